Source: an optimization exercise on an open RTL-to-GDS flow (aim: small area). Production flows keep margins and buffers that such runs may drop.
Where RTL was checked, it was by simulation tests only, not by an equivalence proof against the original.
Order is by start time. A run may have started before the one above it ended, and the first run may already hold edits.
The series may have gaps, and a smaller design here may also do less where the tests do not look.
The RTL of runs 8, 9, 13 to 15, 18 and 19 was laid out without a check of its function.
Power figures rest on the tool's default switching activity, not on a simulated workload.

===== design.v =====
`timescale 1ns / 1ps
module ALU(function_select,shift,A,B,F,zero,neg,carry,overflow,X);
    input [3:0] function_select;
    input [2:0] shift;
    input [7:0] A,B;
    output reg [7:0] X;
    output wire [7:0] F;
    output zero,neg,carry,overflow;
     reg zero,neg,carry,overflow;
    reg [8:0] regcarry;  
    always@(*)begin
        regcarry = 9'b0;
        X = ~B+1;
        case(function_select)
            4'b0000: regcarry = A+B;
            4'b0001: regcarry = A&B;
            4'b0010: regcarry[7:0] = A+ (~B +1);
            4'b0011: regcarry = A<B;
            4'b0100: regcarry = ~A;
            4'b0101: regcarry = A|B;
            4'b0110: regcarry = A^B;
            4'b0111: regcarry = A<< shift;
            4'b1000: regcarry = A>> shift; 
            4'b1001: regcarry = A;
            default: regcarry = 9'b0;
        endcase
        if(regcarry == 0)
        begin
           zero = 1; 
        end
        else 
        begin 
            zero = 0;
         end
        if( regcarry[7]== 1 )
            begin 
            neg = 1;
            end
        else
            begin
            neg = 0;
            end
        if(regcarry[8]== 1'b1)
        begin
            carry = 1;
        end
        else
        begin
            carry = 0;
        end 
        if(function_select == 4'b0010)
        begin
            if(A[7]== X[7] && regcarry[7]!=A[7])
                begin
                overflow = 1;
                end
           else
                begin
                overflow = 0;
                end
        end
        else
        if(A[7]== B[7]&& regcarry[7]!=A[7])
        begin
            overflow = 1;
        end
        else
        begin
            overflow = 0;
        end
     end
    assign F = regcarry[7:0];
endmodule
`timescale 1ns / 1ps
module BranchDetection(BS_In,RW_In,MW_In,PS_In,Inst_In,BranchD_O,BS_N);
input wire [1:0] BS_In;
input wire  RW_In,MW_In,PS_In;
input wire [16:0] Inst_In;
output wire BS_N;
output wire [16:0] BranchD_O;
wire  BSTemp;
assign BSTemp = BS_In[0] || BS_In[1];
assign BS_N = ~ BSTemp;
assign RW_O = RW_In && BS_N;
assign MW_O = MW_In && BS_N;
assign PS_O = PS_In && BS_N;
assign BranchD_O = Inst_In & BS_N;
endmodule
`timescale 1ns / 1ps
module Branch_select(pc,bus_B,BrA);
input [7:0] pc,bus_B;
output reg [7:0]BrA;
always @(pc,bus_B)
begin
    BrA = pc + bus_B;
end
endmodule
`timescale 1ns / 1ps
module Constant_unit(IM,CS,cu_out);
input [5:0] IM;
input CS;
output reg [7:0] cu_out;
    always @(CS or IM)
begin
if(CS==0)
     cu_out[7:0] = {2'b00,IM[5:0]};
else if(CS==1 && IM[5]==1'b1)
     cu_out[7:0] = {{2{IM[5]}},IM[5:0]};
else
     cu_out[7:0] = {{2{IM[5]}},IM[5:0]};
end
endmodule
`timescale 1ns / 1ps
module DHS(MA,MB,RW,AA,BA,DA,DHS_O,DHS_I);
input wire MA,MB,RW;
input wire [2:0] AA,BA,DA;
output wire DHS_O,DHS_I;
wire HA,HB,CmpAOut,CmpBOut,NMA,NMB,DAOr;
assign CmpAOut = (AA == DA) ? 1:0;
assign CmpBOut = (BA == DA) ? 1:0;
assign DAOr = (DA[2] || DA[1] || DA[0]);
assign NMA = ~MA;
assign NMB = ~MB;
assign HA = RW && NMA && DAOr && CmpAOut;
assign HB = RW && NMB && DAOr && CmpBOut;
assign DHS_O = HA || HB;
assign DHS_I = ~DHS_O;
endmodule
`timescale 1ns / 1ps
module Reg_f(clk,A_add,B_add,D_add,Data_in,write_enable,A_data,B_data);
input clk;
input write_enable;
input [2:0] A_add,B_add,D_add;
input [7:0] Data_in;
output reg [7:0] A_data, B_data;
reg [7:0] Rf [1:7];  
always @(*) begin
    case(A_add)
    0 : A_data = 8'b0;
    1 : A_data = Rf[1];
    2 : A_data = Rf[2];
    3 : A_data = Rf[3];
    4 : A_data = Rf[4];
    5 : A_data = Rf[5];
    6 : A_data = Rf[6];
    default : A_data = Rf[7];
    endcase
    case(B_add)
    0 : B_data = 8'b0;
    1 : B_data = Rf[1];
    2 : B_data = Rf[2];
    3 : B_data = Rf[3];
    4 : B_data = Rf[4];
    5 : B_data = Rf[5];
    6 : B_data = Rf[6];
    default : B_data = Rf[7];
    endcase
end
always @(negedge clk)begin
    if(write_enable) begin
    case(D_add)
    0 : ;
    1 : Rf[1] <= Data_in;
    2 : Rf[2] <= Data_in;
    3 : Rf[3] <= Data_in;
    4 : Rf[4] <= Data_in;
    5 : Rf[5] <= Data_in;
    6 : Rf[6] <= Data_in;
    7 : Rf[7] <= Data_in;
endcase
    end
    end
endmodule
`timescale 1ns / 1ps
module MUX_A(registerA,pc_1,bus_A,MA);
    input [7:0] registerA;
    input [7:0] pc_1;
    input MA;
    output reg [7:0] bus_A;
    always@(MA or pc_1 or registerA)
    begin
        if(MA == 0)
        begin
            bus_A = registerA;
        end
       else 
        begin
            bus_A = pc_1;
        end
        end
endmodule
`timescale 1ns / 1ps
module MUX_B(registerB,CS,MB,bus_B);
input [7 :0] registerB;
    input [7:0] CS;
    input MB;
    output reg [7:0]bus_B;
    always@(MB or registerB or CS)
    begin
        if(MB == 0)
        begin
            bus_B = registerB;
        end
       else
        begin
            bus_B = CS;
        end
        end
endmodule
`timescale 1ns / 1ps
module MUX_C(BS,PCIn,PCout,BrA,RAA,PS,Z);
input PS,Z;
input [1:0] BS;
input [7:0] BrA,RAA,PCIn;
output [7:0] PCout;
wire [1:0] Select;
assign Select = {BS[1] & ~BS[0], BS[0] & (BS [1] | (PS^Z))};
assign PCout = (Select == 2'b00) ? PCIn:
               (Select == 2'b01) ? BrA:
               (Select == 2'b10) ? RAA:
               (Select == 2'b11) ? BrA:
               8'b0;
endmodule
`timescale 1ns / 1ps
module MUX_D(alu_fs,datamem_out,MD,bus_D,Fpga_imp);
input [7:0] alu_fs,datamem_out,Fpga_imp;
input [1:0] MD;
output reg [7:0] bus_D;
always@(*)
    begin
        if(MD == 0)
        begin
            bus_D = alu_fs;
        end
       else if (MD == 1)
        begin
            bus_D = datamem_out;
        end
        else if(MD == 2)
        begin 
            bus_D = Fpga_imp;
        end
        else
        begin
            bus_D = alu_fs;
        end
        end
endmodule
`timescale 1ns / 1ps
module Instruction_Decoder(instruct,RW,DA,MD,BS,PS,MW,FS,MA,MB,AA,BA,CS,fpga_wrt);
    input [16:0] instruct;
    output reg [1:0] MD,BS;
    output reg [3:0] FS;
    output reg RW,PS,MW,MA,MB,CS;
    output reg [2:0] DA,AA,BA;
    output reg fpga_wrt;  
    reg [4:0] OPCODE;
    always@(*)
    begin
    AA = instruct[8:6];
    BA = instruct[5:3];
    DA = instruct[11:9];
    OPCODE=instruct[16:12];
    FS = 4'b1001; MD = 2'b00; BS = 2'b00; RW = 1'b0; PS = 1'b0; MW = 1'b0;
    MA = 1'b0; MB = 1'b0; CS = 1'b0; fpga_wrt = 1'b0;
    case(OPCODE)
    5'b00000: begin
     FS = 4'b1001; 
     MD = 2'b00;
     BS = 2'b00; 
     RW = 1'b0;
     PS = 1'b0; 
     MW = 1'b0;
     MA = 1'b0; 
     MB = 1'b0; 
     CS = 1'b0;
     AA = 3'b000;
     BA = 3'b000;
     DA = 3'b000;
     end
    5'b00001: begin 
    FS = 4'b0000; 
    MD = 2'b00 ; 
    BS = 2'b00;
    RW = 1'b1;
    PS = 1'b0; 
    MW = 1'b0;
    MA = 1'b0; 
    MB = 1'b0; 
    CS = 1'b0; 
    AA = instruct[8:6];
    BA = instruct[5:3];
    DA = instruct[11:9];
    end
    5'b00010: begin 
    FS = 4'b0001; 
    MD = 2'b00 ; 
    BS = 2'b00;
    RW = 1'b1;
    PS = 1'b0; 
    MW = 1'b0;
    MA = 1'b0; 
    MB = 1'b1; 
    CS = 1'b0;
    BA = 3'b000; 
    AA = instruct[8:6];
    DA = instruct[11:9];
    end
    5'b00011: begin 
    FS = 4'b0000; 
    MD = 2'b00; 
    BS = 2'b00; 
    RW = 1'b1;
    PS = 1'b0; 
    MW = 1'b0;
    MA = 1'b0; 
    MB = 1'b1; 
    CS = 1'b1;
    BA = 3'b000;
    AA = instruct[8:6];
    DA = instruct[11:9];
    end
    5'b00100: begin 
    FS = 4'b0010; 
    MD = 2'b00 ; 
    BS = 2'b00;
    RW = 1'b1;
    PS = 1'b0; 
    MW = 1'b0;
    MA = 1'b0; 
    MB = 1'b0; 
    CS = 1'b0; 
    AA = instruct[8:6];
    BA = instruct[5:3];
    DA = instruct[11:9];
    end
    5'b00101: begin 
    FS = 4'b0011; 
    MD = 2'b00; 
    BS = 2'b00; 
    RW = 1'b1;
    PS = 1'b0; 
    MW = 1'b0;
    MA = 1'b0; 
    MB = 1'b0; 
    CS = 1'b0; 
    AA = instruct[8:6];
    BA = instruct[5:3];
    DA = instruct[11:9];
    end
    5'b00110: begin 
    FS = 4'b0100;
    MD = 2'b00; 
    BS = 2'b00; 
    RW = 1'b1;
    PS = 1'b0; 
    MW = 1'b0;
    MA = 1'b0; 
    MB = 1'b0; 
    CS = 1'b0;
    BA = 3'b000; 
    AA = instruct[8:6];
    DA = instruct[11:9];
    end
    5'b00111: begin 
    FS = 4'b1001; 
    MD = 2'b01; 
    BS = 2'b00;
    RW = 1'b1;
    PS = 1'b0; 
    MW = 1'b0;
    MA = 1'b0; 
    MB = 1'b0; 
    CS = 1'b0;
    BA = 3'b000;
    AA = instruct[8:6];
    DA = instruct[11:9];
    end
    5'b01000: begin 
    FS = 4'b1001; 
    MD = 2'b00; 
    BS = 2'b00; 
    RW = 1'b0;
    PS = 1'b0; 
    MW = 1'b1;
    MA = 1'b0; 
    MB = 1'b0; 
    CS = 1'b0;
    DA = 3'b000;
    AA = instruct[8:6]; 
    BA = instruct[5:3];
    end
    5'b01001: begin 
    FS = 4'b1001; 
    MD = 2'b00; 
    BS = 2'b00; 
    RW = 1'b1;
    PS = 1'b0; 
    MW = 1'b0;
    MA = 1'b0; 
    MB = 1'b0; 
    CS = 1'b0;
    BA = 3'b000; 
    AA = instruct[8:6];
    DA = instruct[11:9];
    end
    5'b01010: begin 
    FS = 4'b1001; 
    MD = 2'b00; 
    BS = 2'b11; 
    RW = 1'b0;
    PS = 1'b0; 
    MW = 1'b0;
    MA = 1'b1; 
    MB = 1'b1; 
    CS = 1'b1;
    DA = 3'b000;
    AA = 3'b000;
    BA = 3'b000; 
    end
    5'b01011:begin 
    FS = 4'b1001; 
    MD = 2'b00; 
    BS = 2'b10; 
    RW = 1'b0;
    PS = 1'b0; 
    MW = 1'b0;
    MA = 1'b0; 
    MB = 1'b0; 
    CS = 1'b1;
    DA = 3'b000;
    BA = instruct[5:3];
    AA = instruct[8:6]; 
    end
    5'b01100: begin 
    FS = 4'b1001; 
    MD = 2'b00; 
    BS = 2'b11; 
    RW = 1'b1;
    PS = 1'b0; 
    MW = 1'b0;
    MA = 1'b1; 
    MB = 1'b1; 
    CS = 1'b1;
    DA = instruct[11:9]; 
    AA = 3'b000;
    BA = 3'b000;
    end
    5'b01101: begin 
    FS = 4'b0101; 
    MD = 2'b00; 
    BS = 2'b00;
    RW = 1'b1;
    PS = 1'b0; 
    MW = 1'b0;
    MA = 1'b0; 
    MB = 1'b1; 
    CS = 1'b0;
    BA = 3'b000; 
    AA = instruct[8:6];
    DA = instruct[11:9];
    end 
    5'b01110: begin 
    FS = 4'b0110; 
    MD = 2'b00; 
    BS = 2'b00; 
    RW = 1'b1;
    PS = 1'b0; 
    MW = 1'b0;
    MA = 1'b0; 
    MB = 1'b0; 
    CS = 1'b0; 
    AA = instruct[8:6];
    BA = instruct[5:3];
    end
    5'b01111: begin 
    FS = 4'b0111; 
    MD = 2'b00; 
    BS = 2'b00; 
    RW = 1'b1;
    PS = 1'b0; 
    MW = 1'b0;
    MA = 1'b0; 
    MB = 1'b0; 
    CS = 1'b0;
    BA = 3'b000;  
    AA = instruct[8:6];
    DA = instruct[11:9];
    end
    5'b10001: begin 
    FS = 4'b1000; 
    MD = 2'b00; 
    BS = 2'b00;
    RW = 1'b1;
    PS = 1'b0; 
    MW = 1'b0;
    MA = 1'b0; 
    MB = 1'b0; 
    CS = 1'b0;
    BA = 3'b000;
    AA = instruct[8:6];
    DA = instruct[11:9]; 
    end
    5'b10010: begin 
    FS = 4'b1001; 
    MD = 2'b00; 
    BS = 2'b01; 
    RW = 1'b0;
    PS = 1'b0; 
    MW = 1'b0;
    MA = 1'b0; 
    MB = 1'b1; 
    CS = 1'b1;
    DA = 3'b000;
    AA = instruct[8:6];
    BA = 3'b000; 
    end
    5'b10011: begin 
    FS = 4'b1001; 
    MD = 2'b00; 
    BS = 2'b01;
    RW = 1'b0;
    PS = 1'b1; 
    MW = 1'b0;
    MA = 1'b0; 
    MB = 1'b1; 
    CS = 1'b1;
    DA = 3'b000;
    AA = instruct[8:6];
    BA = 3'b000; 
    end
    5'b10100: begin
    FS = 4'b0000; MD = 2'b10 ; BS = 2'b00; DA = instruct[11:9]; AA = instruct[8:6]; BA = instruct[5:3]; 
    RW = 1'b1;PS = 1'b0; MW = 1'b0;MA = 1'b0; MB = 1'b0; CS = 1'b0; fpga_wrt = 1'b0;
    end
    5'b10101: begin
     FS = 4'b0000; MD = 2'b00 ; BS = 2'b00; DA = 3'b000; AA = instruct[8:6]; BA = instruct[5:3]; 
    RW = 1'b1;PS = 1'b0; MW = 1'b0;MA = 1'b0; MB = 1'b0; CS = 1'b0; fpga_wrt = 1'b1;
    end
    default : begin
    AA = 3'b000; BA = 3'b000; DA = 3'b000;
    end
    endcase
    end
endmodule
`timescale 1ns / 1ps
module MCU(clk,reset,imem_addr,imem_data,dmem_addr,dmem_we,dmem_wdata,dmem_rdata,
           in_data,out_we,out_addr,out_data);
input clk,reset;
output [7:0] imem_addr;    
input [16:0] imem_data;    
output [7:0] dmem_addr;    
output dmem_we;            
output [7:0] dmem_wdata;   
input [7:0] dmem_rdata;    
input [7:0] in_data;       
output out_we;             
output [7:0] out_addr, out_data;
reg [7:0] PC_R;
wire [7:0] MuxC_Out;
wire [7:0] Pc_Fetch, Pc_pc1_Fetch;
wire [16:0] Inst_Fetch;
wire [16:0] Branch_Fetch;
reg [7:0] Pc1_IF_R;
reg [16:0] IR_IF_R;
assign Pc_Fetch = PC_R;
assign Pc_pc1_Fetch = PC_R + 8'h1;  
assign imem_addr = Pc_Fetch;
assign Inst_Fetch = imem_data;
wire [2:0] AA_Decoder,BA_Decoder, DA_Dec, SH_Dec;
wire [7:0] A_Data_Decoder,B_Data_Decoder,PC1_Dec;
wire RW_Dec,PS_Dec,MW_Dec, MA_Dec, MB_Dec,CS_Dec,BS_Invert_wire;
wire [1:0] MD_Dec, BS_Dec;
wire [3:0] FS_Dec;
wire [7:0] busA_Dec, busB_Dec, constant_output_Dec;
wire [5:0] IM_Dec;
wire [16:0] IR_Dec;
wire FPGA_Dec;  
reg [7:0] PC2_Dec_R, busA_Dec_R,busB_Dec_R;
reg RW_Dec_R,PS_Dec_R,MW_Dec_R;
reg [2:0] DA_Dec_R,SH_Dec_R;
reg [1:0] MD_Dec_R, BS_Dec_R;
reg [3 :0] FS_Dec_R;
assign PC1_Dec = Pc1_IF_R;
assign IR_Dec = IR_IF_R;
assign IM_Dec = IR_IF_R[5:0];
assign SH_Dec = IR_IF_R[2:0];
MUX_A MuxACall(.registerA(A_Data_Decoder),.pc_1(PC1_Dec),.bus_A(busA_Dec),.MA(MA_Dec));
MUX_B MuxBCall(.registerB(B_Data_Decoder),.CS(constant_output_Dec),.MB(MB_Dec),.bus_B(busB_Dec));
Instruction_Decoder InstructionDecoderCall(.instruct(IR_Dec),.RW(RW_Dec),.DA(DA_Dec),.MD(MD_Dec),.BS(BS_Dec),
           .PS(PS_Dec),.MW(MW_Dec),.FS(FS_Dec),.MA(MA_Dec),.MB(MB_Dec),.AA(AA_Decoder),.BA(BA_Decoder),.CS(CS_Dec),.fpga_wrt(FPGA_Dec));
   Constant_unit ConstantunitCall(.IM(IM_Dec),.CS(CS_Dec),.cu_out(constant_output_Dec));
BranchDetection BranchdetectCall(.BS_In(BS_Dec),.RW_In(RW_Dec),.MW_In(MW_Dec),.PS_In(PS_Dec),.Inst_In(Inst_Fetch),.BranchD_O(Branch_Fetch),.BS_N(BS_Invert_wire));   
wire RW_EX,PS_EX, MW_EX;
wire [2:0] DA_EX,SH_EX; 
wire [1:0] MD_EX,BS_EX;
wire [3:0] FS_EX; 
wire [7:0] PC2_EX;
wire [7:0] BrA_EX; 
wire [7:0] BusB_EX,RAA_EX;
wire [7:0] ALU_FS_EX,Datamem_EX;
wire Zero_EX,Carry_EX,Neg_EX,Overflow_EX;
wire DHS_Out, DHS_Not_W;
wire [7:0] Fpga_DataIO_Ex;  
reg RW_EX_R;
reg [2:0] DA_EX_R;
reg [1:0] MD_EX_R;
reg [7:0] ALU_EX_R, Datamem_EX_R;
reg [7:0] FPGA_DataIO_R;
reg FPGA_Dec_R;  
assign RW_EX = RW_Dec_R; 
assign PS_EX = PS_Dec_R;
assign MW_EX = MW_Dec_R;
assign DA_EX = DA_Dec_R; 
assign SH_EX = SH_Dec_R;
assign MD_EX = MD_Dec_R;
assign BS_EX = BS_Dec_R;
assign FS_EX = FS_Dec_R;
assign PC2_EX = PC2_Dec_R; 
assign BusB_EX = busB_Dec_R;
assign RAA_EX = busA_Dec_R;
Branch_select AdderCall(.pc(PC2_EX),.bus_B(BusB_EX),.BrA(BrA_EX));
ALU ALUCall(.function_select(FS_EX),.shift(SH_EX),.A(RAA_EX),.B(BusB_EX),.F(ALU_FS_EX),.zero(Zero_EX),.neg(Neg_EX),.carry(Carry_EX),.overflow(Overflow_EX));
assign dmem_addr = RAA_EX;
assign dmem_we = MW_EX;
assign dmem_wdata = BusB_EX;
assign Datamem_EX = dmem_rdata;
MUX_C PC_Fetch(.BS(BS_EX),.PCIn(Pc_pc1_Fetch),.PCout(MuxC_Out),.BrA(BrA_EX),.RAA(RAA_EX),.PS(PS_EX),.Z(Zero_EX));
DHS DHSCall(.MA(MA_Dec),.MB(MB_Dec),.RW(RW_EX),.AA(AA_Decoder),.BA(BA_Decoder),.DA(DA_EX),.DHS_O(DHS_Out),.DHS_I(DHS_Not_W));
assign out_we = FPGA_Dec_R;
assign out_addr = RAA_EX;
assign out_data = BusB_EX;
assign Fpga_DataIO_Ex = in_data;
wire [7:0] alu_wb,busD_wb;
wire [2:0] da_wb;
wire rw_wb;
wire [7:0] datamem_wb;
wire [1:0] md_wb;
wire [7:0] FPGA_wb;
assign alu_wb = ALU_EX_R;
assign da_wb = DA_EX_R;
assign rw_wb = RW_EX_R;
assign datamem_wb = Datamem_EX_R;
assign md_wb = MD_EX_R;
assign FPGA_wb = FPGA_DataIO_R;
Reg_f Regfile_Fetch(.clk(clk),.A_add(AA_Decoder),.B_add(BA_Decoder),.D_add(da_wb),.Data_in(busD_wb),.write_enable(rw_wb),.A_data(A_Data_Decoder),.B_data(B_Data_Decoder));
MUX_D MUX_D_Call(.alu_fs(alu_wb),.datamem_out(datamem_wb),.MD(md_wb),.bus_D(busD_wb),.Fpga_imp(FPGA_wb));
always @(posedge clk or negedge reset)
begin
if(!reset)
begin
PC_R <= 0;
Pc1_IF_R <= 0;
IR_IF_R <= 0;
PC2_Dec_R <= 0;
busA_Dec_R <= 0;
busB_Dec_R <= 0;
RW_Dec_R <= 0;
PS_Dec_R <= 0;
MW_Dec_R <= 0;
DA_Dec_R <= 0;
SH_Dec_R <= 0;
MD_Dec_R <= 0;
BS_Dec_R <= 0;
FS_Dec_R <= 0;
FPGA_Dec_R <= 0;
 RW_EX_R <= 0;
 DA_EX_R <= 0;
 MD_EX_R <= 0;
 ALU_EX_R <= 0;
 Datamem_EX_R <= 0;
 FPGA_DataIO_R <= 0;
end
else
begin
if(DHS_Out == 0)  
begin
PC_R <= MuxC_Out;
Pc1_IF_R <= Pc_pc1_Fetch;
IR_IF_R <= (BS_Dec[0] || BS_Dec[1]) ? Branch_Fetch : Inst_Fetch;
PC2_Dec_R <= PC1_Dec;
busA_Dec_R <= busA_Dec;
busB_Dec_R <= busB_Dec;
RW_Dec_R <= RW_Dec;
PS_Dec_R <= PS_Dec;
MW_Dec_R <= MW_Dec;
DA_Dec_R <= DA_Dec;
SH_Dec_R <= SH_Dec;
MD_Dec_R <= MD_Dec;
BS_Dec_R <= BS_Dec;
FS_Dec_R <= FS_Dec;
FPGA_Dec_R <= FPGA_Dec;
end
else  
begin
 PC_R   <= PC_R;
 Pc1_IF_R <= Pc1_IF_R;
 IR_IF_R <= IR_IF_R;
 PC2_Dec_R <= PC2_Dec_R;
 busA_Dec_R <= busA_Dec;
 busB_Dec_R <= busB_Dec;
 RW_Dec_R <= RW_Dec && DHS_Not_W;
 DA_Dec_R <= DA_Dec & {3{DHS_Not_W}};
 MD_Dec_R <= MD_Dec;
 BS_Dec_R <= BS_Dec & {2{DHS_Not_W}};
 PS_Dec_R <= PS_Dec;
 MW_Dec_R <= MW_Dec && DHS_Not_W;
 FS_Dec_R <= FS_Dec;
 SH_Dec_R <= SH_Dec;
 FPGA_Dec_R <= FPGA_Dec && DHS_Not_W;
  end 
 RW_EX_R <= RW_EX;
 DA_EX_R <= DA_EX;
 MD_EX_R <= MD_EX;
 ALU_EX_R <= ALU_FS_EX;
 Datamem_EX_R <= Datamem_EX;
 FPGA_DataIO_R <= Fpga_DataIO_Ex;
end
end
endmodule

===== run.sh =====
#!/bin/bash
# synth_recipe.tcl (not shown) runs the flow's synth.tcl, then flattens the netlist and writes it again
# the make line also repeats each setting of config.mk as NAME=value (left out here)
make -C /OpenROAD-flow-scripts/flow DESIGN_CONFIG=/design/flow/config.mk WORK_HOME=/design/flow/orfs CLKGATE_MAP_FILE= SYNTH_SCRIPT=/design/flow/synth_recipe.tcl finish

===== config.mk =====
export PLATFORM = sky130hd
export DESIGN_NAME = MCU
export DESIGN_NICKNAME = MCU
export VERILOG_FILES = /design/flow/design.v
export SDC_FILE = /design/flow/constraint.sdc
export NUM_CORES = 4
export LEC_CHECK = 0
export CAP_MARGIN = 20
export CORE_MARGIN = 2
export CORE_UTILIZATION = 40
export SLEW_MARGIN = 20

===== constraint.sdc =====
create_clock -name core_clock -period 10.0 [get_ports {clk}]
set_input_delay 2.0000 -clock core_clock [delete_from_list [all_inputs] [get_ports {clk}]]
set_output_delay 2.0000 -clock core_clock [all_outputs]
set_load 0.01 [all_outputs]

==> results.rst, run 1 <==
.. list-table::
   :header-rows: 1

   * - Metric
     - Value
   * - Clock net sink count
     - 161
   * - Area growth, synth to finish
     - 17.75%
   * - Power, Total
     - 3.732 mW
   * - Final net count
     - 1094
   * - Height of the die
     - 155.8 um
   * - Hold Fails Final Rpt
     - 0
   * - Final HPWL DP
     - 19090 um
   * - Worst slew pin tran
     - 1.112 ns
   * - Post-synthesis average cell area
     - 9.874 sq um
   * - Initial DRC Count
     - 733
   * - Number of port buffers
     - 76
   * - Warnings, synthesis
     - 13
   * - Kind of start point of the critical path
     - flip-flop
   * - Core region area
     - 22640 sq um
   * - TritonCTS clock tree
     - built
   * - Number of gates resized after cts
     - 0
   * - Number of ports placed on the die boundary
     - 77
   * - Total nets after synthesis
     - 1004
   * - Clock root buffer master
     - clkbuf_16
   * - Clk latency of the worst-skew pair
     - 0.47 ns
   * - Number of placement rows
     - 55
   * - Via density per instance
     - 5.747
   * - Routed via count
     - 7598
   * - Total placed cells including tap cells
     - 1234
   * - Total clock buffers created by CTS
     - 17
   * - Arrival @ worst endpoint
     - 1.91 ns
   * - VDD IR-drop max
     - 0.1951 mV
   * - Max Slew Vio Count
     - 0
   * - Number of remaining DRC errors
     - 0
   * - Largest net degree at the start of global routing
     - 55
   * - DRT Pass-1 Iters
     - 7
   * - Async set-reset flop share out of synthesis
     - 0.6522
   * - Max-slew headroom
     - 0.2559
   * - Hold buffer count at CTS
     - 0
   * - Routed WL per cell
     - 20.30 um
   * - Max clock buf depth
     - 2
   * - Utilization after layout
     - 0.4791
   * - Count of H-tree levels built during CTS
     - 4
   * - Total GRT Usage
     - 0.2271
   * - Remaining Overflow, GRT
     - 0
   * - Required time of the worst setup path
     - 5.19 ns
   * - Path class of the lowest-slack min-delay path
     - flip-flop to flip-flop
   * - Initial antenna violation count
     - 0
   * - Post-synthesis sequential element count
     - 161
   * - Die outline area
     - 24260 sq um
   * - Remaining number of nets flagged by the antenna check after routing
     - 0
   * - First-pass GRT wire length
     - 41820 um
   * - Max Cap Violations
     - 0
   * - Starting density of the core
     - 0.4069
   * - Number of enable-type register cells in the synthesized netlist
     - 56
   * - Setup TNS after final layout
     - 0 ns
   * - Worst setup path category
     - flip-flop to flip-flop
   * - Power per cell area
     - 344.0 nW/um^2
   * - Detailed Route WL
     - 26840 um
   * - Sequential element share of the synthesized area
     - 0.4677
   * - CP endpoint kind
     - flip-flop
   * - Number of buffers inserted to repair setup after CTS
     - 0
   * - Unrepaired setup endpoints after global routing
     - false
   * - Layout cell share with drive strength beyond 1
     - 0.07143
   * - Post-layout instance count excluding filler cells
     - 1322
   * - Distinct cell type count after synthesis
     - 71
   * - Post-synth top flop
     - dfrtp_1
   * - Via count of the first global-routing pass
     - 7303
   * - Clock transition at the registers of the reported paths
     - 0.07 ns
   * - Routability cong.
     - 0.9289
   * - Total of fill cells in the finished design
     - 2095
   * - Final setup violation count
     - 0
   * - Cell count after synthesis
     - 933
   * - Static power due to leakage
     - 4.461 nW
   * - Cell area after technology mapping
     - 9213 sq um
   * - Result of the run
     - complete, no violations
   * - Width of the die
     - 155.8 um
   * - Setup Skew
     - 0.03833 ns
   * - Maximum fanout encountered on the critical timing path
     - 14
==> worst paths after layout <==
kind                                  start                      to  slack, ns  depth (start not counted)
worst max-delay path             MD_EX_R[0]  Regfile_Fetch.Rf[2][2]       3.29                          4
worst min-delay path            MD_Dec_R[0]              MD_EX_R[0]       0.34                          0
worst max register to register   MD_EX_R[0]  Regfile_Fetch.Rf[2][2]       3.29                          4
worst min register to register  MD_Dec_R[0]              MD_EX_R[0]       0.34                          0
max in group asynchronous             reset           busB_Dec_R[5]       7.30                          2
min in group asynchronous             reset             IR_IF_R[11]       1.59                          1
==> routing by layer <==
layer  part of all wire  vias up  global-route usage
li1                   -     3571                   -
met1               0.44     3664              0.3032
met2               0.46      296              0.3584
met3              0.054       67             0.04250
met4              0.042        0              0.1083
met5                  0        -                   0
==> worst max-delay path, stage by stage, from the launching register on <==
cell      delay, ns
dfrtp_1        0.63
nand2b_1       0.23
nand2_1        0.18
nor2_1         0.06
nor2_1         0.37
==> metrics by stage <==
step / instance area (sq um) / setup WS (ns) / hold WS, ns
2_1_floorplan: 9213 / 3.582 / 0.3312
3_3_place_gp: 10060 / 3.398 / 0.3360
3_5_place_dp: 10060 / 3.322 / 0.3379
4_1_cts: 10850 / 3.291 / 0.3463
5_1_grt: 10850 / 3.084 / 0.3495
6_report: 10850 / 3.286 / 0.3448
==> placed cells by master (no fill, tap or decap), types with 27 or more instances in the layout <==
cell / netlist / routed
a21oi_1: 45 / 45
clkdlybuf4s50_1: 0 / 75
dfrtp_1: 105 / 105
edfxtp_1: 56 / 56
ha_1: 33 / 33
inv_1: 46 / 101
mux2i_1: 27 / 27
nand2_1: 110 / 110
nor2_1: 69 / 69
o21ai_0: 66 / 66
==> Yosys cell counts (15+ instances only) <==
cell type    n  share of area
a21oi_1     45          0.024
a22oi_1     26          0.021
a32oi_1     15          0.014
buf_4       17          0.014
clkbuf_1    37          0.015
dfrtp_1    105           0.29
edfxtp_1    56           0.18
ha_1        33          0.045
inv_1       46          0.019
mux2i_1     27          0.029
nand2_1    110          0.045
nand2b_1    17          0.012
nor2_1      69          0.028
nor2b_1     19          0.013
nor3_1      18         0.0098
o21ai_0     66          0.036
==> cell type report <==
| class | count | area (sq um) | share of cell area |
|---|---|---|---|
| clock buffers | 20 | 456.7 | 0.04210 |
| flip-flops and latches | 161 | 4309 | 0.3972 |
| diodes | 1 | 2.502 | 0.0002307 |
| well taps | 285 | 356.6 | 0.03287 |
| inverters | 45 | 168.9 | 0.01557 |
| multi-input cells | 658 | 4400 | 0.4057 |
| repair buffers | 84 | 818.3 | 0.07543 |
| clock inverters | 68 | 335.3 | 0.03091 |
==> cell families after synthesis <==
group | count (synthesis) | share of synthesized area
flops | 161 | 0.4677
xor+xnor | 20 | 0.01983
fa+ha+maj | 36 | 0.05134
mux | 48 | 0.06641
buf+inv | 114 | 0.05609
compound gates | 250 | 0.1791
simple gates | 304 | 0.1594
==> sequential cells by signal, indices dropped and copies added, names as in the netlist <==
name / flops
IR_IF_R: 17
busB_Dec_R: 8
FPGA_Dec_R: 1
SH_Dec_R: 3
MD_Dec_R: 2
Datamem_EX_R: 8
BS_Dec_R: 2
DA_EX_R: 3
MW_Dec_R: 1
MD_EX_R: 2
PC2_Dec_R: 8
DA_Dec_R: 3
Regfile_Fetch.Rf: 56
PS_Dec_R: 1
FPGA_DataIO_R: 8
PC_R: 8
RW_Dec_R: 1
RW_EX_R: 1
Pc1_IF_R: 8
busA_Dec_R: 8
FS_Dec_R: 4
ALU_EX_R: 8
==> where the power goes <==
part | leakage, nW | internal (mW) | switching, mW
combinational | 2.06 | 0.739 | 0.973
sequential | 1.82 | 0.910 | 0.377
clock | 0.586 | 0.392 | 0.340
total | 4.46 | 2.04 | 1.69
==> inputs of run 2 (changes only) <==
==> design.v (replaced) <==
`timescale 1ns / 1ps
module MCU(clk,reset,imem_addr,imem_data,dmem_addr,dmem_we,dmem_wdata,dmem_rdata,
           in_data,out_we,out_addr,out_data);
input clk,reset;
output [7:0] imem_addr;
input [16:0] imem_data;
output [7:0] dmem_addr;
output dmem_we;
output [7:0] dmem_wdata;
input [7:0] dmem_rdata;
input [7:0] in_data;
output out_we;
output [7:0] out_addr, out_data;
reg [7:0] pc;         
reg [7:0] pc1;        
reg [4:0] ir_op;      
reg [11:0] ir_f;
reg [7:0] exA;        
reg [7:0] exB;        
reg [2:0] exD;        
reg [1:0] exC;        
reg [7:0] rf1, rf2, rf3, rf4, rf5, rf6, rf7;
wire ex_nod  = (exD == 3'd0);
wire jump    = (exC == 2'b11);
assign dmem_we   = (exC == 2'b01) & ex_nod;
assign out_we    = (exC == 2'b10) & ex_nod;
assign dmem_addr = exA;
assign out_addr  = exA;
assign dmem_wdata = exB;
assign out_data   = exB;
wire [7:0] wb = (exC == 2'b00) ? exB :
                (exC == 2'b01) ? dmem_rdata :
                (exC == 2'b10) ? in_data : exA;
always @(posedge clk) begin
    case (exD)
    3'd1: rf1 <= wb;
    3'd2: rf2 <= wb;
    3'd3: rf3 <= wb;
    3'd4: rf4 <= wb;
    3'd5: rf5 <= wb;
    3'd6: rf6 <= wb;
    3'd7: rf7 <= wb;
    default: ;
    endcase
end
wire [2:0] fD = ir_f[11:9];
wire [2:0] fA = ir_f[8:6];
wire [2:0] fB = ir_f[5:3];
wire [5:0] im = ir_f[5:0];
wire [2:0] sh = ir_f[2:0];
wire o_add = ir_op == 5'b00001;
wire o_ani = ir_op == 5'b00010;
wire o_adi = ir_op == 5'b00011;
wire o_sub = ir_op == 5'b00100;
wire o_slt = ir_op == 5'b00101;
wire o_not = ir_op == 5'b00110;
wire o_ld  = ir_op == 5'b00111;
wire o_st  = ir_op == 5'b01000;
wire o_mov = ir_op == 5'b01001;
wire o_jmp = ir_op == 5'b01010;
wire o_jmr = ir_op == 5'b01011;
wire o_jml = ir_op == 5'b01100;
wire o_ori = ir_op == 5'b01101;
wire o_xor = ir_op == 5'b01110;
wire o_shl = ir_op == 5'b01111;
wire o_shr = ir_op == 5'b10001;
wire o_bz  = ir_op == 5'b10010;
wire o_bnz = ir_op == 5'b10011;
wire o_in  = ir_op == 5'b10100;
wire o_out = ir_op == 5'b10101;
wire rdA = o_add | o_ani | o_adi | o_sub | o_slt | o_not | o_ld | o_st | o_mov |
           o_jmr | o_ori | o_xor | o_shl | o_shr | o_bz | o_bnz | o_in | o_out;
wire rdB = o_add | o_sub | o_slt | o_st | o_jmr | o_xor | o_in | o_out;
wire alu_wr = o_add | o_ani | o_adi | o_sub | o_slt | o_not | o_mov |
              o_ori | o_xor | o_shl | o_shr;
wire branch = o_jmp | o_jmr | o_jml | o_bz | o_bnz;
wire stall = ~ex_nod & ((rdA & (fA == exD)) | (rdB & (fB == exD)));
reg [7:0] rA, rB;
always @(*) begin
    case (fA)
    3'd1: rA = rf1; 3'd2: rA = rf2; 3'd3: rA = rf3; 3'd4: rA = rf4;
    3'd5: rA = rf5; 3'd6: rA = rf6; 3'd7: rA = rf7; default: rA = 8'd0;
    endcase
    case (fB)
    3'd1: rB = rf1; 3'd2: rB = rf2; 3'd3: rB = rf3; 3'd4: rB = rf4;
    3'd5: rB = rf5; 3'd6: rB = rf6; 3'd7: rB = rf7; default: rB = 8'd0;
    endcase
end
wire use_pc = o_jmp | o_jml | o_bz | o_bnz;
wire [7:0] opA = use_pc ? pc1 : rA;
wire use_rb  = o_add | o_sub | o_slt | o_xor | o_st | o_out;
wire use_sx  = o_adi | use_pc;
wire use_zx  = o_ani | o_ori;
wire [7:0] opB = use_rb ? rB :
                 use_sx ? {{2{im[5]}}, im} :
                 use_zx ? {2'b00, im} : 8'd0;
wire inv = o_sub | o_slt;
wire [8:0] sum = {1'b0, opA} + {1'b0, opB ^ {8{inv}}} + {8'd0, inv};
reg [7:0] res;
always @(*) begin
    if (o_slt)                 res = {7'd0, ~sum[8]};
    else if (o_ani)            res = opA & opB;
    else if (o_ori)            res = opA | opB;
    else if (o_xor)            res = opA ^ opB;
    else if (o_not)            res = ~opA;
    else if (o_shl)            res = opA << sh;
    else if (o_shr)            res = opA >> sh;
    else if (o_st | o_out)     res = opB;
    else                       res = sum[7:0];
end
wire zA = (rA == 8'd0);
wire taken = o_jmp | o_jmr | o_jml | (o_bz & zA) | (o_bnz & ~zA);
wire dnz = (fD != 3'd0);
reg [2:0] nD;
reg [1:0] nC;
always @(*) begin
    nD = 3'd0; nC = 2'b00;
    if (alu_wr) nD = fD;
    if (o_ld)  begin nD = fD; nC = {1'b0, dnz}; end
    if (o_in)  begin nD = fD; nC = {dnz, 1'b0}; end
    if (o_st)  nC = 2'b01;
    if (o_out) nC = 2'b10;
    if (o_jml) nD = fD;
    if (taken) nC = 2'b11;
end
wire [7:0] pc_inc = pc + 8'd1;
always @(posedge clk or negedge reset) begin
    if (!reset) begin
        pc <= 8'd0;
        ir_op <= 5'd0;
        exD <= 3'd0;
        exC <= 2'b00;
    end else begin
        exD <= stall ? 3'd0 : nD;
        exC <= stall ? 2'b00 : nC;
        if (!stall) begin
            pc <= jump ? exB : pc_inc;
            ir_op <= branch ? 5'd0 : imem_data[16:12];
        end
    end
end
always @(posedge clk) begin
    exA <= opA;
    exB <= res;
    if (!stall) begin
        pc1 <= pc_inc;
        ir_f <= imem_data[11:0];
    end
end
assign imem_addr = pc;
endmodule
--- a/config.mk
+++ b/config.mk
@@ -5,6 +5,7 @@
 export SDC_FILE = /design/flow/constraint.sdc
 export NUM_CORES = 4
 export LEC_CHECK = 0
+export ABC_AREA = 1
 export CAP_MARGIN = 20
 export CORE_MARGIN = 2
 export CORE_UTILIZATION = 40
==> run 2 against run 1 <==
Still clean. Sequential cell count shrank 51. Cell count shrank 12%. Clock-buffer cell count decreased by 11. Via count is 16% lower. Sequential share of layout area fell by 2.3 points. Synthesized area fell by 24%. Clock skew fell by 0.031 ns. Global-route usage increased by 1.0 points. Critical path depth unchanged. Wire length decreased by 21%.
==> results.rst, run 2 <==
.. list-table::
   :header-rows: 1

   * - Metric
     - Value
   * - Library cell with the largest summed area after synthesis
     - edfxtp_1
   * - Remaining number of nets flagged by the antenna check after routing
     - 0 (unchanged)
   * - Required time of the worst setup path
     - 8.00 ns (+2.81 ns)
   * - Met2 demand-to-capacity share in global routing
     - 0.3649 (+0.006473)
   * - Initial DRC Count
     - 600 (-18%)
   * - Number of enable-type register cells in the synthesized netlist
     - 76 (+36%)
   * - Arrival @ worst endpoint
     - 2.60 ns (+0.69 ns)
   * - Largest net degree at the start of global routing
     - 47 (-15%)
   * - Number of remaining DRC errors
     - 0 (unchanged)
   * - Number of port buffers
     - 76 (unchanged)
   * - Clk latency of the worst-skew pair
     - 0.37 ns (-0.10 ns)
   * - Cell breakdown of the critical path
     - clkinv_1 -> nand2_1 -> nor2_1 -> clkdlybuf4s50_1
   * - Hold buffer count at CTS
     - 0 (unchanged)
   * - DRT Pass-1 Iters
     - 5 (-2)
   * - Sequential element share of the synthesized area
     - 0.4365 (-0.03125)
   * - Final cycle utilization of the critical path
     - 0.4603
   * - Cell count after synthesis
     - 882 (-5.5%)
   * - Busiest grt layer
     - met2
   * - Total nets after synthesis
     - 942 (-6.2%)
   * - Worst-path cell with the longest stage delay
     - dfrtp_1
   * - Number of buffers inserted to repair setup after CTS
     - 0 (unchanged)
   * - Path class of the lowest-slack min-delay path
     - flip-flop to flip-flop
   * - Most frequent cells in the layout
     - 193 x nand2_1, 107 x inv_1, 81 x nor2_1, 76 x clkdlybuf4s50_1, 76 x edfxtp_1
   * - Cell area after technology mapping
     - 6994 sq um (-24%)
   * - Remaining Overflow, GRT
     - 0 (unchanged)
   * - Max Slew Vio Count
     - 0 (unchanged)
   * - Unrepaired setup endpoints after global routing
     - false
   * - Setup Skew
     - 0.007192 ns (-0.03114 ns)
   * - Final setup violation count
     - 0 (unchanged)
   * - Met1 Use GR
     - 0.3457 (+0.04246)
   * - Max clock buf depth
     - 2 (unchanged)
   * - Count leader, synth
     - nand2_1
   * - Final HPWL DP
     - 16380 um (-14%)
   * - Max Cap Violations
     - 0 (unchanged)
   * - Warnings, synthesis
     - 1 (-12)
   * - Result of the run
     - complete, no violations
   * - Post-synthesis average cell area
     - 7.930 sq um (-20%)
   * - Diode count
     - 0 (-1)
   * - Worst setup path category
     - flip-flop to output port
   * - Kind of start point of the critical path
     - flip-flop
   * - Total clock buffers created by CTS
     - 9 (-8)
   * - Hold Fails Final Rpt
     - 0 (unchanged)
   * - Final net count
     - 996 (-9.0%)
   * - Post-synthesis sequential element count
     - 110 (-32%)
   * - Total of fill cells in the finished design
     - 1701 (-19%)
   * - Fraction of met3 tracks used by global routing
     - 0.03468 (-0.007824)
   * - Async set-reset flop share out of synthesis
     - 0.1636 (-0.4885)
   * - Clock transition at the registers of the reported paths
     - 0.08 ns (about the same)
   * - Fmax achieved
     - 0.2173 GHz
   * - Die outline area
     - 18560 sq um (-24%)
   * - Initial antenna violation count
     - 0 (unchanged)
   * - Setup TNS after final layout
     - 0 ns (unchanged)
   * - Routed WL per cell
     - 18.22 um (-10%)
   * - Distinct cell type count after synthesis
     - 50 (-30%)
   * - Max-slew headroom
     - 0.3030 (+0.04707)
   * - Register containing the most flip-flops in the final layout
     - ir_f
   * - Clock root buffer master
     - clkbuf_16
   * - Worst slew pin tran
     - 1.037 ns (-0.07536 ns)
   * - Area growth, synth to finish
     - 16.58%
   * - Maximum fanout encountered on the critical timing path
     - 14 (unchanged)
   * - Number of ports placed on the die boundary
     - 77 (unchanged)
   * - Tmin final
     - 4.603 ns
   * - Via count of the first global-routing pass
     - 5862 (-20%)
   * - Yosys top cell area share
     - 0.3263 (+0.04109)
   * - Starting density of the core
     - 0.4072 (about the same)
   * - Routability cong.
     - 0.9670 (+4.1%)
   * - Leading post-synthesis cells by instance count
     - 193 x nand2_1, 107 x inv_1, 81 x nor2_1, 76 x edfxtp_1, 63 x nand3_1
   * - Detailed Route WL
     - 21240 um (-21%)
   * - Number of gates resized after cts
     - 0 (unchanged)
   * - Core region area
     - 17180 sq um (-24%)
   * - Routed via count
     - 6372 (-16%)
   * - Max FFs per register
     - 12 (-79%)
   * - Slowest cell delay on critical path
     - 0.73 ns (+0.10 ns)
   * - CP endpoint kind
     - output port
   * - First-pass GRT wire length
     - 33260 um (-20%)
   * - Biggest area contributors in the synthesized netlist
     - edfxtp_1 33%, nand2_1 10%, dfrtp_1 6.4%
   * - Count of H-tree levels built during CTS
     - 3 (-1)
   * - Total GRT Usage
     - 0.2376 (+0.01050)
   * - Via density per instance
     - 5.465 (-4.9%)
   * - Leading cell type in the layout, fill and taps excluded
     - nand2_1
   * - Post-synth top flop
     - edfxtp_1
   * - Number of placement rows
     - 48 (-13%)
   * - Layout cell share with drive strength beyond 1
     - 0.07120 (-0.0002277)
   * - Clock net sink count
     - 110 (-32%)
   * - TritonCTS clock tree
     - built
   * - Height of the die
     - 136.2 um (-13%)
   * - Width of the die
     - 136.2 um (-13%)
-- run 2: layer usage --
| layer | vias to the layer above | part of all wire |
|---|---|---|
| met5 | - | 0 |
| met4 | 0 | 0.019 |
| met3 | 33 | 0.076 |
| met2 | 302 | 0.44 |
| met1 | 2993 | 0.46 |
| li1 | 3044 | - |
-- run 2: cells by family (layout without fill, tap and decap cells) --
kind of cell | Yosys count | in the layout | synth area share
compound gates | 160 | 160 | 0.1338
simple gates | 403 | 403 | 0.2553
xor+xnor | 23 | 23 | 0.02880
flops | 110 | 110 | 0.4365
fa+ha+maj | 25 | 25 | 0.04580
buf+inv | 161 | 220 | 0.09982
-- run 2: worst max-delay path, delay by kind of cell (launching register included) --
| family | cells | cell delay [ns] |
|---|---|---|
| DFF | 1 | 0.73 |
| buffers and inverters | 2 | 0.96 |
| and+or+nand+nor | 2 | 0.56 |
-- run 2: layout make-up --
cell class,count,area (sq um),area share
clock buffers,9,225.2,0.02762
clock inverters,7,83.83,0.01028
inverters,121,454.2,0.05570
multi-input cells,611,3243,0.3977
flip-flops and latches,110,3053,0.3744
well taps,225,281.5,0.03453
repair buffers,83,813.3,0.09974
-- run 2: path summary, 6_finish.rpt --
check / startpoint / endpoint / slack (ns) / cells past startpoint
hold reg to reg: ir_f[11] / exD[2] / 0.52 / 2
min in group asynchronous: reset / pc[4] / 2.11 / 1
setup / recovery: exC[0] / out_we / 5.40 / 4
setup reg to reg: ir_op[4] / exB[6] / 6.01 / 24
hold / removal: ir_f[11] / exD[2] / 0.52 / 2
max in group asynchronous: reset / exD[1] / 7.36 / 1
-- run 2: per-stage QoR --
| stage | instance area, sq um | hold WS [ns] | utilization | cells | setup WS, ns |
|---|---|---|---|---|---|
| 6_report | 8154 | 0.5172 | 0.4747 | 1166 | 5.397 |
| 3_3_place_gp | 7845 | 0.5061 | 0.4567 | 1150 | 5.858 |
| 5_1_grt | 8154 | 0.5664 | 0.4747 | 1166 | 5.286 |
| 4_1_cts | 8154 | 0.5150 | 0.4747 | 1166 | 5.474 |
| 2_1_floorplan | 6994 | 0.4916 | - | 882 | 6.879 |
| 3_5_place_dp | 7845 | 0.5026 | 0.4567 | 1150 | 5.882 |
Power of run 2 is not shown: the default activity estimate is doubtful for this run.
==> inputs of run 3 (changes only) <==
--- a/config.mk
+++ b/config.mk
@@ -5,7 +5,6 @@
 export SDC_FILE = /design/flow/constraint.sdc
 export NUM_CORES = 4
 export LEC_CHECK = 0
-export ABC_AREA = 1
 export CAP_MARGIN = 20
 export CORE_MARGIN = 2
 export CORE_UTILIZATION = 40
==> run 3 against run 2 <==
Still clean on timing, DRC and antenna. Via count shrank 9.7%. Clock-buffer cell count unchanged. Maximum frequency down 4.8%. Critical endpoint is now exB[6]. Largest cell class unchanged. First-iteration DRC count down 2.2%. Global-route usage up 0.33 points. Non-clock buffer count shrank 4. Clock skew is 0.0036 ns higher.
==> results.rst, run 3 <==
.. list-table::
   :header-rows: 1

   * - Metric
     - Value
   * - Biggest area contributors in the synthesized netlist
     - edfxtp_1 32%, dfrtp_1 6.3%, mux4_2 5.6%
   * - Via density per instance
     - 5.995 (+9.7%)
   * - Total GRT Usage
     - 0.2410 (+0.003329)
   * - Final setup violation count
     - 0 (unchanged)
   * - Worst setup path category
     - flip-flop to flip-flop
   * - Max clock buf depth
     - 2 (unchanged)
   * - Hold buffer count at CTS
     - 0 (unchanged)
   * - Post-synthesis sequential element count
     - 110 (unchanged)
   * - Number of ports placed on the die boundary
     - 77 (unchanged)
   * - Result of the run
     - complete, no violations
   * - Total clock buffers created by CTS
     - 9 (unchanged)
   * - Count leader, synth
     - edfxtp_1
   * - Routed via count
     - 5755 (-9.7%)
   * - Required time of the worst setup path
     - 10.26 ns (+2.26 ns)
   * - Remaining number of nets flagged by the antenna check after routing
     - 0 (unchanged)
   * - Post-synthesis average cell area
     - 10.27 sq um (+29%)
   * - Largest net degree at the start of global routing
     - 34 (-28%)
   * - Fmax achieved
     - 0.2069 GHz (-4.8%)
   * - Layout cell share with drive strength beyond 1
     - 0.09252 (+0.02132)
   * - Kind of start point of the critical path
     - flip-flop
   * - Initial antenna violation count
     - 0 (unchanged)
   * - Remaining Overflow, GRT
     - 0 (unchanged)
   * - Path class of the lowest-slack min-delay path
     - flip-flop to flip-flop
   * - First-pass GRT wire length
     - 33720 um (+1.4%)
   * - Clock transition at the registers of the reported paths
     - 0.08 ns (about the same)
   * - Die outline area
     - 19030 sq um (+2.6%)
   * - Clk latency of the worst-skew pair
     - 0.37 ns (about the same)
   * - Clock root buffer master
     - clkbuf_16
   * - CP endpoint kind
     - flip-flop
   * - Sequential element share of the synthesized area
     - 0.4253 (-0.01118)
   * - Max Cap Violations
     - 0 (unchanged)
   * - Maximum fanout encountered on the critical timing path
     - 33 (+19)
   * - Distinct cell type count after synthesis
     - 76 (+52%)
   * - Area growth, synth to finish
     - 14.94%
   * - Post-synth top flop
     - edfxtp_1
   * - Initial DRC Count
     - 587 (-2.2%)
   * - Warnings, synthesis
     - 1 (unchanged)
   * - Multi-input logic area
     - 3729 sq um (+15%)
   * - Routed WL per cell
     - 22.99 um (+26%)
   * - Via count of the first global-routing pass
     - 5622 (-4.1%)
   * - Most frequent cells in the layout
     - 76 x clkdlybuf4s50_1, 76 x edfxtp_1, 62 x nand2_1, 53 x nor2_1, 49 x a21oi_1
   * - Starting density of the core
     - 0.4121 (+0.004944)
   * - Max Slew Vio Count
     - 0 (unchanged)
   * - Total of fill cells in the finished design
     - 1626 (-4.4%)
   * - Setup Skew
     - 0.01080 ns (+0.003603 ns)
   * - Width of the die
     - 138.0 um (+1.3%)
   * - Async set-reset flop share out of synthesis
     - 0.1636 (unchanged)
   * - Height of the die
     - 138.0 um (+1.3%)
   * - Count of H-tree levels built during CTS
     - 3 (unchanged)
   * - Leading post-synthesis cells by instance count
     - 76 x edfxtp_1, 62 x nand2_1, 53 x nor2_1, 49 x a21oi_1, 48 x o21ai_0
   * - FF+latch area
     - 3053 sq um (unchanged)
   * - Number of port buffers
     - 76 (unchanged)
   * - Max-slew headroom
     - 0.2574 (-0.04560)
   * - Number of buffers inserted to repair setup after CTS
     - 0 (unchanged)
   * - Routability cong.
     - 0.9979 (+3.2%)
   * - Cell area after technology mapping
     - 7178 sq um (+2.6%)
   * - Core region area
     - 17420 sq um (+1.4%)
   * - Final net count
     - 790 (-21%)
   * - Final HPWL DP
     - 16200 um (-1.1%)
   * - Number of enable-type register cells in the synthesized netlist
     - 76 (unchanged)
   * - Final cycle utilization of the critical path
     - 0.4834 (+0.02312)
   * - Hold Fails Final Rpt
     - 0 (unchanged)
   * - Arrival @ worst endpoint
     - 5.09 ns (+2.49 ns)
   * - Setup TNS after final layout
     - 0 ns (unchanged)
   * - Diode count
     - 0 (unchanged)
   * - Library cell with the largest summed area after synthesis
     - edfxtp_1
   * - Number of placement rows
     - 48 (unchanged)
   * - DRT Pass-1 Iters
     - 5 (unchanged)
   * - Detailed Route WL
     - 22070 um (+3.9%)
   * - Number of gates resized after cts
     - 0 (unchanged)
   * - Yosys top cell area share
     - 0.3179 (-0.008361)
   * - Max FFs per register
     - 12 (unchanged)
   * - Total nets after synthesis
     - 759 (-19%)
   * - TritonCTS clock tree
     - built
   * - Unrepaired setup endpoints after global routing
     - false
   * - Register containing the most flip-flops in the final layout
     - ir_f
   * - Cell count after synthesis
     - 699 (-21%)
   * - Worst slew pin tran
     - 1.105 ns (+0.06875 ns)
   * - Tmin final
     - 4.834 ns (+0.2312 ns)
   * - Clock net sink count
     - 110 (unchanged)
   * - Number of remaining DRC errors
     - 0 (unchanged)
## run 3: kinds of logic (layout without fill, tap and decap cells)
family	after synthesis	in the layout	share of synthesized area
XOR/XNOR	27	27	0.03556
AND/OR/NAND/NOR	213	213	0.1452
flip-flops	110	110	0.4253
AO/OA/AOI/OAI	177	177	0.1658
buffers and inverters	85	121	0.05787
adder cells (fa/ha/maj)	25	25	0.04462
multiplexers	62	62	0.1257
## run 3: metal layers
metal | track usage | part of all wire
met4 | 0.09127 | 0.029
met1 | 0.3319 | 0.45
met2 | 0.3859 | 0.47
met3 | 0.03436 | 0.050
met5 | 0 | 0
## run 3: layout make-up
| class | instances | share of cell area |
|---|---|---|
| sequential | 110 | 0.3700 |
| timing repair buffer | 79 | 0.09493 |
| tap | 225 | 0.03412 |
| clock inverter | 7 | 0.009554 |
| inverter | 26 | 0.01213 |
| clock buffer | 9 | 0.02730 |
| multi-input combinational | 504 | 0.4519 |
## run 3: final timing paths
check	from	endpoint	slack, ns	depth (start not counted)
setup reg to reg	ir_op[3]	exB[6]	5.17	17
min in group asynchronous	reset	pc[6]	2.12	1
hold reg to reg	ir_f[11]	exD[2]	0.50	1
max in group asynchronous	reset	exD[1]	7.35	1
hold / removal	ir_f[11]	exD[2]	0.50	1
setup / recovery	ir_op[3]	exB[6]	5.17	17
## run 3: critical path: stages, from the launching register on
cell      delay (ns)
dfrtp_1         1.01
nor4b_1         0.42
a211oi_1        0.09
o22ai_1         0.61
o31ai_1         0.28
nor2_1          0.24
a21o_1          0.16
xor2_1          0.16
ha_1            0.29
a21o_1          0.19
a21oi_1         0.20
o21ai_0         0.20
xnor2_1         0.18
nor2_1          0.05
a21oi_1         0.18
o32a_1          0.17
nand2_1         0.06
a31o_1          0.24
## run 3: metrics by stage
stage	hold WS, ns	cells	setup slack [ns]	utilization	instance area [sq um]
floorplan	0.4449	699	6.314	-	7178
global placement	0.4790	944	5.452	0.4563	7946
CTS	0.5032	960	5.274	0.4737	8250
global route	0.5173	960	4.661	0.4737	8250
detailed placement	0.4842	944	5.316	0.4563	7946
finish	0.4991	960	5.166	0.4737	8250
Power of run 3 is not shown: the default activity estimate is doubtful for this run.
==> inputs of run 4 (changes only) <==
==> flow/run.sh (new file) <==
#!/bin/bash
# Own layout flow: the standard ORFS flow, with
#  - synthesis as standard.sh synth runs it, but with a stronger ABC area
#    script (flow/abc_area.script); the flip-flops are mapped before ABC
#    runs, so the registers, their names and cells are the standard ones;
#  - port buffers of the smallest buffer cell;
#  - clock tree without dummy loads.
# Each step's full output goes to a log file in this folder.
set -euo pipefail
W=$PWD
rm -rf "$W/scripts_mod"
cp -r "$FLOW_HOME/scripts" "$W/scripts_mod"
cp "$W/flow/abc_area.script" "$W/scripts_mod/abc_area.script"

SCRIPTS_DIR="$W/scripts_mod" ABC_AREA=1 bash standard.sh synth > "$W/log_synth.txt" 2>&1

source "$W/flow/knobs.sh"
bash standard.sh finish > "$W/log_layout.txt" 2>&1
==> flow/abc_area.script (new file) <==
strash
&get -n
&deepsyn -T 30
&put
dch -f
map -a
topo
==> flow/knobs.sh (new file) <==
export BUFFER_PORTS_ARGS="-buffer_cell sky130_fd_sc_hd__buf_1"
export CTS_ARGS="-sink_clustering_enable -repair_clock_nets -dont_use_dummy_load"
==> standard.sh (new file) <==
#!/bin/bash
# synth_recipe.tcl (not shown) runs the flow's synth.tcl, then flattens the netlist and writes it again
# the make line also repeats each setting of config.mk as NAME=value (left out here)
make -C /OpenROAD-flow-scripts/flow DESIGN_CONFIG=/design/flow/config.mk WORK_HOME=/design/flow/orfs CLKGATE_MAP_FILE= SYNTH_SCRIPT=/design/flow/synth_recipe.tcl "${@:-finish}"
--- a/config.mk
+++ b/config.mk
@@ -5,6 +5,7 @@
 export SDC_FILE = /design/flow/constraint.sdc
 export NUM_CORES = 4
 export LEC_CHECK = 0
+export ABC_AREA = 1
 export CAP_MARGIN = 20
 export CORE_MARGIN = 2
 export CORE_UTILIZATION = 40
removed: run.sh
==> run 4 against run 3 <==
Largest cell class is now sequential cells. Global-route usage is 0.80 points higher. Core utilization fell by 1.4 points. Sequential cell count unchanged.
==> results.rst, run 4 <==
.. list-table::
   :header-rows: 1

   * - Metric
     - Value
   * - Async set-reset flop share out of synthesis
     - 0.1636 (unchanged)
   * - First-pass GRT wire length
     - 30580 um (-9.3%)
   * - Sink of the worst hold path
     - exD[2]
   * - CP endpoint kind
     - flip-flop
   * - FF+latch area
     - 3053 sq um (unchanged)
   * - Layout cell share with drive strength beyond 1
     - 0.04675 (-0.04576)
   * - Max Slew Vio Count
     - 0 (unchanged)
   * - Clock root buffer master
     - clkbuf_16
   * - Number of gates resized after cts
     - 0 (unchanged)
   * - Fmax achieved
     - 0.1862 GHz (-10%)
   * - Area growth, synth to finish
     - 12.18%
   * - Diode count
     - 0 (unchanged)
   * - Path class of the lowest-slack min-delay path
     - flip-flop to flip-flop
   * - Most frequent cells in the layout
     - 97 x nor2_1, 92 x clkinv_1, 89 x nand2_1, 76 x edfxtp_1, 75 x buf_1
   * - Met1 Use GR
     - 0.3531 (+0.02118)
   * - Max-slew headroom
     - 0.4006 (+0.1432)
   * - Via count of the first global-routing pass
     - 5303 (-5.7%)
   * - Worst setup startpoint
     - ir_op[0]
   * - Worst slew pin tran
     - 0.8958 ns (-0.2096 ns)
   * - Kind of start point of the critical path
     - flip-flop
   * - Total cell area at the placement stage
     - 6782 sq um (-15%)
   * - Die outline area
     - 16630 sq um (-13%)
   * - Remaining number of nets flagged by the antenna check after routing
     - 0 (unchanged)
   * - Number of enable-type register cells in the synthesized netlist
     - 76 (unchanged)
   * - Startpoint of the lowest-slack hold path
     - ir_f[11]
   * - Hold buffer count at CTS
     - 0 (unchanged)
   * - Max Cap Violations
     - 0 (unchanged)
   * - Library cell with the largest summed area after synthesis
     - edfxtp_1
   * - Distinct cell type count after synthesis
     - 33 (-57%)
   * - Setup TNS after final layout
     - 0 ns (unchanged)
   * - Crit path buf inv count
     - 3 (+3)
   * - Hold Fails Final Rpt
     - 0 (unchanged)
   * - Via density per instance
     - 5.886 (-1.8%)
   * - Leading cell type in the layout, fill and taps excluded
     - nor2_1
   * - Largest net degree at the start of global routing
     - 32 (-5.9%)
   * - Clock transition at the registers of the reported paths
     - 0.07 ns (about the same)
   * - Initial antenna violation count
     - 1 (+1)
   * - Routed via count
     - 5774 (+0.33%)
   * - Met2 demand-to-capacity share in global routing
     - 0.3754 (-0.01051)
   * - Core region area
     - 15260 sq um (-12%)
   * - TritonCTS clock tree
     - built
   * - Count of H-tree levels built during CTS
     - 3 (unchanged)
   * - Final cycle utilization of the critical path
     - 0.5371 (+0.05366)
   * - Starting density of the core
     - 0.4094 (-0.002711)
   * - Detailed Route WL
     - 20370 um (-7.7%)
   * - Total clock buffers created by CTS
     - 9 (unchanged)
   * - Post-synthesis sequential element count
     - 110 (unchanged)
   * - Cell class contributing the biggest share of worst-path delay
     - compound AO/OA/AOI/OAI gates
   * - Cell breakdown of the critical path
     - clkinv_1 -> nor2_1 -> clkinv_1 -> nor2_1 -> clkinv_1 -> nand2_1 -> a21oi_1 -> o41ai_1 -> nand2_1 -> nor2_1 -> a22o_2 -> nor2_1 -> o21ai_0 -> fa_1 -> a21oi_1 -> o21bai_1 -> a21oi_1 -> o21bai_1 -> a21oi_1 -> o21ai_0 -> nand4_1 -> o21ai_0 -> o211ai_1
   * - Unrepaired setup endpoints after global routing
     - false
   * - Warnings, synthesis
     - 1 (unchanged)
   * - Max clock buf depth
     - 2 (unchanged)
   * - Number of buffers inserted to repair setup after CTS
     - 0 (unchanged)
   * - Leading post-synthesis cells by instance count
     - 97 x nor2_1, 93 x clkinv_1, 89 x nand2_1, 76 x edfxtp_1, 57 x a22oi_1
   * - Yosys top cell area share
     - 0.3653 (+0.04738)
   * - Busiest grt layer
     - met2
   * - Total of fill cells in the finished design
     - 1473 (-9.4%)
   * - Result of the run
     - complete, no violations
   * - DRT Pass-1 Iters
     - 6 (+1)
   * - Number of ports placed on the die boundary
     - 77 (unchanged)
   * - Remaining Overflow, GRT
     - 0 (unchanged)
   * - Count leader, synth
     - nor2_1
   * - Final HPWL DP
     - 15850 um (-2.2%)
   * - Number of port buffers
     - 76 (unchanged)
   * - Register containing the most flip-flops in the final layout
     - ir_f
   * - Clk latency of the worst-skew pair
     - 0.36 ns (about the same)
   * - Worst-path cell with the longest stage delay
     - nor2_1
   * - Cell count after synthesis
     - 687 (-1.7%)
   * - Routed WL per cell
     - 20.77 um (-9.6%)
   * - Clock net sink count
     - 110 (unchanged)
   * - Cell area after technology mapping
     - 6247 sq um (-13%)
   * - Total GRT Usage
     - 0.2489 (+0.007978)
   * - Number of placement rows
     - 45 (-6.3%)
   * - Reg2Reg Setup Slack
     - 4.63 ns (-0.54 ns)
   * - Final design instance area without fill
     - 7008 sq um (-15%)
   * - Initial DRC Count
     - 640 (+9.0%)
   * - Final setup violation count
     - 0 (unchanged)
   * - Worst Reg2Reg Path Length in Cells
     - 23 (+6)
   * - Critical register-to-register path endpoint
     - exB[6]
   * - Required time of the worst setup path
     - 10.23 ns (-0.03 ns)
   * - Post-synthesis average cell area
     - 9.094 sq um (-11%)
   * - Total nets after synthesis
     - 747 (-1.6%)
   * - Width of the die
     - 129.0 um (-6.5%)
   * - Height of the die
     - 129.0 um (-6.5%)
   * - Number of remaining DRC errors
     - 0 (unchanged)
   * - Final net count
     - 832 (+5.3%)
   * - Worst hold stages
     - 2 (+1)
   * - Multi-input logic area
     - 2725 sq um (-27%)
   * - RR Startpoint
     - ir_op[0]
   * - Slowest cell delay on critical path
     - 0.62 ns (-0.39 ns)
   * - Routability cong.
     - 0.9895 (-0.84%)
   * - Post-synth top flop
     - edfxtp_1
   * - Maximum fanout encountered on the critical timing path
     - 9 (-73%)
   * - Sequential element share of the synthesized area
     - 0.4887 (+0.06337)
   * - Fraction of met3 tracks used by global routing
     - 0.05198 (+0.01762)
   * - Worst setup path category
     - flip-flop to flip-flop
   * - Biggest area contributors in the synthesized netlist
     - edfxtp_1 37%, dfrtp_1 7.2%, a22oi_1 6.8%
   * - Tmin final
     - 5.371 ns (+0.5366 ns)
   * - Max FFs per register
     - 12 (unchanged)
   * - Setup Skew
     - 0.02382 ns (+0.01302 ns)
   * - Arrival @ worst endpoint
     - 5.60 ns (+0.51 ns)
-- run 4: changes by cell type after synthesis, sizes merged, moves of 28 or more --
cell,delta
a21oi,-28
a22oi,+55
clkbuf,-29
clkinv,+93
mux2i,-30
nor2,+44
-- run 4: worst register-to-register path: stages, from the launching register on --
cell and delay (ns):
dfrtp_1 0.50, clkinv_1 0.22, nor2_1 0.18, clkinv_1 0.12, nor2_1 0.11, clkinv_1 0.10
nand2_1 0.07, a21oi_1 0.06, o41ai_1 0.60, nand2_1 0.27, nor2_1 0.62, a22o_2 0.28
nor2_1 0.08, o21ai_0 0.49, fa_1 0.32, a21oi_1 0.08, o21bai_1 0.20, a21oi_1 0.10
o21bai_1 0.23, a21oi_1 0.10, o21ai_0 0.10, nand4_1 0.11, o21ai_0 0.20, o211ai_1 0.12
-- run 4: per-stage QoR --
stage,setup slack (ns),std cells,utilization,hold slack [ns]
after floorplan,6.105,687,-,0.4771
after global placement,4.760,972,0.4444,0.4899
after detailed placement,4.737,972,0.4444,0.4879
after CTS,4.713,981,0.4592,0.4834
after global routing,4.117,981,0.4593,0.4865
final,4.629,981,0.4593,0.4877
-- run 4: layout make-up --
cell class,instances,share of cell area
Clock buffer,9,0.03214
Inverter,93,0.04981
Multi-Input combinational cell,468,0.3889
Sequential cell,110,0.4356
Tap cell,211,0.03767
Timing Repair Buffer,90,0.05588
-- run 4: worst max-delay path by stage --
stage / to / slack, ns / cells past startpoint
global route: exB[6] / 4.12 / 23
global placement: exB[6] / 4.76 / 23
CTS: exB[6] / 4.71 / 23
finish: exB[6] / 4.63 / 23
floorplan: exB[7] / 6.10 / 26
detailed placement: exB[6] / 4.74 / 23
-- run 4: layer usage --
layer | part of all wire | up-vias | routed length [um]
li1 | - | 2642 | -
met1 | 0.44 | 2763 | 8985
met2 | 0.45 | 318 | 9075
met3 | 0.079 | 49 | 1605
met4 | 0.034 | 2 | 697
met5 | 0.00049 | - | 10
-- run 4: logic make-up (layout without fill, tap and decap cells) --
logic type	Yosys count	after routing	synth area share
buffers and inverters	109	192	0.07511
XOR/XNOR	17	17	0.02383
adder cells (fa/ha/maj)	25	25	0.05127
AND/OR/NAND/NOR	246	246	0.1634
AO/OA/AOI/OAI	180	180	0.1977
flip-flops	110	110	0.4887
Power of run 4 is not shown: the default activity estimate is doubtful for this run.
==> inputs of run 5 (changes only) <==
--- a/design.v
+++ b/design.v
@@ -12,7 +12,7 @@
 output out_we;
 output [7:0] out_addr, out_data;
 reg [7:0] pc;         
-reg [7:0] pc1;        
+reg aj;               
 reg [4:0] ir_op;      
 reg [11:0] ir_f;
 reg [7:0] exA;        
@@ -86,16 +86,26 @@
     3'd5: rB = rf5; 3'd6: rB = rf6; 3'd7: rB = rf7; default: rB = 8'd0;
     endcase
 end
-wire use_pc = o_jmp | o_jml | o_bz | o_bnz;
+wire [7:0] pc1 = aj ? exB : pc;
+wire use_br = o_jmp | o_jml | o_bz | o_bnz;
+wire use_pc = use_br | (ir_op == 5'b00000);
 wire [7:0] opA = use_pc ? pc1 : rA;
 wire use_rb  = o_add | o_sub | o_slt | o_xor | o_st | o_out;
-wire use_sx  = o_adi | use_pc;
+wire use_sx  = o_adi | use_br;
 wire use_zx  = o_ani | o_ori;
 wire [7:0] opB = use_rb ? rB :
                  use_sx ? {{2{im[5]}}, im} :
                  use_zx ? {2'b00, im} : 8'd0;
+wire o_nop = ir_op == 5'b00000;
 wire inv = o_sub | o_slt;
-wire [8:0] sum = {1'b0, opA} + {1'b0, opB ^ {8{inv}}} + {8'd0, inv};
+wire cin = inv | o_nop;    
+wire [8:0] sum = {1'b0, opA} + {1'b0, opB ^ {8{inv}}} + {8'd0, cin};
+wire [2:0] ra = o_shr ? (3'd0 - sh) : sh;
+wire [15:0] rot2 = {opA, opA} << ra;
+wire [7:0] rot = rot2[15:8];
+wire [7:0] mskl = 8'hff << sh;
+wire [7:0] mskr = 8'hff >> sh;
+wire [7:0] shv = rot & (o_shr ? mskr : mskl);
 reg [7:0] res;
 always @(*) begin
     if (o_slt)                 res = {7'd0, ~sum[8]};
@@ -103,8 +113,7 @@
     else if (o_ori)            res = opA | opB;
     else if (o_xor)            res = opA ^ opB;
     else if (o_not)            res = ~opA;
-    else if (o_shl)            res = opA << sh;
-    else if (o_shr)            res = opA >> sh;
+    else if (o_shl | o_shr)    res = shv;
     else if (o_st | o_out)     res = opB;
     else                       res = sum[7:0];
 end
@@ -130,7 +139,9 @@
         ir_op <= 5'd0;
         exD <= 3'd0;
         exC <= 2'b00;
+        aj <= 1'b0;
     end else begin
+        aj <= jump;
         exD <= stall ? 3'd0 : nD;
         exC <= stall ? 2'b00 : nC;
         if (!stall) begin
@@ -143,7 +154,6 @@
     exA <= opA;
     exB <= res;
     if (!stall) begin
-        pc1 <= pc_inc;
         ir_f <= imem_data[11:0];
     end
 end
==> flow/run.sh (replaced) <==
#!/bin/bash
# Own layout flow: the standard ORFS flow, with
#  - synthesis as standard.sh synth runs it, but with a stronger ABC area
#    script (flow/abc_area.script); the flip-flops are mapped before ABC
#    runs, so the registers, their names and cells are the standard ones;
#  - no separate full/half-adder extraction, so ABC maps adders with the
#    rest of the logic;
#  - port buffers of the smallest buffer cell;
#  - clock tree without dummy loads.
# Each step's full output goes to a log file in this folder.
set -euo pipefail
W=$PWD
rm -rf "$W/scripts_mod"
cp -r "$FLOW_HOME/scripts" "$W/scripts_mod"
cp "$W/flow/abc_area.script" "$W/scripts_mod/abc_area.script"

SCRIPTS_DIR="$W/scripts_mod" ABC_AREA=1 ADDER_MAP_FILE= bash standard.sh synth > "$W/log_synth.txt" 2>&1

source "$W/flow/knobs.sh"
bash standard.sh finish > "$W/log_layout.txt" 2>&1
==> flow/abc_area.script (replaced) <==
strash
&get -n
&deepsyn -T 30
&put
dch -f
amap
topo
==> flow/knobs.sh (replaced) <==
export BUFFER_PORTS_ARGS="-buffer_cell sky130_fd_sc_hd__buf_1"
export CTS_ARGS="-sink_clustering_enable -repair_clock_nets -dont_use_dummy_load -buf_list sky130_fd_sc_hd__clkbuf_8"
==> run 5 against run 4 <==
Via count decreased by 6.4%. Die area decreased by 11%. Synthesized area decreased by 11%. Cell area decreased by 12%. Core utilization decreased by 0.14 points. Cell count decreased by 14%. Largest cell class unchanged. Maximum frequency decreased by 15%. Register-to-register slack got worse by 0.93 ns. First-iteration DRC count increased by 55%. Hold slack improved by 0.040 ns.
==> results.rst, run 5 <==
.. list-table::
   :header-rows: 1

   * - Metric
     - Value
   * - Result of the run
     - complete, no violations
   * - Number of placement rows
     - 42 (-6.7%)
   * - DRT Pass-1 Iters
     - 7 (+1)
   * - Distinct cell type count after synthesis
     - 43 (+30%)
   * - Library cell with the largest summed area after synthesis
     - edfxtp_1
   * - Final net count
     - 706 (-15%)
   * - Initial DRC Count
     - 992 (+55%)
   * - Hold buffer count at CTS
     - 0 (unchanged)
   * - Total GRT Usage
     - 0.2612 (+0.01227)
   * - Leading post-synthesis cells by instance count
     - 101 x nor2_1, 68 x clkinv_1, 68 x edfxtp_1, 45 x o22ai_1, 35 x nand2_1
   * - Leading cell type in the layout, fill and taps excluded
     - nor2_1
   * - Cell count after synthesis
     - 593 (-14%)
   * - TritonCTS clock tree
     - built
   * - Area growth, synth to finish
     - 10.85%
   * - Total clock buffers created by CTS
     - 9 (unchanged)
   * - Routed via count
     - 5406 (-6.4%)
   * - Most frequent cells in the layout
     - 101 x nor2_1, 76 x buf_1, 68 x clkinv_1, 68 x edfxtp_1, 45 x o22ai_1
   * - Clk latency of the worst-skew pair
     - 0.38 ns (+0.02 ns)
   * - Unrepaired setup endpoints after global routing
     - false
   * - Max-slew headroom
     - 0.2910 (-0.1096)
   * - Hold Fails Final Rpt
     - 0 (unchanged)
   * - Async set-reset flop share out of synthesis
     - 0.1845 (+0.02083)
   * - Number of ports placed on the die boundary
     - 77 (unchanged)
   * - Max clock buf depth
     - 2 (unchanged)
   * - Register containing the most flip-flops in the final layout
     - ir_f
   * - Slowest cell delay on critical path
     - 0.55 ns (-0.07 ns)
   * - Yosys top cell area share
     - 0.3689 (+0.003585)
   * - Post-synthesis average cell area
     - 9.334 sq um (+2.6%)
   * - Clock transition at the registers of the reported paths
     - 0.09 ns (+0.02 ns)
   * - Required time of the worst setup path
     - 10.28 ns (+0.05 ns)
   * - Setup TNS after final layout
     - 0 ns (unchanged)
   * - Worst hold-check slack
     - 0.5275 ns (+0.03978 ns)
   * - Initial antenna violation count
     - 0 (-1)
   * - Final HPWL DP
     - 14610 um (-7.8%)
   * - CP endpoint kind
     - flip-flop
   * - First-pass GRT wire length
     - 28260 um (-7.6%)
   * - Diode count
     - 0 (unchanged)
   * - Width of the die
     - 121.6 um (-5.7%)
   * - Max FFs per register
     - 12 (unchanged)
   * - Via count of the first global-routing pass
     - 4883 (-7.9%)
   * - Path class of the lowest-slack min-delay path
     - flip-flop to flip-flop
   * - Tmin final
     - 6.304 ns (+0.9331 ns)
   * - Starting density of the core
     - 0.4131 (+0.003642)
   * - Core region area
     - 13400 sq um (-12%)
   * - Routability cong.
     - 0.9817 (-0.79%)
   * - Post-synthesis sequential element count
     - 103 (-6.4%)
   * - Final setup violation count
     - 0 (unchanged)
   * - Post-synth top flop
     - edfxtp_1
   * - Layout cell share with drive strength beyond 1
     - 0.03438 (-0.01237)
   * - Warnings, synthesis
     - 1 (unchanged)
   * - Number of remaining DRC errors
     - 0 (unchanged)
   * - Largest net degree at the start of global routing
     - 21 (-34%)
   * - Height of the die
     - 121.6 um (-5.7%)
   * - Final cycle utilization of the critical path
     - 0.6304 (+0.09331)
   * - Via density per instance
     - 6.398 (+8.7%)
   * - Worst-path cell with the longest stage delay
     - a222oi_1
   * - Most Frequent Cell on Critical Path
     - nor2_1
   * - Biggest area contributors in the synthesized netlist
     - edfxtp_1 37%, dfrtp_1 8.6%, nor2_1 6.8%
   * - Arrival @ worst endpoint
     - 6.59 ns (+0.99 ns)
   * - Clock root buffer master
     - clkbuf_8
   * - Total nets after synthesis
     - 628 (-16%)
   * - Number of enable-type register cells in the synthesized netlist
     - 68 (-11%)
   * - Cell area after technology mapping
     - 5535 sq um (-11%)
   * - Number of port buffers
     - 76 (unchanged)
   * - Max Cap Violations
     - 0 (unchanged)
   * - Remaining Overflow, GRT
     - 0 (unchanged)
   * - Fmax achieved
     - 0.1586 GHz (-15%)
   * - Number of buffers inserted to repair setup after CTS
     - 0 (unchanged)
   * - Worst slew pin tran
     - 1.055 ns (+0.1596 ns)
   * - Maximum fanout encountered on the critical timing path
     - 11 (+2)
   * - Clock net sink count
     - 103 (-6.4%)
   * - Sequential element share of the synthesized area
     - 0.5127 (+0.02397)
   * - Max Slew Vio Count
     - 0 (unchanged)
   * - Detailed Route WL
     - 19210 um (-5.7%)
   * - Die outline area
     - 14800 sq um (-11%)
   * - Number of gates resized after cts
     - 0 (unchanged)
   * - Worst setup path category
     - flip-flop to flip-flop
   * - Count leader, synth
     - nor2_1
   * - Kind of start point of the critical path
     - flip-flop
   * - Setup Skew
     - 0.01669 ns (-0.007125 ns)
   * - Remaining number of nets flagged by the antenna check after routing
     - 0 (unchanged)
   * - Routed WL per cell
     - 22.74 um (+9.5%)
   * - Count of H-tree levels built during CTS
     - 3 (unchanged)
==> run 5: changes by cell type after synthesis, sizes merged, moves of 8 or more <==
cell	previous run	this run
a222oi	0	15
a22oi	57	16
a31oi	3	12
and3	0	10
clkinv	93	68
edfxtp	76	68
ha	24	0
nand2	89	35
nand4	10	1
o211ai	11	1
o21ai	30	19
o22ai	20	45
xor2	11	0
==> run 5: metal layers <==
| layer | vias to the layer above | share of wire | routed length (um) | global-route usage |
|---|---|---|---|---|
| li1 | 2422 | - | - | - |
| met1 | 2508 | 0.43 | 8193 | 0.3738 |
| met2 | 413 | 0.42 | 7983 | 0.3792 |
| met3 | 63 | 0.12 | 2291 | 0.06320 |
| met4 | 0 | 0.039 | 743 | 0.1085 |
| met5 | - | 0 | 0 | 0 |
==> run 5: area by class of cell <==
| cell class | count | area, sq um |
|---|---|---|
| Tap cell | 176 | 220.2 |
| Sequential cell | 103 | 2838 |
| Clock buffer | 9 | 123.9 |
| Timing Repair Buffer | 83 | 341.6 |
| Fill cell | 1309 | 7264 |
| Inverter | 68 | 255.2 |
| Multi-Input combinational cell | 406 | 2357 |
==> run 5: critical path, delay by kind of cell (launching register included) <==
family | cells | cell delay (ns)
simple gates | 16 | 2.79
compound gates | 7 | 1.76
buf+inv | 6 | 1.28
flops | 1 | 0.38
==> run 5: stage by stage <==
step	setup WS [ns]	util	cell area [sq um]	instances
floorplan	5.101	-	5535	593
global placement	4.124	0.4474	5996	835
detailed placement	3.835	0.4483	6007	836
CTS	3.776	0.4575	6131	845
global route	2.954	0.4579	6136	845
finish	3.696	0.4579	6136	845
==> run 5: final timing paths <==
path | slack [ns] | endpoint | depth (start not counted) | from
max in group asynchronous | 7.94 | exC[1] | 2 | reset
worst max-delay path | 3.70 | exB[7] | 29 | ir_op[1]
worst max register to register | 3.70 | exB[7] | 29 | ir_op[1]
min in group asynchronous | 1.55 | pc[1] | 1 | reset
worst min-delay path | 0.53 | pc[5] | 2 | exB[5]
worst min register to register | 0.53 | pc[5] | 2 | exB[5]
==> run 5: cell families after synthesis <==
kind of cell | synth area share
AO/OA/AOI/OAI | 0.2502
buffers and inverters | 0.06781
flip-flops | 0.5127
AND/OR/NAND/NOR | 0.1693
Power of run 5 is not shown: the default activity estimate is doubtful for this run.
==> inputs of run 6 (changes only) <==
==> flow/knobs.sh (replaced) <==
export BUFFER_PORTS_ARGS="-buffer_cell sky130_fd_sc_hd__buf_1"
export CTS_ARGS="-sink_clustering_enable -repair_clock_nets -dont_use_dummy_load -buf_list sky130_fd_sc_hd__clkbuf_8 -sink_clustering_size 25 -sink_clustering_max_diameter 200"
==> run 6 against run 5 <==
Clock skew did not move. Maximum frequency did not move. Non-clock buffer count did not move. Global-route usage did not move. Cell count did not move. Wire length did not move. Cell area did not move. Via count did not move. Highest routed layer unchanged. Synthesized cell count did not move. Still clean. Sequential share of layout area did not move.
==> results.rst, run 6 <==
.. list-table::
   :header-rows: 1

   * - Metric
     - Value
   * - Result of the run
     - complete, no violations
   * - Layout cell share with drive strength beyond 1
     - 0.03438 (unchanged)
   * - Final setup violation count
     - 0 (unchanged)
   * - Clock transition at the registers of the reported paths
     - 0.09 ns (about the same)
   * - Total stage count of the critical path
     - 29 (unchanged)
   * - Clock root buffer master
     - clkbuf_8
   * - Routed via count
     - 5406 (unchanged)
   * - Detailed Route WL
     - 19210 um (unchanged)
   * - Setup Skew
     - 0.01669 ns (unchanged)
   * - Unrepaired setup endpoints after global routing
     - false
   * - Number of buffers inserted to repair setup after CTS
     - 0 (unchanged)
   * - Maximum fanout encountered on the critical timing path
     - 11 (unchanged)
   * - Slowest cell delay on critical path
     - 0.55 ns (about the same)
   * - Total GRT Usage
     - 0.2612 (unchanged)
   * - Path class of the lowest-slack min-delay path
     - flip-flop to flip-flop
   * - Final HPWL DP
     - 14610 um (unchanged)
   * - Post-synth top flop
     - edfxtp_1
   * - Total nets after synthesis
     - 628 (unchanged)
   * - Clock net sink count
     - 103 (unchanged)
   * - Count of H-tree levels built during CTS
     - 3 (unchanged)
   * - Tmin final
     - 6.304 ns (unchanged)
   * - Reg2Reg Setup Slack
     - 3.70 ns (about the same)
   * - Worst slew pin tran
     - 1.055 ns (unchanged)
   * - Area growth, synth to finish
     - 10.85% (unchanged)
   * - Timing endpoint of the critical path
     - exB[7]
   * - Initial DRC Count
     - 992 (unchanged)
   * - Cell class contributing the biggest share of worst-path delay
     - simple AND/OR/NAND/NOR gates
   * - DRT Pass-1 Iters
     - 7 (unchanged)
   * - Leading cell type in the layout, fill and taps excluded
     - nor2_1
   * - Yosys top cell area share
     - 0.3689 (unchanged)
   * - Worst setup startpoint
     - ir_op[1]
   * - Via density per instance
     - 6.398 (unchanged)
   * - Max Cap Violations
     - 0 (unchanged)
   * - Fmax achieved
     - 0.1586 GHz (unchanged)
   * - Number of placement rows
     - 42 (unchanged)
   * - TritonCTS clock tree
     - built
   * - Warnings, synthesis
     - 1 (unchanged)
   * - Required time of the worst setup path
     - 10.28 ns (about the same)
   * - Post-layout instance count excluding filler cells
     - 845 (unchanged)
   * - Number of port buffers
     - 76 (unchanged)
   * - Die outline area
     - 14800 sq um (unchanged)
   * - Most Frequent Cell on Critical Path
     - nor2_1
   * - Cell count after synthesis
     - 593 (unchanged)
   * - Kind of start point of the critical path
     - flip-flop
   * - Hold buffer count at CTS
     - 0 (unchanged)
   * - Count leader, synth
     - nor2_1
   * - Number of remaining DRC errors
     - 0 (unchanged)
   * - Critical register-to-register path endpoint
     - exB[7]
   * - Worst Reg2Reg Path Length in Cells
     - 29 (unchanged)
   * - Hold Fails Final Rpt
     - 0 (unchanged)
   * - Initial antenna violation count
     - 0 (unchanged)
   * - Worst setup path category
     - flip-flop to flip-flop
   * - Number of ports placed on the die boundary
     - 77 (unchanged)
   * - Biggest area contributors in the synthesized netlist
     - edfxtp_1 37%, dfrtp_1 8.6%, nor2_1 6.8%
   * - Distinct cell type count after synthesis
     - 43 (unchanged)
   * - Remaining number of nets flagged by the antenna check after routing
     - 0 (unchanged)
   * - CP endpoint kind
     - flip-flop
   * - Cell area after technology mapping
     - 5535 sq um (unchanged)
   * - Leading post-synthesis cells by instance count
     - 101 x nor2_1, 68 x clkinv_1, 68 x edfxtp_1, 45 x o22ai_1, 35 x nand2_1
   * - Largest net degree at the start of global routing
     - 21 (unchanged)
   * - Clk latency of the worst-skew pair
     - 0.38 ns (about the same)
   * - Total placed cells including tap cells
     - 836 (unchanged)
   * - Met2 demand-to-capacity share in global routing
     - 0.3792 (unchanged)
   * - Post-synthesis average cell area
     - 9.334 sq um (unchanged)
   * - Core region area
     - 13400 sq um (unchanged)
   * - Register containing the most flip-flops in the final layout
     - ir_f
   * - Remaining Overflow, GRT
     - 0 (unchanged)
   * - Async set-reset flop share out of synthesis
     - 0.1845 (unchanged)
   * - Max-slew headroom
     - 0.2910 (unchanged)
   * - Total clock buffers created by CTS
     - 9 (unchanged)
   * - Fraction of met3 tracks used by global routing
     - 0.06320 (unchanged)
   * - Sequential element share of the synthesized area
     - 0.5127 (unchanged)
   * - Crit path buf inv count
     - 6 (unchanged)
   * - Max Slew Vio Count
     - 0 (unchanged)
   * - Busiest grt layer
     - met2
   * - Number of enable-type register cells in the synthesized netlist
     - 68 (unchanged)
   * - Width of the die
     - 121.6 um (unchanged)
   * - Worst-path cell with the longest stage delay
     - a222oi_1
   * - Final net count
     - 706 (unchanged)
   * - Met1 Use GR
     - 0.3738 (unchanged)
   * - Starting density of the core
     - 0.4131 (unchanged)
   * - RR Startpoint
     - ir_op[1]
   * - Via count of the first global-routing pass
     - 4883 (unchanged)
   * - Max clock buf depth
     - 2 (unchanged)
   * - Routability cong.
     - 0.9817 (unchanged)
   * - Most frequent cells in the layout
     - 101 x nor2_1, 76 x buf_1, 68 x clkinv_1, 68 x edfxtp_1, 45 x o22ai_1
   * - Arrival @ worst endpoint
     - 6.59 ns (about the same)
   * - Post-synthesis sequential element count
     - 103 (unchanged)
   * - Routed WL per cell
     - 22.74 um (unchanged)
   * - Library cell with the largest summed area after synthesis
     - edfxtp_1
   * - First-pass GRT wire length
     - 28260 um (unchanged)
   * - Diode count
     - 0 (unchanged)
   * - Setup TNS after final layout
     - 0 ns (unchanged)
   * - Final cycle utilization of the critical path
     - 0.6304 (unchanged)
   * - Height of the die
     - 121.6 um (unchanged)
   * - Max FFs per register
     - 12 (unchanged)
   * - Number of gates resized after cts
     - 0 (unchanged)
run 6: cell counts in the layout (fill, tap and decap cells not counted):
Identical to the previous run, type by type.
run 6: cell type report:
cell class	instances	area [sq um]
Multi-Input combinational cell	406	2357
Inverter	68	255.2
Clock buffer	9	123.9
Timing Repair Buffer	83	341.6
Fill cell	1309	7264
Sequential cell	103	2838
Tap cell	176	220.2
run 6: routing by layer:
layer  vias up  share of wire
met5         -              0
met4         0          0.039
met3        63           0.12
met2       413           0.42
met1      2508           0.43
li1       2422              -
run 6: logic make-up (layout without fill, tap and decap cells):
group,count (synthesis),count (layout),share of synthesized area
simple gates,213,213,0.1693
buf+inv,84,160,0.06781
compound gates,193,193,0.2502
flops,103,103,0.5127
run 6: worst reg2reg max path, delay by kind of cell (launching register included):
| kind | cells | cell delay [ns] |
|---|---|---|
| AOI/OAI and AO/OA | 7 | 1.76 |
| buffers and inverters | 6 | 1.28 |
| DFF | 1 | 0.38 |
| and+or+nand+nor | 16 | 2.79 |
run 6: worst min-delay path by stage:
| stage | from | slack, ns | end | depth (start not counted) |
|---|---|---|---|---|
| floorplan | ir_f[9] | 0.49 | exD[0] | 1 |
| global placement | ir_f[9] | 0.50 | exD[0] | 1 |
| detailed placement | ir_f[11] | 0.52 | exD[2] | 1 |
| CTS | exB[5] | 0.51 | pc[5] | 2 |
| global route | ir_f[10] | 0.56 | exD[1] | 1 |
| finish | exB[5] | 0.53 | pc[5] | 2 |
run 6: through the flow:
stage / hold slack, ns / utilization / area (sq um) / setup slack (ns)
floorplan: 0.4916 / - / 5535 / 5.101
global placement: 0.5022 / 0.4474 / 5996 / 4.124
detailed placement: 0.5161 / 0.4483 / 6007 / 3.835
CTS: 0.5145 / 0.4575 / 6131 / 3.776
global route: 0.5567 / 0.4579 / 6136 / 2.954
finish: 0.5275 / 0.4579 / 6136 / 3.696
Power of run 6 is not shown: the default activity estimate is doubtful for this run.
==> inputs of run 7 (changes only) <==
==> flow/knobs.sh (replaced) <==
export BUFFER_PORTS_ARGS="-buffer_cell sky130_fd_sc_hd__buf_1"
export CTS_ARGS="-sink_clustering_enable -repair_clock_nets -dont_use_dummy_load -buf_list \"sky130_fd_sc_hd__clkbuf_4 sky130_fd_sc_hd__clkbuf_8\""
==> run 7 against run 6 <==
Clock-buffer cell count unchanged. Core utilization unchanged. Cell area unchanged. Wire length unchanged. Synthesized cell count unchanged. Maximum frequency unchanged. Sequential cell count unchanged. Largest cell class unchanged. Critical path type unchanged.
==> results.rst, run 7 <==
.. list-table::
   :header-rows: 1

   * - Metric
     - Value
   * - Post-placement setup slack
     - 3.835 ns (unchanged)
   * - Setup TNS after final layout
     - 0 ns (unchanged)
   * - Most frequent cells in the layout
     - 101 x nor2_1, 76 x buf_1, 68 x clkinv_1, 68 x edfxtp_1, 45 x o22ai_1
   * - Setup Skew
     - 0.01669 ns (unchanged)
   * - Slowest cell delay on critical path
     - 0.55 ns (about the same)
   * - Max FFs per register
     - 12 (unchanged)
   * - Layout cell share with drive strength beyond 1
     - 0.03438 (unchanged)
   * - Cell area after technology mapping
     - 5535 sq um (unchanged)
   * - Number of enable-type register cells in the synthesized netlist
     - 68 (unchanged)
   * - Core region area
     - 13400 sq um (unchanged)
   * - Count leader, synth
     - nor2_1
   * - Initial antenna violation count
     - 0 (unchanged)
   * - Total nets after synthesis
     - 628 (unchanged)
   * - Total GRT Usage
     - 0.2612 (unchanged)
   * - Worst setup path category
     - flip-flop to flip-flop
   * - Register containing the most flip-flops in the final layout
     - ir_f
   * - Crit path buf inv count
     - 6 (unchanged)
   * - Number of ports placed on the die boundary
     - 77 (unchanged)
   * - Diode count
     - 0 (unchanged)
   * - Post-synthesis sequential element count
     - 103 (unchanged)
   * - Tmin final
     - 6.304 ns (unchanged)
   * - Routed WL per cell
     - 22.74 um (unchanged)
   * - Worst hold-check slack
     - 0.5275 ns (unchanged)
   * - Library cell with the largest summed area after synthesis
     - edfxtp_1
   * - Worst Reg2Reg Path Length in Cells
     - 29 (unchanged)
   * - Critical register-to-register path endpoint
     - exB[7]
   * - Path class of the lowest-slack min-delay path
     - flip-flop to flip-flop
   * - Kind of start point of the critical path
     - flip-flop
   * - Reg2Reg Setup Slack
     - 3.70 ns (about the same)
   * - Number of placement rows
     - 42 (unchanged)
   * - Remaining number of nets flagged by the antenna check after routing
     - 0 (unchanged)
   * - Sequential element share of the synthesized area
     - 0.5127 (unchanged)
   * - Largest net degree at the start of global routing
     - 21 (unchanged)
   * - Dominant combinational cell family by area after synthesis
     - compound AO/OA/AOI/OAI gates
   * - Routability cong.
     - 0.9817 (unchanged)
   * - Total cell area at the placement stage
     - 6007 sq um (unchanged)
   * - Height of the die
     - 121.6 um (unchanged)
   * - Cell count after synthesis
     - 593 (unchanged)
   * - Post-synth top flop
     - edfxtp_1
   * - Post-route worst setup slack
     - 3.696 ns (unchanged)
   * - FF+latch area
     - 2838 sq um (unchanged)
   * - Final net count
     - 706 (unchanged)
   * - Compound-cell area share of the yosys netlist
     - 0.2502 (unchanged)
   * - Xor and xnor area share after synthesis
     - 0 (unchanged)
   * - Final setup violation count
     - 0 (unchanged)
   * - Maximum fanout encountered on the critical timing path
     - 11 (unchanged)
   * - Routed via count
     - 5406 (unchanged)
   * - Most Frequent Cell on Critical Path
     - nor2_1
   * - Hold Fails Final Rpt
     - 0 (unchanged)
   * - Synth Area in Adders
     - 0 (unchanged)
   * - Leading cell type in the layout, fill and taps excluded
     - nor2_1
   * - Hold buffer count at CTS
     - 0 (unchanged)
   * - Biggest area contributors in the synthesized netlist
     - edfxtp_1 37%, dfrtp_1 8.6%, nor2_1 6.8%
   * - Cell class contributing the biggest share of worst-path delay
     - simple AND/OR/NAND/NOR gates
   * - Clock transition at the registers of the reported paths
     - 0.09 ns (about the same)
   * - Starting density of the core
     - 0.4131 (unchanged)
   * - Final HPWL DP
     - 14610 um (unchanged)
   * - CP endpoint kind
     - flip-flop
   * - Worst-path cell with the longest stage delay
     - a222oi_1
   * - Initial DRC Count
     - 992 (unchanged)
   * - Distinct cell type count after synthesis
     - 43 (unchanged)
   * - Fraction of the mapped netlist area in simple logic gates
     - 0.1693 (unchanged)
   * - Max Slew Vio Count
     - 0 (unchanged)
   * - Post-synthesis average cell area
     - 9.334 sq um (unchanged)
   * - DRT Pass-1 Iters
     - 7 (unchanged)
   * - Sink of the worst hold path
     - pc[5]
   * - Number of port buffers
     - 76 (unchanged)
   * - Required time of the worst setup path
     - 10.28 ns (about the same)
   * - Clk latency of the worst-skew pair
     - 0.38 ns (about the same)
   * - Arrival @ worst endpoint
     - 6.59 ns (about the same)
   * - Clock root buffer master
     - clkbuf_8
   * - Total clock buffers created by CTS
     - 9 (unchanged)
   * - Number of gates resized after cts
     - 0 (unchanged)
   * - Detailed Route WL
     - 19210 um (unchanged)
   * - Via density per instance
     - 6.398 (unchanged)
   * - TritonCTS clock tree
     - built
   * - Max-slew headroom
     - 0.2910 (unchanged)
   * - Width of the die
     - 121.6 um (unchanged)
   * - Fmax achieved
     - 0.1586 GHz (unchanged)
   * - Multi-input logic area
     - 2357 sq um (unchanged)
   * - Area growth, synth to finish
     - 10.85% (unchanged)
   * - First-pass GRT wire length
     - 28260 um (unchanged)
   * - Die outline area
     - 14800 sq um (unchanged)
   * - Async set-reset flop share out of synthesis
     - 0.1845 (unchanged)
   * - Remaining Overflow, GRT
     - 0 (unchanged)
   * - Number of buffers inserted to repair setup after CTS
     - 0 (unchanged)
   * - Yosys top cell area share
     - 0.3689 (unchanged)
   * - RR Startpoint
     - ir_op[1]
   * - Multiplexer area fraction after synthesis
     - 0 (unchanged)
   * - Max Cap Violations
     - 0 (unchanged)
   * - Number of remaining DRC errors
     - 0 (unchanged)
   * - Total of fill cells in the finished design
     - 1309 (unchanged)
   * - Count of H-tree levels built during CTS
     - 3 (unchanged)
   * - Clock net sink count
     - 103 (unchanged)
   * - Via count of the first global-routing pass
     - 4883 (unchanged)
   * - Worst hold stages
     - 2 (unchanged)
   * - Leading post-synthesis cells by instance count
     - 101 x nor2_1, 68 x clkinv_1, 68 x edfxtp_1, 45 x o22ai_1, 35 x nand2_1
   * - Final cycle utilization of the critical path
     - 0.6304 (unchanged)
   * - Warnings, synthesis
     - 1 (unchanged)
   * - Startpoint of the lowest-slack hold path
     - exB[5]
   * - Unrepaired setup endpoints after global routing
     - false
   * - Final design instance area without fill
     - 6136 sq um (unchanged)
   * - Result of the run
     - complete, no violations
   * - Worst slew pin tran
     - 1.055 ns (unchanged)
   * - Max clock buf depth
     - 2 (unchanged)
==> run 7: final cells by class <==
cell class,count,share of cell area
well taps,176,0.03589
inverters,68,0.04160
clock buffers,9,0.02019
repair buffers,83,0.05567
flip-flops and latches,103,0.4625
multi-input cells,406,0.3842
==> run 7: logic make-up after synthesis <==
kind of cell | after synthesis
AOI/OAI and AO/OA | 193
buffers and inverters | 84
DFF | 103
and+or+nand+nor | 213
==> run 7: worst min-delay path, cell delays in order (launching register included) <==
cell and delay (ns):
dfxtp_1 0.37, nand2_1 0.08, o31ai_1 0.06
==> run 7: layer usage <==
metal,up-vias,part of all wire,track usage
li1,2422,-,-
met1,2508,0.43,0.3738
met2,413,0.42,0.3792
met3,63,0.12,0.06320
met4,0,0.039,0.1085
met5,-,0,0
==> run 7: how the worst max path moves through the flow <==
| stage | cells after the start | end | start | slack (ns) |
|---|---|---|---|---|
| global route | 29 | exB[7] | ir_op[1] | 2.95 |
| detailed placement | 29 | exB[7] | ir_op[1] | 3.83 |
| floorplan | 29 | exB[7] | ir_op[1] | 5.10 |
| finish | 29 | exB[7] | ir_op[1] | 3.70 |
| global placement | 27 | exB[7] | ir_op[0] | 4.12 |
| CTS | 29 | exB[7] | ir_op[1] | 3.78 |
==> run 7: stage by stage <==
| stage | utilization | instances |
|---|---|---|
| 6_report | 0.4579 | 845 |
| 5_1_grt | 0.4579 | 845 |
| 4_1_cts | 0.4575 | 845 |
| 3_5_place_dp | 0.4483 | 836 |
| 3_3_place_gp | 0.4474 | 835 |
| 2_1_floorplan | - | 593 |
Power of run 7 is not shown: the default activity estimate is doubtful for this run.
==> inputs of run 8 (changes only) <==
--- a/design.v
+++ b/design.v
@@ -75,48 +75,12 @@
               o_ori | o_xor | o_shl | o_shr;
 wire branch = o_jmp | o_jmr | o_jml | o_bz | o_bnz;
 wire stall = ~ex_nod & ((rdA & (fA == exD)) | (rdB & (fB == exD)));
-reg [7:0] rA, rB;
-always @(*) begin
-    case (fA)
-    3'd1: rA = rf1; 3'd2: rA = rf2; 3'd3: rA = rf3; 3'd4: rA = rf4;
-    3'd5: rA = rf5; 3'd6: rA = rf6; 3'd7: rA = rf7; default: rA = 8'd0;
-    endcase
-    case (fB)
-    3'd1: rB = rf1; 3'd2: rB = rf2; 3'd3: rB = rf3; 3'd4: rB = rf4;
-    3'd5: rB = rf5; 3'd6: rB = rf6; 3'd7: rB = rf7; default: rB = 8'd0;
-    endcase
-end
+wire [7:0] rA, rB;
+RfRead u_rdA(.a(fA), .r1(rf1), .r2(rf2), .r3(rf3), .r4(rf4), .r5(rf5), .r6(rf6), .r7(rf7), .q(rA));
+RfRead u_rdB(.a(fB), .r1(rf1), .r2(rf2), .r3(rf3), .r4(rf4), .r5(rf5), .r6(rf6), .r7(rf7), .q(rB));
 wire [7:0] pc1 = aj ? exB : pc;
-wire use_br = o_jmp | o_jml | o_bz | o_bnz;
-wire use_pc = use_br | (ir_op == 5'b00000);
-wire [7:0] opA = use_pc ? pc1 : rA;
-wire use_rb  = o_add | o_sub | o_slt | o_xor | o_st | o_out;
-wire use_sx  = o_adi | use_br;
-wire use_zx  = o_ani | o_ori;
-wire [7:0] opB = use_rb ? rB :
-                 use_sx ? {{2{im[5]}}, im} :
-                 use_zx ? {2'b00, im} : 8'd0;
-wire o_nop = ir_op == 5'b00000;
-wire inv = o_sub | o_slt;
-wire cin = inv | o_nop;    
-wire [8:0] sum = {1'b0, opA} + {1'b0, opB ^ {8{inv}}} + {8'd0, cin};
-wire [2:0] ra = o_shr ? (3'd0 - sh) : sh;
-wire [15:0] rot2 = {opA, opA} << ra;
-wire [7:0] rot = rot2[15:8];
-wire [7:0] mskl = 8'hff << sh;
-wire [7:0] mskr = 8'hff >> sh;
-wire [7:0] shv = rot & (o_shr ? mskr : mskl);
-reg [7:0] res;
-always @(*) begin
-    if (o_slt)                 res = {7'd0, ~sum[8]};
-    else if (o_ani)            res = opA & opB;
-    else if (o_ori)            res = opA | opB;
-    else if (o_xor)            res = opA ^ opB;
-    else if (o_not)            res = ~opA;
-    else if (o_shl | o_shr)    res = shv;
-    else if (o_st | o_out)     res = opB;
-    else                       res = sum[7:0];
-end
+wire [7:0] opA, res;
+Alu u_alu(.ir_op(ir_op), .ir_f(ir_f), .rA(rA), .rB(rB), .pc1(pc1), .opA(opA), .res(res));
 wire zA = (rA == 8'd0);
 wire taken = o_jmp | o_jmr | o_jml | (o_bz & zA) | (o_bnz & ~zA);
 wire dnz = (fD != 3'd0);
@@ -132,7 +96,7 @@
     if (o_jml) nD = fD;
     if (taken) nC = 2'b11;
 end
-wire [7:0] pc_inc = pc + 8'd1;
+wire [7:0] pc_inc = pc + {7'd0, ~stall};    
 always @(posedge clk or negedge reset) begin
     if (!reset) begin
         pc <= 8'd0;
@@ -144,8 +108,8 @@
         aj <= jump;
         exD <= stall ? 3'd0 : nD;
         exC <= stall ? 2'b00 : nC;
+        pc <= jump ? exB : pc_inc;
         if (!stall) begin
-            pc <= jump ? exB : pc_inc;
             ir_op <= branch ? 5'd0 : imem_data[16:12];
         end
     end
@@ -159,3 +123,71 @@
 end
 assign imem_addr = pc;
 endmodule
+module RfRead(a, r1, r2, r3, r4, r5, r6, r7, q);
+input [2:0] a;
+input [7:0] r1, r2, r3, r4, r5, r6, r7;
+output reg [7:0] q;
+always @(*) begin
+    case (a)
+    3'd1: q = r1; 3'd2: q = r2; 3'd3: q = r3; 3'd4: q = r4;
+    3'd5: q = r5; 3'd6: q = r6; 3'd7: q = r7; default: q = 8'd0;
+    endcase
+end
+endmodule
+module Alu(ir_op, ir_f, rA, rB, pc1, opA, res);
+input [4:0] ir_op;
+input [11:0] ir_f;
+input [7:0] rA, rB, pc1;
+output [7:0] opA;
+output reg [7:0] res;
+wire [5:0] im = ir_f[5:0];
+wire [2:0] sh = ir_f[2:0];
+wire o_nop = ir_op == 5'b00000;
+wire o_add = ir_op == 5'b00001;
+wire o_ani = ir_op == 5'b00010;
+wire o_adi = ir_op == 5'b00011;
+wire o_sub = ir_op == 5'b00100;
+wire o_slt = ir_op == 5'b00101;
+wire o_not = ir_op == 5'b00110;
+wire o_st  = ir_op == 5'b01000;
+wire o_jmp = ir_op == 5'b01010;
+wire o_jml = ir_op == 5'b01100;
+wire o_ori = ir_op == 5'b01101;
+wire o_xor = ir_op == 5'b01110;
+wire o_shl = ir_op == 5'b01111;
+wire o_shr = ir_op == 5'b10001;
+wire o_bz  = ir_op == 5'b10010;
+wire o_bnz = ir_op == 5'b10011;
+wire o_out = ir_op == 5'b10101;
+wire use_br = o_jmp | o_jml | o_bz | o_bnz;
+wire use_pc = use_br | (ir_op == 5'b00000);
+assign opA = use_pc ? pc1 : rA;
+wire use_rb  = o_add | o_sub | o_slt | o_xor | o_st | o_out;
+wire use_sx  = o_adi | use_br;
+wire use_zx  = o_ani | o_ori;
+wire [7:0] opB = use_rb ? rB :
+                 use_sx ? {{2{im[5]}}, im} :
+                 use_zx ? {2'b00, im} : 8'd0;
+wire inv = o_sub | o_slt;
+wire cin = inv | o_nop;    
+wire pass = o_st | o_out;
+wire [7:0] aA = opA & {8{~pass}};
+wire [7:0] bB = (opB ^ {8{inv}}) | {8{o_not}};
+wire [7:0] p = aA ^ bB;
+wire [7:0] g = aA & bB;
+wire [8:0] s9 = {1'b0, aA} + {1'b0, bB} + {8'd0, cin};
+wire [7:0] c = s9[7:0] ^ p;
+wire arith = ~(o_ani | o_ori | o_xor | o_not | pass);
+wire [7:0] alu = (p & {8{~o_ani}}) ^ (g & {8{o_ani | o_ori}}) ^ (c & {8{arith}});
+wire [2:0] ra = o_shr ? (3'd0 - sh) : sh;
+wire [15:0] rot2 = {opA, opA} << ra;
+wire [7:0] rot = rot2[15:8];
+wire [7:0] mskl = 8'hff << sh;
+wire [7:0] mskr = 8'hff >> sh;
+wire [7:0] shv = rot & (o_shr ? mskr : mskl);
+always @(*) begin
+    if (o_slt)                 res = {7'd0, ~s9[8]};
+    else if (o_shl | o_shr)    res = shv;
+    else                       res = alu;
+end
+endmodule
--- a/flow/run.sh
+++ b/flow/run.sh
@@ -5,6 +5,9 @@
 #    runs, so the registers, their names and cells are the standard ones;
 #  - no separate full/half-adder extraction, so ABC maps adders with the
 #    rest of the logic;
+#  - each module of the RTL (the register-file read ports and the ALU are
+#    modules of their own) mapped on its own, then flattened as the standard flow's
+#    synthesis script does; all registers are in MCU;
 #  - port buffers of the smallest buffer cell;
 #  - clock tree without dummy loads.
 # Each step's full output goes to a log file in this folder.
@@ -14,7 +17,8 @@
 cp -r "$FLOW_HOME/scripts" "$W/scripts_mod"
 cp "$W/flow/abc_area.script" "$W/scripts_mod/abc_area.script"
 
-SCRIPTS_DIR="$W/scripts_mod" ABC_AREA=1 ADDER_MAP_FILE= bash standard.sh synth > "$W/log_synth.txt" 2>&1
+SCRIPTS_DIR="$W/scripts_mod" ABC_AREA=1 ADDER_MAP_FILE= SYNTH_HIERARCHICAL=1 \
+  SYNTH_MINIMUM_KEEP_SIZE=0 bash standard.sh synth > "$W/log_synth.txt" 2>&1
 
 source "$W/flow/knobs.sh"
 bash standard.sh finish > "$W/log_layout.txt" 2>&1
==> flow/knobs.sh (replaced) <==
export BUFFER_PORTS_ARGS="-buffer_cell sky130_fd_sc_hd__buf_1"
export CTS_ARGS="-sink_clustering_enable -repair_clock_nets -dont_use_dummy_load -buf_list sky130_fd_sc_hd__clkbuf_8"
==> run 8 against run 7 <==
Die area decreased by 0.33%. Critical endpoint is now exB[7]. Sequential cell count is the same. Non-clock buffer count up 9. Register-to-register slack improved by 1.7 ns. Clock skew rose by 0.0094 ns. Synthesized area down 0.34%. Via count is 4.3% lower. First-iteration DRC count decreased by 23%.
==> results.rst, run 8 <==
.. list-table::
   :header-rows: 1

   * - Metric
     - Value
   * - Worst setup startpoint
     - ir_op[2]
   * - Clock net sink count
     - 103 (unchanged)
   * - Max clock buf depth
     - 2 (unchanged)
   * - Number of port buffers
     - 76 (unchanged)
   * - Layout cell share with drive strength beyond 1
     - 0.03801 (+0.003632)
   * - RR Startpoint
     - ir_op[2]
   * - Final cycle utilization of the critical path
     - 0.4630 (-0.1674)
   * - Core region area
     - 13350 sq um (-0.39%)
   * - CP endpoint kind
     - flip-flop
   * - Initial antenna violation count
     - 0 (unchanged)
   * - Cell count after synthesis
     - 599 (+1.0%)
   * - Remaining Overflow, GRT
     - 0 (unchanged)
   * - Most frequent cells in the layout
     - 102 x nor2_1, 87 x clkinv_1, 76 x buf_1, 68 x edfxtp_1, 54 x o22ai_1
   * - Post-synthesis average cell area
     - 9.210 sq um (-1.3%)
   * - Total nets after synthesis
     - 634 (+0.96%)
   * - Sum of met3 wire segment lengths after detailed routing
     - 1423 um (-38%)
   * - Diode count
     - 0 (unchanged)
   * - Total GRT Usage
     - 0.2297 (-0.03146)
   * - Total stage count of the critical path
     - 22 (-24%)
   * - Clock transition at the registers of the reported paths
     - 0.10 ns (about the same)
   * - Result of the run
     - complete, no violations
   * - Biggest area contributors in the synthesized netlist
     - edfxtp_1 37%, dfrtp_1 8.6%, nor2_1 6.9%
   * - Sequential element share of the synthesized area
     - 0.5144 (+0.001744)
   * - Register containing the most flip-flops in the final layout
     - ir_f
   * - Path class of the lowest-slack min-delay path
     - flip-flop to flip-flop
   * - Worst setup path category
     - flip-flop to flip-flop
   * - Worst slew pin tran
     - 0.9990 ns (-0.05642 ns)
   * - Number of ports placed on the die boundary
     - 77 (unchanged)
   * - Arrival @ worst endpoint
     - 4.95 ns (-1.64 ns)
   * - Number of buffers inserted to repair setup after CTS
     - 0 (unchanged)
   * - Routed WL per cell
     - 19.25 um (-15%)
   * - Starting density of the core
     - 0.4133 (about the same)
   * - Total clock buffers created by CTS
     - 9 (unchanged)
   * - Final net count
     - 721 (+2.1%)
   * - TritonCTS clock tree
     - built
   * - Yosys top cell area share
     - 0.3702 (+0.001255)
   * - Largest net degree at the start of global routing
     - 20 (-4.8%)
   * - Hold buffer count at CTS
     - 0 (unchanged)
   * - Required time of the worst setup path
     - 10.32 ns (+0.04 ns)
   * - Warnings, synthesis
     - 9 (+8)
   * - Number of placement rows
     - 42 (unchanged)
   * - Timing endpoint of the critical path
     - exB[7]
   * - Fmax achieved
     - 0.2160 GHz (+36%)
   * - Die outline area
     - 14750 sq um (-0.33%)
   * - Setup Skew
     - 0.02610 ns (+0.009411 ns)
   * - Library cell with the largest summed area after synthesis
     - edfxtp_1
   * - Routability cong.
     - 0.8807 (-10%)
   * - Height of the die
     - 121.4 um (-0.16%)
   * - Most Frequent Cell on Critical Path
     - nor2_1
   * - Async set-reset flop share out of synthesis
     - 0.1845 (unchanged)
   * - Max Slew Vio Count
     - 0 (unchanged)
   * - Kind of start point of the critical path
     - flip-flop
   * - Post-synth top flop
     - edfxtp_1
   * - Max Cap Violations
     - 0 (unchanged)
   * - Crit path buf inv count
     - 2 (-4)
   * - Number of remaining DRC errors
     - 0 (unchanged)
   * - Slowest cell delay on critical path
     - 0.78 ns (+0.23 ns)
   * - Number of gates resized after cts
     - 0 (unchanged)
   * - Count of H-tree levels built during CTS
     - 3 (unchanged)
   * - Leading post-synthesis cells by instance count
     - 102 x nor2_1, 87 x clkinv_1, 68 x edfxtp_1, 54 x o22ai_1, 34 x a22oi_1
   * - Width of the die
     - 121.4 um (-0.16%)
   * - Top routing layer used
     - met4
   * - Unrepaired setup endpoints after global routing
     - false
   * - Via count of the first global-routing pass
     - 4818 (-1.3%)
   * - Maximum fanout encountered on the critical timing path
     - 18 (+7)
   * - Routed via count
     - 5175 (-4.3%)
   * - Post-synthesis sequential element count
     - 103 (unchanged)
   * - Hold Fails Final Rpt
     - 0 (unchanged)
   * - Count leader, synth
     - nor2_1
   * - Final HPWL DP
     - 12870 um (-12%)
   * - DRT Pass-1 Iters
     - 7 (unchanged)
   * - Initial DRC Count
     - 761 (-23%)
   * - Via density per instance
     - 6.017 (-5.9%)
   * - Met2 routed wirelength
     - 7487 um (-6.2%)
   * - Critical register-to-register path endpoint
     - exB[7]
   * - Distinct cell type count after synthesis
     - 35 (-19%)
   * - Worst-path cell with the longest stage delay
     - o21ai_0
   * - Clock root buffer master
     - clkbuf_8
   * - Max-slew headroom
     - 0.3279 (+0.03688)
   * - Cell area after technology mapping
     - 5517 sq um (-0.34%)
   * - Routed met1 length
     - 7203 um (-12%)
   * - Area growth, synth to finish
     - 11.50%
   * - Detailed Route WL
     - 16560 um (-14%)
   * - Number of enable-type register cells in the synthesized netlist
     - 68 (unchanged)
   * - Leading cell type in the layout, fill and taps excluded
     - nor2_1
   * - Final setup violation count
     - 0 (unchanged)
   * - Max FFs per register
     - 12 (unchanged)
   * - Setup TNS after final layout
     - 0 ns (unchanged)
   * - Cell class contributing the biggest share of worst-path delay
     - compound AO/OA/AOI/OAI gates
   * - Reg2Reg Setup Slack
     - 5.37 ns (+1.67 ns)
   * - Worst Reg2Reg Path Length in Cells
     - 22 (-24%)
   * - Clk latency of the worst-skew pair
     - 0.38 ns (about the same)
   * - Total of fill cells in the finished design
     - 1351 (+3.2%)
   * - Tmin final
     - 4.630 ns (-1.674 ns)
   * - Remaining number of nets flagged by the antenna check after routing
     - 0 (unchanged)
   * - First-pass GRT wire length
     - 25480 um (-9.8%)
   * - Cell breakdown of the critical path
     - clkinv_1 -> nand3_1 -> o21ai_0 -> clkinv_1 -> o22ai_1 -> nor2_1 -> or2_0 -> a21oi_1 -> nor2_1 -> nor2_1 -> nor2_1 -> nor2_1 -> nor2_1 -> nor2_1 -> nor2_1 -> nor2_1 -> o21a_1 -> o21ai_0 -> nor2b_1 -> a211oi_1 -> nor2_1 -> nor2_1
==> run 8: metrics by stage <==
| step | std cells | util | instance area (sq um) | hold slack [ns] | setup WS, ns |
|---|---|---|---|---|---|
| floorplan | 599 | - | 5517 | 0.4666 | 6.149 |
| global placement | 851 | 0.4512 | 6022 | 0.4777 | 5.678 |
| detailed placement | 851 | 0.4515 | 6027 | 0.4920 | 5.477 |
| CTS | 860 | 0.4608 | 6151 | 0.5136 | 5.453 |
| global route | 860 | 0.4608 | 6151 | 0.5518 | 4.853 |
| finish | 860 | 0.4608 | 6151 | 0.5121 | 5.370 |
==> run 8: cell type report <==
| type | count | area, sq um | area share |
|---|---|---|---|
| Tap cell | 176 | 220.2 | 0.03580 |
| Multi-Input combinational cell | 393 | 2237 | 0.3637 |
| Clock buffer | 9 | 123.9 | 0.02014 |
| Sequential cell | 103 | 2838 | 0.4614 |
| Timing Repair Buffer | 92 | 405.4 | 0.06591 |
| Inverter | 87 | 326.6 | 0.05309 |
==> run 8: how the worst min path moves through the flow <==
stage / start / slack [ns] / end / cells past startpoint
CTS: ir_f[11] / 0.51 / exD[2] / 1
detailed placement: ir_f[11] / 0.49 / exD[2] / 1
floorplan: ir_f[9] / 0.47 / exD[0] / 1
finish: ir_f[11] / 0.51 / exD[2] / 1
global placement: ir_f[11] / 0.48 / exD[2] / 1
global route: ir_f[11] / 0.55 / exD[2] / 1
==> run 8: modules after synthesis (local to each module, per instance) <==
module	flops+latches	cell area [sq um]	times used	cells
Alu	0	1179	1	236
RfRead	0	287.8	2	41
MCU	103	3762	1	281
==> run 8: per-layer routing <==
metal  GRT usage  vias up
met1      0.3182     2461
met4     0.07902        0
met5           0        -
li1            -     2429
met2      0.3578      250
met3     0.04934       35
==> run 8: cell families (layout without fill, tap and decap cells) <==
logic type             count (synthesis)  count (layout)  share of synthesized area
AO/OA/AOI/OAI                        194             194                     0.2488
buffers and inverters                103             188                    0.08097
flip-flops                           103             103                     0.5144
AND/OR/NAND/NOR                      199             199                     0.1558
Power of run 8 is not shown: the default activity estimate is doubtful for this run.
==> inputs of run 9 (changes only) <==
--- a/config.mk
+++ b/config.mk
@@ -6,7 +6,7 @@
 export NUM_CORES = 4
 export LEC_CHECK = 0
 export ABC_AREA = 1
-export CAP_MARGIN = 20
+export CAP_MARGIN = 0
 export CORE_MARGIN = 2
 export CORE_UTILIZATION = 40
-export SLEW_MARGIN = 20
+export SLEW_MARGIN = 0
==> run 9 against run 8 <==
Still clean on timing, DRC and antenna. Register-to-register slack worse by 0.03 ns. Non-clock buffer count stayed put. Global-route usage hardly changed.
==> results.rst, run 9 <==
.. list-table::
   :header-rows: 1

   * - Metric
     - Value
   * - Post-synthesis sequential element count
     - 103 (unchanged)
   * - Number of remaining DRC errors
     - 0 (unchanged)
   * - Reg2Reg Setup Slack
     - 5.34 ns (-0.03 ns)
   * - Core region area
     - 13350 sq um (unchanged)
   * - Diode count
     - 0 (unchanged)
   * - Largest net degree at the start of global routing
     - 20 (unchanged)
   * - Count of H-tree levels built during CTS
     - 3 (unchanged)
   * - Path class of the lowest-slack min-delay path
     - flip-flop to flip-flop
   * - Clk latency of the worst-skew pair
     - 0.39 ns (about the same)
   * - Starting density of the core
     - 0.4133 (unchanged)
   * - Clock net sink count
     - 103 (unchanged)
   * - Post-synthesis average cell area
     - 9.210 sq um (unchanged)
   * - Sequential element share of the synthesized area
     - 0.5144 (unchanged)
   * - Unrepaired setup endpoints after global routing
     - false
   * - Routed WL per cell
     - 19.18 um (-0.36%)
   * - Fmax achieved
     - 0.2145 GHz (-0.68%)
   * - Max FFs per register
     - 12 (unchanged)
   * - Final HPWL DP
     - 12830 um (-0.33%)
   * - Max-slew headroom
     - 0.1499 (-0.1779)
   * - Via density per instance
     - 5.969 (-0.81%)
   * - Cell count after synthesis
     - 599 (unchanged)
   * - Number of gates resized after cts
     - 0 (unchanged)
   * - Cell area after technology mapping
     - 5517 sq um (unchanged)
   * - Result of the run
     - complete, no violations
   * - Number of placement rows
     - 42 (unchanged)
   * - Initial antenna violation count
     - 0 (unchanged)
   * - Max clock buf depth
     - 2 (unchanged)
   * - Worst setup path category
     - flip-flop to flip-flop
   * - Final cycle utilization of the critical path
     - 0.4661 (+0.003162)
   * - Setup Skew
     - 0.02753 ns (+0.001421 ns)
   * - Via count of the first global-routing pass
     - 4820 (+0.042%)
   * - Total cell area at the placement stage
     - 6022 sq um (about the same)
   * - Remaining number of nets flagged by the antenna check after routing
     - 0 (unchanged)
   * - Worst slew pin tran
     - 1.265 ns (+0.2664 ns)
   * - Routability cong.
     - 0.8807 (unchanged)
   * - Required time of the worst setup path
     - 10.32 ns (about the same)
   * - DRT Pass-1 Iters
     - 8 (+1)
   * - Max Cap Violations
     - 0 (unchanged)
   * - First-pass GRT wire length
     - 25340 um (-0.57%)
   * - Detailed Route WL
     - 16500 um (-0.36%)
   * - Maximum fanout encountered on the critical timing path
     - 18 (unchanged)
   * - Count leader, synth
     - nor2_1
   * - Hold buffer count at CTS
     - 0 (unchanged)
   * - CP endpoint kind
     - flip-flop
   * - Number of port buffers
     - 76 (unchanged)
   * - Setup TNS after final layout
     - 0 ns (unchanged)
   * - Height of the die
     - 121.4 um (unchanged)
   * - Leading post-synthesis cells by instance count
     - 102 x nor2_1, 87 x clkinv_1, 68 x edfxtp_1, 54 x o22ai_1, 34 x a22oi_1
   * - Leading cell type in the layout, fill and taps excluded
     - nor2_1
   * - TritonCTS clock tree
     - built
   * - Yosys top cell area share
     - 0.3702 (unchanged)
   * - Library cell with the largest summed area after synthesis
     - edfxtp_1
   * - Most frequent cells in the layout
     - 102 x nor2_1, 87 x clkinv_1, 76 x buf_1, 68 x edfxtp_1, 54 x o22ai_1
   * - Area growth, synth to finish
     - 11.41% (about the same)
   * - Warnings, synthesis
     - 9 (unchanged)
   * - Clock root buffer master
     - clkbuf_8
   * - Number of buffers inserted to repair setup after CTS
     - 0 (unchanged)
   * - Remaining Overflow, GRT
     - 0 (unchanged)
   * - Layout cell share with drive strength beyond 1
     - 0.03655 (-0.001462)
   * - Final net count
     - 721 (unchanged)
   * - Total of fill cells in the finished design
     - 1320 (-2.3%)
   * - Max Slew Vio Count
     - 0 (unchanged)
   * - Post-synth top flop
     - edfxtp_1
   * - Final setup violation count
     - 0 (unchanged)
   * - Die outline area
     - 14750 sq um (unchanged)
   * - Register containing the most flip-flops in the final layout
     - ir_f
   * - Biggest area contributors in the synthesized netlist
     - edfxtp_1 37%, dfrtp_1 8.6%, nor2_1 6.9%
   * - Width of the die
     - 121.4 um (unchanged)
   * - Total clock buffers created by CTS
     - 9 (unchanged)
   * - Total nets after synthesis
     - 634 (unchanged)
   * - Final design instance area without fill
     - 6146 sq um (about the same)
   * - Number of ports placed on the die boundary
     - 77 (unchanged)
   * - Total GRT Usage
     - 0.2301 (+0.0003251)
   * - Hold Fails Final Rpt
     - 0 (unchanged)
   * - Tmin final
     - 4.661 ns (+0.03162 ns)
   * - Routed via count
     - 5133 (-0.81%)
   * - Kind of start point of the critical path
     - flip-flop
   * - Distinct cell type count after synthesis
     - 35 (unchanged)
   * - Async set-reset flop share out of synthesis
     - 0.1845 (unchanged)
   * - Initial DRC Count
     - 653 (-14%)
   * - Arrival @ worst endpoint
     - 4.98 ns (+0.03 ns)
   * - Clock transition at the registers of the reported paths
     - 0.08 ns (-0.02 ns)
   * - Number of enable-type register cells in the synthesized netlist
     - 68 (unchanged)
-- run 9: cells by family after synthesis --
| group | synth area share |
|---|---|
| AO/OA/AOI/OAI | 0.2488 |
| AND/OR/NAND/NOR | 0.1558 |
| buffers and inverters | 0.08097 |
| flip-flops | 0.5144 |
-- run 9: critical path, cell delays in order (launching register included) --
cell	delay [ns]
dfrtp_1	0.59
clkinv_1	0.15
nand3_1	0.12
o21ai_0	0.78
clkinv_1	0.42
o22ai_1	0.34
nor2_1	0.10
or2_0	0.25
a21oi_1	0.23
nor2_1	0.07
nor2_1	0.13
nor2_1	0.06
nor2_1	0.14
nor2_1	0.06
nor2_1	0.12
nor2_1	0.05
nor2_1	0.14
o21a_1	0.17
o21ai_0	0.11
nor2b_1	0.16
a211oi_1	0.27
nor2_1	0.06
nor2_1	0.09
-- run 9: metrics by stage --
stage	hold WS (ns)	setup slack, ns	utilization	instances
after CTS	0.5130	5.432	0.4604	860
after floorplan	0.4666	6.149	-	599
final	0.5122	5.339	0.4604	860
after global routing	0.5513	4.812	0.4604	860
after global placement	0.4777	5.678	0.4512	851
after detailed placement	0.4900	5.439	0.4512	851
-- run 9: modules after synthesis, one instance, submodules excluded --
module | area, sq um | cells | flops+latches
Alu | 1179 | 236 | 0
RfRead | 287.8 | 41 | 0
MCU | 3762 | 281 | 103
-- run 9: final timing paths --
path / cells past startpoint / to / from
worst min-delay path: 2 / pc[4] / exB[4]
worst max register to register: 22 / exB[7] / ir_op[2]
worst max-delay path: 22 / exB[7] / ir_op[2]
max in group asynchronous: 2 / pc[5] / reset
min in group asynchronous: 2 / ir_op[0] / reset
worst min register to register: 2 / pc[4] / exB[4]
-- run 9: final cells by class --
class                      instances  area, sq um  area share
tap                              176        220.2     0.03583
timing repair buffer              92        405.4     0.06596
inverter                          87        326.6     0.05314
clock buffer                       9        123.9     0.02015
sequential                       103         2838      0.4617
multi-input combinational        393         2232      0.3632
-- run 9: layer usage --
metal | routed length (um) | up-vias | global-route usage
met2 | 7527 | 275 | 0.3655
met4 | 414 | 0 | 0.08118
li1 | - | 2435 | -
met5 | 0 | - | 0
met1 | 7076 | 2395 | 0.3155
met3 | 1477 | 28 | 0.04323
Power of run 9 is not shown: the default activity estimate is doubtful for this run.
==> inputs of run 10 (changes only) <==
--- a/design.v
+++ b/design.v
@@ -179,15 +179,22 @@
 wire [7:0] c = s9[7:0] ^ p;
 wire arith = ~(o_ani | o_ori | o_xor | o_not | pass);
 wire [7:0] alu = (p & {8{~o_ani}}) ^ (g & {8{o_ani | o_ori}}) ^ (c & {8{arith}});
-wire [2:0] ra = o_shr ? (3'd0 - sh) : sh;
-wire [15:0] rot2 = {opA, opA} << ra;
-wire [7:0] rot = rot2[15:8];
-wire [7:0] mskl = 8'hff << sh;
-wire [7:0] mskr = 8'hff >> sh;
-wire [7:0] shv = rot & (o_shr ? mskr : mskl);
+wire [7:0] shv;
+Shift u_sh(.a(opA), .sh(sh), .shr(o_shr), .y(shv));
 always @(*) begin
     if (o_slt)                 res = {7'd0, ~s9[8]};
     else if (o_shl | o_shr)    res = shv;
     else                       res = alu;
 end
 endmodule
+module Shift(a, sh, shr, y);
+input [7:0] a;
+input [2:0] sh;
+input shr;
+output [7:0] y;
+wire [7:0] ar = {a[0], a[1], a[2], a[3], a[4], a[5], a[6], a[7]};
+wire [7:0] x = shr ? ar : a;
+wire [7:0] z = x << sh;
+wire [7:0] zr = {z[0], z[1], z[2], z[3], z[4], z[5], z[6], z[7]};
+assign y = shr ? zr : z;
+endmodule
--- a/flow/run.sh
+++ b/flow/run.sh
@@ -3,6 +3,7 @@
 #  - synthesis as standard.sh synth runs it, but with a stronger ABC area
 #    script (flow/abc_area.script); the flip-flops are mapped before ABC
 #    runs, so the registers, their names and cells are the standard ones;
+#  - after area mapping, ABC sizes gates for their loads;
 #  - no separate full/half-adder extraction, so ABC maps adders with the
 #    rest of the logic;
 #  - each module of the RTL (the register-file read ports and the ALU are
==> flow/abc_area.script (replaced) <==
strash
&get -n
&deepsyn -T 30
&put
dch -f
amap
topo
stime -c
upsize -c
dnsize -c
--- a/config.mk
+++ b/config.mk
@@ -6,7 +6,7 @@
 export NUM_CORES = 4
 export LEC_CHECK = 0
 export ABC_AREA = 1
-export CAP_MARGIN = 0
+export CAP_MARGIN = 20
 export CORE_MARGIN = 2
 export CORE_UTILIZATION = 40
-export SLEW_MARGIN = 0
+export SLEW_MARGIN = 20
==> run 10 against run 9 <==
Critical path depth increased by 1. Largest cell class unchanged. Synthesized cell count decreased by 4.5%. Hold slack got worse by 0.0050 ns. Cell count decreased by 3.6%. Core utilization decreased by 0.75 points. Register-to-register slack got worse by 0.03 ns. Global-route usage increased by 0.22 points. Wire length increased by 4.2%.
==> results.rst, run 10 <==
.. list-table::
   :header-rows: 1

   * - Metric
     - Value
   * - Total clock buffers created by CTS
     - 9 (unchanged)
   * - Biggest area contributors in the synthesized netlist
     - edfxtp_1 36%, dfrtp_1 8.3%, dfxtp_1 5.6%
   * - Maximum fanout encountered on the critical timing path
     - 9 (-9)
   * - Initial antenna violation count
     - 0 (unchanged)
   * - Count leader, synth
     - edfxtp_1
   * - Remaining number of nets flagged by the antenna check after routing
     - 0 (unchanged)
   * - Routed via count
     - 4992 (-2.7%)
   * - Clock root buffer master
     - clkbuf_8
   * - Worst setup path category
     - flip-flop to flip-flop
   * - Die outline area
     - 15280 sq um (+3.6%)
   * - Required time of the worst setup path
     - 10.27 ns (-0.05 ns)
   * - Worst slew pin tran
     - 0.8856 ns (-0.3797 ns)
   * - Busiest grt layer
     - met2
   * - Number of remaining DRC errors
     - 0 (unchanged)
   * - Layout cell share with drive strength beyond 1
     - 0.1248 (+0.08826)
   * - Result of the run
     - complete, no violations
   * - Remaining Overflow, GRT
     - 0 (unchanged)
   * - Warnings, synthesis
     - 9 (unchanged)
   * - Clock net sink count
     - 103 (unchanged)
   * - Routability cong.
     - 0.9308 (+5.7%)
   * - Count of H-tree levels built during CTS
     - 3 (unchanged)
   * - Leading post-synthesis cells by instance count
     - 68 x edfxtp_1, 62 x nor2_1, 57 x clkinv_1, 47 x o22ai_1, 35 x nand2_1
   * - Clock transition at the registers of the reported paths
     - 0.10 ns (+0.02 ns)
   * - TritonCTS clock tree
     - built
   * - Max FFs per register
     - 12 (unchanged)
   * - First-pass GRT wire length
     - 26080 um (+2.9%)
   * - Arrival @ worst endpoint
     - 4.95 ns (-0.03 ns)
   * - Number of port buffers
     - 76 (unchanged)
   * - Sequential element share of the synthesized area
     - 0.4960 (-0.01845)
   * - Diode count
     - 0 (unchanged)
   * - Worst hold-check slack
     - 0.5071 ns (-0.005050 ns)
   * - Number of ports placed on the die boundary
     - 77 (unchanged)
   * - Width of the die
     - 123.6 um (+1.8%)
   * - Final setup violation count
     - 0 (unchanged)
   * - Starting density of the core
     - 0.4106 (-0.002679)
   * - Setup TNS after final layout
     - 0 ns (unchanged)
   * - Initial DRC Count
     - 731 (+12%)
   * - Path class of the lowest-slack min-delay path
     - flip-flop to flip-flop
   * - Most frequent cells in the layout
     - 76 x buf_1, 68 x edfxtp_1, 62 x nor2_1, 57 x clkinv_1, 47 x o22ai_1
   * - Post-synth top flop
     - edfxtp_1
   * - Total GRT Usage
     - 0.2323 (+0.002223)
   * - Final net count
     - 686 (-4.9%)
   * - Hold buffer count at CTS
     - 0 (unchanged)
   * - Fraction of met3 tracks used by global routing
     - 0.04350 (+0.0002651)
   * - Leading cell type in the layout, fill and taps excluded
     - buf_1
   * - Via count of the first global-routing pass
     - 4718 (-2.1%)
   * - Via density per instance
     - 6.022 (+0.89%)
   * - Max clock buf depth
     - 2 (unchanged)
   * - Number of buffers inserted to repair setup after CTS
     - 0 (unchanged)
   * - Area growth, synth to finish
     - 10.30%
   * - Hold Fails Final Rpt
     - 0 (unchanged)
   * - Unrepaired setup endpoints after global routing
     - false
   * - Height of the die
     - 123.6 um (+1.8%)
   * - Total of fill cells in the finished design
     - 1345 (+1.9%)
   * - Number of placement rows
     - 43 (+2.4%)
   * - Largest net degree at the start of global routing
     - 20 (unchanged)
   * - Post-synthesis sequential element count
     - 103 (unchanged)
   * - Max Cap Violations
     - 0 (unchanged)
   * - Final HPWL DP
     - 13230 um (+3.1%)
   * - Total nets after synthesis
     - 607 (-4.3%)
   * - Register containing the most flip-flops in the final layout
     - ir_f
   * - Cell count after synthesis
     - 572 (-4.5%)
   * - Yosys top cell area share
     - 0.3569 (-0.01327)
   * - Clk latency of the worst-skew pair
     - 0.39 ns (about the same)
   * - Fmax achieved
     - 0.2133 GHz (-0.57%)
   * - Tmin final
     - 4.688 ns (+0.02675 ns)
   * - Post-synthesis average cell area
     - 10.00 sq um (+8.6%)
   * - Async set-reset flop share out of synthesis
     - 0.1845 (unchanged)
   * - Final cycle utilization of the critical path
     - 0.4688 (+0.002675)
   * - Number of gates resized after cts
     - 0 (unchanged)
   * - Library cell with the largest summed area after synthesis
     - edfxtp_1
   * - Core region area
     - 13930 sq um (+4.4%)
   * - Detailed Route WL
     - 17180 um (+4.2%)
   * - Max Slew Vio Count
     - 0 (unchanged)
   * - Cell area after technology mapping
     - 5722 sq um (+3.7%)
   * - Routed WL per cell
     - 20.73 um (+8.1%)
   * - Kind of start point of the critical path
     - flip-flop
   * - Number of enable-type register cells in the synthesized netlist
     - 68 (unchanged)
   * - Setup Skew
     - 0.02435 ns (-0.003177 ns)
   * - Distinct cell type count after synthesis
     - 59 (+69%)
   * - Met2 demand-to-capacity share in global routing
     - 0.3802 (+0.01463)
   * - Max-slew headroom
     - 0.4033 (+0.2534)
   * - DRT Pass-1 Iters
     - 7 (-1)
   * - Met1 Use GR
     - 0.3119 (-0.003643)
   * - CP endpoint kind
     - flip-flop
==> run 10: per-module statistics from Yosys, one instance, submodules excluded <==
module / cells / copies in the design
MCU: 281 / 1
Alu: 159 / 1
Shift: 50 / 1
RfRead: 41 / 2
==> run 10: layer usage <==
| layer | wire length (um) | share of wire |
|---|---|---|
| met5 | 0 | 0 |
| met4 | 258 | 0.015 |
| met3 | 1190 | 0.069 |
| met2 | 8090 | 0.47 |
| met1 | 7645 | 0.44 |
==> run 10: cell families (layout without fill, tap and decap cells) <==
| group | after synthesis | in the layout | share of synthesized area |
|---|---|---|---|
| flip-flops | 103 | 103 | 0.4960 |
| buffers and inverters | 96 | 173 | 0.07632 |
| AO/OA/AOI/OAI | 190 | 190 | 0.2602 |
| AND/OR/NAND/NOR | 183 | 183 | 0.1675 |
==> run 10: final timing paths <==
path                          start     end  slack, ns  cells after the start
max in group asynchronous     reset  exC[0]       8.16                      2
min reg2reg                ir_f[11]  exD[2]       0.51                      1
min                        ir_f[11]  exD[2]       0.51                      1
max                        ir_op[0]  exB[0]       5.31                     23
min in group asynchronous     reset  exD[0]       1.57                      2
max reg2reg                ir_op[0]  exB[0]       5.31                     23
==> run 10: layout make-up <==
cell class / instances / area [sq um] / area share
multi-input cells: 373 / 2462 / 0.3902
inverters: 80 / 316.6 / 0.05016
well taps: 180 / 225.2 / 0.03569
clock buffers: 9 / 123.9 / 0.01963
flip-flops and latches: 103 / 2838 / 0.4496
repair buffers: 84 / 345.3 / 0.05472
==> run 10: critical path, cell delays in order (launching register included) <==
cell and delay (ns):
dfrtp_1 0.46, nor2_1 0.23, inv_1 0.12, o31ai_2 0.57
or2_1 0.20, o21ai_1 0.07, nand3_1 0.12, o21ai_2 0.08
clkinv_2 0.12, o21ai_4 0.09, inv_4 0.09, o21ai_4 0.11
nor2_8 0.20, inv_4 0.08, o22ai_1 0.25, clkinv_1 0.18
a22o_1 0.29, a222oi_1 0.39, o22ai_1 0.17, o221ai_1 0.20
o22ai_1 0.10, nor2_1 0.12, o32ai_1 0.10, a31o_1 0.21
==> run 10: through the flow <==
stage	setup slack [ns]	instances	area [sq um]	util
floorplan	6.169	572	5722	-
global placement	5.604	820	6177	0.4433
detailed placement	5.438	820	6187	0.4440
CTS	5.403	829	6311	0.4529
global route	4.767	829	6311	0.4529
finish	5.312	829	6311	0.4529
Power of run 10 is not shown: the default activity estimate is doubtful for this run.
==> inputs of run 11 (changes only) <==
--- a/flow/run.sh
+++ b/flow/run.sh
@@ -3,7 +3,6 @@
 #  - synthesis as standard.sh synth runs it, but with a stronger ABC area
 #    script (flow/abc_area.script); the flip-flops are mapped before ABC
 #    runs, so the registers, their names and cells are the standard ones;
-#  - after area mapping, ABC sizes gates for their loads;
 #  - no separate full/half-adder extraction, so ABC maps adders with the
 #    rest of the logic;
 #  - each module of the RTL (the register-file read ports and the ALU are
==> flow/abc_area.script (replaced) <==
strash
&get -n
&deepsyn -T 30
&put
dch -f
amap
topo
==> run 11 against run 10 <==
Die area is 4.7% lower. Global-route usage is 0.25 points higher. Critical path type unchanged. Cell count is 0.12% lower. Non-clock buffer count is 3 higher. Maximum frequency decreased by 28%. Clock skew shrank 0.011 ns. First-iteration DRC count fell by 18%. Largest cell class unchanged. Cell area down 4.1%. Critical endpoint is now exB[6]. Setup slack lost 1.8 ns.
==> results.rst, run 11 <==
.. list-table::
   :header-rows: 1

   * - Metric
     - Value
   * - Count of H-tree levels built during CTS
     - 3 (unchanged)
   * - Total nets after synthesis
     - 607 (unchanged)
   * - CP endpoint kind
     - flip-flop
   * - Clock root buffer master
     - clkbuf_8
   * - Max Slew Vio Count
     - 0 (unchanged)
   * - Number of gates resized after cts
     - 0 (unchanged)
   * - Via count of the first global-routing pass
     - 4696 (-0.47%)
   * - Worst setup path category
     - flip-flop to flip-flop
   * - Core region area
     - 13240 sq um (-5.0%)
   * - Library cell with the largest summed area after synthesis
     - edfxtp_1
   * - Result of the run
     - complete, no violations
   * - Starting density of the core
     - 0.4112 (+0.0005733)
   * - Remaining Overflow, GRT
     - 0 (unchanged)
   * - Height of the die
     - 120.7 um (-2.4%)
   * - Final cycle utilization of the critical path
     - 0.6513 (+0.1825)
   * - Fmax achieved
     - 0.1535 GHz (-28%)
   * - Tmin final
     - 6.513 ns (+1.825 ns)
   * - Kind of start point of the critical path
     - flip-flop
   * - Final setup violation count
     - 0 (unchanged)
   * - Number of remaining DRC errors
     - 0 (unchanged)
   * - Post-synthesis sequential element count
     - 103 (unchanged)
   * - Detailed Route WL
     - 16510 um (-3.9%)
   * - Max clock buf depth
     - 2 (unchanged)
   * - Setup TNS after final layout
     - 0 ns (unchanged)
   * - Clock net sink count
     - 103 (unchanged)
   * - Width of the die
     - 120.7 um (-2.4%)
   * - Arrival @ worst endpoint
     - 6.79 ns (+1.84 ns)
   * - Post-synth top flop
     - edfxtp_1
   * - Sequential element share of the synthesized area
     - 0.5211 (+0.02519)
   * - Setup Skew
     - 0.01363 ns (-0.01072 ns)
   * - Layout cell share with drive strength beyond 1
     - 0.03681 (-0.08800)
   * - Unrepaired setup endpoints after global routing
     - false
   * - Cell area after technology mapping
     - 5445 sq um (-4.8%)
   * - Post-route worst setup slack
     - 3.487 ns (-1.825 ns)
   * - TritonCTS clock tree
     - built
   * - Die outline area
     - 14560 sq um (-4.7%)
   * - Final HPWL DP
     - 12700 um (-4.0%)
   * - Warnings, synthesis
     - 9 (unchanged)
   * - Leading cell type in the layout, fill and taps excluded
     - clkinv_1
   * - Number of buffers inserted to repair setup after CTS
     - 0 (unchanged)
   * - Path class of the lowest-slack min-delay path
     - flip-flop to flip-flop
   * - Routed via count
     - 4979 (-0.26%)
   * - Total placed cells including tap cells
     - 818 (-0.24%)
   * - Clk latency of the worst-skew pair
     - 0.39 ns (about the same)
   * - Initial antenna violation count
     - 0 (unchanged)
   * - Count leader, synth
     - clkinv_1
   * - Clock transition at the registers of the reported paths
     - 0.09 ns (about the same)
   * - Number of enable-type register cells in the synthesized netlist
     - 68 (unchanged)
   * - Total clock buffers created by CTS
     - 9 (unchanged)
   * - Routed WL per cell
     - 19.94 um (-3.8%)
   * - Number of port buffers
     - 76 (unchanged)
   * - Register containing the most flip-flops in the final layout
     - ir_f
   * - Hold Fails Final Rpt
     - 0 (unchanged)
   * - Area growth, synth to finish
     - 11.19%
   * - Number of placement rows
     - 42 (-2.3%)
   * - Post-synthesis average cell area
     - 9.520 sq um (-4.8%)
   * - Utilization after layout
     - 0.4572 (+0.004295)
   * - Hold buffer count at CTS
     - 0 (unchanged)
   * - RR Startpoint
     - ir_op[0]
   * - Max Cap Violations
     - 0 (unchanged)
   * - Worst slew pin tran
     - 1.109 ns (+0.2233 ns)
   * - Largest net degree at the start of global routing
     - 20 (unchanged)
   * - Reg2Reg Setup Slack
     - 3.49 ns (-1.82 ns)
   * - Total of fill cells in the finished design
     - 1312 (-2.5%)
   * - Initial DRC Count
     - 596 (-18%)
   * - Async set-reset flop share out of synthesis
     - 0.1845 (unchanged)
   * - Startpoint of the lowest-slack hold path
     - ir_f[9]
   * - Most frequent cells in the layout
     - 80 x clkinv_1, 76 x buf_1, 73 x nor2_1, 68 x edfxtp_1, 48 x o22ai_1
   * - Total GRT Usage
     - 0.2348 (+0.002529)
   * - Cell count after synthesis
     - 572 (unchanged)
   * - Maximum fanout encountered on the critical timing path
     - 9 (unchanged)
   * - Max FFs per register
     - 12 (unchanged)
   * - DRT Pass-1 Iters
     - 7 (unchanged)
   * - Worst setup startpoint
     - ir_op[0]
   * - Routability cong.
     - 0.9345 (+0.40%)
   * - Required time of the worst setup path
     - 10.27 ns (about the same)
   * - First-pass GRT wire length
     - 25690 um (-1.5%)
   * - Leading post-synthesis cells by instance count
     - 80 x clkinv_1, 73 x nor2_1, 68 x edfxtp_1, 48 x o22ai_1, 39 x nand2_1
   * - Distinct cell type count after synthesis
     - 36 (-39%)
   * - Post-layout instance count excluding filler cells
     - 828 (-0.12%)
   * - Post-placement setup slack
     - 3.761 ns (-1.677 ns)
   * - Number of ports placed on the die boundary
     - 77 (unchanged)
   * - Final net count
     - 689 (+0.44%)
   * - Diode count
     - 0 (unchanged)
   * - Remaining number of nets flagged by the antenna check after routing
     - 0 (unchanged)
   * - Max-slew headroom
     - 0.2551 (-0.1483)
   * - Yosys top cell area share
     - 0.3750 (+0.01812)
   * - Biggest area contributors in the synthesized netlist
     - edfxtp_1 38%, dfrtp_1 8.7%, dfxtp_1 5.9%
   * - Via density per instance
     - 6.013 (-0.14%)
[run 11: through the flow]
stage | area, sq um | hold slack (ns)
global route | 6055 | 0.5318
finish | 6055 | 0.4950
detailed placement | 5911 | 0.4797
floorplan | 5445 | 0.4666
global placement | 5906 | 0.4766
CTS | 6035 | 0.5011
[run 11: worst max-delay path: stages (launching register included)]
cell	delay (ns)
dfrtp_1	0.46
nor2_1	0.21
clkinv_1	0.15
o31ai_1	0.80
or2_0	0.21
o21ai_0	0.09
nand3_1	0.10
o21ai_0	0.14
clkinv_1	0.17
o21ai_0	0.21
clkinv_1	0.16
o21ai_0	0.30
nor2_1	0.57
clkinv_1	0.37
o22ai_1	0.35
nor2_1	0.12
o21ai_0	0.26
clkinv_1	0.09
o21ai_0	0.23
clkinv_1	0.09
o21ai_0	0.23
nand2_1	0.11
a31oi_1	0.24
nand2_1	0.08
nand2_1	0.09
o22ai_1	0.10
and2_0	0.18
o32ai_1	0.27
[run 11: final timing paths]
path                                  to  cells past startpoint
worst max-delay path              exB[6]                     27
max in group asynchronous         exC[0]                      2
worst min register to register    exD[0]                      1
worst max register to register    exB[6]                     27
min in group asynchronous       ir_op[1]                      2
worst min-delay path              exD[0]                      1
[run 11: layout make-up]
class / count / area (sq um) / share of cell area
Sequential cell: 103 / 2838 / 0.4687
Multi-Input combinational cell: 373 / 2207 / 0.3645
Timing Repair Buffer: 87 / 365.4 / 0.06034
Inverter: 80 / 300.3 / 0.04960
Tap cell: 176 / 220.2 / 0.03637
Clock buffer: 9 / 123.9 / 0.02046
[run 11: per-layer routing]
metal	up-vias	track usage	part of all wire
met5	-	0	0
met3	27	0.04387	0.074
met4	0	0.05451	0.016
met1	2365	0.3270	0.44
met2	243	0.3810	0.47
li1	2344	-	-
[run 11: kinds of logic after synthesis]
family / count (synthesis) / synth area share
compound gates: 190 / 0.2516
simple gates: 183 / 0.1500
flops: 103 / 0.5211
buf+inv: 96 / 0.07721
[run 11: per-module statistics from Yosys (local to each module, per instance)]
| module | area, sq um | cells inside | times used | flip-flops and latches |
|---|---|---|---|---|
| MCU | 3762 | 281 | 1 | 103 |
| Alu | 815.8 | 159 | 1 | 0 |
| Shift | 291.5 | 50 | 1 | 0 |
| RfRead | 287.8 | 41 | 2 | 0 |
Power of run 11 is not shown: the default activity estimate is doubtful for this run.
==> inputs of run 12 (changes only) <==
--- a/config.mk
+++ b/config.mk
@@ -9,4 +9,5 @@
 export CAP_MARGIN = 20
 export CORE_MARGIN = 2
 export CORE_UTILIZATION = 40
+export GPL_TIMING_DRIVEN = 0
 export SLEW_MARGIN = 20
==> run 12 against run 11 <==
Still clean. Cell area up 1.6%. Clock skew increased by 0.016 ns. Cell count grew 0.85%. Hold slack improved by 0.0054 ns. Critical path type unchanged.
==> results.rst, run 12 <==
.. list-table::
   :header-rows: 1

   * - Metric
     - Value
   * - Number of port buffers
     - 76 (unchanged)
   * - Height of the die
     - 120.7 um (unchanged)
   * - Total nets after synthesis
     - 607 (unchanged)
   * - TritonCTS clock tree
     - built
   * - DRT Pass-1 Iters
     - 5 (-2)
   * - Worst slew pin tran
     - 1.208 ns (+0.09874 ns)
   * - Routed WL per cell
     - 19.43 um (-2.6%)
   * - Met2 demand-to-capacity share in global routing
     - 0.3697 (-0.01130)
   * - Count leader, synth
     - clkinv_1
   * - Remaining Overflow, GRT
     - 0 (unchanged)
   * - Layout cell share with drive strength beyond 1
     - 0.06070 (+0.02389)
   * - Clock transition at the registers of the reported paths
     - 0.11 ns (+0.02 ns)
   * - Hold Fails Final Rpt
     - 0 (unchanged)
   * - Final setup violation count
     - 0 (unchanged)
   * - Leading post-synthesis cells by instance count
     - 80 x clkinv_1, 73 x nor2_1, 68 x edfxtp_1, 48 x o22ai_1, 39 x nand2_1
   * - Setup Skew
     - 0.03008 ns (+0.01645 ns)
   * - Diode count
     - 0 (unchanged)
   * - Area growth, synth to finish
     - 13.01%
   * - CP endpoint kind
     - flip-flop
   * - Post-synthesis average cell area
     - 9.520 sq um (unchanged)
   * - Most frequent cells in the layout
     - 80 x clkinv_1, 75 x buf_1, 73 x nor2_1, 68 x edfxtp_1, 48 x o22ai_1
   * - Biggest area contributors in the synthesized netlist
     - edfxtp_1 38%, dfrtp_1 8.7%, dfxtp_1 5.9%
   * - Total of fill cells in the finished design
     - 1307 (-0.38%)
   * - Total GRT Usage
     - 0.2275 (-0.007280)
   * - Count of H-tree levels built during CTS
     - 3 (unchanged)
   * - Fraction of met3 tracks used by global routing
     - 0.03443 (-0.009434)
   * - Total clock buffers created by CTS
     - 9 (unchanged)
   * - Worst setup path category
     - flip-flop to flip-flop
   * - Setup TNS after final layout
     - 0 ns (unchanged)
   * - Clock root buffer master
     - clkbuf_8
   * - Via density per instance
     - 5.944 (-1.2%)
   * - Number of gates resized after cts
     - 0 (unchanged)
   * - Fmax achieved
     - 0.1487 GHz (-3.1%)
   * - Result of the run
     - complete, no violations
   * - Die outline area
     - 14560 sq um (unchanged)
   * - Starting density of the core
     - 0.4112 (unchanged)
   * - Maximum fanout encountered on the critical timing path
     - 9 (unchanged)
   * - Async set-reset flop share out of synthesis
     - 0.1845 (unchanged)
   * - Final cycle utilization of the critical path
     - 0.6725 (+0.02117)
   * - Width of the die
     - 120.7 um (unchanged)
   * - Final HPWL DP
     - 12400 um (-2.3%)
   * - Library cell with the largest summed area after synthesis
     - edfxtp_1
   * - Sequential element share of the synthesized area
     - 0.5211 (unchanged)
   * - Max-slew headroom
     - 0.1887 (-0.06633)
   * - Max FFs per register
     - 12 (unchanged)
   * - Yosys top cell area share
     - 0.3750 (unchanged)
   * - Hold buffer count at CTS
     - 0 (unchanged)
   * - Register containing the most flip-flops in the final layout
     - ir_f
   * - Initial antenna violation count
     - 0 (unchanged)
   * - Max Cap Violations
     - 0 (unchanged)
   * - Number of placement rows
     - 42 (unchanged)
   * - Distinct cell type count after synthesis
     - 36 (unchanged)
   * - Max clock buf depth
     - 2 (unchanged)
   * - Largest net degree at the start of global routing
     - 20 (unchanged)
   * - Met1 Use GR
     - 0.3079 (-0.01918)
   * - Routed via count
     - 4963 (-0.32%)
   * - Number of buffers inserted to repair setup after CTS
     - 0 (unchanged)
   * - Final net count
     - 696 (+1.0%)
   * - First-pass GRT wire length
     - 24850 um (-3.3%)
   * - Leading cell type in the layout, fill and taps excluded
     - clkinv_1
   * - Via count of the first global-routing pass
     - 4636 (-1.3%)
   * - Number of enable-type register cells in the synthesized netlist
     - 68 (unchanged)
   * - Post-synth top flop
     - edfxtp_1
   * - Post-synthesis sequential element count
     - 103 (unchanged)
   * - Busiest grt layer
     - met2
   * - Core region area
     - 13240 sq um (unchanged)
   * - Cell count after synthesis
     - 572 (unchanged)
   * - Path class of the lowest-slack min-delay path
     - flip-flop to flip-flop
   * - Clock net sink count
     - 103 (unchanged)
   * - Clk latency of the worst-skew pair
     - 0.40 ns (about the same)
   * - Initial DRC Count
     - 497 (-17%)
   * - Number of ports placed on the die boundary
     - 77 (unchanged)
   * - Warnings, synthesis
     - 9 (unchanged)
   * - Detailed Route WL
     - 16230 um (-1.7%)
   * - Tmin final
     - 6.725 ns (+0.2117 ns)
   * - Number of remaining DRC errors
     - 0 (unchanged)
   * - Required time of the worst setup path
     - 10.28 ns (about the same)
   * - Cell area after technology mapping
     - 5445 sq um (unchanged)
   * - Routability cong.
     - 0.9040 (-3.3%)
   * - Remaining number of nets flagged by the antenna check after routing
     - 0 (unchanged)
   * - Unrepaired setup endpoints after global routing
     - false
   * - Arrival @ worst endpoint
     - 7.01 ns (+0.22 ns)
   * - Kind of start point of the critical path
     - flip-flop
   * - Max Slew Vio Count
     - 0 (unchanged)
run 12: changes by cell type in the layout (fill, tap and decap cells not counted):
cell | previous run | this run
o21ai_2 | 0 | 1
nor3_2 | 4 | 11
nor3_1 | 15 | 8
buf_4 | 10 | 17
o21ai_1 | 1 | 0
buf_1 | 76 | 75
buf_6 | 0 | 1
run 12: area by class of cell:
cell class	instances	area [sq um]	area share
multi-input combinational	373	2246	0.3650
sequential	103	2838	0.4612
buffer	16	120.1	0.01952
tap	176	220.2	0.03579
timing repair buffer	78	305.3	0.04961
clock buffer	9	123.9	0.02013
inverter	80	300.3	0.04880
run 12: metal layers:
metal,wire [um],vias to the layer above
met2,7554,219
met5,0,-
li1,-,2353
met4,316,0
met1,7117,2367
met3,1238,24
run 12: metrics by stage:
stage	worst slack [ns]	hold WS (ns)	area [sq um]	cells	util
6_report	3.275	0.5004	6153	835	0.4647
5_1_grt	2.607	0.5268	6153	835	0.4647
4_1_cts	3.443	0.5035	6138	835	0.4635
3_5_place_dp	3.463	0.4781	6015	826	0.4542
3_3_place_gp	3.592	0.4791	5951	824	0.4494
2_1_floorplan	5.005	0.4666	5445	572	-
run 12: cells by family after synthesis:
family	share of synthesized area
buffers and inverters	0.07721
AOI/OAI and AO/OA	0.2516
and+or+nand+nor	0.1500
DFF	0.5211
run 12: final timing paths:
kind                               start       end  slack (ns)  cells past startpoint
worst max-delay path            ir_op[0]    exB[6]        3.28                     27
worst min-delay path            ir_f[11]    exD[2]        0.50                      1
worst max register to register  ir_op[0]    exB[6]        3.28                     27
min in group asynchronous          reset    exD[1]        1.56                      1
worst min register to register  ir_f[11]    exD[2]        0.50                      1
max in group asynchronous          reset  ir_op[4]        8.07                      1
run 12: worst max-delay path: stages (launching register included):
cell and delay [ns]:
dfrtp_1 0.47, nor2_1 0.20, clkinv_1 0.14, o31ai_1 0.81, or2_0 0.23, o21ai_0 0.09, nand3_1 0.09, o21ai_0 0.18
clkinv_1 0.20, o21ai_0 0.23, clkinv_1 0.18, o21ai_0 0.31, nor2_1 0.55, clkinv_1 0.36, o22ai_1 0.41, nor2_1 0.12
o21ai_0 0.27, clkinv_1 0.09, o21ai_0 0.23, clkinv_1 0.09, o21ai_0 0.27, nand2_1 0.11, a31oi_1 0.27, nand2_1 0.09
nand2_1 0.10, o22ai_1 0.10, and2_0 0.18, o32ai_1 0.26
run 12: per-module statistics from Yosys (local to each module, per instance):
module  flops+latches  cells inside  area, sq um  times used
Alu                 0           159        815.8           1
MCU               103           281         3762           1
RfRead              0            41        287.8           2
Shift               0            50        291.5           1
Power of run 12 is not shown: the default activity estimate is doubtful for this run.
==> inputs of run 13 (changes only) <==
--- a/design.v
+++ b/design.v
@@ -103,9 +103,7 @@
         ir_op <= 5'd0;
         exD <= 3'd0;
         exC <= 2'b00;
-        aj <= 1'b0;
     end else begin
-        aj <= jump;
         exD <= stall ? 3'd0 : nD;
         exC <= stall ? 2'b00 : nC;
         pc <= jump ? exB : pc_inc;
@@ -114,6 +112,7 @@
         end
     end
 end
+always @(posedge clk) aj <= jump;
 always @(posedge clk) begin
     exA <= opA;
     exB <= res;
--- a/config.mk
+++ b/config.mk
@@ -9,5 +9,4 @@
 export CAP_MARGIN = 20
 export CORE_MARGIN = 2
 export CORE_UTILIZATION = 40
-export GPL_TIMING_DRIVEN = 0
 export SLEW_MARGIN = 20
==> run 13 against run 12 <==
Setup slack improved by 0.15 ns. Maximum frequency is 2.4% higher. Global-route usage rose by 1.2 points. Hold slack gained 0.014 ns. Clock skew decreased by 0.0085 ns. Cell area down 1.6%. Highest routed layer unchanged.
==> results.rst, run 13 <==
.. list-table::
   :header-rows: 1

   * - Metric
     - Value
   * - Maximum fanout encountered on the critical timing path
     - 9 (unchanged)
   * - Hold Fails Final Rpt
     - 0 (unchanged)
   * - Leading post-synthesis cells by instance count
     - 72 x clkinv_1, 72 x nor2_1, 68 x edfxtp_1, 38 x nand2_1, 38 x o22ai_1
   * - Cell count after synthesis
     - 569 (-0.52%)
   * - Post-placement setup slack
     - 3.616 ns (+0.1529 ns)
   * - Core region area
     - 13240 sq um (unchanged)
   * - Layout cell share with drive strength beyond 1
     - 0.03846 (-0.02224)
   * - Width of the die
     - 120.6 um (about the same)
   * - Max Cap Violations
     - 0 (unchanged)
   * - Remaining number of nets flagged by the antenna check after routing
     - 0 (unchanged)
   * - Clock root buffer master
     - clkbuf_8
   * - DRT Pass-1 Iters
     - 7 (+2)
   * - Final net count
     - 687 (-1.3%)
   * - Total cell area at the placement stage
     - 5926 sq um (-1.5%)
   * - CP endpoint kind
     - flip-flop
   * - Clock transition at the registers of the reported paths
     - 0.08 ns (-0.03 ns)
   * - Worst setup path category
     - flip-flop to flip-flop
   * - Max Slew Vio Count
     - 0 (unchanged)
   * - Count of H-tree levels built during CTS
     - 3 (unchanged)
   * - Register containing the most flip-flops in the final layout
     - ir_f
   * - Arrival @ worst endpoint
     - 6.84 ns (-0.17 ns)
   * - Post-synth top flop
     - edfxtp_1
   * - Final HPWL DP
     - 12820 um (+3.4%)
   * - Initial DRC Count
     - 541 (+8.9%)
   * - Final cycle utilization of the critical path
     - 0.6570 (-0.01546)
   * - Detailed Route WL
     - 17040 um (+5.0%)
   * - Unrepaired setup endpoints after global routing
     - false
   * - Post-synthesis sequential element count
     - 103 (unchanged)
   * - Setup TNS after final layout
     - 0 ns (unchanged)
   * - Clock net sink count
     - 103 (unchanged)
   * - Max clock buf depth
     - 2 (unchanged)
   * - Height of the die
     - 120.6 um (about the same)
   * - Utilization after layout
     - 0.4572 (-0.007464)
   * - Leading cell type in the layout, fill and taps excluded
     - buf_1
   * - Via density per instance
     - 6.071 (+2.1%)
   * - Library cell with the largest summed area after synthesis
     - edfxtp_1
   * - Tmin final
     - 6.570 ns (-0.1546 ns)
   * - Number of gates resized after cts
     - 0 (unchanged)
   * - Starting density of the core
     - 0.4105 (-0.0006613)
   * - Post-route worst setup slack
     - 3.430 ns (+0.1546 ns)
   * - Fmax achieved
     - 0.1522 GHz (+2.4%)
   * - Result of the run
     - complete, no violations
   * - Area growth, synth to finish
     - 11.37%
   * - First-pass GRT wire length
     - 26000 um (+4.6%)
   * - Number of enable-type register cells in the synthesized netlist
     - 68 (unchanged)
   * - Worst Reg2Reg Path Length in Cells
     - 27 (unchanged)
   * - Number of placement rows
     - 42 (unchanged)
   * - Distinct cell type count after synthesis
     - 36 (unchanged)
   * - Largest net degree at the start of global routing
     - 20 (unchanged)
   * - Sequential element share of the synthesized area
     - 0.5211 (about the same)
   * - Async set-reset flop share out of synthesis
     - 0.1748 (-0.009709)
   * - Number of port buffers
     - 76 (unchanged)
   * - Number of remaining DRC errors
     - 0 (unchanged)
   * - Final setup violation count
     - 0 (unchanged)
   * - Biggest area contributors in the synthesized netlist
     - edfxtp_1 38%, dfrtp_1 8.3%, dfxtp_1 6.3%
   * - Kind of start point of the critical path
     - flip-flop
   * - Routed WL per cell
     - 20.62 um (+6.1%)
   * - Number of buffers inserted to repair setup after CTS
     - 0 (unchanged)
   * - Path class of the lowest-slack min-delay path
     - flip-flop to flip-flop
   * - Yosys top cell area share
     - 0.3756 (+0.0006041)
   * - Final design instance area without fill
     - 6055 sq um (-1.6%)
   * - Number of ports placed on the die boundary
     - 77 (unchanged)
   * - Warnings, synthesis
     - 9 (unchanged)
   * - Total GRT Usage
     - 0.2397 (+0.01212)
   * - Worst hold stages
     - 1 (unchanged)
   * - Max FFs per register
     - 12 (unchanged)
   * - Required time of the worst setup path
     - 10.27 ns (about the same)
   * - Total clock buffers created by CTS
     - 9 (unchanged)
   * - Routed via count
     - 5015 (+1.0%)
   * - Diode count
     - 0 (unchanged)
   * - Most frequent cells in the layout
     - 76 x buf_1, 72 x clkinv_1, 72 x nor2_1, 68 x edfxtp_1
   * - Initial antenna violation count
     - 0 (unchanged)
   * - Cell area after technology mapping
     - 5436 sq um (-0.16%)
   * - Die outline area
     - 14540 sq um (-0.16%)
   * - Hold buffer count at CTS
     - 0 (unchanged)
   * - Total of fill cells in the finished design
     - 1292 (-1.1%)
   * - Post-synthesis average cell area
     - 9.554 sq um (+0.37%)
   * - Worst slew pin tran
     - 1.129 ns (-0.07815 ns)
   * - Clk latency of the worst-skew pair
     - 0.38 ns (-0.02 ns)
   * - Remaining Overflow, GRT
     - 0 (unchanged)
   * - Routability cong.
     - 0.9471 (+4.8%)
   * - Max-slew headroom
     - 0.2412 (+0.05250)
   * - TritonCTS clock tree
     - built
   * - Setup Skew
     - 0.02159 ns (-0.008485 ns)
   * - Via count of the first global-routing pass
     - 4743 (+2.3%)
   * - Total nets after synthesis
     - 604 (-0.49%)
-- run 13: cell count changes after synthesis, sizes merged, moves of 2 or more --
cell,change
o22ai,-10
nand3,+4
a32oi,-2
o211ai,-2
a21oi,+3
a221o,+4
nor3,+2
o221ai,-3
clkinv,-8
a32o,+3
o21ai,+6
a31oi,+3
-- run 13: cells by family (layout without fill, tap and decap cells) --
logic type | after synthesis | count (layout) | share of synthesized area
and+or+nand+nor | 188 | 188 | 0.1558
AOI/OAI and AO/OA | 190 | 190 | 0.2513
buffers and inverters | 88 | 169 | 0.07181
DFF | 103 | 103 | 0.5211
-- run 13: area by class of cell --
| cell class | instances | area, sq um | share of cell area |
|---|---|---|---|
| flip-flops and latches | 103 | 2833 | 0.4679 |
| multi-input cells | 378 | 2232 | 0.3687 |
| repair buffers | 88 | 375.4 | 0.06200 |
| inverters | 72 | 270.3 | 0.04464 |
| well taps | 176 | 220.2 | 0.03637 |
| clock buffers | 9 | 123.9 | 0.02046 |
-- run 13: layer usage --
metal | wire length (um) | up-vias | track usage
met1 | 7374 | 2349 | 0.3325
met3 | 1464 | 36 | 0.04151
met4 | 406 | 0 | 0.07558
li1 | - | 2332 | -
met2 | 7790 | 298 | 0.3835
met5 | 0 | - | 0
-- run 13: worst paths after layout --
path | slack [ns] | start | to
setup / recovery | 3.43 | ir_op[4] | exB[6]
hold / removal | 0.51 | ir_f[10] | exD[1]
min in group asynchronous | 1.58 | reset | pc[7]
max in group asynchronous | 8.17 | reset | ir_op[4]
hold reg to reg | 0.51 | ir_f[10] | exD[1]
setup reg to reg | 3.43 | ir_op[4] | exB[6]
-- run 13: worst max-delay path: stages, from the launching register on --
cell	delay (ns)
dfrtp_1	0.46
nor2_1	0.22
clkinv_1	0.15
o31ai_1	0.86
or2_0	0.23
o21ai_0	0.10
nand3_1	0.10
o21ai_0	0.12
clkinv_1	0.16
o21ai_0	0.23
clkinv_1	0.18
o21ai_0	0.32
nor2_1	0.54
clkinv_1	0.35
o22ai_1	0.41
nor2_1	0.12
o21ai_0	0.27
clkinv_1	0.09
o21ai_0	0.23
clkinv_1	0.09
o21ai_0	0.20
nand2_1	0.10
a31oi_1	0.27
nand2_1	0.08
nand2_1	0.09
o22ai_1	0.09
and2_0	0.17
o32ai_1	0.25
-- run 13: metrics by stage --
| step | cells | hold slack, ns |
|---|---|---|
| after floorplan | 569 | 0.4666 |
| after global placement | 817 | 0.4875 |
| after detailed placement | 817 | 0.4913 |
| after CTS | 826 | 0.5171 |
| after global routing | 826 | 0.5356 |
| final | 826 | 0.5145 |
-- run 13: Yosys stat by module, one instance, submodules excluded --
module	cells	flops+latches
Alu	159	0
MCU	278	103
RfRead	41	0
Shift	50	0
Power of run 13 is not shown: the default activity estimate is doubtful for this run.
==> inputs of run 14 (changes only) <==
==> flow/knobs.sh (replaced) <==
export BUFFER_PORTS_ARGS="-buffer_cell sky130_fd_sc_hd__buf_1"
export CTS_ARGS="-sink_clustering_enable -repair_clock_nets -dont_use_dummy_load -buf_list sky130_fd_sc_hd__clkbuf_8"
export GPL_KEEP_OVERFLOW=0
==> run 14 against run 13 <==
Still clean. Via count is 0.72% lower. Global-route usage down 0.60 points. Cell area is the same. Sequential cell count stayed put. Critical endpoint is now exB[7].
==> results.rst, run 14 <==
.. list-table::
   :header-rows: 1

   * - Metric
     - Value
   * - Result of the run
     - complete, no violations
   * - Number of enable-type register cells in the synthesized netlist
     - 68 (unchanged)
   * - Sink of the worst hold path
     - exD[0]
   * - Unrepaired setup endpoints after global routing
     - false
   * - Hold buffer count at CTS
     - 0 (unchanged)
   * - Detailed Route WL
     - 16590 um (-2.6%)
   * - Remaining Overflow, GRT
     - 0 (unchanged)
   * - Routability cong.
     - 0.9488 (+0.18%)
   * - Xor and xnor area share after synthesis
     - 0 (unchanged)
   * - Total clock buffers created by CTS
     - 9 (unchanged)
   * - Layout cell share with drive strength beyond 1
     - 0.04510 (+0.006640)
   * - Count of H-tree levels built during CTS
     - 3 (unchanged)
   * - Area growth, synth to finish
     - 11.37% (unchanged)
   * - Clock root buffer master
     - clkbuf_8
   * - Required time of the worst setup path
     - 10.28 ns (about the same)
   * - Max Cap Violations
     - 0 (unchanged)
   * - Synth Area in Adders
     - 0 (unchanged)
   * - Reg2Reg Setup Slack
     - 3.49 ns (+0.06 ns)
   * - Number of buffers inserted to repair setup after CTS
     - 0 (unchanged)
   * - Worst setup path category
     - flip-flop to flip-flop
   * - CP endpoint kind
     - flip-flop
   * - Remaining number of nets flagged by the antenna check after routing
     - 0 (unchanged)
   * - Post-synth top flop
     - edfxtp_1
   * - Fraction of the mapped netlist area in simple logic gates
     - 0.1558 (unchanged)
   * - Final setup violation count
     - 0 (unchanged)
   * - Max-slew headroom
     - 0.3192 (+0.07800)
   * - Leading post-synthesis cells by instance count
     - 72 x clkinv_1, 72 x nor2_1, 68 x edfxtp_1, 38 x nand2_1, 38 x o22ai_1
   * - Worst slew pin tran
     - 1.017 ns (-0.1121 ns)
   * - Via density per instance
     - 6.079 (+0.13%)
   * - Clk latency of the worst-skew pair
     - 0.38 ns (about the same)
   * - Worst setup startpoint
     - ir_op[2]
   * - Path class of the lowest-slack min-delay path
     - flip-flop to flip-flop
   * - Arrival @ worst endpoint
     - 6.79 ns (-0.05 ns)
   * - Width of the die
     - 120.6 um (unchanged)
   * - Max clock buf depth
     - 2 (unchanged)
   * - Max Slew Vio Count
     - 0 (unchanged)
   * - First-pass GRT wire length
     - 25270 um (-2.8%)
   * - Clock net sink count
     - 103 (unchanged)
   * - RR Startpoint
     - ir_op[2]
   * - Async set-reset flop share out of synthesis
     - 0.1748 (unchanged)
   * - Biggest area contributors in the synthesized netlist
     - edfxtp_1 38%, dfrtp_1 8.3%, dfxtp_1 6.3%
   * - Largest net degree at the start of global routing
     - 19 (-5.0%)
   * - Initial DRC Count
     - 710 (+31%)
   * - Via count of the first global-routing pass
     - 4576 (-3.5%)
   * - Compound-cell area share of the yosys netlist
     - 0.2513 (unchanged)
   * - Worst Reg2Reg Path Length in Cells
     - 31 (+15%)
   * - Diode count
     - 0 (unchanged)
   * - Slowest cell delay on critical path
     - 0.55 ns (-0.31 ns)
   * - Hold Fails Final Rpt
     - 0 (unchanged)
   * - Library cell with the largest summed area after synthesis
     - edfxtp_1
   * - Multiplexer area fraction after synthesis
     - 0 (unchanged)
   * - Cell area after technology mapping
     - 5436 sq um (unchanged)
   * - Total nets after synthesis
     - 604 (unchanged)
   * - Startpoint of the lowest-slack hold path
     - ir_f[9]
   * - Warnings, synthesis
     - 9 (unchanged)
   * - Clock transition at the registers of the reported paths
     - 0.09 ns (about the same)
   * - Distinct cell type count after synthesis
     - 36 (unchanged)
   * - Final cycle utilization of the critical path
     - 0.6511 (-0.005851)
   * - DRT Pass-1 Iters
     - 8 (+1)
   * - Max FFs per register
     - 12 (unchanged)
   * - Die outline area
     - 14540 sq um (unchanged)
   * - Sequential element share of the synthesized area
     - 0.5211 (unchanged)
   * - Post-synthesis average cell area
     - 9.554 sq um (unchanged)
   * - Leading cell type in the layout, fill and taps excluded
     - buf_1
   * - Final HPWL DP
     - 12690 um (-1.0%)
   * - Routed via count
     - 4979 (-0.72%)
   * - Total GRT Usage
     - 0.2337 (-0.006007)
   * - Setup Skew
     - 0.02314 ns (+0.001549 ns)
   * - Core region area
     - 13240 sq um (unchanged)
   * - Tmin final
     - 6.511 ns (-0.05851 ns)
   * - Kind of start point of the critical path
     - flip-flop
   * - Fmax achieved
     - 0.1536 GHz (+0.90%)
   * - Height of the die
     - 120.6 um (unchanged)
   * - Maximum fanout encountered on the critical timing path
     - 10 (+1)
   * - Starting density of the core
     - 0.4105 (unchanged)
   * - Initial antenna violation count
     - 0 (unchanged)
   * - Worst hold stages
     - 1 (unchanged)
   * - TritonCTS clock tree
     - built
   * - Critical register-to-register path endpoint
     - exB[7]
   * - Number of placement rows
     - 42 (unchanged)
   * - Number of ports placed on the die boundary
     - 77 (unchanged)
   * - Dominant combinational cell family by area after synthesis
     - compound AO/OA/AOI/OAI gates
   * - Final net count
     - 680 (-1.0%)
   * - Post-synthesis sequential element count
     - 103 (unchanged)
   * - Register containing the most flip-flops in the final layout
     - ir_f
   * - Cell count after synthesis
     - 569 (unchanged)
   * - Number of port buffers
     - 76 (unchanged)
   * - Yosys top cell area share
     - 0.3756 (unchanged)
   * - Number of remaining DRC errors
     - 0 (unchanged)
   * - Total of fill cells in the finished design
     - 1329 (+2.9%)
   * - Setup TNS after final layout
     - 0 ns (unchanged)
   * - Routed WL per cell
     - 20.26 um (-1.8%)
   * - Most frequent cells in the layout
     - 75 x buf_1, 72 x clkinv_1, 72 x nor2_1, 68 x edfxtp_1
   * - Number of gates resized after cts
     - 0 (unchanged)
   * - Worst-path cell with the longest stage delay
     - dfrtp_1
-- run 14: cell counts after synthesis --
Identical to the previous run, type by type.
-- run 14: layout make-up --
cell class / instances / area (sq um) / area share
Sequential cell: 103 / 2833 / 0.4679
Multi-Input combinational cell: 378 / 2282 / 0.3769
Timing Repair Buffer: 81 / 325.3 / 0.05373
Inverter: 72 / 270.3 / 0.04464
Tap cell: 176 / 220.2 / 0.03637
Clock buffer: 9 / 123.9 / 0.02046
-- run 14: metal layers --
layer | wire, um | GRT usage | vias up
met3 | 1824 | 0.07358 | 35
met5 | 0 | 0 | -
met4 | 446 | 0.08067 | 0
met1 | 6912 | 0.3157 | 2338
li1 | - | - | 2334
met2 | 7407 | 0.3556 | 272
-- run 14: how the worst max path moves through the flow --
| stage | to | slack [ns] | cells past startpoint |
|---|---|---|---|
| CTS | exB[7] | 3.63 | 31 |
| finish | exB[7] | 3.49 | 31 |
| global placement | exB[0] | 4.05 | 23 |
| floorplan | exB[7] | 4.98 | 28 |
| detailed placement | exB[7] | 3.68 | 31 |
| global route | exB[6] | 2.70 | 30 |
-- run 14: Yosys stat by module (local to each module, per instance) --
module	flip-flops and latches	copies in the design
Alu	0	1
MCU	103	1
RfRead	0	2
Shift	0	1
-- run 14: stage by stage --
step	area [sq um]	hold slack [ns]	util	std cells	setup WS, ns
2_1_floorplan	5436	0.4666	-	569	4.979
3_3_place_gp	5822	0.4925	0.4396	805	4.052
3_5_place_dp	5911	0.4795	0.4463	810	3.681
4_1_cts	6035	0.5000	0.4557	819	3.629
5_1_grt	6055	0.5471	0.4572	819	2.695
6_report	6055	0.4949	0.4572	819	3.489
-- run 14: critical path: cells and delay by family, from the launching register on --
family	cells	cell delay, ns
simple gates	11	1.84
flops	1	0.55
buf+inv	7	1.23
compound gates	13	2.78
-- run 14: cell families after synthesis --
group,count (synthesis)
AND/OR/NAND/NOR,188
buffers and inverters,88
flip-flops,103
AO/OA/AOI/OAI,190
Power of run 14 is not shown: the default activity estimate is doubtful for this run.
==> inputs of run 15 (changes only) <==
==> flow/knobs.sh (replaced) <==
export BUFFER_PORTS_ARGS="-buffer_cell sky130_fd_sc_hd__buf_1"
export CTS_ARGS="-sink_clustering_enable -repair_clock_nets -dont_use_dummy_load -buf_list sky130_fd_sc_hd__clkbuf_8 -sink_buffer_max_cap_derate 2.0 -sink_clustering_size 30 -sink_clustering_max_diameter 120"
==> run 15 against run 14 <==
The run now fails in clock tree synthesis. Synthesized area stayed put. Synthesized cell count unchanged.
==> results.rst, run 15 <==
.. list-table::
   :header-rows: 1

   * - Metric
     - Value
   * - Sequential element share of the synthesized area
     - 0.5211 (unchanged)
   * - Distinct cell type count after synthesis
     - 36 (unchanged)
   * - Leading post-synthesis cells by instance count
     - 72 x clkinv_1, 72 x nor2_1, 68 x edfxtp_1, 38 x nand2_1, 38 x o22ai_1
   * - Number of enable-type register cells in the synthesized netlist
     - 68 (unchanged)
   * - Cell count after synthesis
     - 569 (unchanged)
   * - Last stage the flow got to
     - clock tree synthesis
   * - Starting density of the core
     - 0.4105 (unchanged)
   * - Synth Area in Adders
     - 0 (unchanged)
   * - Total placed cells including tap cells
     - 817 (+0.86%)
   * - Number of placement rows
     - 42 (unchanged)
   * - Yosys top cell area share
     - 0.3756 (unchanged)
   * - Total nets after synthesis
     - 604 (unchanged)
   * - Warnings, synthesis
     - 9 (unchanged)
   * - Library cell with the largest summed area after synthesis
     - edfxtp_1
   * - Width of the die
     - 120.6 um (unchanged)
   * - Fraction of the mapped netlist area in simple logic gates
     - 0.1558 (unchanged)
   * - Final HPWL DP
     - 12820 um (+1.1%)
   * - Compound-cell area share of the yosys netlist
     - 0.2513 (unchanged)
   * - Error Message
     - [ERROR CTS-0109] sink_buffer_max_cap_derate needs to be between 0 and 1.0.
   * - Post-synthesis average cell area
     - 9.554 sq um (unchanged)
   * - Post-synth top flop
     - edfxtp_1
   * - Biggest area contributors in the synthesized netlist
     - edfxtp_1 38%, dfrtp_1 8.3%, dfxtp_1 6.3%
   * - Result of the run
     - did not finish
   * - Dominant combinational cell family by area after synthesis
     - compound AO/OA/AOI/OAI gates
   * - Cell area after technology mapping
     - 5436 sq um (unchanged)
   * - Multiplexer area fraction after synthesis
     - 0 (unchanged)
   * - Height of the die
     - 120.6 um (unchanged)
   * - Number of port buffers
     - 76 (unchanged)
   * - Number of ports placed on the die boundary
     - 77 (unchanged)
   * - Async set-reset flop share out of synthesis
     - 0.1748 (unchanged)
   * - Routability cong.
     - 0.9471 (-0.18%)
   * - Xor and xnor area share after synthesis
     - 0 (unchanged)
   * - Post-synthesis sequential element count
     - 103 (unchanged)
[run 15: cells by family after synthesis]
logic type | count (synthesis)
compound gates | 190
simple gates | 188
flops | 103
buf+inv | 88
[run 15: worst max-delay path by stage]
stage / end / cells past startpoint / startpoint
after detailed placement: exB[6] / 27 / ir_op[4]
after global placement: exB[7] / 28 / ir_op[4]
after floorplan: exB[7] / 28 / ir_op[4]
[run 15: stage by stage]
stage / setup WS (ns) / cell area, sq um
after detailed placement: 3.616 / 5926
after floorplan: 4.979 / 5436
after global placement: 3.981 / 5926
[run 15: modules after synthesis (local to each module, per instance)]
module | cell area, sq um | flip-flops and latches
MCU | 3754 | 103
Alu | 815.8 | 0
Shift | 291.5 | 0
RfRead | 287.8 | 0
==> inputs of run 16 (changes only) <==
--- a/design.v
+++ b/design.v
@@ -164,14 +164,14 @@
 wire use_rb  = o_add | o_sub | o_slt | o_xor | o_st | o_out;
 wire use_sx  = o_adi | use_br;
 wire use_zx  = o_ani | o_ori;
-wire [7:0] opB = use_rb ? rB :
+wire [7:0] opB = o_not ? 8'hff : use_rb ? (rB ^ {8{inv}}) :
                  use_sx ? {{2{im[5]}}, im} :
                  use_zx ? {2'b00, im} : 8'd0;
 wire inv = o_sub | o_slt;
 wire cin = inv | o_nop;    
 wire pass = o_st | o_out;
 wire [7:0] aA = opA & {8{~pass}};
-wire [7:0] bB = (opB ^ {8{inv}}) | {8{o_not}};
+wire [7:0] bB = opB;
 wire [7:0] p = aA ^ bB;
 wire [7:0] g = aA & bB;
 wire [8:0] s9 = {1'b0, aA} + {1'b0, bB} + {8'd0, cin};
==> flow/knobs.sh (replaced) <==
export BUFFER_PORTS_ARGS="-buffer_cell sky130_fd_sc_hd__buf_1"
export CTS_ARGS="-sink_clustering_enable -repair_clock_nets -dont_use_dummy_load -buf_list sky130_fd_sc_hd__clkbuf_8"
==> run 16 against run 15 <==
The run now finishes clean. Synthesized area fell by 0.92%. Synthesized cell count is 2.5% lower.
==> results.rst, run 16 <==
.. list-table::
   :header-rows: 1

   * - Metric
     - Value
   * - Routed via count
     - 5049
   * - Compound-cell area share of the yosys netlist
     - 0.2551 (+0.003729)
   * - Leading post-synthesis cells by instance count
     - 75 x nor2_1, 68 x edfxtp_1, 61 x clkinv_1, 36 x nand2_1, 34 x o22ai_1
   * - Max Cap Violations
     - 0
   * - Clock root buffer master
     - clkbuf_8
   * - Multiplexer area fraction after synthesis
     - 0 (unchanged)
   * - Total nets after synthesis
     - 590 (-2.3%)
   * - Detailed Route WL
     - 17180 um
   * - Initial DRC Count
     - 831
   * - Area growth, synth to finish
     - 11.34%
   * - Critical register-to-register path endpoint
     - exB[7]
   * - RR Startpoint
     - ir_op[2]
   * - Post-synthesis average cell area
     - 9.705 sq um (+1.6%)
   * - Required time of the worst setup path
     - 10.27 ns
   * - Final net count
     - 672
   * - Height of the die
     - 120.0 um (-0.44%)
   * - Cell area after technology mapping
     - 5386 sq um (-0.92%)
   * - Post-synthesis sequential element count
     - 103 (unchanged)
   * - Maximum fanout encountered on the critical timing path
     - 9
   * - Dominant combinational cell family by area after synthesis
     - compound AO/OA/AOI/OAI gates
   * - Number of placement rows
     - 42 (unchanged)
   * - Startpoint of the lowest-slack hold path
     - ir_f[9]
   * - Width of the die
     - 120.0 um (-0.44%)
   * - Number of port buffers
     - 76 (unchanged)
   * - Sequential element share of the synthesized area
     - 0.5259 (+0.004841)
   * - Worst setup startpoint
     - ir_op[2]
   * - Routability cong.
     - 0.9475 (about the same)
   * - Total cell area at the placement stage
     - 5868 sq um (-0.97%)
   * - Fmax achieved
     - 0.1700 GHz
   * - Final setup violation count
     - 0
   * - Arrival @ worst endpoint
     - 6.15 ns
   * - Synth Area in Adders
     - 0 (unchanged)
   * - Starting density of the core
     - 0.4084 (-0.002159)
   * - Number of gates resized after cts
     - 0
   * - Worst slew pin tran
     - 1.118 ns
   * - Warnings, synthesis
     - 9 (unchanged)
   * - Sink of the worst hold path
     - exD[0]
   * - Worst hold stages
     - 1
   * - Total clock buffers created by CTS
     - 9
   * - Number of remaining DRC errors
     - 0
   * - First-pass GRT wire length
     - 25740 um
   * - Reg2Reg Setup Slack
     - 4.12 ns
   * - Clk latency of the worst-skew pair
     - 0.38 ns
   * - Most frequent cells in the layout
     - 76 x buf_1, 75 x nor2_1, 68 x edfxtp_1, 61 x clkinv_1, 36 x nand2_1
   * - Total placed cells including tap cells
     - 802 (-1.8%)
   * - Diode count
     - 0
   * - Cell count after synthesis
     - 555 (-2.5%)
   * - Setup Skew
     - 0.01927 ns
   * - Max-slew headroom
     - 0.2493
   * - Max Slew Vio Count
     - 0
   * - Number of buffers inserted to repair setup after CTS
     - 0
   * - Die outline area
     - 14410 sq um
   * - TritonCTS clock tree
     - built
   * - Setup TNS after final layout
     - 0 ns
   * - Path class of the lowest-slack min-delay path
     - flip-flop to flip-flop
   * - Result of the run
     - complete, no violations
   * - Post-synth top flop
     - edfxtp_1
   * - Max clock buf depth
     - 2
   * - Tmin final
     - 5.882 ns
   * - Core region area
     - 13190 sq um
   * - Max FFs per register
     - 12
   * - Via count of the first global-routing pass
     - 4558
   * - Layout cell share with drive strength beyond 1
     - 0.03780
   * - Register containing the most flip-flops in the final layout
     - ir_f
   * - Hold Fails Final Rpt
     - 0
   * - Largest net degree at the start of global routing
     - 21
   * - Initial antenna violation count
     - 0
   * - Via density per instance
     - 6.226
   * - Library cell with the largest summed area after synthesis
     - edfxtp_1
   * - Clock transition at the registers of the reported paths
     - 0.09 ns
   * - Distinct cell type count after synthesis
     - 36 (unchanged)
   * - DRT Pass-1 Iters
     - 6
   * - Biggest area contributors in the synthesized netlist
     - edfxtp_1 38%, dfrtp_1 8.4%, dfxtp_1 6.3%
   * - Final design instance area without fill
     - 5997 sq um
   * - Count of H-tree levels built during CTS
     - 3
   * - Unrepaired setup endpoints after global routing
     - false
   * - Worst setup path category
     - flip-flop to flip-flop
   * - Clock net sink count
     - 103
   * - Final HPWL DP
     - 13190 um (+2.9%)
   * - Hold buffer count at CTS
     - 0
   * - Final cycle utilization of the critical path
     - 0.5882
   * - CP endpoint kind
     - flip-flop
   * - Remaining Overflow, GRT
     - 0
   * - Count leader, synth
     - nor2_1
   * - Kind of start point of the critical path
     - flip-flop
   * - Fraction of the mapped netlist area in simple logic gates
     - 0.1542 (-0.001572)
   * - Number of ports placed on the die boundary
     - 77 (unchanged)
   * - Post-layout instance count excluding filler cells
     - 811
   * - Multi-input logic area
     - 2223 sq um
   * - Number of enable-type register cells in the synthesized netlist
     - 68 (unchanged)
   * - Routed WL per cell
     - 21.19 um
   * - Xor and xnor area share after synthesis
     - 0 (unchanged)
   * - Total GRT Usage
     - 0.2412
   * - Remaining number of nets flagged by the antenna check after routing
     - 0
   * - Leading cell type in the layout, fill and taps excluded
     - buf_1
   * - Yosys top cell area share
     - 0.3791 (+0.003490)
   * - Total of fill cells in the finished design
     - 1266
   * - Worst Reg2Reg Path Length in Cells
     - 26
   * - Async set-reset flop share out of synthesis
     - 0.1748 (unchanged)
   * - FF+latch area
     - 2833 sq um
-- run 16: layer usage --
metal  share of wire  global-route usage
met2            0.45              0.3643
met4           0.025             0.08309
met1            0.43              0.3335
met3           0.096             0.06654
met5               0                   0
-- run 16: how the worst max path moves through the flow --
stage / to / depth (start not counted)
floorplan: exB[7] / 26
global placement: exB[7] / 26
detailed placement: exB[7] / 26
CTS: exB[7] / 26
global route: exB[7] / 26
finish: exB[7] / 26
-- run 16: cell type report --
type	instances	share of cell area
clock buffer	9	0.02066
inverter	61	0.03818
multi-input combinational	375	0.3707
sequential	103	0.4724
tap	176	0.03672
timing repair buffer	87	0.06134
-- run 16: critical path, stage by stage (launching register included) --
cell and delay [ns]:
dfrtp_1 0.52, clkinv_1 0.20, nor2_1 0.18, clkinv_1 0.14
nor2_1 0.20, nor2_1 0.11, and3_1 0.20, a21oi_1 0.57
nand2_1 0.13, o22ai_1 0.59, clkinv_1 0.41, a22o_1 0.40
nand3_1 0.15, nor2_1 0.06, o21ai_0 0.24, nor2_1 0.06
nor2_1 0.17, nand2_1 0.07, o21ai_0 0.10, o21ai_0 0.14
nand2_1 0.08, o21ai_0 0.09, o21ai_0 0.24, nor2_1 0.06
a21oi_1 0.26, nor3_1 0.08, a211o_1 0.31
-- run 16: modules after synthesis, one instance, submodules excluded --
module	cell area (sq um)	cells inside
Alu	765.7	145
MCU	3754	278
RfRead	287.8	41
Shift	291.5	50
-- run 16: stage by stage --
step	setup WS (ns)	utilization	hold WS, ns
global placement	4.623	0.4441	0.4757
global route	3.593	0.4547	0.5277
floorplan	5.448	-	0.4666
detailed placement	4.368	0.4449	0.4874
CTS	4.317	0.4543	0.5102
finish	4.118	0.4547	0.5024
-- run 16: cells by family after synthesis --
group | Yosys count
AOI/OAI and AO/OA | 188
and+or+nand+nor | 187
DFF | 103
buffers and inverters | 77
Power of run 16 is not shown: the default activity estimate is doubtful for this run.
==> inputs of run 17 (changes only) <==
--- a/config.mk
+++ b/config.mk
@@ -8,5 +8,5 @@
 export ABC_AREA = 1
 export CAP_MARGIN = 20
 export CORE_MARGIN = 2
-export CORE_UTILIZATION = 40
+export CORE_UTILIZATION = 60
 export SLEW_MARGIN = 20
==> run 17 against run 16 <==
Wire length fell by 9.0%. Core utilization up 22 points. Sequential cell count unchanged. Register-to-register slack better by 0.17 ns. Global-route usage is 8.8 points higher. Die area is 32% lower. Critical path depth is the same. Clock skew is 0.022 ns higher. First-iteration DRC count fell by 21%. Sequential share of layout area rose by 0.82 points.
==> results.rst, run 17 <==
.. list-table::
   :header-rows: 1

   * - Metric
     - Value
   * - Width of the die
     - 98.75 um (-18%)
   * - Initial DRC Count
     - 653 (-21%)
   * - Leading post-synthesis cells by instance count
     - 75 x nor2_1, 68 x edfxtp_1, 61 x clkinv_1, 36 x nand2_1, 34 x o22ai_1
   * - Kind of start point of the critical path
     - flip-flop
   * - Fraction of the mapped netlist area in simple logic gates
     - 0.1542 (unchanged)
   * - Die outline area
     - 9752 sq um (-32%)
   * - Dominant combinational cell family by area after synthesis
     - compound AO/OA/AOI/OAI gates
   * - Final cycle utilization of the critical path
     - 0.5710 (-0.01719)
   * - Setup TNS after final layout
     - 0 ns (unchanged)
   * - Leading cell type in the layout, fill and taps excluded
     - buf_1
   * - Detailed Route WL
     - 15640 um (-9.0%)
   * - Number of port buffers
     - 76 (unchanged)
   * - Path class of the lowest-slack min-delay path
     - flip-flop to flip-flop
   * - Unrepaired setup endpoints after global routing
     - false
   * - Tmin final
     - 5.710 ns (-0.1719 ns)
   * - Routed via count
     - 5072 (+0.46%)
   * - Cell area after technology mapping
     - 5386 sq um (unchanged)
   * - Number of placement rows
     - 34 (-19%)
   * - Worst hold-check slack
     - 0.4866 ns (-0.01587 ns)
   * - Maximum fanout encountered on the critical timing path
     - 9 (unchanged)
   * - Synth Area in Adders
     - 0 (unchanged)
   * - Count leader, synth
     - nor2_1
   * - Required time of the worst setup path
     - 10.23 ns (-0.04 ns)
   * - Largest net degree at the start of global routing
     - 21 (unchanged)
   * - Fraction of met3 tracks used by global routing
     - 0.04894 (-0.01760)
   * - Via density per instance
     - 6.873 (+10%)
   * - Sequential element share of the synthesized area
     - 0.5259 (unchanged)
   * - Number of gates resized after cts
     - 0 (unchanged)
   * - Busiest grt layer
     - met2
   * - Remaining Overflow, GRT
     - 0 (unchanged)
   * - Compound-cell area share of the yosys netlist
     - 0.2551 (unchanged)
   * - Area growth, synth to finish
     - 9.431%
   * - Xor and xnor area share after synthesis
     - 0 (unchanged)
   * - Final setup violation count
     - 0 (unchanged)
   * - Max clock buf depth
     - 2 (unchanged)
   * - Clk latency of the worst-skew pair
     - 0.38 ns (about the same)
   * - Number of enable-type register cells in the synthesized netlist
     - 68 (unchanged)
   * - Distinct cell type count after synthesis
     - 36 (unchanged)
   * - Total nets after synthesis
     - 590 (unchanged)
   * - Cell count after synthesis
     - 555 (unchanged)
   * - Initial antenna violation count
     - 0 (unchanged)
   * - Via count of the first global-routing pass
     - 4664 (+2.3%)
   * - Starting density of the core
     - 0.6176 (+0.2093)
   * - Warnings, synthesis
     - 9 (unchanged)
   * - Final HPWL DP
     - 12090 um (-8.4%)
   * - DRT Pass-1 Iters
     - 8 (+2)
   * - Hold buffer count at CTS
     - 0 (unchanged)
   * - Clock transition at the registers of the reported paths
     - 0.09 ns (about the same)
   * - Register containing the most flip-flops in the final layout
     - ir_f
   * - Remaining number of nets flagged by the antenna check after routing
     - 0 (unchanged)
   * - Total of fill cells in the finished design
     - 706 (-44%)
   * - Routed WL per cell
     - 21.20 um (about the same)
   * - Core region area
     - 8721 sq um (-34%)
   * - Layout cell share with drive strength beyond 1
     - 0.03651 (-0.001287)
   * - Async set-reset flop share out of synthesis
     - 0.1748 (unchanged)
   * - Met1 Use GR
     - 0.4681 (+0.1345)
   * - Max Slew Vio Count
     - 0 (unchanged)
   * - Multiplexer area fraction after synthesis
     - 0 (unchanged)
   * - Post-synth top flop
     - edfxtp_1
   * - Total clock buffers created by CTS
     - 9 (unchanged)
   * - Diode count
     - 0 (unchanged)
   * - Number of ports placed on the die boundary
     - 77 (unchanged)
   * - First-pass GRT wire length
     - 24880 um (-3.3%)
   * - Count of H-tree levels built during CTS
     - 3 (unchanged)
   * - Height of the die
     - 98.75 um (-18%)
   * - Fmax achieved
     - 0.1751 GHz (+3.0%)
   * - Worst setup path category
     - flip-flop to flip-flop
   * - CP endpoint kind
     - flip-flop
   * - Routability cong.
     - 0.9959 (+5.1%)
   * - Worst slew pin tran
     - 1.140 ns (+0.02259 ns)
   * - Met2 demand-to-capacity share in global routing
     - 0.5307 (+0.1663)
   * - Biggest area contributors in the synthesized netlist
     - edfxtp_1 38%, dfrtp_1 8.4%, dfxtp_1 6.3%
   * - Number of remaining DRC errors
     - 0 (unchanged)
   * - Post-synthesis sequential element count
     - 103 (unchanged)
   * - Max FFs per register
     - 12 (unchanged)
   * - Max Cap Violations
     - 0 (unchanged)
   * - Total placed cells including tap cells
     - 729 (-9.1%)
   * - Library cell with the largest summed area after synthesis
     - edfxtp_1
   * - Utilization after layout
     - 0.6759 (+0.2212)
   * - Hold Fails Final Rpt
     - 0 (unchanged)
   * - Most frequent cells in the layout
     - 76 x buf_1, 75 x nor2_1, 68 x edfxtp_1, 61 x clkinv_1, 36 x nand2_1
   * - Max-slew headroom
     - 0.2341 (-0.01518)
   * - Total GRT Usage
     - 0.3295 (+0.08838)
   * - Setup Skew
     - 0.04144 ns (+0.02217 ns)
   * - Number of buffers inserted to repair setup after CTS
     - 0 (unchanged)
   * - Clock net sink count
     - 103 (unchanged)
   * - TritonCTS clock tree
     - built
   * - Clock root buffer master
     - clkbuf_8
   * - Post-layout instance count excluding filler cells
     - 738 (-9.0%)
   * - Yosys top cell area share
     - 0.3791 (unchanged)
   * - Arrival @ worst endpoint
     - 5.94 ns (-0.21 ns)
   * - Final net count
     - 667 (-0.74%)
   * - Result of the run
     - complete, no violations
   * - Post-synthesis average cell area
     - 9.705 sq um (unchanged)
-- run 17: cell counts after synthesis --
Identical to the previous run, type by type.
-- run 17: critical path, cell delays in order (launching register included) --
cell	delay, ns
dfrtp_1	0.50
clkinv_1	0.17
nor2_1	0.19
clkinv_1	0.12
nor2_1	0.16
nor2_1	0.10
and3_1	0.20
a21oi_1	0.50
nand2_1	0.14
o22ai_1	0.60
clkinv_1	0.41
a22o_1	0.42
nand3_1	0.15
nor2_1	0.06
o21ai_0	0.24
nor2_1	0.07
nor2_1	0.17
nand2_1	0.07
o21ai_0	0.09
o21ai_0	0.14
nand2_1	0.08
o21ai_0	0.09
o21ai_0	0.24
nor2_1	0.06
a21oi_1	0.22
nor3_1	0.07
a211o_1	0.30
-- run 17: layout make-up --
cell class	instances	area, sq um	area share
clock buffers	9	123.9	0.02101
inverters	61	229.0	0.03885
multi-input cells	375	2243	0.3806
flip-flops and latches	103	2833	0.4806
well taps	108	135.1	0.02293
repair buffers	82	330.3	0.05604
-- run 17: final timing paths --
kind	startpoint	end	slack, ns	cells past startpoint
worst min-delay path	exB[1]	pc[1]	0.49	2
worst max-delay path	ir_op[2]	exB[7]	4.29	26
worst max register to register	ir_op[2]	exB[7]	4.29	26
worst min register to register	exB[1]	pc[1]	0.49	2
max in group asynchronous	reset	exC[0]	8.14	2
min in group asynchronous	reset	ir_op[3]	1.59	2
-- run 17: cell families (layout without fill, tap and decap cells) --
family	after synthesis	after routing
buf+inv	77	152
compound gates	188	188
flops	103	103
simple gates	187	187
-- run 17: stage by stage --
stage	setup slack, ns	instance area [sq um]
global placement	4.746	5736
CTS	4.449	5889
detailed placement	4.491	5766
floorplan	5.448	5386
global route	3.380	5894
finish	4.290	5894
-- run 17: modules after synthesis (local to each module, per instance) --
module	cell area, sq um	cells inside	copies in the design	flip-flops and latches
Shift	291.5	50	1	0
MCU	3754	278	1	103
RfRead	287.8	41	2	0
Alu	765.7	145	1	0
-- run 17: metal layers --
layer / vias up / routed length [um] / part of all wire
met3: 32 / 1463 / 0.094
met4: 0 / 299 / 0.019
met5: - / 0 / 0
met1: 2412 / 6335 / 0.40
met2: 318 / 7543 / 0.48
li1: 2310 / - / -
Power of run 17 is not shown: the default activity estimate is doubtful for this run.
==> inputs of run 18 (changes only) <==
--- a/design.v
+++ b/design.v
@@ -100,17 +100,19 @@
 always @(posedge clk or negedge reset) begin
     if (!reset) begin
         pc <= 8'd0;
-        ir_op <= 5'd0;
         exD <= 3'd0;
         exC <= 2'b00;
     end else begin
         exD <= stall ? 3'd0 : nD;
         exC <= stall ? 2'b00 : nC;
         pc <= jump ? exB : pc_inc;
-        if (!stall) begin
-            ir_op <= branch ? 5'd0 : imem_data[16:12];
-        end
     end
+end
+always @(posedge clk) begin
+    if (!reset)
+        ir_op <= 5'd0;
+    else if (!stall)
+        ir_op <= branch ? 5'd0 : imem_data[16:12];
 end
 always @(posedge clk) aj <= jump;
 always @(posedge clk) begin
--- a/config.mk
+++ b/config.mk
@@ -8,5 +8,5 @@
 export ABC_AREA = 1
 export CAP_MARGIN = 20
 export CORE_MARGIN = 2
-export CORE_UTILIZATION = 60
+export CORE_UTILIZATION = 75
 export SLEW_MARGIN = 20
==> run 18 against run 17 <==
Synthesized cell count increased by 0.18%. Clock-buffer cell count unchanged. Maximum frequency decreased by 2.4%. Die area decreased by 19%. Sequential share of layout area decreased by 0.46 points. Global-route usage increased by 11 points. Synthesized area decreased by 0.14%. First-iteration DRC count increased by 82%.
==> results.rst, run 18 <==
.. list-table::
   :header-rows: 1

   * - Metric
     - Value
   * - Compound-cell area share of the yosys netlist
     - 0.2596 (+0.004543)
   * - Sequential element share of the synthesized area
     - 0.5220 (-0.003918)
   * - Fraction of the mapped netlist area in simple logic gates
     - 0.1507 (-0.003507)
   * - Most frequent cells in the layout
     - 76 x buf_1, 75 x nor2_1, 68 x edfxtp_1, 65 x clkinv_1, 38 x o22ai_1
   * - TritonCTS clock tree
     - built
   * - Final setup violation count
     - 0 (unchanged)
   * - Count leader, synth
     - nor2_1
   * - Worst Reg2Reg Path Length in Cells
     - 26 (unchanged)
   * - VDD IR-drop max
     - 0.1720 mV
   * - Post-route worst setup slack
     - 4.148 ns (-0.1419 ns)
   * - Max clock buf depth
     - 2 (unchanged)
   * - Post-synthesis average cell area
     - 9.674 sq um (-0.32%)
   * - Max Cap Violations
     - 0 (unchanged)
   * - Library cell with the largest summed area after synthesis
     - edfxtp_1
   * - First-pass GRT wire length
     - 25440 um (+2.2%)
   * - Yosys top cell area share
     - 0.3796 (+0.0005291)
   * - Final design instance area without fill
     - 5898 sq um (about the same)
   * - Leading cell type in the layout, fill and taps excluded
     - buf_1
   * - Worst hold stages
     - 1 (-1)
   * - Diode count
     - 0 (unchanged)
   * - Final HPWL DP
     - 12560 um (+3.9%)
   * - Largest net degree at the start of global routing
     - 20 (-4.8%)
   * - Via count of the first global-routing pass
     - 4968 (+6.5%)
   * - Post-synthesis sequential element count
     - 103 (unchanged)
   * - Async set-reset flop share out of synthesis
     - 0.1262 (-0.04854)
   * - Power, Total
     - 1.927 mW
   * - Register containing the most flip-flops in the final layout
     - ir_f
   * - Crit path buf inv count
     - 3 (unchanged)
   * - Number of port buffers
     - 76 (unchanged)
   * - Routed WL per cell
     - 23.07 um (+8.9%)
   * - Number of ports placed on the die boundary
     - 77 (unchanged)
   * - Routability cong.
     - 1.028 (+3.2%)
   * - Total internal power
     - 1.035 mW
   * - CP endpoint kind
     - flip-flop
   * - Multiplexer area fraction after synthesis
     - 0 (unchanged)
   * - Dominant combinational cell family by area after synthesis
     - compound AO/OA/AOI/OAI gates
   * - Worst setup path category
     - flip-flop to flip-flop
   * - Path class of the lowest-slack min-delay path
     - flip-flop to flip-flop
   * - Slowest cell delay on critical path
     - 0.61 ns (about the same)
   * - Number of gates resized after cts
     - 0 (unchanged)
   * - Most Frequent Cell on Critical Path
     - nor2_1
   * - Leading post-synthesis cells by instance count
     - 75 x nor2_1, 68 x edfxtp_1, 65 x clkinv_1, 38 x o22ai_1, 37 x nand2_1
   * - Net Sw Power
     - 0.8924 mW
   * - Distinct cell type count after synthesis
     - 36 (unchanged)
   * - Tmin final
     - 5.852 ns (+0.1419 ns)
   * - Via density per instance
     - 7.479 (+8.8%)
   * - Xor and xnor area share after synthesis
     - 0 (unchanged)
   * - Remaining number of nets flagged by the antenna check after routing
     - 0 (unchanged)
   * - Detailed Route WL
     - 16910 um (+8.1%)
   * - Fmax achieved
     - 0.1709 GHz (-2.4%)
   * - Layout cell share with drive strength beyond 1
     - 0.03925 (+0.002739)
   * - Required time of the worst setup path
     - 10.25 ns (+0.02 ns)
   * - Initial DRC Count
     - 1186 (+82%)
   * - Maximum fanout encountered on the critical timing path
     - 9 (unchanged)
   * - Worst hold-check slack
     - 0.5097 ns (+0.02315 ns)
   * - DRT Pass-1 Iters
     - 10 (+2)
   * - Post-placement setup slack
     - 4.505 ns (+0.01416 ns)
   * - Core region area
     - 6869 sq um (-21%)
   * - Initial antenna violation count
     - 0 (unchanged)
   * - Kind of start point of the critical path
     - flip-flop
   * - Setup TNS after final layout
     - 0 ns (unchanged)
   * - Height of the die
     - 88.69 um (-10%)
   * - Utilization after layout
     - 0.8587 (+0.1828)
   * - Unrepaired setup endpoints after global routing
     - false
   * - Post-synth top flop
     - edfxtp_1
   * - Max FFs per register
     - 12 (unchanged)
   * - Number of remaining DRC errors
     - 0 (unchanged)
   * - Clock transition at the registers of the reported paths
     - 0.09 ns (about the same)
   * - Setup Skew
     - 0.03459 ns (-0.006846 ns)
   * - Die outline area
     - 7865 sq um (-19%)
   * - Static power due to leakage
     - 2.034 nW
   * - Post-layout instance count excluding filler cells
     - 733 (-0.68%)
   * - Result of the run
     - complete, no violations
   * - Arrival @ worst endpoint
     - 6.10 ns (+0.16 ns)
   * - Routed via count
     - 5482 (+8.1%)
   * - Count of H-tree levels built during CTS
     - 3 (unchanged)
   * - Combinational power share
     - 0.511
   * - Total clock buffers created by CTS
     - 9 (unchanged)
   * - Final net count
     - 674 (+1.0%)
   * - Max Slew Vio Count
     - 0 (unchanged)
   * - Hold buffer count at CTS
     - 0 (unchanged)
   * - Starting density of the core
     - 0.7831 (+0.1654)
   * - Hold Fails Final Rpt
     - 0 (unchanged)
   * - Biggest area contributors in the synthesized netlist
     - edfxtp_1 38%, dfxtp_1 8.2%, dfrtp_1 6.0%
   * - Remaining Overflow, GRT
     - 0 (unchanged)
   * - Worst slew pin tran
     - 0.9699 ns (-0.1703 ns)
   * - Number of placement rows
     - 30 (-12%)
   * - Final cycle utilization of the critical path
     - 0.5852 (+0.01419)
   * - Max-slew headroom
     - 0.3466 (+0.1125)
   * - Cell class contributing the biggest share of worst-path delay
     - compound AO/OA/AOI/OAI gates
   * - Power per cell area
     - 326.7 nW/um^2
   * - Proportion of total power due to net switching
     - 0.4631
   * - Worst-path cell with the longest stage delay
     - o22ai_1
   * - Synth Area in Adders
     - 0 (unchanged)
   * - Warnings, synthesis
     - 9 (unchanged)
   * - Cell area after technology mapping
     - 5379 sq um (-0.14%)
   * - Total nets after synthesis
     - 591 (+0.17%)
   * - Cell count after synthesis
     - 556 (+0.18%)
   * - Clock root buffer master
     - clkbuf_8
   * - Total stage count of the critical path
     - 26 (unchanged)
   * - Total placed cells including tap cells
     - 724 (-0.69%)
   * - Part of the power in registers
     - 0.384
   * - Reg2Reg Setup Slack
     - 4.15 ns (-0.14 ns)
   * - Area growth, synth to finish
     - 9.653%
   * - Total cell area at the placement stage
     - 5769 sq um (about the same)
   * - Number of buffers inserted to repair setup after CTS
     - 0 (unchanged)
   * - Clock net sink count
     - 103 (unchanged)
   * - Width of the die
     - 88.69 um (-10%)
   * - Share of total power in the clock network
     - 0.105
   * - Total GRT Usage
     - 0.4347 (+0.1052)
   * - Clk latency of the worst-skew pair
     - 0.38 ns (about the same)
   * - Number of enable-type register cells in the synthesized netlist
     - 68 (unchanged)
run 18: changes by cell type after synthesis, sizes merged, moves of 3 or more:
cell,previous run,this run
nand3,28,25
clkinv,61,65
o21ai,29,26
dfxtp,17,22
dfrtp,18,13
a31oi,5,2
o22ai,34,38
a21oi,14,10
run 18: modules after synthesis (local to each module, per instance):
module  flops+latches  copies in the design
RfRead              0                     2
Alu                 0                     1
MCU               103                     1
Shift               0                     1
run 18: worst paths after layout:
kind / start / end
worst max-delay path: ir_op[2] / exB[7]
worst min-delay path: ir_f[9] / exD[0]
worst max register to register: ir_op[2] / exB[7]
worst min register to register: ir_f[9] / exD[0]
max in group asynchronous: reset / exC[0]
min in group asynchronous: reset / pc[1]
run 18: cell type report:
class / instances / area, sq um
Clock buffer: 9 / 123.9
Tap cell: 96 / 120.1
Sequential cell: 103 / 2808
Inverter: 65 / 244.0
Fill cell: 384 / 970.9
Timing Repair Buffer: 88 / 375.4
Multi-Input combinational cell: 372 / 2227
run 18: kinds of logic (layout without fill, tap and decap cells):
group,Yosys count,count (layout)
AOI/OAI and AO/OA,188,188
DFF,103,103
and+or+nand+nor,184,184
buffers and inverters,81,162
run 18: worst reg2reg max path: stages, from the launching register on:
cell	delay, ns
dfxtp_1	0.46
clkinv_1	0.17
nor2_1	0.18
clkinv_1	0.12
nor2_1	0.17
nor2_1	0.11
and3_1	0.21
a21oi_1	0.54
nand2_1	0.14
o22ai_1	0.61
clkinv_1	0.42
a22o_1	0.41
nand3_1	0.15
nor2_1	0.06
o21ai_0	0.25
nor2_1	0.06
nor2_1	0.17
nand2_1	0.07
o21ai_0	0.10
o21ai_0	0.14
nand2_1	0.08
o21ai_0	0.11
o21ai_0	0.26
nor2_1	0.08
a21oi_1	0.23
nor3_1	0.10
a211o_1	0.32
run 18: layer usage:
metal / GRT usage / vias up / routed length, um
met3: 0.1166 / 127 / 2616
met5: 0 / - / 0
li1: - / 2317 / -
met1: 0.5577 / 2463 / 5580
met2: 0.6920 / 575 / 7634
met4: 0.2011 / 0 / 1079
run 18: power by group through the flow:
stage               registers (mW)  clock network [mW]  logic (mW)
CTS                          0.731               0.200       0.939
floorplan                    0.733                   0       0.655
global placement             0.726                   0       0.891
global route                 0.746               0.215        1.05
detailed placement           0.739                   0       0.928
finish                       0.740               0.202       0.985
==> inputs of run 19 (changes only) <==
--- a/config.mk
+++ b/config.mk
@@ -8,5 +8,5 @@
 export ABC_AREA = 1
 export CAP_MARGIN = 20
 export CORE_MARGIN = 2
-export CORE_UTILIZATION = 75
+export CORE_UTILIZATION = 60
 export SLEW_MARGIN = 20
==> run 19 against run 18 <==
Highest routed layer unchanged. Largest cell class unchanged. Clock-buffer cell count did not move. Die area rose by 24%. Maximum frequency rose by 3.0%. Clock power barely moved. Cell count rose by 1.6%. Wire length fell by 7.0%. Sequential power fell by 1%. Power fell by 2.3%. Synthesized area did not move. Sequential cell count did not move. Via count fell by 8.0%. Critical path depth did not move.
==> results.rst, run 19 <==
.. list-table::
   :header-rows: 1

   * - Metric
     - Value
   * - Result of the run
     - complete, no violations
   * - Static power due to leakage
     - 2.034 nW (unchanged)
   * - Final design instance area without fill
     - 5913 sq um (+0.25%)
   * - Leading post-synthesis cells by instance count
     - 75 x nor2_1, 68 x edfxtp_1, 65 x clkinv_1, 38 x o22ai_1, 37 x nand2_1
   * - Hold Fails Final Rpt
     - 0 (unchanged)
   * - Busiest grt layer
     - met2
   * - Initial antenna violation count
     - 0 (unchanged)
   * - Fraction of met3 tracks used by global routing
     - 0.04894 (-0.06767)
   * - Final net count
     - 674 (unchanged)
   * - Unrepaired setup endpoints after global routing
     - false
   * - Clock net sink count
     - 103 (unchanged)
   * - Remaining Overflow, GRT
     - 0 (unchanged)
   * - Total GRT Usage
     - 0.3339 (-0.1008)
   * - Total clock buffers created by CTS
     - 9 (unchanged)
   * - Die outline area
     - 9738 sq um (+24%)
   * - Width of the die
     - 98.68 um (+11%)
   * - Max Slew Vio Count
     - 0 (unchanged)
   * - Count leader, synth
     - nor2_1
   * - Register containing the most flip-flops in the final layout
     - ir_f
   * - Sequential element share of the synthesized area
     - 0.5220 (unchanged)
   * - Remaining number of nets flagged by the antenna check after routing
     - 0 (unchanged)
   * - Setup TNS after final layout
     - 0 ns (unchanged)
   * - Worst hold stages
     - 2 (+1)
   * - Fmax achieved
     - 0.1760 GHz (+3.0%)
   * - Required time of the worst setup path
     - 10.23 ns (-0.02 ns)
   * - Worst Reg2Reg Path Length in Cells
     - 26 (unchanged)
   * - Max FFs per register
     - 12 (unchanged)
   * - Part of the power in registers
     - 0.387 (+0.003)
   * - Tmin final
     - 5.680 ns (-0.1713 ns)
   * - RR Startpoint
     - ir_op[2]
   * - Starting density of the core
     - 0.6168 (-0.1663)
   * - Share of total power in the clock network
     - 0.109 (+0.004)
   * - Async set-reset flop share out of synthesis
     - 0.1262 (unchanged)
   * - Leading cell type in the layout, fill and taps excluded
     - buf_1
   * - Final cycle utilization of the critical path
     - 0.5680 (-0.01713)
   * - Combinational power share
     - 0.504 (-0.007)
   * - Power, Total
     - 1.883 mW (-2.3%)
   * - FF+latch area
     - 2808 sq um (unchanged)
   * - Library cell with the largest summed area after synthesis
     - edfxtp_1
   * - Total internal power
     - 1.034 mW (about the same)
   * - Sink of the worst hold path
     - pc[3]
   * - Worst slew pin tran
     - 0.9346 ns (-0.03523 ns)
   * - Final HPWL DP
     - 12050 um (-4.0%)
   * - Post-synthesis average cell area
     - 9.674 sq um (unchanged)
   * - Multi-input logic area
     - 2227 sq um (unchanged)
   * - Max Cap Violations
     - 0 (unchanged)
   * - Arrival @ worst endpoint
     - 5.91 ns (-0.19 ns)
   * - Initial DRC Count
     - 795 (-33%)
   * - Kind of start point of the critical path
     - flip-flop
   * - Via count of the first global-routing pass
     - 4731 (-4.8%)
   * - Total cell area at the placement stage
     - 5784 sq um (+0.26%)
   * - Setup Skew
     - 0.04707 ns (+0.01248 ns)
   * - Number of remaining DRC errors
     - 0 (unchanged)
   * - Startpoint of the lowest-slack hold path
     - exB[3]
   * - Clock root buffer master
     - clkbuf_8
   * - Count of H-tree levels built during CTS
     - 3 (unchanged)
   * - Routability cong.
     - 0.9657 (-6.0%)
   * - Clk latency of the worst-skew pair
     - 0.37 ns (about the same)
   * - Cell count after synthesis
     - 556 (unchanged)
   * - Post-route worst setup slack
     - 4.320 ns (+0.1713 ns)
   * - Met2 demand-to-capacity share in global routing
     - 0.5322 (-0.1598)
   * - Slowest cell delay on critical path
     - 0.58 ns (-0.03 ns)
   * - TritonCTS clock tree
     - built
   * - Layout cell share with drive strength beyond 1
     - 0.03925 (unchanged)
   * - Number of ports placed on the die boundary
     - 77 (unchanged)
   * - Critical register-to-register path endpoint
     - exB[7]
   * - Total of fill cells in the finished design
     - 723 (+88%)
   * - Number of placement rows
     - 34 (+13%)
   * - Met1 Use GR
     - 0.4870 (-0.07068)
   * - Yosys top cell area share
     - 0.3796 (unchanged)
   * - Post-placement setup slack
     - 4.495 ns (-0.01013 ns)
   * - Max clock buf depth
     - 2 (unchanged)
   * - VDD IR-drop max
     - 0.1238 mV (-28%)
   * - Total nets after synthesis
     - 591 (unchanged)
   * - Routed via count
     - 5045 (-8.0%)
   * - Max-slew headroom
     - 0.3703 (+0.02374)
   * - Final setup violation count
     - 0 (unchanged)
   * - Warnings, synthesis
     - 9 (unchanged)
   * - Worst setup path category
     - flip-flop to flip-flop
   * - Number of enable-type register cells in the synthesized netlist
     - 68 (unchanged)
   * - Worst-path cell with the longest stage delay
     - o22ai_1
   * - Height of the die
     - 98.68 um (+11%)
   * - Most frequent cells in the layout
     - 76 x buf_1, 75 x nor2_1, 68 x edfxtp_1, 65 x clkinv_1, 38 x o22ai_1
   * - Cell area after technology mapping
     - 5379 sq um (unchanged)
   * - Reg2Reg Setup Slack
     - 4.32 ns (+0.17 ns)
   * - Number of port buffers
     - 76 (unchanged)
   * - Net Sw Power
     - 0.8496 mW (-4.8%)
   * - Distinct cell type count after synthesis
     - 36 (unchanged)
   * - Routed WL per cell
     - 21.11 um (-8.5%)
   * - Area growth, synth to finish
     - 9.933%
   * - DRT Pass-1 Iters
     - 8 (-2)
   * - Clock transition at the registers of the reported paths
     - 0.09 ns (about the same)
   * - Most Frequent Cell on Critical Path
     - nor2_1
   * - Number of buffers inserted to repair setup after CTS
     - 0 (unchanged)
   * - Via density per instance
     - 6.772 (-9.5%)
   * - Detailed Route WL
     - 15730 um (-7.0%)
   * - Hold buffer count at CTS
     - 0 (unchanged)
   * - Number of gates resized after cts
     - 0 (unchanged)
   * - Biggest area contributors in the synthesized netlist
     - edfxtp_1 38%, dfxtp_1 8.2%, dfrtp_1 6.0%
   * - Post-synth top flop
     - edfxtp_1
   * - Proportion of total power due to net switching
     - 0.4511 (-0.01196)
   * - Post-synthesis sequential element count
     - 103 (unchanged)
   * - Maximum fanout encountered on the critical timing path
     - 9 (unchanged)
   * - CP endpoint kind
     - flip-flop
   * - Power per cell area
     - 318.5 nW/um^2 (-2.5%)
   * - Diode count
     - 0 (unchanged)
   * - Core region area
     - 8721 sq um (+27%)
   * - First-pass GRT wire length
     - 25210 um (-0.92%)
   * - Path class of the lowest-slack min-delay path
     - flip-flop to flip-flop
   * - Largest net degree at the start of global routing
     - 21 (+5.0%)
[run 19: cell counts after synthesis]
Identical to the previous run, type by type.
[run 19: cell families (layout without fill, tap and decap cells)]
kind of cell,Yosys count,after routing,share of synthesized area
buffers and inverters,81,162,0.06769
AO/OA/AOI/OAI,188,188,0.2596
AND/OR/NAND/NOR,184,184,0.1507
flip-flops,103,103,0.5220
[run 19: final cells by class]
cell class                 instances  share of cell area
multi-input combinational        372              0.3766
sequential                       103              0.4748
inverter                          65             0.04126
tap                              108             0.02285
clock buffer                       9             0.02095
timing repair buffer              88             0.06348
[run 19: power groups by stage]
stage | registers [mW] | logic, mW | clock network (mW)
final | 0.729 | 0.950 | 0.204
after CTS | 0.726 | 0.929 | 0.205
after global placement | 0.728 | 0.905 | 0
after detailed placement | 0.735 | 0.925 | 0
after floorplan | 0.733 | 0.655 | 0
after global routing | 0.743 | 1.04 | 0.221
[run 19: per-module statistics from Yosys (local to each module, per instance)]
module | cell area (sq um) | cells inside | copies in the design | flops+latches
MCU | 3746 | 279 | 1 | 103
Alu | 765.7 | 145 | 1 | 0
Shift | 291.5 | 50 | 1 | 0
RfRead | 287.8 | 41 | 2 | 0
[run 19: worst max-delay path: cells and delay by family (launching register included)]
family / cells / cell delay (ns)
buf+inv: 3 / 0.70
compound gates: 10 / 2.83
simple gates: 13 / 1.58
flops: 1 / 0.44
[run 19: worst max-delay path by stage]
stage / from / end / slack [ns] / depth (start not counted)
2_1_floorplan: ir_op[2] / exB[7] / 5.51 / 26
3_3_place_gp: ir_op[2] / exB[7] / 4.81 / 26
3_5_place_dp: ir_op[2] / exB[7] / 4.50 / 26
4_1_cts: ir_op[2] / exB[7] / 4.47 / 26
5_1_grt: ir_op[2] / exB[7] / 3.51 / 26
6_report: ir_op[2] / exB[7] / 4.32 / 26
[run 19: layer usage]
layer  vias up  share of wire
met1      2373           0.41
li1       2323              -
met2       319           0.47
met5         -              0
met3        30           0.10
met4         0          0.016
[run 19: stage by stage]
stage | utilization | cells | hold slack [ns]
after floorplan | - | 556 | 0.4666
after global placement | 0.6621 | 736 | 0.4805
after detailed placement | 0.6633 | 736 | 0.4870
after CTS | 0.6775 | 745 | 0.4974
after global routing | 0.6780 | 745 | 0.5223
final | 0.6780 | 745 | 0.4945
==> inputs of run 20 (changes only) <==
--- a/design.v
+++ b/design.v
@@ -100,19 +100,17 @@
 always @(posedge clk or negedge reset) begin
     if (!reset) begin
         pc <= 8'd0;
+        ir_op <= 5'd0;
         exD <= 3'd0;
         exC <= 2'b00;
     end else begin
         exD <= stall ? 3'd0 : nD;
         exC <= stall ? 2'b00 : nC;
         pc <= jump ? exB : pc_inc;
+        if (!stall) begin
+            ir_op <= branch ? 5'd0 : imem_data[16:12];
+        end
     end
-end
-always @(posedge clk) begin
-    if (!reset)
-        ir_op <= 5'd0;
-    else if (!stall)
-        ir_op <= branch ? 5'd0 : imem_data[16:12];
 end
 always @(posedge clk) aj <= jump;
 always @(posedge clk) begin
--- a/config.mk
+++ b/config.mk
@@ -8,5 +8,5 @@
 export ABC_AREA = 1
 export CAP_MARGIN = 20
 export CORE_MARGIN = 2
-export CORE_UTILIZATION = 60
+export CORE_UTILIZATION = 75
 export SLEW_MARGIN = 20
==> run 20 against run 19 <==
Setup slack got worse by 0.13 ns. Critical endpoint unchanged. Sequential cell count did not move. Still clean. Largest cell class unchanged. Die area fell by 19%.
==> results.rst, run 20 <==
.. list-table::
   :header-rows: 1

   * - Metric
     - Value
   * - Cell count after synthesis
     - 555 (-0.18%)
   * - Leading post-synthesis cells by instance count
     - 75 x nor2_1, 68 x edfxtp_1, 61 x clkinv_1, 36 x nand2_1, 34 x o22ai_1
   * - Sequential element share of the synthesized area
     - 0.5259 (+0.003918)
   * - Slowest cell delay on critical path
     - 0.62 ns (+0.04 ns)
   * - Final cycle utilization of the critical path
     - 0.5808 (+0.01275)
   * - Final net count
     - 666 (-1.2%)
   * - Critical register-to-register path endpoint
     - exB[7]
   * - Via count of the first global-routing pass
     - 4942 (+4.5%)
   * - Total nets after synthesis
     - 590 (-0.17%)
   * - Clock transition at the registers of the reported paths
     - 0.08 ns (about the same)
   * - Unrepaired setup endpoints after global routing
     - false
   * - Leading cell type in the layout, fill and taps excluded
     - buf_1
   * - Total GRT Usage
     - 0.4181 (+0.08414)
   * - Tmin final
     - 5.808 ns (+0.1275 ns)
   * - Count leader, synth
     - nor2_1
   * - Post-synthesis sequential element count
     - 103 (unchanged)
   * - Biggest area contributors in the synthesized netlist
     - edfxtp_1 38%, dfrtp_1 8.4%, dfxtp_1 6.3%
   * - Post-synth top flop
     - edfxtp_1
   * - Arrival @ worst endpoint
     - 6.05 ns (+0.14 ns)
   * - Routed via count
     - 5308 (+5.2%)
   * - Final setup violation count
     - 0 (unchanged)
   * - Number of ports placed on the die boundary
     - 77 (unchanged)
   * - Max FFs per register
     - 12 (unchanged)
   * - Max Slew Vio Count
     - 0 (unchanged)
   * - RR Startpoint
     - ir_op[2]
   * - Number of remaining DRC errors
     - 0 (unchanged)
   * - Routability cong.
     - 1.178 (+22%)
   * - Number of placement rows
     - 30 (-12%)
   * - Async set-reset flop share out of synthesis
     - 0.1748 (+0.04854)
   * - Library cell with the largest summed area after synthesis
     - edfxtp_1
   * - Path class of the lowest-slack min-delay path
     - flip-flop to flip-flop
   * - Clock net sink count
     - 103 (unchanged)
   * - Number of port buffers
     - 76 (unchanged)
   * - TritonCTS clock tree
     - built
   * - Total of fill cells in the finished design
     - 395 (-45%)
   * - Clock root buffer master
     - clkbuf_8
   * - Hold buffer count at CTS
     - 0 (unchanged)
   * - Final HPWL DP
     - 11840 um (-1.7%)
   * - Initial antenna violation count
     - 0 (unchanged)
   * - Setup Skew
     - 0.02522 ns (-0.02185 ns)
   * - DRT Pass-1 Iters
     - 7 (-1)
   * - Diode count
     - 0 (unchanged)
   * - Distinct cell type count after synthesis
     - 36 (unchanged)
   * - Cell area after technology mapping
     - 5386 sq um (+0.14%)
   * - Core region area
     - 6869 sq um (-21%)
   * - Kind of start point of the critical path
     - flip-flop
   * - Fmax achieved
     - 0.1722 GHz (-2.2%)
   * - Remaining Overflow, GRT
     - 0 (unchanged)
   * - Area growth, synth to finish
     - 9.036%
   * - Most frequent cells in the layout
     - 76 x buf_1, 75 x nor2_1, 68 x edfxtp_1, 61 x clkinv_1, 36 x nand2_1
   * - Total clock buffers created by CTS
     - 9 (unchanged)
   * - Worst setup path category
     - flip-flop to flip-flop
   * - Startpoint of the lowest-slack hold path
     - ir_f[11]
   * - Die outline area
     - 7876 sq um (-19%)
   * - Number of enable-type register cells in the synthesized netlist
     - 68 (unchanged)
   * - Via density per instance
     - 7.321 (+8.1%)
   * - Setup TNS after final layout
     - 0 ns (unchanged)
   * - Warnings, synthesis
     - 9 (unchanged)
   * - Reg2Reg Setup Slack
     - 4.19 ns (-0.13 ns)
   * - Post-synthesis average cell area
     - 9.705 sq um (+0.32%)
   * - Hold Fails Final Rpt
     - 0 (unchanged)
   * - Maximum fanout encountered on the critical timing path
     - 9 (unchanged)
   * - Max clock buf depth
     - 2 (unchanged)
   * - Max Cap Violations
     - 0 (unchanged)
   * - First-pass GRT wire length
     - 24350 um (-3.4%)
   * - Initial DRC Count
     - 1063 (+34%)
   * - Most Frequent Cell on Critical Path
     - nor2_1
   * - Max-slew headroom
     - 0.2601 (-0.1102)
   * - Remaining number of nets flagged by the antenna check after routing
     - 0 (unchanged)
   * - Number of gates resized after cts
     - 0 (unchanged)
   * - Worst-path cell with the longest stage delay
     - o22ai_1
   * - Count of H-tree levels built during CTS
     - 3 (unchanged)
   * - Worst slew pin tran
     - 1.101 ns (+0.1667 ns)
   * - Yosys top cell area share
     - 0.3791 (-0.0005291)
   * - Register containing the most flip-flops in the final layout
     - ir_f
   * - Detailed Route WL
     - 16040 um (+1.9%)
   * - Layout cell share with drive strength beyond 1
     - 0.03498 (-0.004270)
   * - Required time of the worst setup path
     - 10.24 ns (about the same)
   * - Worst Reg2Reg Path Length in Cells
     - 26 (unchanged)
   * - Result of the run
     - complete, no violations
   * - CP endpoint kind
     - flip-flop
   * - Height of the die
     - 88.75 um (-10%)
   * - Sink of the worst hold path
     - exD[2]
   * - Number of buffers inserted to repair setup after CTS
     - 0 (unchanged)
   * - Routed WL per cell
     - 22.12 um (+4.8%)
   * - Largest net degree at the start of global routing
     - 21 (unchanged)
   * - Starting density of the core
     - 0.7842 (+0.1674)
   * - Width of the die
     - 88.75 um (-10%)
   * - Worst hold stages
     - 1 (-1)
   * - Clk latency of the worst-skew pair
     - 0.37 ns (about the same)
## run 20: cell count changes in the layout (fill, tap and decap cells not counted), sizes merged, moves of 3 or more
cell    change
dfxtp       -5
a31oi       +3
buf         -7
o21ai       +3
dfrtp       +5
clkinv      -4
nand3       +3
o22ai       -4
a21oi       +4
## run 20: worst max path at each step
stage / from / end / slack, ns / cells past startpoint
floorplan: ir_op[2] / exB[7] / 5.45 / 26
global placement: ir_op[2] / exB[7] / 5.02 / 26
detailed placement: ir_op[2] / exB[7] / 4.52 / 26
CTS: ir_op[2] / exB[7] / 4.43 / 26
global route: ir_op[2] / exB[7] / 3.78 / 26
finish: ir_op[2] / exB[7] / 4.19 / 26
## run 20: stage by stage
step | hold slack [ns] | instance area [sq um] | utilization | worst slack, ns | std cells
after floorplan | 0.4666 | 5386 | - | 5.448 | 555
after global placement | 0.4738 | 5709 | 0.8311 | 5.020 | 716
after detailed placement | 0.4859 | 5709 | 0.8311 | 4.518 | 716
after CTS | 0.5062 | 5833 | 0.8492 | 4.428 | 725
after global routing | 0.5361 | 5873 | 0.8550 | 3.779 | 725
final | 0.5007 | 5873 | 0.8550 | 4.192 | 725
## run 20: area by class of cell
cell class | count | area [sq um] | share of cell area
Clock buffer | 9 | 123.9 | 0.02109
Inverter | 61 | 229.0 | 0.03899
Multi-Input combinational cell | 375 | 2245 | 0.3822
Sequential cell | 103 | 2833 | 0.4823
Tap cell | 96 | 120.1 | 0.02045
Timing Repair Buffer | 81 | 322.8 | 0.05496
## run 20: Yosys stat by module, one instance, submodules excluded
module	cell area (sq um)	flops+latches
Shift	291.5	0
RfRead	287.8	0
Alu	765.7	0
MCU	3754	103
## run 20: per-layer routing
metal / wire (um) / vias up / global-route usage / part of all wire
met1: 5296 / 2392 / 0.5041 / 0.33
li1: - / 2300 / - / -
met2: 7484 / 498 / 0.6791 / 0.47
met5: 0 / - / 0 / 0
met4: 840 / 0 / 0.1860 / 0.052
met3: 2414 / 118 / 0.1483 / 0.15
## run 20: logic make-up (layout without fill, tap and decap cells)
| group | after synthesis | after routing | synth area share |
|---|---|---|---|
| DFF | 103 | 103 | 0.5259 |
| buffers and inverters | 77 | 151 | 0.06481 |
| AOI/OAI and AO/OA | 188 | 188 | 0.2551 |
| and+or+nand+nor | 187 | 187 | 0.1542 |
## run 20: worst max-delay path: cells and delay by family (launching register included)
| family | cells | cell delay, ns |
|---|---|---|
| AOI/OAI and AO/OA | 10 | 2.85 |
| and+or+nand+nor | 13 | 1.56 |
| buffers and inverters | 3 | 0.77 |
| DFF | 1 | 0.51 |
Power of run 20 is not shown: the default activity estimate is doubtful for this run.

re-timing with driven ports:
The results above use ideal ports. As a check the final layouts listed here were re-extracted and re-timed, cells and wires unchanged.
Step 1, drivers: a clkbuf_16 drives clk and a buf_2 each remaining input, both assumed.
Step 2 times the ports against the registers' clock, not the clock port: input delays grow and output delays shrink by t, the midpoint of the rising clock arrivals with the driver on.
a / b / c = no drivers / after step 1 / after step 2; a / b = the first two.
run	t, ns	setup WS [ns]	worst setup path at the end	worst slew at a driven data input, ns
run 2	0.407	5.397 / 5.353 / 5.760	register to output	0.04
run 3	0.401	5.166 / 5.166 / 5.166	register to register	0.06
run 4	0.398	4.629 / 4.629 / 4.629	register to register	0.04
run 5	0.411	3.696 / 3.696 / 3.696	register to register	0.03
run 6	0.411	3.696 / 3.696 / 3.696	register to register	0.03
run 7	0.411	3.696 / 3.696 / 3.696	register to register	0.03
run 8	0.401	5.370 / 5.370 / 5.370	register to register	0.03
run 9	0.417	5.339 / 5.339 / 5.339	register to register	0.03
run 10	0.410	5.312 / 5.312 / 5.312	register to register	0.03
run 11	0.414	3.487 / 3.487 / 3.487	register to register	0.03
run 12	0.423	3.275 / 3.275 / 3.275	register to register	0.04
run 13	0.403	3.430 / 3.430 / 3.430	register to register	0.03
run 14	0.402	3.489 / 3.489 / 3.489	register to register	0.03
run 16	0.412	4.118 / 4.118 / 4.118	register to register	0.04
run 17	0.390	4.290 / 4.290 / 4.290	register to register	0.04
run 18	0.390	4.148 / 4.148 / 4.148	register to register	0.04
run 19	0.379	4.320 / 4.320 / 4.320	register to register	0.03
run 20	0.390	4.192 / 4.192 / 4.192	register to register	0.04
After both steps setup and hold are still met in every run listed.
